Background: an optimization exercise with open tools, aiming at small area and a short achievable clock period. Do not read the settings as production practice.
At most, simulation tests tie the RTL to the original design; equivalence was not proved.
The runs stand in the order in which they began. Some may have run side by side, so a run need not build on the results above it, and the first need not be the original design.
Not every run is shown, and edits may drop behaviour that the tests do not exercise.
For runs 1 to 5 and 8, only the layout was checked, not whether the RTL still works.

[flow/design.v]
`timescale 1ns / 1ps
module wallace_16bit(A,B,Z);
input [15:0] A,B;
output [31:0] Z;
reg p [15:0][15:0];
integer i,j;
wire [278:0]s,c;
always@(*)
begin
for(i=0;i<=15;i=i+1)
for(j=0;j<=15;j=j+1)
p[i][j] <= A[i]&B[j];
end
assign s[0] = p[0][0];
HA h1(s[1],c[1],p[0][1],p[1][0]);
FA f1(s[2],c[2],p[0][2],p[1][1],p[2][0]);
FA f2(s[3],c[3],p[0][3],p[1][2],p[2][1]);
FA f3(s[4],c[4],p[0][4],p[1][3],p[2][2]);
FA f4(s[5],c[5],p[0][5],p[1][4],p[2][3]);
FA f5(s[6],c[6],p[0][6],p[1][5],p[2][4]);
FA f6(s[7],c[7],p[0][7],p[1][6],p[2][5]);
FA f7(s[8],c[8],p[0][8],p[1][7],p[2][6]);
FA f8(s[9],c[9],p[0][9],p[1][8],p[2][7]);
FA f9(s[10],c[10],p[0][10],p[1][9],p[2][8]);
FA f10(s[11],c[11],p[0][11],p[1][10],p[2][9]);
FA f11(s[12],c[12],p[0][12],p[1][11],p[2][10]);
FA f12(s[13],c[13],p[0][13],p[1][12],p[2][11]);
FA f13(s[14],c[14],p[0][14],p[1][13],p[2][12]);
FA f14(s[15],c[15],p[0][15],p[1][14],p[2][13]);
HA h2(s[16],c[16],p[1][15],p[2][14]);
HA h3(s[17],c[17],p[3][1],p[4][0]);
FA f15(s[18],c[18],p[3][2],p[4][1],p[5][0]);
FA f16(s[19],c[19],p[3][3],p[4][2],p[5][1]);
FA f17(s[20],c[20],p[3][4],p[4][3],p[5][2]);
FA f18(s[21],c[21],p[3][5],p[4][4],p[5][3]);
FA f19(s[22],c[22],p[3][6],p[4][5],p[5][4]);
FA f20(s[23],c[23],p[3][7],p[4][6],p[5][5]);
FA f21(s[24],c[24],p[3][8],p[4][7],p[5][6]);
FA f22(s[25],c[25],p[3][9],p[4][8],p[5][7]);
FA f23(s[26],c[26],p[3][10],p[4][9],p[5][8]);
FA f24(s[27],c[27],p[3][11],p[4][10],p[5][9]);
FA f25(s[28],c[28],p[3][12],p[4][11],p[5][10]);
FA f26(s[29],c[29],p[3][13],p[4][12],p[5][11]);
FA f27(s[30],c[30],p[3][14],p[4][13],p[5][12]);
FA f28(s[31],c[31],p[3][15],p[4][14],p[5][13]);
HA h4(s[32],c[32],p[4][15],p[5][14]);
HA h5(s[33],c[33],p[6][1],p[7][0]);
FA f29(s[34],c[34],p[6][2],p[7][1],p[8][0]);
FA f30(s[35],c[35],p[6][3],p[7][2],p[8][1]);
FA f31(s[36],c[36],p[6][4],p[7][3],p[8][2]);
FA f32(s[37],c[37],p[6][5],p[7][4],p[8][3]);
FA f33(s[38],c[38],p[6][6],p[7][5],p[8][4]);
FA f34(s[39],c[39],p[6][7],p[7][6],p[8][5]);
FA f35(s[40],c[40],p[6][8],p[7][7],p[8][6]);
FA f36(s[41],c[41],p[6][9],p[7][8],p[8][7]);
FA f37(s[42],c[42],p[6][10],p[7][9],p[8][8]);
FA f38(s[43],c[43],p[6][11],p[7][10],p[8][9]);
FA f39(s[44],c[44],p[6][12],p[7][11],p[8][10]);
FA f40(s[45],c[45],p[6][13],p[7][12],p[8][11]);
FA f41(s[46],c[46],p[6][14],p[7][13],p[8][12]);
FA f42(s[47],c[47],p[6][15],p[7][14],p[8][13]);
HA h6(s[48],c[48],p[7][15],p[8][14]);
HA h7(s[49],c[49],p[9][1],p[10][0]);
FA f43(s[50],c[50],p[9][2],p[10][1],p[11][0]);
FA f44(s[51],c[51],p[9][3],p[10][2],p[11][1]);
FA f45(s[52],c[52],p[9][4],p[10][3],p[11][2]);
FA f46(s[53],c[53],p[9][5],p[10][4],p[11][3]);
FA f47(s[54],c[54],p[9][6],p[10][5],p[11][4]);
FA f48(s[55],c[55],p[9][7],p[10][6],p[11][5]);
FA f49(s[56],c[56],p[9][8],p[10][7],p[11][6]);
FA f50(s[57],c[57],p[9][9],p[10][8],p[11][7]);
FA f51(s[58],c[58],p[9][10],p[10][9],p[11][8]);
FA f52(s[59],c[59],p[9][11],p[10][10],p[11][9]);
FA f53(s[60],c[60],p[9][12],p[10][11],p[11][10]);
FA f54(s[61],c[61],p[9][13],p[10][12],p[11][11]);
FA f55(s[62],c[62],p[9][14],p[10][13],p[11][12]);
FA f56(s[63],c[63],p[9][15],p[10][14],p[11][13]);
HA h53(s[64],c[64],p[10][15],p[11][14]);
HA h8(s[65],c[65],p[12][1],p[13][0]);
FA f57(s[66],c[66],p[12][2],p[13][1],p[14][0]);
FA f58(s[67],c[67],p[12][3],p[13][2],p[14][1]);
FA f59(s[68],c[68],p[12][4],p[13][3],p[14][2]);
FA f60(s[69],c[69],p[12][5],p[13][4],p[14][3]);
FA f61(s[70],c[70],p[12][6],p[13][5],p[14][4]);
FA f62(s[71],c[71],p[12][7],p[13][6],p[14][5]);
FA f63(s[72],c[72],p[12][8],p[13][7],p[14][6]);
FA f64(s[73],c[73],p[12][9],p[13][8],p[14][7]);
FA f65(s[74],c[74],p[12][10],p[13][9],p[14][8]);
FA f66(s[75],c[75],p[12][11],p[13][10],p[14][9]);
FA f67(s[76],c[76],p[12][12],p[13][11],p[14][10]);
FA f68(s[77],c[77],p[12][13],p[13][12],p[14][11]);
FA f69(s[78],c[78],p[12][14],p[13][13],p[14][12]);
FA f70(s[79],c[79],p[12][15],p[13][14],p[14][13]);
HA h54(s[80],c[80],p[13][15],p[14][14]);
HA h9(s[81],c[81],s[2],c[1]);
FA f71(s[82],c[82],s[3],c[2],p[3][0]);
FA f72(s[83],c[83],s[4],c[3],s[17]);
FA f73(s[84],c[84],s[5],c[4],s[18]);
FA f74(s[85],c[85],s[6],c[5],s[19]);
FA f75(s[86],c[86],s[7],c[6],s[20]);
FA f76(s[87],c[87],s[8],c[7],s[21]);
FA f77(s[88],c[88],s[9],c[8],s[22]);
FA f78(s[89],c[89],s[10],c[9],s[23]);
FA f79(s[90],c[90],s[11],c[10],s[24]);
FA f80(s[91],c[91],s[12],c[11],s[25]);
FA f81(s[92],c[92],s[13],c[12],s[26]);
FA f82(s[93],c[93],s[14],c[13],s[27]);
FA f83(s[94],c[94],s[15],c[14],s[28]);
FA f84(s[95],c[95],s[16],c[15],s[29]);
FA f85(s[96],c[96],p[2][15],c[16],s[30]);
HA h10(s[97],c[97],p[6][0],c[18]);
HA h11(s[98],c[98],c[19],s[33]);
FA f86(s[99],c[99],c[20],s[34],c[33]);
FA f87(s[100],c[100],c[21],s[35],c[34]);
FA f88(s[101],c[101],c[22],s[36],c[35]);
FA f89(s[102],c[102],c[23],s[37],c[36]);
FA f90(s[103],c[103],c[24],s[38],c[37]);
FA f91(s[104],c[104],c[25],s[39],c[38]);
FA f92(s[105],c[105],c[26],s[40],c[39]);
FA f93(s[106],c[106],c[27],s[41],c[40]);
FA f94(s[107],c[107],c[28],s[42],c[41]);
FA f95(s[108],c[108],c[29],s[43],c[42]);
FA f96(s[109],c[109],c[30],s[44],c[43]);
FA f97(s[110],c[110],c[31],s[45],c[44]);
FA f98(s[111],c[111],c[32],s[46],c[45]);
HA h12(s[112],c[112],s[47],c[46]);
HA h13(s[113],c[113],s[48],c[47]);
HA h14(s[114],c[114],p[8][15],c[48]);
HA h15(s[115],c[115],s[50],c[49]);
FA f99(s[116],c[116],s[51],c[50],p[12][0]);
FA f100(s[117],c[117],s[52],c[51],s[65]);
FA f101(s[118],c[118],s[53],c[52],s[66]);
FA f102(s[119],c[119],s[54],c[53],s[67]);
FA f103(s[120],c[120],s[55],c[54],s[68]);
FA f104(s[121],c[121],s[56],c[55],s[69]);
FA f105(s[122],c[122],s[57],c[56],s[70]);
FA f106(s[123],c[123],s[58],c[57],s[71]);
FA f107(s[124],c[124],s[59],c[58],s[72]);
FA f108(s[125],c[125],s[60],c[59],s[73]);
FA f109(s[126],c[126],s[61],c[60],s[74]);
FA f110(s[127],c[127],s[62],c[61],s[75]);
FA f111(s[128],c[128],s[63],c[62],s[76]);
FA f112(s[129],c[129],s[64],c[63],s[77]);
FA f113(s[130],c[130],p[11][15],c[64],s[78]);
HA h16(s[131],c[131],s[82],c[81]);
HA h17(s[132],c[132],s[83],c[82]);
FA f114(s[133],c[133],s[84],c[83],c[17]);
FA f115(s[134],c[134],s[85],c[84],s[97]);
FA f116(s[135],c[135],s[86],c[85],s[98]);
FA f117(s[136],c[136],s[87],c[86],s[99]);
FA f118(s[137],c[137],s[88],c[87],s[100]);
FA f119(s[138],c[138],s[89],c[88],s[101]);
FA f120(s[139],c[139],s[90],c[89],s[102]);
FA f121(s[140],c[140],s[91],c[90],s[103]);
FA f122(s[141],c[141],s[92],c[91],s[104]);
FA f123(s[142],c[142],s[93],c[92],s[105]);
FA f124(s[143],c[143],s[94],c[93],s[106]);
FA f125(s[144],c[144],s[95],c[94],s[107]);
FA f126(s[145],c[145],s[96],c[95],s[108]);
FA f127(s[146],c[146],s[31],c[96],s[109]);
HA h18(s[147],c[147],s[32],s[110]);
HA h19(s[148],c[148],p[5][15],s[111]);
HA h20(s[149],c[149],c[99],p[9][0]);
HA h21(s[150],c[150],c[100],s[49]);
HA h22(s[151],c[151],c[101],s[115]);
FA f128(s[152],c[152],c[102],s[116],c[115]);
FA f129(s[153],c[153],c[103],s[117],c[116]);
FA f130(s[154],c[154],c[104],s[118],c[117]);
FA f131(s[155],c[155],c[105],s[119],c[118]);
FA f132(s[156],c[156],c[106],s[120],c[119]);
FA f133(s[157],c[157],c[107],s[121],c[120]);
FA f134(s[158],c[158],c[108],s[122],c[121]);
FA f135(s[159],c[159],c[109],s[123],c[122]);
FA f136(s[160],c[160],c[110],s[124],c[123]);
FA f137(s[161],c[161],c[111],s[125],c[124]);
FA f138(s[162],c[162],c[112],s[126],c[125]);
FA f139(s[163],c[163],c[113],s[127],c[126]);
FA f140(s[164],c[164],c[114],s[128],c[127]);
HA h23(s[165],c[165],s[129],c[128]);
HA h24(s[166],c[166],s[130],c[129]);
HA h25(s[167],c[167],s[79],c[130]);
HA h26(s[168],c[168],s[132],c[131]);
HA h27(s[169],c[169],s[133],c[132]);
HA h28(s[170],c[170],s[134],c[133]);
FA f141(s[171],c[171],s[135],c[134],c[97]);
FA f142(s[172],c[172],s[136],c[135],c[98]);
FA f143(s[173],c[173],s[137],c[136],s[149]);
FA f144(s[174],c[174],s[138],c[137],s[150]);
FA f145(s[175],c[175],s[139],c[138],s[151]);
FA f146(s[176],c[176],s[140],c[139],s[152]);
FA f147(s[177],c[177],s[141],c[140],s[153]);
FA f148(s[178],c[178],s[142],c[141],s[154]);
FA f149(s[179],c[179],s[143],c[142],s[155]);
FA f150(s[180],c[180],s[144],c[143],s[156]);
FA f151(s[181],c[181],s[145],c[144],s[157]);
FA f152(s[182],c[182],s[146],c[145],s[158]);
FA f153(s[183],c[183],s[147],c[146],s[159]);
FA f154(s[184],c[184],s[148],c[147],s[160]);
FA f155(s[185],c[185],s[112],c[148],s[161]);
HA h55(s[186],c[186],s[113],s[162]);
HA h29(s[187],c[187],s[114],c[163]);
HA h30(s[188],c[188],c[153],c[65]);
FA f156(s[189],c[189],c[154],c[66],p[15][0]);
FA f157(s[190],c[190],c[155],c[67],p[15][1]);
FA f158(s[191],c[191],c[156],c[68],p[15][2]);
FA f159(s[192],c[192],c[157],c[69],p[15][3]);
FA f160(s[193],c[193],c[158],c[70],p[15][4]);
FA f161(s[194],c[194],c[159],c[71],p[15][5]);
FA f162(s[195],c[195],c[160],c[72],p[15][6]);
FA f163(s[196],c[196],c[161],c[73],p[15][7]);
FA f164(s[197],c[197],c[162],c[74],p[15][8]);
FA f165(s[198],c[198],c[163],c[75],p[15][9]);
FA f166(s[199],c[199],c[164],c[76],p[15][10]);
FA f167(s[200],c[200],c[165],c[77],p[15][11]);
FA f168(s[201],c[201],c[166],c[78],p[15][12]);
FA f169(s[202],c[202],c[167],c[79],p[15][13]);
HA h31(s[203],c[203],c[80],p[15][14]);
HA h32(s[204],c[204],s[169],c[168]);
HA h33(s[205],c[205],s[170],c[169]);
HA h34(s[206],c[206],s[171],c[170]);
HA h35(s[207],c[207],s[172],c[171]);
HA h36(s[208],c[208],s[173],c[172]);
FA f170(s[209],c[209],s[174],c[173],c[149]);
FA f171(s[210],c[210],s[175],c[174],c[150]);
FA f172(s[211],c[211],s[176],c[175],c[151]);
FA f173(s[212],c[212],s[177],c[176],c[152]);
FA f174(s[213],c[213],s[178],c[177],s[188]);
FA f175(s[214],c[214],s[179],c[178],s[189]);
FA f176(s[215],c[215],s[180],c[179],s[190]);
FA f177(s[216],c[216],s[181],c[180],s[191]);
FA f178(s[217],c[217],s[182],c[181],s[192]);
FA f179(s[218],c[218],s[183],c[182],s[193]);
FA f180(s[219],c[219],s[184],c[183],s[194]);
FA f181(s[220],c[220],s[185],c[184],s[195]);
FA f182(s[221],c[221],s[186],c[185],s[196]);
FA f183(s[222],c[222],s[187],c[186],s[197]);
FA f184(s[223],c[223],s[164],c[187],s[198]);
HA h37(s[224],c[224],s[165],s[199]);
HA h38(s[225],c[225],s[166],s[200]);
HA h39(s[226],c[226],s[167],s[201]);
HA h40(s[227],c[227],s[80],s[202]);
HA h41(s[228],c[228],p[14][15],s[203]);
HA h42(s[229],c[229],s[205],c[204]);
HA h43(s[230],c[230],s[206],c[205]);
HA h44(s[231],c[231],s[207],c[206]);
HA h45(s[232],c[232],s[208],c[207]);
HA h46(s[233],c[233],s[209],c[208]);
HA h47(s[234],c[234],s[210],c[209]);
HA h48(s[235],c[235],s[211],c[210]);
HA h49(s[236],c[236],s[212],c[211]);
HA h50(s[237],c[237],s[213],c[212]);
FA f185(s[238],c[238],s[214],c[213],c[188]);
FA f186(s[239],c[239],s[215],c[214],c[189]);
FA f187(s[240],c[240],s[216],c[215],c[190]);
FA f188(s[241],c[241],s[217],c[216],c[191]);
FA f189(s[242],c[242],s[218],c[217],c[192]);
FA f190(s[243],c[243],s[219],c[218],c[193]);
FA f191(s[244],c[244],s[220],c[219],c[194]);
FA f192(s[245],c[245],s[221],c[220],c[195]);
FA f193(s[246],c[246],s[222],c[221],c[196]);
FA f194(s[247],c[247],s[223],c[222],c[197]);
FA f195(s[248],c[248],s[224],c[223],c[198]);
FA f196(s[249],c[249],s[225],c[224],c[199]);
FA f197(s[250],c[250],s[226],c[225],c[200]);
FA f198(s[251],c[251],s[227],c[226],c[201]);
FA f199(s[252],c[252],s[228],c[227],c[202]);
FA f200(s[253],c[253],p[15][15],c[228],c[203]);
HA h51(s[254],c[254],s[230],c[229]);
FA f201(s[255],c[255],s[231],c[230],c[254]);
FA f202(s[256],c[256],s[232],c[231],c[255]);
FA f203(s[257],c[257],s[233],c[232],c[256]);
FA f204(s[258],c[258],s[234],c[233],c[257]);
FA f205(s[259],c[259],s[235],c[234],c[258]);
FA f206(s[260],c[260],s[236],c[235],c[259]);
FA f207(s[261],c[261],s[237],c[236],c[260]);
FA f208(s[262],c[262],s[238],c[237],c[261]);
FA f209(s[263],c[263],s[239],c[238],c[262]);
FA f210(s[264],c[264],s[240],c[239],c[263]);
FA f211(s[265],c[265],s[241],c[240],c[264]);
FA f212(s[266],c[266],s[242],c[241],c[265]);
FA f213(s[267],c[267],s[243],c[242],c[266]);
FA f214(s[268],c[268],s[244],c[243],c[267]);
FA f215(s[269],c[269],s[245],c[244],c[268]);
FA f216(s[270],c[270],s[246],c[245],c[269]);
FA f217(s[271],c[271],s[247],c[246],c[270]);
FA f218(s[272],c[272],s[248],c[247],c[271]);
FA f219(s[273],c[273],s[249],c[248],c[272]);
FA f220(s[274],c[274],s[250],c[249],c[273]);
FA f221(s[275],c[275],s[251],c[250],c[274]);
FA f222(s[276],c[276],s[252],c[251],c[275]);
FA f223(s[277],c[277],s[253],c[252],c[276]);
HA h52(s[278],c[278],c[277],c[253]);
assign Z ={s[278],s[277],s[276],s[275],s[274],s[273],s[272],s[271],s[270],s[269],s[268],s[267],s[266],s[265],s[264],s[263],s[262],s[261],s[260],s[259],s[258],s[257],s[256],s[255],s[254],s[229],s[204],s[168],s[131],s[81],s[1],s[0]};
endmodule
module HA(sum,carry,a,b);
input a,b;
output sum,carry;
assign sum=a^b;
assign carry=a&b;
endmodule
module FA( S, Cout, X1, X2, Cin);  
  input X1, X2, Cin; 
  output S, Cout;
    reg[1:0] temp;
   always @(*)
   begin 
   temp = {1'b0,X1} + {1'b0,X2}+{1'b0,Cin};
   end 
   assign S = temp[0];
   assign Cout = temp[1];
endmodule  
`timescale 1ns / 1ps
module ALU_16bit(A, B, op_dec, data_in,clk,reset,
ans_ex, DM_data, data_out, flag_ex);
input [15:0] A,B,data_in;
input [5:0] op_dec;
input	clk,reset;
output reg [15:0] ans_ex, DM_data, data_out;
reg [1:0] flag_prv;
output wire [1:0] flag_ex;
wire [15:0] ans_tmp,data_out_buff;
wire[15:0] out;
wire [15:0] z;
wire[31:0] w;
wire c1,c2,b;
wire [15:0]sum,A1,B1,B3;
assign B3 = (op_dec[0]==1'b0) ? B :
					(op_dec[0]==1'b1) ? ~B + 16'b0000000000000001 : B;  
wallace_16bit w1(A,B,w);
assign b = (w[31:16] == 16'b0)?1'b0:1'b1;					
   assign {c1,sum[14:0]}=A[14:0]+B3[14:0];      
	assign {c2,sum[15]}=A[15]+B3[15]+c1;         
   assign flag_ex[0]=((op_dec==6'b000000) | (op_dec==6'b000001) | (op_dec==6'b001000) | (op_dec==6'b001001))?c1^c2:(op_dec== 6'b111111)?b:1'b0;  
right_shift r1(A,B,out);     
 assign ans_tmp = (op_dec==6'b000000)?sum:					 
                  (op_dec==6'b000001)?sum:					 
						(op_dec==6'b000010)?B:						 
					   (op_dec==6'b000100)?A&B:					 
						(op_dec==6'b000101)?A|B:					 
						(op_dec==6'b000110)?A^B:					 
					   (op_dec==6'b000111)?~B:						 
						(op_dec==6'b001000)?sum:					 
						(op_dec==6'b001001)?sum:					 
					   (op_dec==6'b001010)?B:						 
						(op_dec==6'b001100)?A&B:					 
						(op_dec==6'b001101)?A|B:					 
						(op_dec==6'b001110)?A^B:					 
						(op_dec==6'b001111)?~B:						 
					   (op_dec==6'b010000)?ans_ex:				 
						(op_dec==6'b010001)?ans_ex:				 
						(op_dec==6'b010100)?A:						 
					   (op_dec==6'b010101)?A:						 
						(op_dec==6'b010110)?data_in:				 
						(op_dec==6'b010111)?ans_ex:				 
						(op_dec==6'b011000)?ans_ex:				 
						(op_dec==6'b011001)?A<<B:					 
						(op_dec==6'b011010)?A>>B:					 
						(op_dec==6'b011011)?out:
						(op_dec==6'b111111)?w[15:0]:ans_ex;			 
	assign flag_ex[1]=(ans_tmp==0)?1'b1:1'b0;              
	assign data_out_buff = (op_dec==6'b010111)?A:data_out;  
	always@(posedge clk)
	begin	
	if(reset==0)
	begin
	ans_ex<=0;
	data_out<=0;							 
	flag_prv<=0;
	DM_data<=0;
	end
	else
	begin
	ans_ex<=ans_tmp;
   data_out <= data_out_buff;     
   flag_prv <= flag_ex;
	DM_data<=B;
	end
end	
endmodule
module right_shift(A1,B1,out);
input signed[15:0]A1;
input [3:0] B1;					 
output [15:0]out;
assign out=A1>>>B1;
endmodule
`timescale 1ns / 1ps
module Data_memory(ans_ex,DM_out,mem_mux_sel_dm,reset,clk,ans_dm);
input [15:0] ans_ex,DM_out;
input mem_mux_sel_dm,reset,clk;
output [15:0] ans_dm;
reg [15:0] Ex_out;
always@(posedge clk)
begin
if(reset==1'b0)
	begin					
		Ex_out<= 16'b0;				 
	end
else
	begin
		Ex_out<=ans_ex;        
	end
end
assign ans_dm = (mem_mux_sel_dm==0)?Ex_out:DM_out;		 
endmodule
`timescale 1ns / 1ps
module Dependency_check_block(ins,clk,reset,imm,op_dec,RW_dm,mux_sel_A,mux_sel_B,imm_sel,
mem_en_ex,mem_rw_ex,mem_mux_sel_dm);
input [31:0]ins;
input clk,reset;
output reg [15:0] imm;
output reg [5:0] op_dec;
output reg[4:0] RW_dm;
output [1:0] mux_sel_A,mux_sel_B;
output reg imm_sel,mem_en_ex,mem_rw_ex,mem_mux_sel_dm;
reg q1,q2,q3,q4,q5;
reg [4:0]reg1,reg2,reg3,reg4,reg5,reg6;
wire [14:0] in_ex,ins_and;
assign JMP = ((~ins[31])&ins[30]&ins[29]&(~ins[28])&(~ins[27])&(~ins[26]));  
assign Cond_J = ((~ins[31])&ins[30]&(ins[29])&(ins[28])); 
assign LD_fb = ((~ins[31])&ins[30]&(~ins[29])&(ins[28])&(~ins[27])&(~ins[26])&(~q1)); 
assign Imm = ((~ins[31])&(~ins[30])&ins[29]); 
assign LD1 = ((~ins[31])&ins[30]&(~ins[29])&(ins[28])&(~ins[27])&(~ins[26])); 
assign ST = ((~ins[31])&ins[30]&(~ins[29])&(ins[28])&(~ins[27])&(ins[26])); 
always@(posedge clk)
begin
	if(reset==0)
		begin
			q1<=0;
			op_dec<=0;
			imm<=0;
			imm_sel<=0;
			q2<=0;
			mem_rw_ex<=0;
			q3<=0;
			q4<=0;
			mem_en_ex<=0;								 
			q5<=0;
			mem_mux_sel_dm<=0;
			reg1<=0;
			reg2<=0;
			reg3<=0;
			reg4<=0;
			reg5<=0;
			reg6<=0;
		end
	else
		begin
			q1 <= LD_fb;
			op_dec <=ins[31:26];
			imm <=ins[15:0];
			imm_sel<=Imm;
			q2<=ins[26];
			mem_rw_ex<=q2;
			q3<=LD1&(~q3);
			q4<=ST;
			mem_en_ex<=(q3|q4);
			q5<=((~q2)&(q3|q4));
			mem_mux_sel_dm<=q5;		 
			reg1<=ins_and[14:10];
			reg2<=reg1;
			RW_dm<=reg2;
			reg4<=RW_dm;
			reg5<=ins_and[4:0];
			reg6<=ins_and[9:5];
		end
end 
assign in_ex = {15{~(JMP|Cond_J|q1)}};  
assign ins_and = ins[25:11]&in_ex;	
assign comp1 = (reg2==reg6)?1'b1:1'b0;
assign comp2 = (RW_dm==reg6)?1'b1:1'b0;
assign comp3 = (reg4==reg6)?1'b1:1'b0;		 
assign comp4 = (reg2==reg5)?1'b1:1'b0;
assign comp5 = (RW_dm==reg5)?1'b1:1'b0;
assign comp6 = (reg4==reg5)?1'b1:1'b0;
assign and1 = (~comp1)&comp2;
assign and2 = (~comp1)&(~comp2)&comp3;
assign and3 = (~comp4)&comp5;						 
assign and4 = (~comp4)&(~comp5)&comp6;
assign mux_sel_A=(and2==1)?2'b11:(and1==1)?2'b10:(comp1==1)?2'b01:2'b00; 
assign mux_sel_B=(and4==1)?2'b11:(and3==1)?2'b10:(comp4==1)?2'b01:2'b00; 
endmodule
`timescale 1ns / 1ps
module jump_control_block(jmp_address_pm,current_address, op, flag_ex,interrupt,clk, reset,jmp_loc,pc_mux_sel
    );
input [15:0] jmp_address_pm,current_address;
input [5:0] op;
input [1:0] flag_ex;
input interrupt,clk, reset;
output wire [15:0] jmp_loc;
output pc_mux_sel;
wire jnv, jv, jz, jnz, jmp, ret;
wire [1:0] flag_tmp,  flag_mux;
wire [15:0] jmp_address_pm_out, next_address;
wire [15:0] pc_counter_mux;
reg [15:0] current_address_tmp;
reg [1:0] flag_ex_tmp;
reg jmp_address_pm_sel, flag_ex_sel;
assign jv =(~op[5] & op[4] & op[3] & op[2] & ~op[1] & ~op[0]);
assign jnv = (~op[5] & op[4] & op[3] & op[2] & ~op[1] & op[0]);
assign jz = (~op[5] & op[4] & op[3] & op[2] & op[1] & ~op[0]);
assign jnz = (~op[5] & op[4] & op[3] & op[2] & op[1] & op[0]);
assign jmp = (~op[5] & op[4] & op[3] & ~op[2] & ~op[1] & ~op[0]);
assign ret = (~op[5] & op[4] & ~op[3] & ~op[2] & ~op[1] & ~op[0]);
always@(posedge clk)
begin
	if(reset == 1'b0)
	begin
	jmp_address_pm_sel <=0;
	flag_ex_sel	<= 0;
	end
	else
	begin
	jmp_address_pm_sel <= interrupt;
	flag_ex_sel	<= jmp_address_pm_sel;
	end
end
assign w1 = jv & flag_tmp[0];
assign w2 = jnv & ~flag_tmp[0];
assign w3 = jz & flag_tmp[1];
assign w4 = jnz & ~flag_tmp[1];
assign next_address = current_address + 16'b0000000000000001;
assign pc_mux_sel = (w1|w2|w3|w4|ret|jmp|jmp_address_pm_sel);
assign pc_counter_mux = ( interrupt == 0) ? current_address_tmp : next_address;
assign jmp_address_pm_out = (jmp_address_pm_sel == 0) ? jmp_address_pm : 16'b1111000000000000; 
assign jmp_loc = (ret == 1'b0) ? jmp_address_pm_out : current_address_tmp; 
assign flag_mux = (flag_ex_sel == 1'b0) ? flag_ex_tmp : flag_ex;
assign flag_tmp = (ret == 1'b0) ? flag_ex : flag_ex_tmp;
always@(posedge clk)
begin
if(reset == 1'b0)
begin
current_address_tmp <= 0;
flag_ex_tmp <= 0;
end
else
begin
current_address_tmp <= pc_counter_mux;
flag_ex_tmp <= flag_mux;
end
end
endmodule
`timescale 1ns / 1ps
module prog_memory(jmp_loc,pc_mux_sel,stall,stall_pm,reset,clk,PM_out,ins,current_address
    );
input [15:0] jmp_loc;
input pc_mux_sel,stall,stall_pm,reset,clk;
input [31:0] PM_out;
output [31:0] ins;
output [15:0] current_address;
wire [31:0] ins_pm;
wire [15:0] CAJ,CAR;
reg [31:0] ins_prv;
reg [15:0] hold_address,next_address;
assign CAJ = (stall==0)?next_address:hold_address;			 
assign CAR = (pc_mux_sel==0)?CAJ:jmp_loc;						 
assign current_address = (reset==0)?16'b0:CAR;				 
assign ins_pm = (stall_pm==0)?PM_out:ins_prv;				 
assign ins = (reset==0)?32'b0:ins_pm;							 
always@(posedge clk)
begin
if(reset==0)
begin
  ins_prv<=0;
  hold_address<=0;						 
  next_address<=0;
end
else
begin
 hold_address<=current_address;
 next_address<=current_address+16'b0000000000000001;		 
 ins_prv<=ins;
end
end
endmodule
`timescale 1ns / 1ps
module Register_bank(ans_ex,ans_wb,imm,mux_sel_A,mux_sel_B,imm_sel,RA,RB,RW_dm,clk,reset,ans_dm,A,B,AR,BR);
input [4:0] RA,RB,RW_dm;
input clk,reset,imm_sel;
input[1:0]mux_sel_A,mux_sel_B;
input [15:0] ans_dm,ans_ex,ans_wb,imm;
output wire [15:0]A,B;
output reg[15:0] AR,BR;
wire [15:0]BI;
integer k;
reg [15:0] register [31:1];   
assign A = (mux_sel_A==2'b00)?AR:(mux_sel_A==2'b01)?ans_ex:(mux_sel_A==2'b10)?ans_dm:(mux_sel_A==2'b11)?ans_wb:16'd0; 
assign BI = (mux_sel_B==2'b00)?BR:(mux_sel_B==2'b01)?ans_ex:(mux_sel_B==2'b10)?ans_dm:(mux_sel_B==2'b11)?ans_wb:16'd0;    
assign B = (imm_sel==1'b0)?BI:imm;  
always@(posedge clk)
begin
if(reset==1'b0)
begin
for(k=1;k<32;k=k+1)
  register[k] <= 16'd0;
AR <= 16'd0;
BR <= 16'd0;
end
else
begin
if(RW_dm!=5'd0)
  register[RW_dm] <= ans_dm;    
AR <= (RA==RW_dm)?ans_dm:(RA==5'd0)?16'b0000000000001000:register[RA];   
BR <= (RB==RW_dm)?ans_dm:(RB==5'd0)?16'b0000000000001000:register[RB];   
end
end
endmodule
`timescale 1ns / 1ps
module stall_control(op,clk,reset,stall,stall_pm);
input [5:0] op;
input clk,reset;
output reg stall_pm;
output stall;
wire jump,ld,hlt;
reg q,q1,q2;
wire p,p1,p2,stall_pm_tmp;
assign jump = (~op[5])&op[4]&op[3]&op[2]&(~q1);							 
assign ld = op[4]&op[2]&(~op[1])&(~op[5])&(~op[3])&(~op[0])&(~q2); 
assign hlt = (op==6'b010001)?1'b1:1'b0;											 
assign stall= (jump|ld|hlt);													 
assign p=(reset==0)?1'b0:jump;													 
assign p1=(reset==0)?1'b0:q;														 
assign p2=(reset==0)?1'b0:ld;
assign stall_pm_tmp=(reset==0)?1'b0:stall;
always@(posedge clk)
begin
	q<=p;																				 
	q1<=p1;
	q2<=p2;
	stall_pm<=stall_pm_tmp;
end
endmodule
`timescale 1ns / 1ps
module write_back(ans_dm,clk,reset,ans_wb);
input [15:0] ans_dm;
input clk,reset;
output reg [15:0] ans_wb;
always@(posedge clk)
begin
	if(reset==1'b0)
		ans_wb<=16'b0;
	else
		ans_wb<=ans_dm;								 
end
endmodule
`timescale 1ns / 1ps
module top(data_in,clk,interrupt,reset,data_out,
           pm_addr,pm_rdata,dm_en,dm_we,dm_addr,dm_wdata,dm_rdata);
input[15:0] data_in;
input clk,reset,interrupt;
output[15:0] data_out;
output [15:0] pm_addr;		 
input  [31:0] pm_rdata;		 
output dm_en,dm_we;		 
output [15:0] dm_addr,dm_wdata;	 
input  [15:0] dm_rdata;		 
wire [31:0] ins;
wire [15:0] A;
wire [15:0] B;
wire [15:0] Current_Address;
wire [15:0] ans_ex;
wire [15:0] ans_dm;
wire[15:0] ans_wb;
wire [1:0] mux_sel_A;
wire [1:0] mux_sel_B;
wire imm_sel;
wire [15:0] AR,BR;
wire [5:0] op_dec;
wire [4:0] RA ;
wire [4:0] RB ;
wire [4:0] RW_dm;
wire [15:0] DM_data, imm, jmp_address_pm, jmp_loc;
wire  [1:0] flag_ex;
wire pc_mux_sel, stall, stall_pm;
wire mem_rw_ex, mem_en_ex, mem_mux_sel_dm;
assign RB = ins[15:11];
assign RA = ins [20:16];
assign jmp_address_pm = ins[15:0]; 
assign pm_addr = Current_Address;
assign dm_en = mem_en_ex;
assign dm_we = mem_rw_ex;
assign dm_addr = ans_ex;
assign dm_wdata = DM_data;
ALU_16bit a1(A, B, op_dec, data_in,clk,reset,ans_ex, DM_data, data_out, flag_ex);		 
Data_memory a2(ans_ex,dm_rdata,mem_mux_sel_dm,reset,clk,ans_dm);		 
Dependency_check_block a7(ins,clk,reset,imm,op_dec,RW_dm,mux_sel_A,mux_sel_B,imm_sel,mem_en_ex,mem_rw_ex,mem_mux_sel_dm);  
jump_control_block a4(jmp_address_pm,Current_Address, ins[31:26], flag_ex,interrupt,clk, reset,jmp_loc,pc_mux_sel);  
prog_memory a8(jmp_loc,pc_mux_sel,stall,stall_pm,reset,clk,pm_rdata,ins,Current_Address);  
Register_bank a3(ans_ex,ans_wb,imm,mux_sel_A,mux_sel_B,imm_sel,RA,RB,RW_dm,clk,reset,ans_dm,A,B,AR,BR);  
stall_control a5(ins[31:26],clk,reset,stall,stall_pm);  
write_back a6(ans_dm,clk,reset,ans_wb);  
endmodule
[flow/run.sh]
#!/bin/bash
# synth_recipe.tcl (not shown) runs the flow's synth.tcl, then flattens the netlist and writes it again
# the make line also repeats each setting of config.mk as NAME=value (left out here)
make -C /OpenROAD-flow-scripts/flow DESIGN_CONFIG=/design/flow/config.mk WORK_HOME=/design/flow/orfs CLKGATE_MAP_FILE= SYNTH_SCRIPT=/design/flow/synth_recipe.tcl finish
[flow/config.mk]
export PLATFORM = sky130hd
export DESIGN_NAME = top
export DESIGN_NICKNAME = top
export VERILOG_FILES = /design/flow/design.v
export SDC_FILE = /design/flow/constraint.sdc
export NUM_CORES = 4
export LEC_CHECK = 0
export CAP_MARGIN = 20
export CORE_MARGIN = 2
export CORE_UTILIZATION = 40
export SLEW_MARGIN = 20
[flow/constraint.sdc]
create_clock -name core_clock -period 25.0 [get_ports {clk}]
set_input_delay 5.0000 -clock core_clock [delete_from_list [all_inputs] [get_ports {clk}]]
set_output_delay 5.0000 -clock core_clock [all_outputs]
set_load 0.01 [all_outputs]
==> results.ini, run 1 <==
[drt]
ant_nets = 0
drtIter0Drc = 6179
dr_total_vias = 48200
drc = 0
dr.pass1.iters = 6
wl_um = 234000
drt-vias-per-instance = 6.22
wl_per_cell_um = 30.1

[floorplan]
fp.dieW_um = 361
coreArea_mm2 = 0.126
ios = 133
die_h_um = 361
rows = 130
die_area_mm2 = 0.130
initial_utilization_pct = 40.4

[final_layout]
drive_above_1_share_pct = 9.62
nets = 6419
syn2layout_area_growth_pct = 14.3
stdcell_count = 7754
largest_register_ffs = 512
regMostFlops = a3.register

[placed_design]
io_buffers = 132
dp_hpwl_um = 161000
place.gp.congestion = 1.08
placed_cells = 7577

[clock_tree]
clkSinkCount = 747
clock-root-buffer = clkbuf_16
cts_buffer_depth = 3
numCtsBuffers = 87
htree_levels = 3
clk_pin_slew_worst_paths_ns = 0.06
cts-hold-fix-buffers = 0
cts_tree = done
clk_latency_ns = 0.74

[synthesis]
synth-edff-count = 517
synth.distinct_cells = 94
yosysSeqAreaShare_pct = 39.5
yosysMostFrequentCell = nand2_1
yosys-top-cells-count = nand2_1, nor2_1, edfxtp_1
yosys_warnings = 33
synth_cells = 5994
synthFlopType = edfxtp_1
async_flop_share_pct = 0
synth_top_area_cell = edfxtp_1
netlist_area_mm2 = 0.0509
syn_area_per_cell_um2 = 8.50
ys_top_cells_by_area = edfxtp_1, dfxtp_1, nand2_1, fa_1, nor2_1
synth.top_cell.area_share_pct = 30.5
ys_ff_latch = 747

[grt]
antenna_found_initial = 7
track_usage_pct = 35.0
grt_pass1_vias = 46400
grt_pass1_wl_um = 334000
grt_overflow = 0
grt_max_degree = 145

[setup_path]
worstReg2RegStart = a7.RW_dm[2]
r2r-end = a4.current_address_tmp[8]
crit_end = pm_addr[2]
cp_common_cell = fa_2
cp.required_ns = 20.00
path_class = in2out
crit_path_start = dm_rdata[3]
crit_path_top_delay_cell = fa_2
r2r_slack_ns = 7.16
path_max_fanout = 6
arrival_ns = 19.42
cp-end-kind = primary output
r2r_cells = 68
slowest_delay_ns = 0.52
startpoint_type = input port

[timing]
slew_viol_final = 0
rsz0062_at_grt = no
maxSlewHeadroom_pct = 16.8
hold_viol = 0
fmax_mhz = 40.9
period_minus_slack_ns = 24.42
worstMarginPinSlew_ns = 1.23
fin_crit_sh_pct = 97.7
clock-skew-final_ns = 0.0619
setup_viol = 0

[run]
cap_violations = 0

[worst_hold_path]
hp-start = a7.q1
hold_class = reg2reg

[outcome]
status = finished clean

layout by cell type, fill, tap and decap left out, types with 15 or more instances in the layout:
cell,Yosys,final
a22oi_1,25,22
clkinv_1,6,23
nor3_1,116,112
inv_1,334,329
o2111ai_1,17,17
a21o_1,16,16
clkbuf_16,0,90
xnor2_1,62,61
ha_1,103,101
mux2_2,23,23
mux4_2,15,15
a21oi_1,197,194
nand3_1,195,195
o21ai_0,142,142
nand2_1,1224,1215
o221ai_1,27,25
buf_4,2,267
conb_1,1,16
a211oi_1,66,64
edfxtp_1,517,517
and3_1,189,189
o22ai_1,49,49
clkdlybuf4s50_1,0,112
a221oi_1,29,26
mux2i_4,1,17
xor2_1,30,30
a311oi_1,195,193
o211ai_1,15,15
fa_2,0,22
nor2_1,950,947
dfxtp_1,230,228
clkinv_2,0,18
or3_1,16,16
mux2i_1,157,141
fa_1,224,202
a31oi_1,61,61
and2_1,39,39
worst min-delay path by stage:
stage | endpoint | slack, ns | cells after the start
after global placement | a7.q1 | 0.39 | 1
after floorplan | a7.q1 | 0.38 | 1
after detailed placement | a7.q1 | 0.40 | 1
final | a7.q1 | 0.40 | 1
after global routing | a7.q1 | 0.43 | 1
after CTS | a7.q1 | 0.41 | 1
cells by family after synthesis:
| family | count (synthesis) | share of synthesized area [%] |
|---|---|---|
| XOR/XNOR | 92 | 1.58 |
| other | 1 | 0.00736 |
| AO/OA/AOI/OAI | 978 | 13.6 |
| AND/OR/NAND/NOR | 2813 | 23.2 |
| buffers and inverters | 836 | 6.35 |
| flip-flops | 747 | 39.5 |
| multiplexers | 200 | 4.41 |
| adder cells (fa/ha/maj) | 327 | 11.3 |
cell type report:
type	instances	area (um^2)
flip-flops and latches	747	20100
diodes	4	10.0
repair buffers	416	3580
inverters	347	1330
clock inverters	56	592
fillers	12300	67800
well taps	1650	2060
clock buffers	108	2360
multi-input cells	4426	28200
what timing repair did:
item | in CTS | in global routing
setup endpoints to repair | 16 | 16
buffers inserted | 7 | 2
pin swaps | 8 | 37
resized for setup | 53 | 21
stage by stage:
stage	cell area, um^2	hold WS (ns)	util (%)	setup WS (ns)	setup TNS (ns)
after floorplan	51000	0.384	-	0.0392	0
after global routing	58200	0.430	46.2	0.0285	0
after global placement	55000	0.390	43.7	-1.19	-17.72
final	58200	0.405	46.2	0.576	0
after detailed placement	55000	0.397	43.7	-1.32	-19.94
after CTS	58100	0.405	46.1	0.0166	0
critical path: cells and delay by family:
family                   cells  cell delay (ns)
adder cells (fa/ha/maj)     31             9.89
buffers and inverters       15             2.15
AO/OA/AOI/OAI                7             1.31
AND/OR/NAND/NOR              3             0.46
multiplexers                 3             0.45
XOR/XNOR                     1             0.16
per-layer routing:
| layer | wire [um] | up-vias | global-route usage, % |
|---|---|---|---|
| met3 | 24200 | 664 | 6.74 |
| met4 | 18000 | 12 | 22.5 |
| met5 | 81 | - | 0 |
| met1 | 88400 | 23600 | 45.1 |
| li1 | - | 20800 | - |
| met2 | 103000 | 3160 | 54.0 |
Power of run 1 is not shown: the default activity estimate is doubtful for this run.
==> run 2: changes to the inputs <==
==> flow/design.v (replaced) <==
module wallace_16bit(A, B, LO, HNZ);
input [15:0] A, B;
output [15:0] LO;    
output HNZ;          
wire pp_0_0 = A[0] & B[0];
wire pp_0_1 = A[0] & B[1];
wire pp_0_2 = A[0] & B[2];
wire pp_0_3 = A[0] & B[3];
wire pp_0_4 = A[0] & B[4];
wire pp_0_5 = A[0] & B[5];
wire pp_0_6 = A[0] & B[6];
wire pp_0_7 = A[0] & B[7];
wire pp_0_8 = A[0] & B[8];
wire pp_0_9 = A[0] & B[9];
wire pp_0_10 = A[0] & B[10];
wire pp_0_11 = A[0] & B[11];
wire pp_0_12 = A[0] & B[12];
wire pp_0_13 = A[0] & B[13];
wire pp_0_14 = A[0] & B[14];
wire pp_0_15 = A[0] & B[15];
wire pp_1_0 = A[1] & B[0];
wire pp_1_1 = A[1] & B[1];
wire pp_1_2 = A[1] & B[2];
wire pp_1_3 = A[1] & B[3];
wire pp_1_4 = A[1] & B[4];
wire pp_1_5 = A[1] & B[5];
wire pp_1_6 = A[1] & B[6];
wire pp_1_7 = A[1] & B[7];
wire pp_1_8 = A[1] & B[8];
wire pp_1_9 = A[1] & B[9];
wire pp_1_10 = A[1] & B[10];
wire pp_1_11 = A[1] & B[11];
wire pp_1_12 = A[1] & B[12];
wire pp_1_13 = A[1] & B[13];
wire pp_1_14 = A[1] & B[14];
wire pp_1_15 = A[1] & B[15];
wire pp_2_0 = A[2] & B[0];
wire pp_2_1 = A[2] & B[1];
wire pp_2_2 = A[2] & B[2];
wire pp_2_3 = A[2] & B[3];
wire pp_2_4 = A[2] & B[4];
wire pp_2_5 = A[2] & B[5];
wire pp_2_6 = A[2] & B[6];
wire pp_2_7 = A[2] & B[7];
wire pp_2_8 = A[2] & B[8];
wire pp_2_9 = A[2] & B[9];
wire pp_2_10 = A[2] & B[10];
wire pp_2_11 = A[2] & B[11];
wire pp_2_12 = A[2] & B[12];
wire pp_2_13 = A[2] & B[13];
wire pp_2_14 = A[2] & B[14];
wire pp_2_15 = A[2] & B[15];
wire pp_3_0 = A[3] & B[0];
wire pp_3_1 = A[3] & B[1];
wire pp_3_2 = A[3] & B[2];
wire pp_3_3 = A[3] & B[3];
wire pp_3_4 = A[3] & B[4];
wire pp_3_5 = A[3] & B[5];
wire pp_3_6 = A[3] & B[6];
wire pp_3_7 = A[3] & B[7];
wire pp_3_8 = A[3] & B[8];
wire pp_3_9 = A[3] & B[9];
wire pp_3_10 = A[3] & B[10];
wire pp_3_11 = A[3] & B[11];
wire pp_3_12 = A[3] & B[12];
wire pp_3_13 = A[3] & B[13];
wire pp_3_14 = A[3] & B[14];
wire pp_3_15 = A[3] & B[15];
wire pp_4_0 = A[4] & B[0];
wire pp_4_1 = A[4] & B[1];
wire pp_4_2 = A[4] & B[2];
wire pp_4_3 = A[4] & B[3];
wire pp_4_4 = A[4] & B[4];
wire pp_4_5 = A[4] & B[5];
wire pp_4_6 = A[4] & B[6];
wire pp_4_7 = A[4] & B[7];
wire pp_4_8 = A[4] & B[8];
wire pp_4_9 = A[4] & B[9];
wire pp_4_10 = A[4] & B[10];
wire pp_4_11 = A[4] & B[11];
wire pp_4_12 = A[4] & B[12];
wire pp_4_13 = A[4] & B[13];
wire pp_4_14 = A[4] & B[14];
wire pp_4_15 = A[4] & B[15];
wire pp_5_0 = A[5] & B[0];
wire pp_5_1 = A[5] & B[1];
wire pp_5_2 = A[5] & B[2];
wire pp_5_3 = A[5] & B[3];
wire pp_5_4 = A[5] & B[4];
wire pp_5_5 = A[5] & B[5];
wire pp_5_6 = A[5] & B[6];
wire pp_5_7 = A[5] & B[7];
wire pp_5_8 = A[5] & B[8];
wire pp_5_9 = A[5] & B[9];
wire pp_5_10 = A[5] & B[10];
wire pp_5_11 = A[5] & B[11];
wire pp_5_12 = A[5] & B[12];
wire pp_5_13 = A[5] & B[13];
wire pp_5_14 = A[5] & B[14];
wire pp_5_15 = A[5] & B[15];
wire pp_6_0 = A[6] & B[0];
wire pp_6_1 = A[6] & B[1];
wire pp_6_2 = A[6] & B[2];
wire pp_6_3 = A[6] & B[3];
wire pp_6_4 = A[6] & B[4];
wire pp_6_5 = A[6] & B[5];
wire pp_6_6 = A[6] & B[6];
wire pp_6_7 = A[6] & B[7];
wire pp_6_8 = A[6] & B[8];
wire pp_6_9 = A[6] & B[9];
wire pp_6_10 = A[6] & B[10];
wire pp_6_11 = A[6] & B[11];
wire pp_6_12 = A[6] & B[12];
wire pp_6_13 = A[6] & B[13];
wire pp_6_14 = A[6] & B[14];
wire pp_6_15 = A[6] & B[15];
wire pp_7_0 = A[7] & B[0];
wire pp_7_1 = A[7] & B[1];
wire pp_7_2 = A[7] & B[2];
wire pp_7_3 = A[7] & B[3];
wire pp_7_4 = A[7] & B[4];
wire pp_7_5 = A[7] & B[5];
wire pp_7_6 = A[7] & B[6];
wire pp_7_7 = A[7] & B[7];
wire pp_7_8 = A[7] & B[8];
wire pp_7_9 = A[7] & B[9];
wire pp_7_10 = A[7] & B[10];
wire pp_7_11 = A[7] & B[11];
wire pp_7_12 = A[7] & B[12];
wire pp_7_13 = A[7] & B[13];
wire pp_7_14 = A[7] & B[14];
wire pp_7_15 = A[7] & B[15];
wire pp_8_0 = A[8] & B[0];
wire pp_8_1 = A[8] & B[1];
wire pp_8_2 = A[8] & B[2];
wire pp_8_3 = A[8] & B[3];
wire pp_8_4 = A[8] & B[4];
wire pp_8_5 = A[8] & B[5];
wire pp_8_6 = A[8] & B[6];
wire pp_8_7 = A[8] & B[7];
wire pp_8_8 = A[8] & B[8];
wire pp_8_9 = A[8] & B[9];
wire pp_8_10 = A[8] & B[10];
wire pp_8_11 = A[8] & B[11];
wire pp_8_12 = A[8] & B[12];
wire pp_8_13 = A[8] & B[13];
wire pp_8_14 = A[8] & B[14];
wire pp_8_15 = A[8] & B[15];
wire pp_9_0 = A[9] & B[0];
wire pp_9_1 = A[9] & B[1];
wire pp_9_2 = A[9] & B[2];
wire pp_9_3 = A[9] & B[3];
wire pp_9_4 = A[9] & B[4];
wire pp_9_5 = A[9] & B[5];
wire pp_9_6 = A[9] & B[6];
wire pp_9_7 = A[9] & B[7];
wire pp_9_8 = A[9] & B[8];
wire pp_9_9 = A[9] & B[9];
wire pp_9_10 = A[9] & B[10];
wire pp_9_11 = A[9] & B[11];
wire pp_9_12 = A[9] & B[12];
wire pp_9_13 = A[9] & B[13];
wire pp_9_14 = A[9] & B[14];
wire pp_9_15 = A[9] & B[15];
wire pp_10_0 = A[10] & B[0];
wire pp_10_1 = A[10] & B[1];
wire pp_10_2 = A[10] & B[2];
wire pp_10_3 = A[10] & B[3];
wire pp_10_4 = A[10] & B[4];
wire pp_10_5 = A[10] & B[5];
wire pp_10_6 = A[10] & B[6];
wire pp_10_7 = A[10] & B[7];
wire pp_10_8 = A[10] & B[8];
wire pp_10_9 = A[10] & B[9];
wire pp_10_10 = A[10] & B[10];
wire pp_10_11 = A[10] & B[11];
wire pp_10_12 = A[10] & B[12];
wire pp_10_13 = A[10] & B[13];
wire pp_10_14 = A[10] & B[14];
wire pp_10_15 = A[10] & B[15];
wire pp_11_0 = A[11] & B[0];
wire pp_11_1 = A[11] & B[1];
wire pp_11_2 = A[11] & B[2];
wire pp_11_3 = A[11] & B[3];
wire pp_11_4 = A[11] & B[4];
wire pp_11_5 = A[11] & B[5];
wire pp_11_6 = A[11] & B[6];
wire pp_11_7 = A[11] & B[7];
wire pp_11_8 = A[11] & B[8];
wire pp_11_9 = A[11] & B[9];
wire pp_11_10 = A[11] & B[10];
wire pp_11_11 = A[11] & B[11];
wire pp_11_12 = A[11] & B[12];
wire pp_11_13 = A[11] & B[13];
wire pp_11_14 = A[11] & B[14];
wire pp_11_15 = A[11] & B[15];
wire pp_12_0 = A[12] & B[0];
wire pp_12_1 = A[12] & B[1];
wire pp_12_2 = A[12] & B[2];
wire pp_12_3 = A[12] & B[3];
wire pp_12_4 = A[12] & B[4];
wire pp_12_5 = A[12] & B[5];
wire pp_12_6 = A[12] & B[6];
wire pp_12_7 = A[12] & B[7];
wire pp_12_8 = A[12] & B[8];
wire pp_12_9 = A[12] & B[9];
wire pp_12_10 = A[12] & B[10];
wire pp_12_11 = A[12] & B[11];
wire pp_12_12 = A[12] & B[12];
wire pp_12_13 = A[12] & B[13];
wire pp_12_14 = A[12] & B[14];
wire pp_12_15 = A[12] & B[15];
wire pp_13_0 = A[13] & B[0];
wire pp_13_1 = A[13] & B[1];
wire pp_13_2 = A[13] & B[2];
wire pp_13_3 = A[13] & B[3];
wire pp_13_4 = A[13] & B[4];
wire pp_13_5 = A[13] & B[5];
wire pp_13_6 = A[13] & B[6];
wire pp_13_7 = A[13] & B[7];
wire pp_13_8 = A[13] & B[8];
wire pp_13_9 = A[13] & B[9];
wire pp_13_10 = A[13] & B[10];
wire pp_13_11 = A[13] & B[11];
wire pp_13_12 = A[13] & B[12];
wire pp_13_13 = A[13] & B[13];
wire pp_13_14 = A[13] & B[14];
wire pp_13_15 = A[13] & B[15];
wire pp_14_0 = A[14] & B[0];
wire pp_14_1 = A[14] & B[1];
wire pp_14_2 = A[14] & B[2];
wire pp_14_3 = A[14] & B[3];
wire pp_14_4 = A[14] & B[4];
wire pp_14_5 = A[14] & B[5];
wire pp_14_6 = A[14] & B[6];
wire pp_14_7 = A[14] & B[7];
wire pp_14_8 = A[14] & B[8];
wire pp_14_9 = A[14] & B[9];
wire pp_14_10 = A[14] & B[10];
wire pp_14_11 = A[14] & B[11];
wire pp_14_12 = A[14] & B[12];
wire pp_14_13 = A[14] & B[13];
wire pp_14_14 = A[14] & B[14];
wire pp_14_15 = A[14] & B[15];
wire pp_15_0 = A[15] & B[0];
wire pp_15_1 = A[15] & B[1];
wire pp_15_2 = A[15] & B[2];
wire pp_15_3 = A[15] & B[3];
wire pp_15_4 = A[15] & B[4];
wire pp_15_5 = A[15] & B[5];
wire pp_15_6 = A[15] & B[6];
wire pp_15_7 = A[15] & B[7];
wire pp_15_8 = A[15] & B[8];
wire pp_15_9 = A[15] & B[9];
wire pp_15_10 = A[15] & B[10];
wire pp_15_11 = A[15] & B[11];
wire pp_15_12 = A[15] & B[12];
wire pp_15_13 = A[15] & B[13];
wire pp_15_14 = A[15] & B[14];
wire pp_15_15 = A[15] & B[15];
wire wc113;
wire wc126;
wire wc127;
wire wc47;
wire wc48;
wire wc60;
wire wc61;
wire wc62;
wire wc74;
wire wc75;
wire ws113;
wire ws126;
wire ws127;
wire ws47;
wire ws48;
wire ws60;
wire ws61;
wire ws62;
wire ws74;
wire ws75;
assign {wc48,ws48} = pp_7_15 + pp_8_14;
assign {wc47,ws47} = pp_6_15 + pp_7_14 + pp_8_13;
assign {wc113,ws113} = ws48 + wc47;
assign {wc62,ws62} = pp_9_14 + pp_10_13 + pp_11_12;
assign {wc61,ws61} = pp_9_13 + pp_10_12 + pp_11_11;
assign {wc75,ws75} = pp_12_11 + pp_13_10 + pp_14_9;
assign {wc127,ws127} = ws62 + wc61 + ws75;
assign {wc60,ws60} = pp_9_12 + pp_10_11 + pp_11_10;
assign {wc74,ws74} = pp_12_10 + pp_13_9 + pp_14_8;
assign {wc126,ws126} = ws61 + wc60 + ws74;
wire e_s, e_c;
assign {e_c, e_s} = wc113 + ws127 + wc126;
wire hs0, hc0;
assign hs0 = pp_0_13 ^ pp_1_12;
assign hc0 = pp_0_13 & pp_1_12;
wire fs1, fc1;
assign fs1 = pp_0_14 ^ pp_1_13 ^ pp_2_12;
assign fc1 = (pp_0_14 & pp_1_13) | (pp_0_14 & pp_2_12) | (pp_1_13 & pp_2_12);
wire hs2, hc2;
assign hs2 = pp_3_11 ^ pp_4_10;
assign hc2 = pp_3_11 & pp_4_10;
wire fs3, fc3;
assign fs3 = pp_0_15 ^ pp_1_14 ^ pp_2_13;
assign fc3 = (pp_0_15 & pp_1_14) | (pp_0_15 & pp_2_13) | (pp_1_14 & pp_2_13);
wire fs4, fc4;
assign fs4 = pp_3_12 ^ pp_4_11 ^ pp_5_10;
assign fc4 = (pp_3_12 & pp_4_11) | (pp_3_12 & pp_5_10) | (pp_4_11 & pp_5_10);
wire hs5, hc5;
assign hs5 = pp_6_9 ^ pp_7_8;
assign hc5 = pp_6_9 & pp_7_8;
wire fs6, fc6;
assign fs6 = pp_1_15 ^ pp_2_14 ^ pp_3_13;
assign fc6 = (pp_1_15 & pp_2_14) | (pp_1_15 & pp_3_13) | (pp_2_14 & pp_3_13);
wire fs7, fc7;
assign fs7 = pp_4_12 ^ pp_5_11 ^ pp_6_10;
assign fc7 = (pp_4_12 & pp_5_11) | (pp_4_12 & pp_6_10) | (pp_5_11 & pp_6_10);
wire hs8, hc8;
assign hs8 = pp_7_9 ^ pp_8_8;
assign hc8 = pp_7_9 & pp_8_8;
wire fs9, fc9;
assign fs9 = pp_2_15 ^ pp_3_14 ^ pp_4_13;
assign fc9 = (pp_2_15 & pp_3_14) | (pp_2_15 & pp_4_13) | (pp_3_14 & pp_4_13);
wire fs10, fc10;
assign fs10 = pp_5_12 ^ pp_6_11 ^ pp_7_10;
assign fc10 = (pp_5_12 & pp_6_11) | (pp_5_12 & pp_7_10) | (pp_6_11 & pp_7_10);
wire fs11, fc11;
assign fs11 = pp_3_15 ^ pp_4_14 ^ pp_5_13;
assign fc11 = (pp_3_15 & pp_4_14) | (pp_3_15 & pp_5_13) | (pp_4_14 & pp_5_13);
wire hs12, hc12;
assign hs12 = pp_0_9 ^ pp_1_8;
assign hc12 = pp_0_9 & pp_1_8;
wire fs13, fc13;
assign fs13 = pp_0_10 ^ pp_1_9 ^ pp_2_8;
assign fc13 = (pp_0_10 & pp_1_9) | (pp_0_10 & pp_2_8) | (pp_1_9 & pp_2_8);
wire hs14, hc14;
assign hs14 = pp_3_7 ^ pp_4_6;
assign hc14 = pp_3_7 & pp_4_6;
wire fs15, fc15;
assign fs15 = pp_0_11 ^ pp_1_10 ^ pp_2_9;
assign fc15 = (pp_0_11 & pp_1_10) | (pp_0_11 & pp_2_9) | (pp_1_10 & pp_2_9);
wire fs16, fc16;
assign fs16 = pp_3_8 ^ pp_4_7 ^ pp_5_6;
assign fc16 = (pp_3_8 & pp_4_7) | (pp_3_8 & pp_5_6) | (pp_4_7 & pp_5_6);
wire hs17, hc17;
assign hs17 = pp_6_5 ^ pp_7_4;
assign hc17 = pp_6_5 & pp_7_4;
wire fs18, fc18;
assign fs18 = pp_0_12 ^ pp_1_11 ^ pp_2_10;
assign fc18 = (pp_0_12 & pp_1_11) | (pp_0_12 & pp_2_10) | (pp_1_11 & pp_2_10);
wire fs19, fc19;
assign fs19 = pp_3_9 ^ pp_4_8 ^ pp_5_7;
assign fc19 = (pp_3_9 & pp_4_8) | (pp_3_9 & pp_5_7) | (pp_4_8 & pp_5_7);
wire fs20, fc20;
assign fs20 = pp_6_6 ^ pp_7_5 ^ pp_8_4;
assign fc20 = (pp_6_6 & pp_7_5) | (pp_6_6 & pp_8_4) | (pp_7_5 & pp_8_4);
wire hs21, hc21;
assign hs21 = pp_9_3 ^ pp_10_2;
assign hc21 = pp_9_3 & pp_10_2;
wire fs22, fc22;
assign fs22 = pp_2_11 ^ pp_3_10 ^ pp_4_9;
assign fc22 = (pp_2_11 & pp_3_10) | (pp_2_11 & pp_4_9) | (pp_3_10 & pp_4_9);
wire fs23, fc23;
assign fs23 = pp_5_8 ^ pp_6_7 ^ pp_7_6;
assign fc23 = (pp_5_8 & pp_6_7) | (pp_5_8 & pp_7_6) | (pp_6_7 & pp_7_6);
wire fs24, fc24;
assign fs24 = pp_8_5 ^ pp_9_4 ^ pp_10_3;
assign fc24 = (pp_8_5 & pp_9_4) | (pp_8_5 & pp_10_3) | (pp_9_4 & pp_10_3);
wire fs25, fc25;
assign fs25 = pp_11_2 ^ pp_12_1 ^ pp_13_0;
assign fc25 = (pp_11_2 & pp_12_1) | (pp_11_2 & pp_13_0) | (pp_12_1 & pp_13_0);
wire fs26, fc26;
assign fs26 = pp_5_9 ^ pp_6_8 ^ pp_7_7;
assign fc26 = (pp_5_9 & pp_6_8) | (pp_5_9 & pp_7_7) | (pp_6_8 & pp_7_7);
wire fs27, fc27;
assign fs27 = pp_8_6 ^ pp_9_5 ^ pp_10_4;
assign fc27 = (pp_8_6 & pp_9_5) | (pp_8_6 & pp_10_4) | (pp_9_5 & pp_10_4);
wire fs28, fc28;
assign fs28 = pp_11_3 ^ pp_12_2 ^ pp_13_1;
assign fc28 = (pp_11_3 & pp_12_2) | (pp_11_3 & pp_13_1) | (pp_12_2 & pp_13_1);
wire fs29, fc29;
assign fs29 = pp_14_0 ^ hc0 ^ hs2;
assign fc29 = (pp_14_0 & hc0) | (pp_14_0 & hs2) | (hc0 & hs2);
wire fs30, fc30;
assign fs30 = pp_8_7 ^ pp_9_6 ^ pp_10_5;
assign fc30 = (pp_8_7 & pp_9_6) | (pp_8_7 & pp_10_5) | (pp_9_6 & pp_10_5);
wire fs31, fc31;
assign fs31 = pp_11_4 ^ pp_12_3 ^ pp_13_2;
assign fc31 = (pp_11_4 & pp_12_3) | (pp_11_4 & pp_13_2) | (pp_12_3 & pp_13_2);
wire fs32, fc32;
assign fs32 = pp_14_1 ^ pp_15_0 ^ hc2;
assign fc32 = (pp_14_1 & pp_15_0) | (pp_14_1 & hc2) | (pp_15_0 & hc2);
wire fs33, fc33;
assign fs33 = hs5 ^ fc1 ^ fs3;
assign fc33 = (hs5 & fc1) | (hs5 & fs3) | (fc1 & fs3);
wire fs34, fc34;
assign fs34 = pp_9_7 ^ pp_10_6 ^ pp_11_5;
assign fc34 = (pp_9_7 & pp_10_6) | (pp_9_7 & pp_11_5) | (pp_10_6 & pp_11_5);
wire fs35, fc35;
assign fs35 = pp_12_4 ^ pp_13_3 ^ pp_14_2;
assign fc35 = (pp_12_4 & pp_13_3) | (pp_12_4 & pp_14_2) | (pp_13_3 & pp_14_2);
wire fs36, fc36;
assign fs36 = pp_15_1 ^ hc5 ^ hs8;
assign fc36 = (pp_15_1 & hc5) | (pp_15_1 & hs8) | (hc5 & hs8);
wire fs37, fc37;
assign fs37 = fc3 ^ fc4 ^ fs6;
assign fc37 = (fc3 & fc4) | (fc3 & fs6) | (fc4 & fs6);
wire fs38, fc38;
assign fs38 = pp_8_9 ^ pp_9_8 ^ pp_10_7;
assign fc38 = (pp_8_9 & pp_9_8) | (pp_8_9 & pp_10_7) | (pp_9_8 & pp_10_7);
wire fs39, fc39;
assign fs39 = pp_11_6 ^ pp_12_5 ^ pp_13_4;
assign fc39 = (pp_11_6 & pp_12_5) | (pp_11_6 & pp_13_4) | (pp_12_5 & pp_13_4);
wire fs40, fc40;
assign fs40 = pp_14_3 ^ pp_15_2 ^ hc8;
assign fc40 = (pp_14_3 & pp_15_2) | (pp_14_3 & hc8) | (pp_15_2 & hc8);
wire fs41, fc41;
assign fs41 = fc6 ^ fc7 ^ fs9;
assign fc41 = (fc6 & fc7) | (fc6 & fs9) | (fc7 & fs9);
wire fs42, fc42;
assign fs42 = pp_6_12 ^ pp_7_11 ^ pp_8_10;
assign fc42 = (pp_6_12 & pp_7_11) | (pp_6_12 & pp_8_10) | (pp_7_11 & pp_8_10);
wire fs43, fc43;
assign fs43 = pp_9_9 ^ pp_10_8 ^ pp_11_7;
assign fc43 = (pp_9_9 & pp_10_8) | (pp_9_9 & pp_11_7) | (pp_10_8 & pp_11_7);
wire fs44, fc44;
assign fs44 = pp_12_6 ^ pp_13_5 ^ pp_14_4;
assign fc44 = (pp_12_6 & pp_13_5) | (pp_12_6 & pp_14_4) | (pp_13_5 & pp_14_4);
wire fs45, fc45;
assign fs45 = pp_15_3 ^ fc9 ^ fc10;
assign fc45 = (pp_15_3 & fc9) | (pp_15_3 & fc10) | (fc9 & fc10);
wire fs46, fc46;
assign fs46 = pp_4_15 ^ pp_5_14 ^ pp_6_13;
assign fc46 = (pp_4_15 & pp_5_14) | (pp_4_15 & pp_6_13) | (pp_5_14 & pp_6_13);
wire fs47, fc47;
assign fs47 = pp_7_12 ^ pp_8_11 ^ pp_9_10;
assign fc47 = (pp_7_12 & pp_8_11) | (pp_7_12 & pp_9_10) | (pp_8_11 & pp_9_10);
wire fs48, fc48;
assign fs48 = pp_10_9 ^ pp_11_8 ^ pp_12_7;
assign fc48 = (pp_10_9 & pp_11_8) | (pp_10_9 & pp_12_7) | (pp_11_8 & pp_12_7);
wire fs49, fc49;
assign fs49 = pp_13_6 ^ pp_14_5 ^ pp_15_4;
assign fc49 = (pp_13_6 & pp_14_5) | (pp_13_6 & pp_15_4) | (pp_14_5 & pp_15_4);
wire fs50, fc50;
assign fs50 = pp_5_15 ^ pp_6_14 ^ pp_7_13;
assign fc50 = (pp_5_15 & pp_6_14) | (pp_5_15 & pp_7_13) | (pp_6_14 & pp_7_13);
wire fs51, fc51;
assign fs51 = pp_8_12 ^ pp_9_11 ^ pp_10_10;
assign fc51 = (pp_8_12 & pp_9_11) | (pp_8_12 & pp_10_10) | (pp_9_11 & pp_10_10);
wire fs52, fc52;
assign fs52 = pp_11_9 ^ pp_12_8 ^ pp_13_7;
assign fc52 = (pp_11_9 & pp_12_8) | (pp_11_9 & pp_13_7) | (pp_12_8 & pp_13_7);
wire fs53, fc53;
assign fs53 = pp_6_15 ^ pp_7_14 ^ pp_8_13;
assign fc53 = (pp_6_15 & pp_7_14) | (pp_6_15 & pp_8_13) | (pp_7_14 & pp_8_13);
wire fs54, fc54;
assign fs54 = pp_9_12 ^ pp_10_11 ^ pp_11_10;
assign fc54 = (pp_9_12 & pp_10_11) | (pp_9_12 & pp_11_10) | (pp_10_11 & pp_11_10);
wire fs55, fc55;
assign fs55 = pp_7_15 ^ pp_8_14 ^ pp_9_13;
assign fc55 = (pp_7_15 & pp_8_14) | (pp_7_15 & pp_9_13) | (pp_8_14 & pp_9_13);
wire fs56, fc56;
assign fs56 = pp_8_15 ^ pp_9_14 ^ pp_10_13;
assign fc56 = (pp_8_15 & pp_9_14) | (pp_8_15 & pp_10_13) | (pp_9_14 & pp_10_13);
wire hs57, hc57;
assign hs57 = pp_0_6 ^ pp_1_5;
assign hc57 = pp_0_6 & pp_1_5;
wire fs58, fc58;
assign fs58 = pp_0_7 ^ pp_1_6 ^ pp_2_5;
assign fc58 = (pp_0_7 & pp_1_6) | (pp_0_7 & pp_2_5) | (pp_1_6 & pp_2_5);
wire hs59, hc59;
assign hs59 = pp_3_4 ^ pp_4_3;
assign hc59 = pp_3_4 & pp_4_3;
wire fs60, fc60;
assign fs60 = pp_0_8 ^ pp_1_7 ^ pp_2_6;
assign fc60 = (pp_0_8 & pp_1_7) | (pp_0_8 & pp_2_6) | (pp_1_7 & pp_2_6);
wire fs61, fc61;
assign fs61 = pp_3_5 ^ pp_4_4 ^ pp_5_3;
assign fc61 = (pp_3_5 & pp_4_4) | (pp_3_5 & pp_5_3) | (pp_4_4 & pp_5_3);
wire hs62, hc62;
assign hs62 = pp_6_2 ^ pp_7_1;
assign hc62 = pp_6_2 & pp_7_1;
wire fs63, fc63;
assign fs63 = pp_2_7 ^ pp_3_6 ^ pp_4_5;
assign fc63 = (pp_2_7 & pp_3_6) | (pp_2_7 & pp_4_5) | (pp_3_6 & pp_4_5);
wire fs64, fc64;
assign fs64 = pp_5_4 ^ pp_6_3 ^ pp_7_2;
assign fc64 = (pp_5_4 & pp_6_3) | (pp_5_4 & pp_7_2) | (pp_6_3 & pp_7_2);
wire fs65, fc65;
assign fs65 = pp_8_1 ^ pp_9_0 ^ hs12;
assign fc65 = (pp_8_1 & pp_9_0) | (pp_8_1 & hs12) | (pp_9_0 & hs12);
wire fs66, fc66;
assign fs66 = pp_5_5 ^ pp_6_4 ^ pp_7_3;
assign fc66 = (pp_5_5 & pp_6_4) | (pp_5_5 & pp_7_3) | (pp_6_4 & pp_7_3);
wire fs67, fc67;
assign fs67 = pp_8_2 ^ pp_9_1 ^ pp_10_0;
assign fc67 = (pp_8_2 & pp_9_1) | (pp_8_2 & pp_10_0) | (pp_9_1 & pp_10_0);
wire fs68, fc68;
assign fs68 = hc12 ^ hs14 ^ fs13;
assign fc68 = (hc12 & hs14) | (hc12 & fs13) | (hs14 & fs13);
wire fs69, fc69;
assign fs69 = pp_8_3 ^ pp_9_2 ^ pp_10_1;
assign fc69 = (pp_8_3 & pp_9_2) | (pp_8_3 & pp_10_1) | (pp_9_2 & pp_10_1);
wire fs70, fc70;
assign fs70 = pp_11_0 ^ hc14 ^ hs17;
assign fc70 = (pp_11_0 & hc14) | (pp_11_0 & hs17) | (hc14 & hs17);
wire fs71, fc71;
assign fs71 = fc13 ^ fs15 ^ fs16;
assign fc71 = (fc13 & fs15) | (fc13 & fs16) | (fs15 & fs16);
wire fs72, fc72;
assign fs72 = pp_11_1 ^ pp_12_0 ^ hc17;
assign fc72 = (pp_11_1 & pp_12_0) | (pp_11_1 & hc17) | (pp_12_0 & hc17);
wire fs73, fc73;
assign fs73 = hs21 ^ fc15 ^ fc16;
assign fc73 = (hs21 & fc15) | (hs21 & fc16) | (fc15 & fc16);
wire fs74, fc74;
assign fs74 = fs18 ^ fs19 ^ fs20;
assign fc74 = (fs18 & fs19) | (fs18 & fs20) | (fs19 & fs20);
wire fs75, fc75;
assign fs75 = hc21 ^ hs0 ^ fc18;
assign fc75 = (hc21 & hs0) | (hc21 & fc18) | (hs0 & fc18);
wire fs76, fc76;
assign fs76 = fc19 ^ fc20 ^ fs22;
assign fc76 = (fc19 & fc20) | (fc19 & fs22) | (fc20 & fs22);
wire fs77, fc77;
assign fs77 = fs23 ^ fs24 ^ fs25;
assign fc77 = (fs23 & fs24) | (fs23 & fs25) | (fs24 & fs25);
wire fs78, fc78;
assign fs78 = fc22 ^ fc23 ^ fc24;
assign fc78 = (fc22 & fc23) | (fc22 & fc24) | (fc23 & fc24);
wire fs79, fc79;
assign fs79 = fc25 ^ fs26 ^ fs27;
assign fc79 = (fc25 & fs26) | (fc25 & fs27) | (fs26 & fs27);
wire fs80, fc80;
assign fs80 = fs28 ^ fs1 ^ fs29;
assign fc80 = (fs28 & fs1) | (fs28 & fs29) | (fs1 & fs29);
wire fs81, fc81;
assign fs81 = fc26 ^ fc27 ^ fc28;
assign fc81 = (fc26 & fc27) | (fc26 & fc28) | (fc27 & fc28);
wire fs82, fc82;
assign fs82 = fs30 ^ fs31 ^ fs4;
assign fc82 = (fs30 & fs31) | (fs30 & fs4) | (fs31 & fs4);
wire fs83, fc83;
assign fs83 = fc29 ^ fs32 ^ fs33;
assign fc83 = (fc29 & fs32) | (fc29 & fs33) | (fs32 & fs33);
wire fs84, fc84;
assign fs84 = fc30 ^ fc31 ^ fs34;
assign fc84 = (fc30 & fc31) | (fc30 & fs34) | (fc31 & fs34);
wire fs85, fc85;
assign fs85 = fs35 ^ fs7 ^ fc32;
assign fc85 = (fs35 & fs7) | (fs35 & fc32) | (fs7 & fc32);
wire fs86, fc86;
assign fs86 = fs36 ^ fc33 ^ fs37;
assign fc86 = (fs36 & fc33) | (fs36 & fs37) | (fc33 & fs37);
wire fs87, fc87;
assign fs87 = fc34 ^ fc35 ^ fs38;
assign fc87 = (fc34 & fc35) | (fc34 & fs38) | (fc35 & fs38);
wire fs88, fc88;
assign fs88 = fs39 ^ fs10 ^ fc36;
assign fc88 = (fs39 & fs10) | (fs39 & fc36) | (fs10 & fc36);
wire fs89, fc89;
assign fs89 = fs40 ^ fc37 ^ fs41;
assign fc89 = (fs40 & fc37) | (fs40 & fs41) | (fc37 & fs41);
wire fs90, fc90;
assign fs90 = fc38 ^ fc39 ^ fs42;
assign fc90 = (fc38 & fc39) | (fc38 & fs42) | (fc39 & fs42);
wire fs91, fc91;
assign fs91 = fs43 ^ fs44 ^ fs11;
assign fc91 = (fs43 & fs44) | (fs43 & fs11) | (fs44 & fs11);
wire fs92, fc92;
assign fs92 = fc40 ^ fc41 ^ fs45;
assign fc92 = (fc40 & fc41) | (fc40 & fs45) | (fc41 & fs45);
wire fs93, fc93;
assign fs93 = fc42 ^ fc43 ^ fc44;
assign fc93 = (fc42 & fc43) | (fc42 & fc44) | (fc43 & fc44);
wire fs94, fc94;
assign fs94 = fs46 ^ fs47 ^ fs48;
assign fc94 = (fs46 & fs47) | (fs46 & fs48) | (fs47 & fs48);
wire fs95, fc95;
assign fs95 = fs49 ^ fc11 ^ fc45;
assign fc95 = (fs49 & fc11) | (fs49 & fc45) | (fc11 & fc45);
wire fs96, fc96;
assign fs96 = pp_14_6 ^ pp_15_5 ^ fc46;
assign fc96 = (pp_14_6 & pp_15_5) | (pp_14_6 & fc46) | (pp_15_5 & fc46);
wire fs97, fc97;
assign fs97 = fc47 ^ fc48 ^ fc49;
assign fc97 = (fc47 & fc48) | (fc47 & fc49) | (fc48 & fc49);
wire fs98, fc98;
assign fs98 = fs50 ^ fs51 ^ fs52;
assign fc98 = (fs50 & fs51) | (fs50 & fs52) | (fs51 & fs52);
wire fs99, fc99;
assign fs99 = pp_12_9 ^ pp_13_8 ^ pp_14_7;
assign fc99 = (pp_12_9 & pp_13_8) | (pp_12_9 & pp_14_7) | (pp_13_8 & pp_14_7);
wire fs100, fc100;
assign fs100 = pp_15_6 ^ fc50 ^ fc51;
assign fc100 = (pp_15_6 & fc50) | (pp_15_6 & fc51) | (fc50 & fc51);
wire fs101, fc101;
assign fs101 = fc52 ^ fs53 ^ fs54;
assign fc101 = (fc52 & fs53) | (fc52 & fs54) | (fs53 & fs54);
wire fs102, fc102;
assign fs102 = pp_10_12 ^ pp_11_11 ^ pp_12_10;
assign fc102 = (pp_10_12 & pp_11_11) | (pp_10_12 & pp_12_10) | (pp_11_11 & pp_12_10);
wire fs103, fc103;
assign fs103 = pp_13_9 ^ pp_14_8 ^ pp_15_7;
assign fc103 = (pp_13_9 & pp_14_8) | (pp_13_9 & pp_15_7) | (pp_14_8 & pp_15_7);
wire fs104, fc104;
assign fs104 = fc53 ^ fc54 ^ fs55;
assign fc104 = (fc53 & fc54) | (fc53 & fs55) | (fc54 & fs55);
wire fs105, fc105;
assign fs105 = pp_11_12 ^ pp_12_11 ^ pp_13_10;
assign fc105 = (pp_11_12 & pp_12_11) | (pp_11_12 & pp_13_10) | (pp_12_11 & pp_13_10);
wire fs106, fc106;
assign fs106 = pp_14_9 ^ pp_15_8 ^ fc55;
assign fc106 = (pp_14_9 & pp_15_8) | (pp_14_9 & fc55) | (pp_15_8 & fc55);
wire fs107, fc107;
assign fs107 = fs56 ^ e_c ^ ~e_s;
assign fc107 = (fs56 & e_c) | (fs56 & ~e_s) | (e_c & ~e_s);
wire fs108, fc108;
assign fs108 = pp_9_15 ^ pp_10_14 ^ pp_11_13;
assign fc108 = (pp_9_15 & pp_10_14) | (pp_9_15 & pp_11_13) | (pp_10_14 & pp_11_13);
wire fs109, fc109;
assign fs109 = pp_12_12 ^ pp_13_11 ^ pp_14_10;
assign fc109 = (pp_12_12 & pp_13_11) | (pp_12_12 & pp_14_10) | (pp_13_11 & pp_14_10);
wire hs110, hc110;
assign hs110 = pp_15_9 ^ fc56;
assign hc110 = pp_15_9 & fc56;
wire fs111, fc111;
assign fs111 = pp_10_15 ^ pp_11_14 ^ pp_12_13;
assign fc111 = (pp_10_15 & pp_11_14) | (pp_10_15 & pp_12_13) | (pp_11_14 & pp_12_13);
wire hs112, hc112;
assign hs112 = pp_13_12 ^ pp_14_11;
assign hc112 = pp_13_12 & pp_14_11;
wire hs113, hc113;
assign hs113 = pp_11_15 ^ pp_12_14;
assign hc113 = pp_11_15 & pp_12_14;
wire hs114, hc114;
assign hs114 = pp_0_4 ^ pp_1_3;
assign hc114 = pp_0_4 & pp_1_3;
wire fs115, fc115;
assign fs115 = pp_0_5 ^ pp_1_4 ^ pp_2_3;
assign fc115 = (pp_0_5 & pp_1_4) | (pp_0_5 & pp_2_3) | (pp_1_4 & pp_2_3);
wire hs116, hc116;
assign hs116 = pp_3_2 ^ pp_4_1;
assign hc116 = pp_3_2 & pp_4_1;
wire fs117, fc117;
assign fs117 = pp_2_4 ^ pp_3_3 ^ pp_4_2;
assign fc117 = (pp_2_4 & pp_3_3) | (pp_2_4 & pp_4_2) | (pp_3_3 & pp_4_2);
wire fs118, fc118;
assign fs118 = pp_5_1 ^ pp_6_0 ^ hs57;
assign fc118 = (pp_5_1 & pp_6_0) | (pp_5_1 & hs57) | (pp_6_0 & hs57);
wire fs119, fc119;
assign fs119 = pp_5_2 ^ pp_6_1 ^ pp_7_0;
assign fc119 = (pp_5_2 & pp_6_1) | (pp_5_2 & pp_7_0) | (pp_6_1 & pp_7_0);
wire fs120, fc120;
assign fs120 = hc57 ^ hs59 ^ fs58;
assign fc120 = (hc57 & hs59) | (hc57 & fs58) | (hs59 & fs58);
wire fs121, fc121;
assign fs121 = pp_8_0 ^ hc59 ^ hs62;
assign fc121 = (pp_8_0 & hc59) | (pp_8_0 & hs62) | (hc59 & hs62);
wire fs122, fc122;
assign fs122 = fc58 ^ fs60 ^ fs61;
assign fc122 = (fc58 & fs60) | (fc58 & fs61) | (fs60 & fs61);
wire fs123, fc123;
assign fs123 = hc62 ^ fc60 ^ fc61;
assign fc123 = (hc62 & fc60) | (hc62 & fc61) | (fc60 & fc61);
wire fs124, fc124;
assign fs124 = fs63 ^ fs64 ^ fs65;
assign fc124 = (fs63 & fs64) | (fs63 & fs65) | (fs64 & fs65);
wire fs125, fc125;
assign fs125 = fc63 ^ fc64 ^ fs66;
assign fc125 = (fc63 & fc64) | (fc63 & fs66) | (fc64 & fs66);
wire fs126, fc126;
assign fs126 = fs67 ^ fc65 ^ fs68;
assign fc126 = (fs67 & fc65) | (fs67 & fs68) | (fc65 & fs68);
wire fs127, fc127;
assign fs127 = fc66 ^ fc67 ^ fs69;
assign fc127 = (fc66 & fc67) | (fc66 & fs69) | (fc67 & fs69);
wire fs128, fc128;
assign fs128 = fs70 ^ fc68 ^ fs71;
assign fc128 = (fs70 & fc68) | (fs70 & fs71) | (fc68 & fs71);
wire fs129, fc129;
assign fs129 = fc69 ^ fc70 ^ fs72;
assign fc129 = (fc69 & fc70) | (fc69 & fs72) | (fc70 & fs72);
wire fs130, fc130;
assign fs130 = fc71 ^ fs73 ^ fs74;
assign fc130 = (fc71 & fs73) | (fc71 & fs74) | (fs73 & fs74);
wire fs131, fc131;
assign fs131 = fc72 ^ fc73 ^ fc74;
assign fc131 = (fc72 & fc73) | (fc72 & fc74) | (fc73 & fc74);
wire fs132, fc132;
assign fs132 = fs75 ^ fs76 ^ fs77;
assign fc132 = (fs75 & fs76) | (fs75 & fs77) | (fs76 & fs77);
wire fs133, fc133;
assign fs133 = fc75 ^ fc76 ^ fc77;
assign fc133 = (fc75 & fc76) | (fc75 & fc77) | (fc76 & fc77);
wire fs134, fc134;
assign fs134 = fs78 ^ fs79 ^ fs80;
assign fc134 = (fs78 & fs79) | (fs78 & fs80) | (fs79 & fs80);
wire fs135, fc135;
assign fs135 = fc78 ^ fc79 ^ fs81;
assign fc135 = (fc78 & fc79) | (fc78 & fs81) | (fc79 & fs81);
wire fs136, fc136;
assign fs136 = fs82 ^ fc80 ^ fs83;
assign fc136 = (fs82 & fc80) | (fs82 & fs83) | (fc80 & fs83);
wire fs137, fc137;
assign fs137 = fc81 ^ fc82 ^ fs84;
assign fc137 = (fc81 & fc82) | (fc81 & fs84) | (fc82 & fs84);
wire fs138, fc138;
assign fs138 = fs85 ^ fc83 ^ fs86;
assign fc138 = (fs85 & fc83) | (fs85 & fs86) | (fc83 & fs86);
wire fs139, fc139;
assign fs139 = fc84 ^ fs87 ^ fc85;
assign fc139 = (fc84 & fs87) | (fc84 & fc85) | (fs87 & fc85);
wire fs140, fc140;
assign fs140 = fs88 ^ fc86 ^ fs89;
assign fc140 = (fs88 & fc86) | (fs88 & fs89) | (fc86 & fs89);
wire fs141, fc141;
assign fs141 = fc87 ^ fs90 ^ fs91;
assign fc141 = (fc87 & fs90) | (fc87 & fs91) | (fs90 & fs91);
wire fs142, fc142;
assign fs142 = fc88 ^ fc89 ^ fs92;
assign fc142 = (fc88 & fc89) | (fc88 & fs92) | (fc89 & fs92);
wire fs143, fc143;
assign fs143 = fc90 ^ fc91 ^ fs93;
assign fc143 = (fc90 & fc91) | (fc90 & fs93) | (fc91 & fs93);
wire fs144, fc144;
assign fs144 = fs94 ^ fc92 ^ fs95;
assign fc144 = (fs94 & fc92) | (fs94 & fs95) | (fc92 & fs95);
wire fs145, fc145;
assign fs145 = fc93 ^ fc94 ^ fs96;
assign fc145 = (fc93 & fc94) | (fc93 & fs96) | (fc94 & fs96);
wire fs146, fc146;
assign fs146 = fs97 ^ fs98 ^ fc95;
assign fc146 = (fs97 & fs98) | (fs97 & fc95) | (fs98 & fc95);
wire fs147, fc147;
assign fs147 = fs99 ^ fc96 ^ fc97;
assign fc147 = (fs99 & fc96) | (fs99 & fc97) | (fc96 & fc97);
wire fs148, fc148;
assign fs148 = fc98 ^ fs100 ^ fs101;
assign fc148 = (fc98 & fs100) | (fc98 & fs101) | (fs100 & fs101);
wire fs149, fc149;
assign fs149 = fc99 ^ fs102 ^ fs103;
assign fc149 = (fc99 & fs102) | (fc99 & fs103) | (fs102 & fs103);
wire fs150, fc150;
assign fs150 = fc100 ^ fc101 ^ fs104;
assign fc150 = (fc100 & fc101) | (fc100 & fs104) | (fc101 & fs104);
wire fs151, fc151;
assign fs151 = fc102 ^ fc103 ^ fs105;
assign fc151 = (fc102 & fc103) | (fc102 & fs105) | (fc103 & fs105);
wire fs152, fc152;
assign fs152 = fc104 ^ fs106 ^ fs107;
assign fc152 = (fc104 & fs106) | (fc104 & fs107) | (fs106 & fs107);
wire fs153, fc153;
assign fs153 = fc105 ^ fs108 ^ fs109;
assign fc153 = (fc105 & fs108) | (fc105 & fs109) | (fs108 & fs109);
wire fs154, fc154;
assign fs154 = hs110 ^ fc106 ^ fc107;
assign fc154 = (hs110 & fc106) | (hs110 & fc107) | (fc106 & fc107);
wire fs155, fc155;
assign fs155 = pp_15_10 ^ hs112 ^ fc108;
assign fc155 = (pp_15_10 & hs112) | (pp_15_10 & fc108) | (hs112 & fc108);
wire fs156, fc156;
assign fs156 = fc109 ^ fs111 ^ hc110;
assign fc156 = (fc109 & fs111) | (fc109 & hc110) | (fs111 & hc110);
wire fs157, fc157;
assign fs157 = pp_13_13 ^ pp_14_12 ^ pp_15_11;
assign fc157 = (pp_13_13 & pp_14_12) | (pp_13_13 & pp_15_11) | (pp_14_12 & pp_15_11);
wire fs158, fc158;
assign fs158 = hc112 ^ hs113 ^ fc111;
assign fc158 = (hc112 & hs113) | (hc112 & fc111) | (hs113 & fc111);
wire fs159, fc159;
assign fs159 = pp_12_15 ^ pp_13_14 ^ pp_14_13;
assign fc159 = (pp_12_15 & pp_13_14) | (pp_12_15 & pp_14_13) | (pp_13_14 & pp_14_13);
wire hs160, hc160;
assign hs160 = pp_15_12 ^ hc113;
assign hc160 = pp_15_12 & hc113;
wire hs161, hc161;
assign hs161 = pp_13_15 ^ pp_14_14;
assign hc161 = pp_13_15 & pp_14_14;
wire hs162, hc162;
assign hs162 = pp_0_3 ^ pp_1_2;
assign hc162 = pp_0_3 & pp_1_2;
wire fs163, fc163;
assign fs163 = pp_2_2 ^ pp_3_1 ^ pp_4_0;
assign fc163 = (pp_2_2 & pp_3_1) | (pp_2_2 & pp_4_0) | (pp_3_1 & pp_4_0);
wire fs164, fc164;
assign fs164 = pp_5_0 ^ hc114 ^ hs116;
assign fc164 = (pp_5_0 & hc114) | (pp_5_0 & hs116) | (hc114 & hs116);
wire fs165, fc165;
assign fs165 = hc116 ^ fc115 ^ fs117;
assign fc165 = (hc116 & fc115) | (hc116 & fs117) | (fc115 & fs117);
wire fs166, fc166;
assign fs166 = fc117 ^ fs119 ^ fc118;
assign fc166 = (fc117 & fs119) | (fc117 & fc118) | (fs119 & fc118);
wire fs167, fc167;
assign fs167 = fc119 ^ fs121 ^ fc120;
assign fc167 = (fc119 & fs121) | (fc119 & fc120) | (fs121 & fc120);
wire fs168, fc168;
assign fs168 = fc121 ^ fc122 ^ fs123;
assign fc168 = (fc121 & fc122) | (fc121 & fs123) | (fc122 & fs123);
wire fs169, fc169;
assign fs169 = fc123 ^ fs125 ^ fc124;
assign fc169 = (fc123 & fs125) | (fc123 & fc124) | (fs125 & fc124);
wire fs170, fc170;
assign fs170 = fc125 ^ fs127 ^ fc126;
assign fc170 = (fc125 & fs127) | (fc125 & fc126) | (fs127 & fc126);
wire fs171, fc171;
assign fs171 = fc127 ^ fs129 ^ fc128;
assign fc171 = (fc127 & fs129) | (fc127 & fc128) | (fs129 & fc128);
wire fs172, fc172;
assign fs172 = fc129 ^ fc130 ^ fs131;
assign fc172 = (fc129 & fc130) | (fc129 & fs131) | (fc130 & fs131);
wire fs173, fc173;
assign fs173 = fc131 ^ fc132 ^ fs133;
assign fc173 = (fc131 & fc132) | (fc131 & fs133) | (fc132 & fs133);
wire fs174, fc174;
assign fs174 = fc133 ^ fs135 ^ fc134;
assign fc174 = (fc133 & fs135) | (fc133 & fc134) | (fs135 & fc134);
wire fs175, fc175;
assign fs175 = fc135 ^ fs137 ^ fc136;
assign fc175 = (fc135 & fs137) | (fc135 & fc136) | (fs137 & fc136);
wire fs176, fc176;
assign fs176 = fc137 ^ fs139 ^ fc138;
assign fc176 = (fc137 & fs139) | (fc137 & fc138) | (fs139 & fc138);
wire fs177, fc177;
assign fs177 = fs141 ^ fc139 ^ fc140;
assign fc177 = (fs141 & fc139) | (fs141 & fc140) | (fc139 & fc140);
wire fs178, fc178;
assign fs178 = fc141 ^ fs143 ^ fc142;
assign fc178 = (fc141 & fs143) | (fc141 & fc142) | (fs143 & fc142);
wire fs179, fc179;
assign fs179 = fc143 ^ fs145 ^ fc144;
assign fc179 = (fc143 & fs145) | (fc143 & fc144) | (fs145 & fc144);
wire fs180, fc180;
assign fs180 = fc145 ^ fs147 ^ fs148;
assign fc180 = (fc145 & fs147) | (fc145 & fs148) | (fs147 & fs148);
wire fs181, fc181;
assign fs181 = fs149 ^ fc147 ^ fc148;
assign fc181 = (fs149 & fc147) | (fs149 & fc148) | (fc147 & fc148);
wire fs182, fc182;
assign fs182 = fc149 ^ fs151 ^ fc150;
assign fc182 = (fc149 & fs151) | (fc149 & fc150) | (fs151 & fc150);
wire fs183, fc183;
assign fs183 = fc151 ^ fs153 ^ fc152;
assign fc183 = (fc151 & fs153) | (fc151 & fc152) | (fs153 & fc152);
wire fs184, fc184;
assign fs184 = fc153 ^ fs155 ^ fs156;
assign fc184 = (fc153 & fs155) | (fc153 & fs156) | (fs155 & fs156);
wire fs185, fc185;
assign fs185 = fs157 ^ fc155 ^ fs158;
assign fc185 = (fs157 & fc155) | (fs157 & fs158) | (fc155 & fs158);
wire fs186, fc186;
assign fs186 = fc157 ^ fs159 ^ hs160;
assign fc186 = (fc157 & fs159) | (fc157 & hs160) | (fs159 & hs160);
wire fs187, fc187;
assign fs187 = pp_15_13 ^ hs161 ^ fc159;
assign fc187 = (pp_15_13 & hs161) | (pp_15_13 & fc159) | (hs161 & fc159);
wire hs188, hc188;
assign hs188 = pp_14_15 ^ pp_15_14;
assign hc188 = pp_14_15 & pp_15_14;
wire hs189, hc189;
assign hs189 = pp_0_2 ^ pp_1_1;
assign hc189 = pp_0_2 & pp_1_1;
wire fs190, fc190;
assign fs190 = pp_2_1 ^ pp_3_0 ^ hs162;
assign fc190 = (pp_2_1 & pp_3_0) | (pp_2_1 & hs162) | (pp_3_0 & hs162);
wire fs191, fc191;
assign fs191 = hc162 ^ hs114 ^ fs163;
assign fc191 = (hc162 & hs114) | (hc162 & fs163) | (hs114 & fs163);
wire fs192, fc192;
assign fs192 = fc163 ^ fs115 ^ fs164;
assign fc192 = (fc163 & fs115) | (fc163 & fs164) | (fs115 & fs164);
wire fs193, fc193;
assign fs193 = fc164 ^ fs118 ^ fs165;
assign fc193 = (fc164 & fs118) | (fc164 & fs165) | (fs118 & fs165);
wire fs194, fc194;
assign fs194 = fc165 ^ fs120 ^ fs166;
assign fc194 = (fc165 & fs120) | (fc165 & fs166) | (fs120 & fs166);
wire fs195, fc195;
assign fs195 = fs122 ^ fc166 ^ fs167;
assign fc195 = (fs122 & fc166) | (fs122 & fs167) | (fc166 & fs167);
wire fs196, fc196;
assign fs196 = fs124 ^ fc167 ^ fs168;
assign fc196 = (fs124 & fc167) | (fs124 & fs168) | (fc167 & fs168);
wire fs197, fc197;
assign fs197 = fc168 ^ fs126 ^ fs169;
assign fc197 = (fc168 & fs126) | (fc168 & fs169) | (fs126 & fs169);
wire fs198, fc198;
assign fs198 = fs128 ^ fc169 ^ fs170;
assign fc198 = (fs128 & fc169) | (fs128 & fs170) | (fc169 & fs170);
wire fs199, fc199;
assign fs199 = fs130 ^ fc170 ^ fs171;
assign fc199 = (fs130 & fc170) | (fs130 & fs171) | (fc170 & fs171);
wire fs200, fc200;
assign fs200 = fs132 ^ fc171 ^ fs172;
assign fc200 = (fs132 & fc171) | (fs132 & fs172) | (fc171 & fs172);
wire fs201, fc201;
assign fs201 = fs134 ^ fc172 ^ fs173;
assign fc201 = (fs134 & fc172) | (fs134 & fs173) | (fc172 & fs173);
wire fs202, fc202;
assign fs202 = fc173 ^ fs136 ^ fs174;
assign fc202 = (fc173 & fs136) | (fc173 & fs174) | (fs136 & fs174);
wire fs203, fc203;
assign fs203 = fs138 ^ fc174 ^ fs175;
assign fc203 = (fs138 & fc174) | (fs138 & fs175) | (fc174 & fs175);
wire fs204, fc204;
assign fs204 = fs140 ^ fc175 ^ fs176;
assign fc204 = (fs140 & fc175) | (fs140 & fs176) | (fc175 & fs176);
wire fs205, fc205;
assign fs205 = fs142 ^ fc176 ^ fs177;
assign fc205 = (fs142 & fc176) | (fs142 & fs177) | (fc176 & fs177);
wire fs206, fc206;
assign fs206 = fs144 ^ fc177 ^ fs178;
assign fc206 = (fs144 & fc177) | (fs144 & fs178) | (fc177 & fs178);
wire fs207, fc207;
assign fs207 = fs146 ^ fc178 ^ fs179;
assign fc207 = (fs146 & fc178) | (fs146 & fs179) | (fc178 & fs179);
wire fs208, fc208;
assign fs208 = fs180 ^ fc146 ^ fc179;
assign fc208 = (fs180 & fc146) | (fs180 & fc179) | (fc146 & fc179);
wire fs209, fc209;
assign fs209 = fs150 ^ fc180 ^ fs181;
assign fc209 = (fs150 & fc180) | (fs150 & fs181) | (fc180 & fs181);
wire fs210, fc210;
assign fs210 = fc181 ^ fs182 ^ fs152;
assign fc210 = (fc181 & fs182) | (fc181 & fs152) | (fs182 & fs152);
wire fs211, fc211;
assign fs211 = fc182 ^ fs154 ^ fs183;
assign fc211 = (fc182 & fs154) | (fc182 & fs183) | (fs154 & fs183);
wire fs212, fc212;
assign fs212 = fs184 ^ fc154 ^ fc183;
assign fc212 = (fs184 & fc154) | (fs184 & fc183) | (fc154 & fc183);
wire fs213, fc213;
assign fs213 = fc156 ^ fs185 ^ fc184;
assign fc213 = (fc156 & fs185) | (fc156 & fc184) | (fs185 & fc184);
wire fs214, fc214;
assign fs214 = fc158 ^ fs186 ^ fc185;
assign fc214 = (fc158 & fs186) | (fc158 & fc185) | (fs186 & fc185);
wire fs215, fc215;
assign fs215 = hc160 ^ fs187 ^ fc186;
assign fc215 = (hc160 & fs187) | (hc160 & fc186) | (fs187 & fc186);
wire fs216, fc216;
assign fs216 = hs188 ^ hc161 ^ fc187;
assign fc216 = (hs188 & hc161) | (hs188 & fc187) | (hc161 & fc187);
wire hs217, hc217;
assign hs217 = pp_15_15 ^ hc188;
assign hc217 = pp_15_15 & hc188;
wire [31:0] X = {hc217, fc216, fc215, fc214, fc213, fc212, fc211, fc210, fc209, fc208, fc207, fc206, fc205, fc204, fc203, fc202, fc201, fc200, fc199, fc198, fc197, fc196, fc195, fc194, fc193, fc192, fc191, fc190, hc189, hs189, pp_0_1, pp_0_0};
wire [31:0] Y = {1'b0, hs217, fs216, fs215, fs214, fs213, fs212, fs211, fs210, fs209, fs208, fs207, fs206, fs205, fs204, fs203, fs202, fs201, fs200, fs199, fs198, fs197, fs196, fs195, fs194, fs193, fs192, fs191, fs190, pp_2_0, pp_1_0, 1'b0};
wire cout;
assign {cout, LO} = X[15:0] + Y[15:0];
localparam [15:0] K = 16'h0080;
wire [15:0] xh = X[31:16], yh = Y[31:16];
wire [15:0] t = xh ^ yh ^ K;    
wire [15:0] g = (K & xh & yh) | (~K & (xh | yh));   
wire loc = &(~(g[14:0] ^ t[15:1]));
assign HNZ = ~(loc & (cout == t[0]));
endmodule
`timescale 1ns / 1ps
module top(data_in,clk,interrupt,reset,data_out,
           pm_addr,pm_rdata,dm_en,dm_we,dm_addr,dm_wdata,dm_rdata);
input[15:0] data_in;
input clk,reset,interrupt;
output[15:0] data_out;
output [15:0] pm_addr;		 
input  [31:0] pm_rdata;		 
output dm_en,dm_we;		 
output [15:0] dm_addr,dm_wdata;	 
input  [15:0] dm_rdata;		 
reg         stall_pm;
reg  [31:0] ins_prv;
wire [31:0] ins = reset ? (stall_pm ? ins_prv : pm_rdata) : 32'd0;
wire [5:0]  op  = ins[31:26];
wire [4:0]  RA  = ins[20:16];
wire [4:0]  RB  = ins[15:11];
reg sq, sq1, sq2;
wire st_jump = ~op[5] & op[4] & op[3] & op[2] & ~sq1;
wire st_ld   = (op == 6'b010100) & ~sq2;
wire st_hlt  = (op == 6'b010001);
wire stall   = st_jump | st_ld | st_hlt;
always @(posedge clk) begin
  sq       <= st_jump;
  sq1      <= reset & sq;
  sq2      <= st_ld;
  stall_pm <= stall;
end
reg  [5:0]  op_dec;
reg  [15:0] imm;
reg         imm_sel;
reg         q1, q2, q3, q4, q5;
reg         mem_rw_ex, mem_en_ex, mem_mux_sel_dm;
reg  [4:0]  reg1, reg2, RW_dm;
reg  [4:0]  RA_q;
wire [4:0]  RB_q = imm[15:11];
wire d_jmp   = (op == 6'b011000);
wire d_condj = (op[5:2] == 4'b0111);
wire d_ld    = (op == 6'b010100);
wire d_st    = (op == 6'b010101);
wire d_imm   = (op[5:3] == 3'b001);
wire keep    = ~(d_jmp | d_condj | q1);
wire [4:0] RWm = ins[25:21] & {5{keep}};
wire [4:0] RAm = RA & {5{keep}};
wire [4:0] RBm = RB & {5{keep}};
wire [4:0] reg2_n = reset ? reg1 : 5'd0;
wire [4:0] RW_n   = reset ? reg2 : RW_dm;
wire [4:0] reg4_n = reset ? RW_dm : 5'd0;
wire a_ex = (reg2_n == RAm);
wire a_dm = ~a_ex & (RW_n == RAm);
wire a_wb = ~a_ex & ~a_dm & (reg4_n == RAm);
wire b_ex = (reg2_n == RBm);
wire b_dm = ~b_ex & (RW_n == RBm);
wire b_wb = ~b_ex & ~b_dm & (reg4_n == RBm);
wire q5_n = reset & q5;	 
reg sA_ex, sA_exo, sA_rd, sA_wb, sA_bk;
reg sB_ex, sB_exo, sB_rd, sB_wb, sB_bk;
reg byA, byB;		 
always @(posedge clk) begin
  q1      <= d_ld & ~q1;
  op_dec  <= op;
  imm     <= ins[15:0];
  imm_sel <= d_imm;
  q2      <= ins[26];
  q3      <= d_ld & ~q3;
  q4      <= d_st;
  reg1    <= RWm;
  RA_q    <= RA;
  mem_rw_ex      <= reset & q2;
  mem_en_ex      <= reset & (q3 | q4);
  q5             <= reset & ~q2 & (q3 | q4);
  mem_mux_sel_dm <= reset & q5;
  reg2    <= reg2_n;
  RW_dm   <= RW_n;
  sA_ex  <= a_ex;
  sA_exo <= a_dm & ~q5_n;
  sA_rd  <= a_dm & q5_n;
  sA_wb  <= a_wb;
  sA_bk  <= ~a_ex & ~a_dm & ~a_wb;
  sB_ex  <= ~d_imm & b_ex;
  sB_exo <= ~d_imm & b_dm & ~q5_n;
  sB_rd  <= ~d_imm & b_dm & q5_n;
  sB_wb  <= ~d_imm & b_wb;
  sB_bk  <= ~d_imm & ~b_ex & ~b_dm & ~b_wb;
  byA    <= ~reset | (RA == RW_dm);
  byB    <= ~reset | (RB == RW_dm);
end
reg  [15:0] ans_ex, Ex_out, ans_wb;
wire [15:0] ans_dm = mem_mux_sel_dm ? dm_rdata : Ex_out;
reg  [15:0] rf [1:31];
integer k;
always @(posedge clk) begin
  if (!reset) begin
    for (k = 1; k < 32; k = k + 1) rf[k] <= 16'd0;
  end else if (RW_dm != 5'd0) begin
    rf[RW_dm] <= ans_dm;
  end
end
wire [15:0] AR = byA ? ans_wb : (RA_q == 5'd0) ? 16'd8 : rf[RA_q];
wire [15:0] BR = byB ? ans_wb : (RB_q == 5'd0) ? 16'd8 : rf[RB_q];
wire [15:0] A_e = ({16{sA_ex}} & ans_ex) | ({16{sA_exo}} & Ex_out) |
                  ({16{sA_wb}} & ans_wb) | ({16{sA_bk}} & AR);
wire [15:0] B_e = ({16{sB_ex}} & ans_ex) | ({16{sB_exo}} & Ex_out) |
                  ({16{sB_wb}} & ans_wb) | ({16{sB_bk}} & BR) | ({16{imm_sel}} & imm);
wire [15:0] A = sA_rd ? dm_rdata : A_e;
wire [15:0] B = sB_rd ? dm_rdata : B_e;
wire        sub = op_dec[0];
wire [15:0] Bx  = B ^ {16{sub}};
wire [15:0] sum = A + Bx + {15'd0, sub};
wire        b3_15 = sub ? (~B[15] ^ (B[14:0] == 15'd0)) : B[15];
wire        ovf_add = (A[15] == b3_15) & (sum[15] != A[15]);
wire        sh_l   = (op_dec == 6'b011001);
wire        sh_a   = (op_dec == 6'b011011);
wire        sh_big = (B[15:4] != 12'd0);
wire [3:0]  shn    = B[3:0];
function [15:0] rev16(input [15:0] x);
  integer i;
  for (i = 0; i < 16; i = i + 1) rev16[i] = x[15-i];
endfunction
wire [15:0] sh_in  = sh_l ? rev16(A) : A;
wire        sh_f   = sh_a & A[15];
wire [31:0] sh_ext = {{16{sh_f}}, sh_in} >> shn;
wire [15:0] sh_r   = sh_ext[15:0];
wire [15:0] sh_out = (sh_big & ~sh_a) ? 16'd0 : (sh_l ? rev16(sh_r) : sh_r);
wire [15:0] mul_lo;
wire        mul_hnz;
wallace_16bit w1(A, B, mul_lo, mul_hnz);
reg [15:0] ans_tmp;
always @(*) begin
  case (op_dec)
    6'b000000, 6'b000001, 6'b001000, 6'b001001: ans_tmp = sum;
    6'b000010, 6'b001010: ans_tmp = B;
    6'b000100, 6'b001100: ans_tmp = A & B;
    6'b000101, 6'b001101: ans_tmp = A | B;
    6'b000110, 6'b001110: ans_tmp = A ^ B;
    6'b000111, 6'b001111: ans_tmp = ~B;
    6'b010100, 6'b010101: ans_tmp = A;
    6'b010110: ans_tmp = data_in;
    6'b011001, 6'b011010, 6'b011011: ans_tmp = sh_out;
    6'b111111: ans_tmp = mul_lo;
    default:   ans_tmp = ans_ex;
  endcase
end
wire [15:0] zx = A, zy = Bx;
wire        z_add = (~((zx[0] ^ zy[0]) ^ sub)) &
                    (&(~((zx[14:0] | zy[14:0]) ^ (zx[15:1] ^ zy[15:1]))));
wire [16:0] za, zb;	 
genvar gi;
generate for (gi = 0; gi <= 16; gi = gi + 1) begin : g_tz
  if (gi == 0) begin
    assign za[gi] = 1'b1;
    assign zb[gi] = 1'b1;
  end else begin
    assign za[gi] = (A[gi-1:0] == 0);
    assign zb[gi] = (B[gi-1:0] == 0);
  end
end endgenerate
wire [16:0] zab;
generate for (gi = 0; gi <= 16; gi = gi + 1) begin : g_tzab
  assign zab[gi] = za[gi] & zb[16-gi];
end endgenerate
wire        z_mul = |zab;
wire [15:0] mask_r = 16'hffff << shn;	 
wire [15:0] mask_l = 16'hffff >> shn;	 
wire        z_shr = ((A & mask_r) == 16'd0);
wire        z_shl = ((A & mask_l) == 16'd0);
reg zero;
always @(*) begin
  case (op_dec)
    6'b000000, 6'b000001, 6'b001000, 6'b001001: zero = z_add;
    6'b000010, 6'b001010: zero = (B == 16'd0);
    6'b000100, 6'b001100: zero = ((A & B) == 16'd0);
    6'b000101, 6'b001101: zero = ((A | B) == 16'd0);
    6'b000110, 6'b001110: zero = (A == B);
    6'b000111, 6'b001111: zero = (B == 16'hffff);
    6'b010100, 6'b010101: zero = (A == 16'd0);
    6'b010110: zero = (data_in == 16'd0);
    6'b011001: zero = sh_big | z_shl;
    6'b011010: zero = sh_big | z_shr;
    6'b011011: zero = z_shr;
    6'b111111: zero = z_mul;
    default:   zero = (ans_ex == 16'd0);
  endcase
end
wire addsub = (op_dec[5:4] == 2'b00) & (op_dec[2:1] == 2'b00);
wire ovf = addsub ? ovf_add : (op_dec == 6'b111111) ? mul_hnz : 1'b0;
wire [1:0] flag_ex = {zero, ovf};
reg [15:0] DM_data, data_out;
always @(posedge clk) begin
  ans_ex   <= reset ? ans_tmp : 16'd0;
  data_out <= reset ? ((op_dec == 6'b010111) ? A : data_out) : 16'd0;
  DM_data  <= B;	 
  Ex_out   <= reset ? ans_ex : 16'd0;
  ans_wb   <= reset ? ans_dm : 16'd0;
end
reg         jsel;
reg  [15:0] cat;		 
reg  [15:0] hold_address, next_address;
wire j_v   = (op == 6'b011100);
wire j_nv  = (op == 6'b011101);
wire j_z   = (op == 6'b011110);
wire j_nz  = (op == 6'b011111);
wire j_mp  = (op == 6'b011000);
wire j_ret = (op == 6'b010000);
wire j_unc = j_mp | j_ret | jsel;
wire taken = j_unc | (j_v & flag_ex[0]) | (j_nv & ~flag_ex[0]) |
             (j_z & flag_ex[1]) | (j_nz & ~flag_ex[1]);
wire [15:0] jmp_loc = j_ret ? cat : (jsel ? 16'hf000 : ins[15:0]);
wire [15:0] CAJ     = stall ? hold_address : next_address;
assign pm_addr = reset ? (taken ? jmp_loc : CAJ) : 16'd0;
wire [15:0] pc_inc = pm_addr + 16'd1;
always @(posedge clk) begin
  jsel         <= reset & interrupt;
  cat          <= reset ? (interrupt ? pc_inc : cat) : 16'd0;
  hold_address <= pm_addr;
  next_address <= reset ? pc_inc : 16'd0;
  ins_prv      <= ins;
end
assign dm_en    = mem_en_ex;
assign dm_we    = mem_rw_ex;
assign dm_addr  = ans_ex;
assign dm_wdata = DM_data;
endmodule
==> run 2 against run 1 <==
Effect of this change:
- still clean
- sequential share of layout area up 1.1 points
- flip-flop and latch count down 35
- cell count down 17%
- critical path depth down 29
- global-route usage down 4.8 points
- register-to-register slack better by 4.4 ns
- wire length down 17%
- die area down 4.9%
- first-iteration DRC count down 4.2%
- clock skew down 0.011 ns
- hold slack better by 0.011 ns
- non-clock buffer count down 147
==> results.ini, run 2 <==
[worst_hold_path]
hp-start = sq1
hold_class = reg2reg

[timing]
slew_viol_final = 0  ; unchanged
clock-skew-final_ns = 0.0511  ; -0.0109 ns
maxSlewHeadroom_pct = 20.9  ; +4.1 points
rsz0062_at_grt = no
fmax_mhz = 50.9  ; +24%
hold_viol = 0  ; unchanged
worst_hold_slack_ns = 0.416  ; +0.0109 ns
fin_crit_sh_pct = 78.6  ; -19 points
worstMarginPinSlew_ns = 1.18  ; -0.0570 ns
setup_viol = 0  ; unchanged
final.setup.tns_ns = 0  ; unchanged
period_minus_slack_ns = 19.66  ; -4.77 ns

[grt]
track_usage_pct = 30.2  ; -4.8 points
antenna_found_initial = 14  ; +7
grt_pass1_vias = 38900  ; -16%
grt_pass1_wl_um = 277000  ; -17%
grt_overflow = 0  ; unchanged
grt_max_degree = 88  ; -39%

[final_layout]
regMostFlops = rf
final_common_cell = nor2_1
post-route-util_pct = 45.4  ; -0.82 points
final_cell_mix = nor2_1, edfxtp_1, inv_1
drive_above_1_share_pct = 12.2  ; +2.6 points
seq_area_mm2 = 0.0194  ; -3.6%
largest_register_ffs = 512  ; unchanged
syn2layout_area_growth_pct = 12.4
multi_input_area_mm2 = 0.0263  ; -6.4%
final_area_mm2 = 0.0544  ; -6.5%
nets = 5136  ; -20%
n_fill_cell = 11200  ; -8.6%

[synthesis]
muxShareOfSynthArea_pct = 14.5  ; +10 points
synthFlopType = edfxtp_1
synth_fa_ha_area_share_pct = 11.3  ; -0.048 points
yosys-top-cells-count = nor2_1, edfxtp_1, inv_1
synth-edff-count = 512  ; -0.97%
synth_cells = 4752  ; -21%
synth_top_family_by_area = multiplexers
yosys_warnings = 1  ; -97%
yosysMostFrequentCell = nor2_1
synth.distinct_cells = 113  ; +20%
synth_top_area_cell = edfxtp_1
synth-xor-area-share_pct = 2.18  ; +0.60 points
netlist_area_mm2 = 0.0484  ; -4.9%
ys_ff_latch = 712  ; -4.7%
synth_compound_area_share_pct = 11.2  ; -2.4 points
synth.top_cell.area_share_pct = 31.7  ; +1.3 points
async_flop_share_pct = 0  ; unchanged
ys_top_cells_by_area = edfxtp_1, dfxtp_1, fa_1, mux4_2, nor2_1
synth-simple-area-share_pct = 14.3  ; -8.9 points
yosysSeqAreaShare_pct = 40.0  ; +0.50 points
syn_area_per_cell_um2 = 10.2  ; +20%

[drt]
wl_um = 193000  ; -17%
wl_per_cell_um = 29.9  ; -0.59%
dr_total_vias = 40400  ; -16%
drc = 0  ; unchanged
dr.pass1.iters = 8  ; +2
drtIter0Drc = 5920  ; -4.2%
drt-vias-per-instance = 6.28  ; +1.0%
ant_nets = 0  ; unchanged

[setup_path]
cp-end-kind = primary output
cp_common_cell = fa_1
crit_path_top_delay_cell = clkdlybuf4s50_1
arrival_ns = 14.66  ; -4.76 ns
path_class = in2out
crit_path_start = dm_rdata[11]
slowest_delay_ns = 0.60  ; +0.08 ns
cp.required_ns = 20.00  ; about the same
startpoint_type = input port
path_max_fanout = 39  ; +33
worstReg2RegStart = RA_q[0]

[outcome]
status = finished clean

[placed_design]
dpl_cell_area_mm2 = 0.0516  ; -6.3%
place.gp.congestion = 1.01  ; -6.7%
dp_hpwl_um = 132000  ; -18%
io_buffers = 132  ; unchanged

[clock_tree]
numCtsBuffers = 86  ; -1.1%
cts_buffer_depth = 3  ; unchanged
htree_levels = 3  ; unchanged
clkSinkCount = 712  ; -4.7%
clk_pin_slew_worst_paths_ns = 0.06  ; about the same
cts_tree = done
clock-root-buffer = clkbuf_16
cts_post_setup_buffers_inserted = 0  ; -7
cts-hold-fix-buffers = 0  ; unchanged
clk_latency_ns = 0.69  ; -0.05 ns
ctsResizeCount = 0  ; -100%

[floorplan]
die_area_mm2 = 0.124  ; -4.9%
fp.dieW_um = 352  ; -2.5%
die_h_um = 352  ; -2.5%
coreArea_mm2 = 0.120  ; -4.8%
initial_utilization_pct = 40.4  ; -0.041 points
ios = 133  ; unchanged
rows = 127  ; -2.3%

[run]
cap_violations = 0  ; unchanged

[run 2: cell count changes in the layout (fill, tap and decap cells not counted), sizes merged, moves of 126 or more]
cell    delta
nand2    -904
a311oi   -193
and3     -176
buf      -147
mux4     +146
nand3    -126
[run 2: cell families after synthesis]
kind of cell | Yosys count
simple gates | 1599
buf+inv | 757
compound gates | 756
flops | 712
mux | 491
fa+ha+maj | 317
xor+xnor | 119
other cells | 1
[run 2: path summary, 6_finish.rpt]
kind | endpoint | slack (ns) | cells after the start
worst max-delay path | pm_addr[14] | 5.34 | 31
worst min-delay path | sq | 0.42 | 1
worst max register to register | cat[14] | 11.51 | 39
worst min register to register | sq | 0.42 | 1
[run 2: cell type report]
cell class              count  share of cell area (%)
inverters                 386                    2.67
flip-flops and latches    712                    35.6
multi-input cells        3298                    48.4
repair buffers            269                    4.40
clock buffers              99                    4.12
well taps                1612                    3.71
clock inverters            58                    1.05
diodes                      4                  0.0184
[run 2: stage by stage]
stage | cells | worst slack [ns]
after floorplan | 4767 | 7.47
after global placement | 6276 | 5.67
after detailed placement | 6277 | 5.51
after CTS | 6434 | 5.47
after global routing | 6438 | 4.64
final | 6438 | 5.34
[run 2: worst max-delay path: cells and delay by family]
| family | cells | cell delay [ns] |
|---|---|---|
| adder cells (fa/ha/maj) | 8 | 3.68 |
| multiplexers | 2 | 0.48 |
| XOR/XNOR | 4 | 0.63 |
| AND/OR/NAND/NOR | 7 | 2.24 |
| buffers and inverters | 4 | 1.33 |
| AO/OA/AOI/OAI | 6 | 1.25 |
[run 2: layer usage]
layer | track usage, % | wire, um | up-vias | share of wire, %
met3 | 8.11 | 24200 | 618 | 13
li1 | - | - | 16900 | -
met1 | 39.6 | 72500 | 20000 | 38
met5 | 0 | 87 | - | 0.045
met4 | 16.2 | 12200 | 14 | 6.3
met2 | 45.6 | 83900 | 2927 | 44
Power of run 2 is not shown: the default activity estimate is doubtful for this run.
==> run 3: changes to the inputs <==
--- a/flow/config.mk
+++ b/flow/config.mk
@@ -7,2 +7,3 @@
 export LEC_CHECK = 0
+export ABC_CLOCK_PERIOD_IN_PS = 10000
 export CAP_MARGIN = 20
==> run 3 against run 2 <==
Effect of this change:
- design area did not move
- critical endpoint unchanged
- clock-buffer cell count did not move
- non-clock buffer count did not move
- still clean on timing, DRC and antenna
- clock skew did not move
- die area did not move
- first-iteration DRC count did not move
- maximum frequency did not move
- wire length did not move
- global-route usage did not move
- sequential share of layout area did not move
==> results.ini, run 3 <==
[setup_path]
path_depth = 31  ; unchanged
crit_end = pm_addr[14]
path_max_fanout = 39  ; unchanged
arrival_ns = 14.66  ; about the same
critical_path_buf_inv_count = 4  ; unchanged
startpoint_type = input port
r2r_slack_ns = 11.51  ; about the same
r2r-end = cat[14]
cp_common_cell = fa_1
cp.required_ns = 20.00  ; about the same
cp_top_family = adder cells
slowest_delay_ns = 0.60  ; about the same
cp-end-kind = primary output
r2r_cells = 39  ; unchanged
worstReg2RegStart = RA_q[0]
crit_path_start = dm_rdata[11]
crit_path_top_delay_cell = clkdlybuf4s50_1
path_class = in2out

[grt]
grt_overflow = 0  ; unchanged
antenna_found_initial = 14  ; unchanged
grt_max_degree = 88  ; unchanged
grt_pass1_vias = 38900  ; unchanged
grt_pass1_wl_um = 277000  ; unchanged
track_usage_pct = 30.2  ; unchanged

[synthesis]
yosysSeqAreaShare_pct = 40.0  ; unchanged
syn_area_per_cell_um2 = 10.2  ; unchanged
synth_cells = 4752  ; unchanged
synth-edff-count = 512  ; unchanged
ys_ff_latch = 712  ; unchanged
yosys-top-cells-count = nor2_1, edfxtp_1, inv_1
yosysMostFrequentCell = nor2_1
yosys_warnings = 1  ; unchanged
synthFlopType = edfxtp_1
ys_top_cells_by_area = edfxtp_1, dfxtp_1, fa_1, mux4_2, nor2_1
synth_top_area_cell = edfxtp_1
netlist_area_mm2 = 0.0484  ; unchanged
synth.top_cell.area_share_pct = 31.7  ; unchanged
async_flop_share_pct = 0  ; unchanged
synth.distinct_cells = 113  ; unchanged

[placed_design]
io_buffers = 132  ; unchanged
dpl_cell_area_mm2 = 0.0516  ; unchanged
place.gp.congestion = 1.01  ; unchanged
dp_hpwl_um = 132000  ; unchanged
placed_cells = 6277  ; unchanged

[clock_tree]
cts-hold-fix-buffers = 0  ; unchanged
cts_tree = done
htree_levels = 3  ; unchanged
numCtsBuffers = 86  ; unchanged
clk_latency_ns = 0.69  ; about the same
cts_buffer_depth = 3  ; unchanged
cts_post_setup_buffers_inserted = 0  ; unchanged
clk_pin_slew_worst_paths_ns = 0.06  ; about the same
ctsResizeCount = 0  ; unchanged
clkSinkCount = 712  ; unchanged
clock-root-buffer = clkbuf_16

[timing]
maxSlewHeadroom_pct = 20.9  ; unchanged
final.setup.tns_ns = 0  ; unchanged
fin_crit_sh_pct = 78.6  ; unchanged
fmax_mhz = 50.9  ; unchanged
rsz0062_at_grt = no
slew_viol_final = 0  ; unchanged
setup_viol = 0  ; unchanged
hold_viol = 0  ; unchanged
period_minus_slack_ns = 19.66  ; unchanged
clock-skew-final_ns = 0.0511  ; unchanged
worstMarginPinSlew_ns = 1.18  ; unchanged

[final_layout]
largest_register_ffs = 512  ; unchanged
seq_area_mm2 = 0.0194  ; unchanged
final_cell_mix = nor2_1, edfxtp_1, inv_1
multi_input_area_mm2 = 0.0263  ; unchanged
regMostFlops = rf
final_common_cell = nor2_1
nets = 5136  ; unchanged
final_area_mm2 = 0.0544  ; unchanged
stdcell_count = 6438  ; unchanged
syn2layout_area_growth_pct = 12.4  ; unchanged
n_fill_cell = 11200  ; unchanged
drive_above_1_share_pct = 12.2  ; unchanged

[floorplan]
rows = 127  ; unchanged
initial_utilization_pct = 40.4  ; unchanged
fp.dieW_um = 352  ; unchanged
coreArea_mm2 = 0.120  ; unchanged
die_area_mm2 = 0.124  ; unchanged
ios = 133  ; unchanged
die_h_um = 352  ; unchanged

[drt]
wl_um = 193000  ; unchanged
dr_total_vias = 40400  ; unchanged
dr.pass1.iters = 8  ; unchanged
drtIter0Drc = 5920  ; unchanged
drt-vias-per-instance = 6.28  ; unchanged
ant_nets = 0  ; unchanged
wl_per_cell_um = 29.9  ; unchanged
drc = 0  ; unchanged

[worst_hold_path]
hold_class = reg2reg

[run]
cap_violations = 0  ; unchanged

[outcome]
status = finished clean

[run 3: cell counts after synthesis]
Identical to the previous run, type by type.
[run 3: worst register-to-register path: cells and delay by family, from the launching register on]
family	cells	cell delay, ns
buf+inv	6	2.58
mux	3	1.12
xor+xnor	1	0.14
flops	1	0.83
simple gates	11	2.81
compound gates	9	2.23
fa+ha+maj	9	3.72
[run 3: per-stage QoR]
stage               setup WS (ns)  hold slack, ns  util [%]
finish                       5.34           0.416      45.4
detailed placement           5.51           0.403      43.0
global placement             5.67           0.402      43.0
CTS                          5.47           0.417      45.3
global route                 4.64           0.445      45.4
floorplan                    7.47           0.393         -
[run 3: layer usage]
metal	part of all wire (%)	vias up	global-route usage, %
met1	38	20000	39.6
met3	13	618	8.11
met5	0.045	-	0
met4	6.3	14	16.2
met2	44	2927	45.6
li1	-	16900	-
[run 3: cell families (layout without fill, tap and decap cells)]
kind of cell	count (synthesis)	after routing	synth area share, %
AND/OR/NAND/NOR	1599	1599	14.3
multiplexers	491	491	14.5
AO/OA/AOI/OAI	756	756	11.2
flip-flops	712	712	40.0
XOR/XNOR	119	119	2.18
buffers and inverters	757	812	6.46
adder cells (fa/ha/maj)	317	317	11.3
other	1	20	0.00774
[run 3: cell type report]
class	count	area share [%]
multi-input combinational	3298	48.4
sequential	712	35.6
timing repair buffer	269	4.40
clock buffer	99	4.12
tap	1612	3.71
inverter	386	2.67
clock inverter	58	1.05
antenna	4	0.0184
[run 3: worst min-delay path by stage]
stage,start,to,slack (ns),cells past startpoint
final,sq1,sq,0.42,1
after global routing,sq2,sq2,0.45,1
after CTS,sq2,sq2,0.42,1
after detailed placement,sq1,sq,0.40,1
after global placement,sq2,sq2,0.40,1
after floorplan,sq2,sq2,0.39,1
Power of run 3 is not shown: the default activity estimate is doubtful for this run.
==> run 4: changes to the inputs <==
--- a/flow/design.v
+++ b/flow/design.v
@@ -1047,12 +1047,25 @@
 reg  [15:0] rf [1:31];
+wire [15:0] rf_wd = ans_dm & {16{reset}};
 integer k;
 always @(posedge clk) begin
-  if (!reset) begin
-    for (k = 1; k < 32; k = k + 1) rf[k] <= 16'd0;
-  end else if (RW_dm != 5'd0) begin
-    rf[RW_dm] <= ans_dm;
-  end
+  for (k = 1; k < 32; k = k + 1)
+    if (!reset || RW_dm == k) rf[k] <= rf_wd;
 end
-wire [15:0] AR = byA ? ans_wb : (RA_q == 5'd0) ? 16'd8 : rf[RA_q];
-wire [15:0] BR = byB ? ans_wb : (RB_q == 5'd0) ? 16'd8 : rf[RB_q];
+function [15:0] rf_rd(input [4:0] a);
+  reg [15:0] m [0:7];
+  integer i;
+  begin
+    for (i = 0; i < 8; i = i + 1) begin
+      case (a[1:0])
+        2'd0:    m[i] = (i == 0) ? 16'd8 : rf[4*i];
+        2'd1:    m[i] = rf[4*i+1];
+        2'd2:    m[i] = rf[4*i+2];
+        default: m[i] = rf[4*i+3];
+      endcase
+    end
+    rf_rd = m[a[4:2]];
+  end
+endfunction
+wire [15:0] AR = byA ? ans_wb : rf_rd(RA_q);
+wire [15:0] BR = byB ? ans_wb : rf_rd(RB_q);
 wire [15:0] A_e = ({16{sA_ex}} & ans_ex) | ({16{sA_exo}} & Ex_out) |
@@ -1100,46 +1113,5 @@
 end
-wire [15:0] zx = A, zy = Bx;
-wire        z_add = (~((zx[0] ^ zy[0]) ^ sub)) &
-                    (&(~((zx[14:0] | zy[14:0]) ^ (zx[15:1] ^ zy[15:1]))));
-wire [16:0] za, zb;	 
-genvar gi;
-generate for (gi = 0; gi <= 16; gi = gi + 1) begin : g_tz
-  if (gi == 0) begin
-    assign za[gi] = 1'b1;
-    assign zb[gi] = 1'b1;
-  end else begin
-    assign za[gi] = (A[gi-1:0] == 0);
-    assign zb[gi] = (B[gi-1:0] == 0);
-  end
-end endgenerate
-wire [16:0] zab;
-generate for (gi = 0; gi <= 16; gi = gi + 1) begin : g_tzab
-  assign zab[gi] = za[gi] & zb[16-gi];
-end endgenerate
-wire        z_mul = |zab;
-wire [15:0] mask_r = 16'hffff << shn;	 
-wire [15:0] mask_l = 16'hffff >> shn;	 
-wire        z_shr = ((A & mask_r) == 16'd0);
-wire        z_shl = ((A & mask_l) == 16'd0);
-reg zero;
-always @(*) begin
-  case (op_dec)
-    6'b000000, 6'b000001, 6'b001000, 6'b001001: zero = z_add;
-    6'b000010, 6'b001010: zero = (B == 16'd0);
-    6'b000100, 6'b001100: zero = ((A & B) == 16'd0);
-    6'b000101, 6'b001101: zero = ((A | B) == 16'd0);
-    6'b000110, 6'b001110: zero = (A == B);
-    6'b000111, 6'b001111: zero = (B == 16'hffff);
-    6'b010100, 6'b010101: zero = (A == 16'd0);
-    6'b010110: zero = (data_in == 16'd0);
-    6'b011001: zero = sh_big | z_shl;
-    6'b011010: zero = sh_big | z_shr;
-    6'b011011: zero = z_shr;
-    6'b111111: zero = z_mul;
-    default:   zero = (ans_ex == 16'd0);
-  endcase
-end
 wire addsub = (op_dec[5:4] == 2'b00) & (op_dec[2:1] == 2'b00);
 wire ovf = addsub ? ovf_add : (op_dec == 6'b111111) ? mul_hnz : 1'b0;
-wire [1:0] flag_ex = {zero, ovf};
+wire [1:0] flag_ex = {ans_tmp == 16'd0, ovf};
 reg [15:0] DM_data, data_out;
==> flow/flow/run.sh (new file) <==
#!/bin/bash
# Own layout flow: the standard ORFS flow (standard synthesis unchanged),
# with port buffers of a faster cell, smaller clock-tree buffers and a
# setup-repair margin, so that repair_timing works below the clock period.
set -euo pipefail
cd "$(dirname "$0")/.."
bash standard.sh \
  "BUFFER_PORTS_ARGS=-buffer_cell sky130_fd_sc_hd__buf_2" \
  "CTS_BUF_LIST=sky130_fd_sc_hd__clkbuf_8" \
  "SETUP_SLACK_MARGIN=5" \
  finish > make_standard.log 2>&1
==> flow/standard.sh (new file) <==
#!/bin/bash
# synth_recipe.tcl (not shown) runs the flow's synth.tcl, then flattens the netlist and writes it again
# the make line also repeats each setting of config.mk as NAME=value (left out here)
make -C /OpenROAD-flow-scripts/flow DESIGN_CONFIG=/design/flow/config.mk WORK_HOME=/design/flow/orfs CLKGATE_MAP_FILE= SYNTH_SCRIPT=/design/flow/synth_recipe.tcl "${@:-finish}"
--- a/flow/config.mk
+++ b/flow/config.mk
@@ -7,3 +7,2 @@
 export LEC_CHECK = 0
-export ABC_CLOCK_PERIOD_IN_PS = 10000
 export CAP_MARGIN = 20
removed: flow/run.sh
==> run 4 against run 3 <==
Effect of this change:
- critical path depth is the same
- worst setup slack gained 0.65 ns
- wire length shrank 9.6%
- global-route usage shrank 0.82 points
- hold slack lost 0.011 ns
- non-clock buffer count shrank 7
- clock skew grew 0.067 ns
- design area shrank 8.1%
- sequential share of layout area grew 2.2 points
- synthesized area shrank 6.4%
- cell count shrank 9.1%
- register-to-register slack gained 0.08 ns
- critical path type unchanged
- highest routed layer unchanged
==> results.ini, run 4 <==
[floorplan]
initial_utilization_pct = 40.3  ; -0.075 points
fp.dieW_um = 341  ; -3.2%
die_area_mm2 = 0.116  ; -6.3%
ios = 133  ; unchanged
coreArea_mm2 = 0.112  ; -6.2%
rows = 123  ; -3.1%
die_h_um = 341  ; -3.2%

[drt]
wl_per_cell_um = 29.8  ; -0.56%
drt-vias-per-instance = 6.32  ; +0.58%
drc = 0  ; unchanged
drtIter0Drc = 4858  ; -18%
ant_nets = 0  ; unchanged
wl_um = 174000  ; -9.6%
dr.pass1.iters = 6  ; -2
dr_total_vias = 37000  ; -8.6%

[clock_tree]
ctsResizeCount = 0  ; unchanged
numCtsBuffers = 120  ; +40%
cts_buffer_depth = 3  ; unchanged
cts_tree = done
clk_pin_slew_worst_paths_ns = 0.06  ; about the same
clkSinkCount = 696  ; -2.2%
cts-hold-fix-buffers = 0  ; unchanged
clk_latency_ns = 0.85  ; +0.16 ns
htree_levels = 3  ; unchanged
cts_post_setup_buffers_inserted = 0  ; unchanged
clock-root-buffer = clkbuf_8

[synthesis]
synth.distinct_cells = 123  ; +8.8%
synthFlopType = edfxtp_1
synth.top_cell.area_share_pct = 32.9  ; +1.1 points
synth_cells = 4147  ; -13%
syn_area_per_cell_um2 = 10.9  ; +7.3%
yosys-top-cells-count = edfxtp_1, nor2_1, inv_1
yosysMostFrequentCell = edfxtp_1
yosys_warnings = 4  ; +3
netlist_area_mm2 = 0.0453  ; -6.4%
yosysSeqAreaShare_pct = 41.7  ; +1.7 points
ys_ff_latch = 696  ; -2.2%
ys_top_cells_by_area = edfxtp_1, dfxtp_1, fa_1, mux4_2, mux2i_1
synth-edff-count = 496  ; -3.1%
async_flop_share_pct = 0  ; unchanged
synth_top_area_cell = edfxtp_1

[setup_path]
path_class = in2out
slowest_delay_ns = 0.82  ; +0.22 ns
startpoint_type = input port
cp_top_family = adder cells
arrival_ns = 14.01  ; -0.65 ns
r2r_cells = 36  ; -7.7%
cp-end-kind = primary output
path_max_fanout = 16  ; -59%
cp.required_ns = 20.00  ; about the same
critical_path_buf_inv_count = 6  ; +2
r2r_slack_ns = 11.59  ; +0.08 ns
crit_path_top_delay_cell = nor3_2
path_depth = 31  ; unchanged

[placed_design]
io_buffers = 132  ; unchanged
dp_hpwl_um = 119000  ; -9.8%
place.gp.congestion = 0.993  ; -1.2%

[grt]
grt_max_degree = 126  ; +43%
gr-max-usage-layer = met2
grtUsageMet1_pct = 38.3  ; -1.3 points
grt_pass1_wl_um = 251000  ; -9.3%
grt_pass1_vias = 36200  ; -6.9%
grt_util_met3_pct = 6.06  ; -2.1 points
grt_overflow = 0  ; unchanged
antenna_found_initial = 11  ; -3
use_met2_pct = 46.0  ; +0.39 points
track_usage_pct = 29.4  ; -0.82 points

[timing]
setup_viol = 0  ; unchanged
slew_viol_final = 0  ; unchanged
fmax_mhz = 52.6  ; +3.4%
rsz0062_at_grt = no
fin_crit_sh_pct = 76.0  ; -2.6 points
hold_viol = 0  ; unchanged
final.setup.tns_ns = 0  ; unchanged
period_minus_slack_ns = 19.01  ; -0.647 ns
maxSlewHeadroom_pct = 17.6  ; -3.3 points
worstMarginPinSlew_ns = 1.23  ; +0.0540 ns
clock-skew-final_ns = 0.118  ; +0.0669 ns

[worst_hold_path]
hold_class = reg2reg
holdPathStages = 1  ; unchanged

[final_layout]
regMostFlops = rf
final_cell_mix = edfxtp_1, nor2_1, inv_1
final_common_cell = edfxtp_1
largest_register_ffs = 496  ; -3.1%
n_fill_cell = 10600  ; -5.5%
nets = 4611  ; -10%
syn2layout_area_growth_pct = 10.3
drive_above_1_share_pct = 16.7  ; +4.4 points

[run]
cap_violations = 0  ; unchanged

[outcome]
status = finished clean

-- run 4: logic make-up after synthesis --
family,share of synthesized area [%]
mux,11.8
fa+ha+maj,11.6
simple gates,12.6
xor+xnor,1.87
flops,41.7
compound gates,14.3
buf+inv,6.14
-- run 4: worst paths after layout --
path          startpoint         end
max          dm_rdata[5]  pm_addr[0]
min                  sq1          sq
max reg2reg      imm[12]      cat[6]
min reg2reg          sq1          sq
-- run 4: routing by layer --
layer	part of all wire, %	wire [um]	vias to the layer above
met5	0.0080	14	-
met4	6.1	10700	2
met3	11	18600	520
met2	45	78400	2381
met1	38	66600	18500
li1	-	-	15600
-- run 4: final cells by class --
type | count | area, um^2 | share of cell area [%]
diodes | 7 | 17.5 | 0.0350
inverters | 331 | 1240 | 2.49
well taps | 1500 | 1880 | 3.75
flip-flops and latches | 696 | 18900 | 37.8
clock inverters | 95 | 571 | 1.14
repair buffers | 262 | 1660 | 3.32
clock buffers | 130 | 1790 | 3.58
multi-input cells | 2832 | 23900 | 47.9
-- run 4: through the flow --
step / utilization [%] / area (um^2) / hold slack (ns) / std cells / worst slack (ns)
floorplan: - / 45300 / 0.380 / 4147 / 7.96
global placement: 42.3 / 47600 / 0.398 / 5619 / 6.31
detailed placement: 42.3 / 47600 / 0.406 / 5620 / 6.24
CTS: 44.4 / 50000 / 0.398 / 5845 / 6.21
global route: 44.4 / 50000 / 0.430 / 5848 / 5.66
finish: 44.5 / 50000 / 0.405 / 5853 / 5.99
Power of run 4 is not shown: the default activity estimate is doubtful for this run.
==> run 5: changes to the inputs <==
--- a/flow/flow/run.sh
+++ b/flow/flow/run.sh
@@ -9,3 +9,3 @@
   "CTS_BUF_LIST=sky130_fd_sc_hd__clkbuf_8" \
-  "SETUP_SLACK_MARGIN=5" \
+  "SETUP_SLACK_MARGIN=9" \
   finish > make_standard.log 2>&1
==> run 5 against run 4 <==
Effect of this change:
- maximum frequency increased by 12%
- die area stayed put
- clock skew decreased by 0.033 ns
- register-to-register slack improved by 1.6 ns
==> results.ini, run 5 <==
[synthesis]
synth_fa_ha_area_share_pct = 11.6  ; unchanged
yosys_warnings = 4  ; unchanged
netlist_area_mm2 = 0.0453  ; unchanged
synth-simple-area-share_pct = 12.6  ; unchanged
yosysSeqAreaShare_pct = 41.7  ; unchanged
yosys-top-cells-count = edfxtp_1, nor2_1, inv_1
synth-xor-area-share_pct = 1.87  ; unchanged
synth.top_cell.area_share_pct = 32.9  ; unchanged
synth_compound_area_share_pct = 14.3  ; unchanged
synth_cells = 4147  ; unchanged
synth_top_area_cell = edfxtp_1
synthFlopType = edfxtp_1
syn_area_per_cell_um2 = 10.9  ; unchanged
ys_top_cells_by_area = edfxtp_1, dfxtp_1, fa_1, mux4_2, mux2i_1
synth-edff-count = 496  ; unchanged
yosysMostFrequentCell = edfxtp_1
muxShareOfSynthArea_pct = 11.8  ; unchanged
synth.distinct_cells = 123  ; unchanged
async_flop_share_pct = 0  ; unchanged
ys_ff_latch = 696  ; unchanged
synth_top_family_by_area = compound AO/OA/AOI/OAI gates

[setup_path]
cp.required_ns = 20.00  ; about the same
worstReg2RegStart = RA_q[1]
r2r-end = cat[6]
cp-end-kind = primary output
crit_path_top_delay_cell = fa_1
startpoint_type = input port
r2r_cells = 42  ; +17%
r2r_slack_ns = 13.19  ; +1.60 ns
crit_end = pm_addr[13]
crit_path_start = dm_rdata[5]
path_max_fanout = 7  ; -9
arrival_ns = 11.92  ; -2.09 ns
slowest_delay_ns = 0.58  ; -0.24 ns
path_class = in2out
cp_common_cell = fa_1

[clock_tree]
cts-hold-fix-buffers = 0  ; unchanged
clk_pin_slew_worst_paths_ns = 0.06  ; about the same
htree_levels = 3  ; unchanged
clk_latency_ns = 0.83  ; -0.02 ns
cts_tree = done
clock-root-buffer = clkbuf_8
cts_buffer_depth = 3  ; unchanged
numCtsBuffers = 121  ; +0.83%
clkSinkCount = 696  ; unchanged

[final_layout]
final_cell_mix = edfxtp_1, nor2_1, inv_1
largest_register_ffs = 496  ; unchanged
regMostFlops = rf
post-route-util_pct = 46.8  ; +2.4 points
final_common_cell = edfxtp_1
stdcell_count = 5960  ; +1.8%
drive_above_1_share_pct = 23.1  ; +6.4 points
nets = 4728  ; +2.5%
syn2layout_area_growth_pct = 16.2

[timing]
worstMarginPinSlew_ns = 1.20  ; -0.0317 ns
fin_crit_sh_pct = 67.7  ; -8.4 points
hold_viol = 0  ; unchanged
clock-skew-final_ns = 0.0851  ; -0.0329 ns
fmax_mhz = 59.1  ; +12%
setup_viol = 0  ; unchanged
period_minus_slack_ns = 16.92  ; -2.09 ns
rsz0062_at_grt = yes
final.setup.tns_ns = 0  ; unchanged
post-route-worst-setup-slack_ns = 8.08  ; +2.09 ns
maxSlewHeadroom_pct = 19.2  ; +1.6 points
slew_viol_final = 0  ; unchanged

[drt]
wl_um = 177000  ; +1.8%
dr.pass1.iters = 9  ; +3
dr_total_vias = 37500  ; +1.3%
drt-vias-per-instance = 6.29  ; -0.50%
ant_nets = 0  ; unchanged
drtIter0Drc = 4725  ; -2.7%
drc = 0  ; unchanged
wl_per_cell_um = 29.8  ; about the same

[grt]
grt_pass1_wl_um = 255000  ; +1.6%
grt_overflow = 0  ; unchanged
track_usage_pct = 29.9  ; +0.44 points
grt_max_degree = 100  ; -21%
antenna_found_initial = 10  ; -1
grt_pass1_vias = 36200  ; +0.099%

[floorplan]
coreArea_mm2 = 0.112  ; unchanged
initial_utilization_pct = 40.3  ; unchanged
die_area_mm2 = 0.116  ; unchanged
rows = 123  ; unchanged
die_h_um = 341  ; unchanged
ios = 133  ; unchanged
fp.dieW_um = 341  ; unchanged

[placed_design]
io_buffers = 132  ; unchanged
place.gp.congestion = 0.977  ; -1.7%
dp_slack_ns = 6.59  ; +0.352 ns
placed_cells = 5607  ; -0.23%
dp_hpwl_um = 120000  ; +0.65%

[outcome]
status = finished clean

[worst_hold_path]
holdPathStages = 1  ; unchanged
hold_class = reg2reg

[run]
cap_violations = 0  ; unchanged

-- run 5: changes by cell type in the layout (fill, tap and decap cells not counted), moves of 13 or more --
cell    before  now
buf_6        0   36
fa_2         0   13
inv_1      363  321
buf_4      127  205
nor2_1     424  404
buf_12       2   16
buf_2      132  111
ha_1       101   86
fa_1       200  187
-- run 5: repair_timing --
item	4_1_cts	5_1_grt
setup endpoints to repair	16	16
hold endpoints to repair	0	0
gates cloned	6	0
pin swaps	71	49
resized for setup	196	63
buffers inserted	97	25
-- run 5: cell type report --
type | instances | area [um^2]
diodes | 10 | 25.0
clock buffers | 126 | 1730
clock inverters | 87 | 646
well taps | 1500 | 1880
multi-input cells | 2833 | 25100
repair inverters | 1 | 8.76
fillers | 10300 | 59800
inverters | 331 | 1350
repair buffers | 376 | 3040
flip-flops and latches | 696 | 18900
-- run 5: worst max-delay path: cells and delay by family --
kind | cells | cell delay [ns]
simple gates | 7 | 1.03
mux | 1 | 0.18
compound gates | 6 | 1.83
buf+inv | 10 | 1.23
xor+xnor | 1 | 0.20
fa+ha+maj | 6 | 2.41
-- run 5: worst min path at each step --
stage	from	endpoint	slack [ns]
floorplan	sq1	sq	0.38
global placement	sq1	sq	0.40
detailed placement	sq1	sq	0.41
CTS	sq1	sq	0.42
global route	q3	q3	0.43
finish	sq1	sq	0.41
-- run 5: kinds of logic (layout without fill, tap and decap cells) --
kind of cell / after synthesis / after routing
AOI/OAI and AO/OA: 892 / 892
xor gates and xnor gates: 95 / 95
and+or+nand+nor: 1148 / 1149
other: 0 / 10
muxes: 395 / 395
adders and majority gates: 302 / 302
DFF: 696 / 696
buffers and inverters: 619 / 921
-- run 5: per-stage QoR --
| step | hold slack, ns | area [um^2] |
|---|---|---|
| 6_report | 0.411 | 52700 |
| 5_1_grt | 0.433 | 52600 |
| 4_1_cts | 0.417 | 52100 |
| 3_5_place_dp | 0.408 | 47900 |
| 3_3_place_gp | 0.398 | 47900 |
| 2_1_floorplan | 0.380 | 45800 |
-- run 5: routing by layer --
metal  GRT usage, %  wire length [um]  vias up
li1               -                 -    15800
met1           39.1             68400    18700
met2           46.8             80200     2463
met3           5.88             18100      528
met4           16.0             10600        6
met5              0                93        -
Power of run 5 is not shown: the default activity estimate is doubtful for this run.
==> run 6: changes to the inputs <==
--- a/flow/design.v
+++ b/flow/design.v
@@ -1091,5 +1091,8 @@
 wire        sh_f   = sh_a & A[15];
-wire [31:0] sh_ext = {{16{sh_f}}, sh_in} >> shn;
-wire [15:0] sh_r   = sh_ext[15:0];
-wire [15:0] sh_out = (sh_big & ~sh_a) ? 16'd0 : (sh_l ? rev16(sh_r) : sh_r);
+wire [15:0] st1    = shn[0] ? {sh_f, sh_in[15:1]} : sh_in;
+wire [15:0] st2    = shn[1] ? {{2{sh_f}}, st1[15:2]} : st1;
+wire [15:0] st3    = shn[2] ? {{4{sh_f}}, st2[15:4]} : st2;
+wire [15:0] st4    = shn[3] ? {{8{sh_f}}, st3[15:8]} : st3;
+wire [15:0] sh_r   = st4 & {16{~(sh_big & ~sh_a)}};	 
+wire [15:0] sh_out = sh_l ? rev16(sh_r) : sh_r;
 wire [15:0] mul_lo;
@@ -1126,3 +1129,4 @@
 reg  [15:0] cat;		 
-reg  [15:0] hold_address, next_address;
+reg  [15:0] hold_address;
+reg         run;		 
 wire j_v   = (op == 6'b011100);
@@ -1137,2 +1141,3 @@
 wire [15:0] jmp_loc = j_ret ? cat : (jsel ? 16'hf000 : ins[15:0]);
+wire [15:0] next_address = run ? hold_address + 16'd1 : 16'd0;
 wire [15:0] CAJ     = stall ? hold_address : next_address;
@@ -1144,3 +1149,3 @@
   hold_address <= pm_addr;
-  next_address <= reset ? pc_inc : 16'd0;
+  run          <= reset;
   ins_prv      <= ins;
==> flow/flow/run.sh (replaced) <==
#!/bin/bash
# Own layout flow: the standard ORFS flow (standard synthesis unchanged),
# with port buffers of a faster cell, a clock tree of mid-size buffers
# without dummy loads, and a setup-repair margin so that repair_timing
# works below the clock period. Each step's log is in orfs/logs/.
set -euo pipefail
cd "$(dirname "$0")/.."
bash standard.sh \
  "BUFFER_PORTS_ARGS=-buffer_cell sky130_fd_sc_hd__buf_2" \
  "CTS_ARGS=-sink_clustering_enable -repair_clock_nets -buf_list sky130_fd_sc_hd__clkbuf_8 -sink_clustering_size 24 -dont_use_dummy_load" \
  "SETUP_SLACK_MARGIN=9" \
  finish > make_standard.log 2>&1
==> run 6 against run 5 <==
Effect of this change:
- still clean on timing, DRC and antenna
- hold slack gained 0.0090 ns
- cell count down 3.2%
- sequential share of layout area up 1.3 points
- die area is 2.4% lower
- synthesized cell count fell by 0.19%
- clock-buffer cell count is 16 lower
- maximum frequency down 1.4%
- clock skew rose by 0.010 ns
- utilization shrank 1.0 points
- worst setup slack got worse by 0.24 ns
- largest cell class unchanged
- highest routed layer unchanged
==> results.ini, run 6 <==
[outcome]
status = finished clean

[synthesis]
synth_fa_ha_area_share_pct = 11.9  ; +0.30 points
synth_top_area_cell = edfxtp_1
yosys_warnings = 4  ; unchanged
synth_compound_area_share_pct = 12.8  ; -1.5 points
synth_cells = 4139  ; -0.19%
yosys-top-cells-count = edfxtp_1, nor2_1, mux2i_1
syn_area_per_cell_um2 = 10.7  ; -2.3%
synth.top_cell.area_share_pct = 33.7  ; +0.83 points
muxShareOfSynthArea_pct = 13.1  ; +1.3 points
netlist_area_mm2 = 0.0442  ; -2.5%
synth-simple-area-share_pct = 12.2  ; -0.46 points
ys_top_cells_by_area = edfxtp_1, fa_1, dfxtp_1, mux2i_1, nor2_1
synth-edff-count = 496  ; unchanged
synth.distinct_cells = 107  ; -13%
yosysMostFrequentCell = edfxtp_1
synth-xor-area-share_pct = 2.08  ; +0.21 points
ys_ff_latch = 681  ; -2.2%
async_flop_share_pct = 0  ; unchanged
synth_top_family_by_area = multiplexers
synthFlopType = edfxtp_1
yosysSeqAreaShare_pct = 42.1  ; +0.37 points

[setup_path]
slowest_delay_ns = 0.54  ; -0.04 ns
cp-end-kind = primary output
cp_common_cell = fa_1
startpoint_type = input port
path_class = in2out
cp.required_ns = 20.00  ; about the same
arrival_ns = 12.16  ; +0.24 ns
crit_path_top_delay_cell = fa_1
path_max_fanout = 8  ; +1

[floorplan]
rows = 121  ; -1.6%
fp.dieW_um = 336  ; -1.2%
die_area_mm2 = 0.113  ; -2.4%
initial_utilization_pct = 40.5  ; +0.16 points
ios = 133  ; unchanged
coreArea_mm2 = 0.109  ; -2.8%
die_h_um = 336  ; -1.2%

[timing]
post-route-worst-setup-slack_ns = 7.84  ; -0.237 ns
worstMarginPinSlew_ns = 1.22  ; +0.0245 ns
fin_crit_sh_pct = 68.6  ; +0.95 points
period_minus_slack_ns = 17.16  ; +0.237 ns
setup_viol = 0  ; unchanged
slew_viol_final = 0  ; unchanged
fmax_mhz = 58.3  ; -1.4%
final.setup.tns_ns = 0  ; unchanged
maxSlewHeadroom_pct = 18.0  ; -1.2 points
clock-skew-final_ns = 0.0953  ; +0.0103 ns
rsz0062_at_grt = yes
hold_viol = 0  ; unchanged

[final_layout]
n_fill_cell = 10300  ; -0.068%
nets = 4662  ; -1.4%
final_common_cell = edfxtp_1
largest_register_ffs = 496  ; unchanged
drive_above_1_share_pct = 18.1  ; -5.0 points
final_cell_mix = edfxtp_1, nor2_1, mux2i_1
multi_input_area_mm2 = 0.0242  ; -3.4%
seq_area_mm2 = 0.0186  ; -1.6%
regMostFlops = rf
syn2layout_area_growth_pct = 13.2

[clock_tree]
cts_buffer_depth = 3  ; unchanged
cts_tree = done
htree_levels = 3  ; unchanged
clkSinkCount = 681  ; -2.2%
clk_pin_slew_worst_paths_ns = 0.06  ; about the same
clock-root-buffer = clkbuf_8
clk_latency_ns = 0.78  ; -0.05 ns
numCtsBuffers = 110  ; -9.1%

[drt]
drt-vias-per-instance = 6.35  ; +0.95%
wl_per_cell_um = 30.1  ; +1.1%
dr.pass1.iters = 7  ; -2
dr_total_vias = 36600  ; -2.3%
wl_um = 174000  ; -2.2%
ant_nets = 0  ; unchanged
drtIter0Drc = 5071  ; +7.3%
drc = 0  ; unchanged

[grt]
grt_overflow = 0  ; unchanged
antenna_found_initial = 12  ; +2
track_usage_pct = 30.0  ; +0.15 points
grt_max_degree = 127  ; +27%
grt_pass1_vias = 35400  ; -2.3%
grt_pass1_wl_um = 247000  ; -3.0%

[run]
cap_violations = 0  ; unchanged

[placed_design]
dp_slack_ns = 6.78  ; +0.182 ns
place.gp.congestion = 0.971  ; -0.55%
io_buffers = 132  ; unchanged
dp_hpwl_um = 116000  ; -2.9%

[worst_hold_path]
hold_class = reg2reg

run 6: changes by cell type after synthesis, sizes merged, moves of 30 or more:
| cell | change |
|---|---|
| mux2 | -30 |
| o22ai | +67 |
| mux4 | -32 |
| mux2i | +153 |
| o221ai | -36 |
| a211oi | -31 |
run 6: area by class of cell:
| type | instances | share of cell area (%) |
|---|---|---|
| Multi-Input combinational cell | 2841 | 48.4 |
| Inverter | 337 | 2.70 |
| Sequential cell | 681 | 37.2 |
| Timing Repair Buffer | 322 | 4.98 |
| Antenna cell | 2 | 0.0100 |
| Tap cell | 1476 | 3.69 |
| Clock buffer | 110 | 3.03 |
run 6: final timing paths:
kind                                  start          to  slack (ns)  cells past startpoint
worst min register to register           q3          q3        0.42                      1
worst max register to register      imm[12]     cat[10]       12.26                     41
worst max-delay path            dm_rdata[4]  pm_addr[7]        7.84                     31
worst min-delay path                     q3          q3        0.42                      1
run 6: timing repair:
item                       in CTS  in global routing
setup endpoints to repair      16                 16
hold buffers                    0                  0
cloned                          3                  1
gates resized for setup       123                 78
setup buffers                  45                 21
pin swaps                      57                 56
run 6: per-stage QoR:
stage,hold slack [ns],cell area (um^2),utilization (%),std cells
finish,0.420,50000,45.8,5769
global route,0.430,50000,45.8,5768
CTS,0.419,49500,45.3,5743
detailed placement,0.409,46900,42.9,5585
global placement,0.401,46900,42.9,5584
floorplan,0.392,44500,-,4139
run 6: cells by family (layout without fill, tap and decap cells):
kind of cell               after synthesis  after routing
buffers and inverters                  617            769
and+or+nand+nor                       1125           1125
other                                    0              2
AOI/OAI and AO/OA                      823            823
muxes                                  486            486
DFF                                    681            681
adders and majority gates              302            302
xor gates and xnor gates               105            105
run 6: critical path, delay by kind of cell:
family	cells	cell delay, ns
xor gates and xnor gates	2	0.40
buffers and inverters	9	1.22
AOI/OAI and AO/OA	10	2.05
and+or+nand+nor	5	1.20
adders and majority gates	5	2.23
run 6: metal layers:
layer	vias to the layer above	track usage, %	share of wire [%]
met2	2318	45.4	44
li1	15400	-	-
met3	460	6.83	11
met4	14	14.5	5.3
met5	-	0	0.048
met1	18400	40.7	40
Power of run 6 is not shown: the default activity estimate is doubtful for this run.
==> run 7: changes to the inputs <==
--- a/flow/flow/run.sh
+++ b/flow/flow/run.sh
@@ -10,3 +10,3 @@
   "CTS_ARGS=-sink_clustering_enable -repair_clock_nets -buf_list sky130_fd_sc_hd__clkbuf_8 -sink_clustering_size 24 -dont_use_dummy_load" \
-  "SETUP_SLACK_MARGIN=9" \
+  "SETUP_SLACK_MARGIN=12" \
   finish > make_standard.log 2>&1
==> run 7 against run 6 <==
Effect of this change:
- wire length fell by 0.30%
- largest cell class unchanged
- first-iteration DRC count decreased by 3.6%
- critical path type unchanged
- utilization about the same
- clock-buffer cell count shrank 1
- still clean on timing, DRC and antenna
- clock skew rose by 0.036 ns
- via count is essentially flat
- global-route usage grew 0.073 points
==> results.ini, run 7 <==
[drt]
wl_um = 173000  ; -0.30%
drc = 0  ; unchanged
ant_nets = 0  ; unchanged
dr_total_vias = 36600  ; +0.085%
drtIter0Drc = 4890  ; -3.6%
drt-vias-per-instance = 6.34  ; -0.16%
dr.pass1.iters = 6  ; -1
wl_per_cell_um = 29.9  ; -0.55%

[synthesis]
yosys-top-cells-count = edfxtp_1, nor2_1, mux2i_1
synth_top_family_by_area = multiplexers
synth-simple-area-share_pct = 12.2  ; unchanged
synth-edff-count = 496  ; unchanged
ys_top_cells_by_area = edfxtp_1, fa_1, dfxtp_1, mux2i_1, nor2_1
synth_fa_ha_area_share_pct = 11.9  ; unchanged
ys_ff_latch = 681  ; unchanged
netlist_area_mm2 = 0.0442  ; unchanged
yosys_warnings = 4  ; unchanged
synth_top_area_cell = edfxtp_1
synthFlopType = edfxtp_1
synth.top_cell.area_share_pct = 33.7  ; unchanged
synth-xor-area-share_pct = 2.08  ; unchanged
synth_cells = 4139  ; unchanged
synth_compound_area_share_pct = 12.8  ; unchanged
synth.distinct_cells = 107  ; unchanged
syn_area_per_cell_um2 = 10.7  ; unchanged
async_flop_share_pct = 0  ; unchanged
muxShareOfSynthArea_pct = 13.1  ; unchanged
yosysSeqAreaShare_pct = 42.1  ; unchanged
yosysMostFrequentCell = edfxtp_1

[setup_path]
cp.required_ns = 20.00  ; about the same
startpoint_type = input port
cp-end-kind = primary output
slowest_delay_ns = 0.55  ; about the same
cp_common_cell = fa_2
path_class = in2out
crit_path_top_delay_cell = fa_2
cp_top_family = adder cells
arrival_ns = 12.08  ; -0.08 ns
critical_path_buf_inv_count = 7  ; -2
path_max_fanout = 16  ; +8

[placed_design]
place.gp.congestion = 0.959  ; -1.3%
io_buffers = 132  ; unchanged
dpl_cell_area_mm2 = 0.0470  ; about the same
dp_slack_ns = 6.93  ; +0.155 ns
dp_hpwl_um = 118000  ; +1.8%

[floorplan]
ios = 133  ; unchanged
rows = 121  ; unchanged
initial_utilization_pct = 40.5  ; unchanged
coreArea_mm2 = 0.109  ; unchanged
die_h_um = 336  ; unchanged
fp.dieW_um = 336  ; unchanged
die_area_mm2 = 0.113  ; unchanged

[timing]
hold_viol = 0  ; unchanged
worstMarginPinSlew_ns = 1.22  ; -0.00554 ns
clock-skew-final_ns = 0.131  ; +0.0355 ns
setup_viol = 0  ; unchanged
final.setup.tns_ns = 0  ; unchanged
fmax_mhz = 58.5  ; +0.42%
worst_hold_slack_ns = 0.416  ; -0.00451 ns
rsz0062_at_grt = yes
slew_viol_final = 0  ; unchanged
maxSlewHeadroom_pct = 18.0  ; +0.052 points
post-route-worst-setup-slack_ns = 7.92  ; +0.0719 ns
period_minus_slack_ns = 17.08  ; -0.0719 ns
fin_crit_sh_pct = 68.3  ; -0.29 points

[clock_tree]
clk_pin_slew_worst_paths_ns = 0.05  ; about the same
cts_buffer_depth = 3  ; unchanged
htree_levels = 3  ; unchanged
clkSinkCount = 681  ; unchanged
numCtsBuffers = 109  ; -0.91%
clk_latency_ns = 0.80  ; +0.02 ns
cts_tree = done
clock-root-buffer = clkbuf_8

[final_layout]
syn2layout_area_growth_pct = 13.3  ; about the same
final_cell_mix = edfxtp_1, nor2_1, mux2i_1
nets = 4673  ; +0.24%
regMostFlops = rf
final_area_mm2 = 0.0501  ; about the same
drive_above_1_share_pct = 18.6  ; +0.44 points
largest_register_ffs = 496  ; unchanged
final_common_cell = edfxtp_1

[grt]
grt_max_degree = 54  ; -57%
grtUsageMet1_pct = 40.8  ; +0.075 points
track_usage_pct = 30.1  ; +0.073 points
gr-max-usage-layer = met2
grt_pass1_wl_um = 249000  ; +0.54%
grt_pass1_vias = 35900  ; +1.6%
grt_util_met3_pct = 7.39  ; +0.56 points
use_met2_pct = 45.1  ; -0.37 points
antenna_found_initial = 12  ; unchanged
grt_overflow = 0  ; unchanged

[outcome]
status = finished clean

[worst_hold_path]
hold_class = reg2reg

[run]
cap_violations = 0  ; unchanged

-- run 7: changes by cell type in the layout (fill, tap and decap cells not counted), sizes merged --
| cell | previous run | this run |
|---|---|---|
| inv | 323 | 320 |
| buf | 319 | 333 |
| clkbuf | 112 | 109 |
| clkinvlp | 6 | 8 |
| diode | 2 | 5 |
| clkinv | 8 | 9 |
-- run 7: per-layer routing --
metal	routed length [um]	share of wire, %
met1	67500	39
met2	74800	43
met3	21000	12
met4	9690	5.6
met5	93	0.054
-- run 7: logic make-up (layout without fill, tap and decap cells) --
logic type	Yosys count	count (layout)
AND/OR/NAND/NOR	1125	1125
AO/OA/AOI/OAI	823	823
flip-flops	681	681
buffers and inverters	617	780
multiplexers	486	486
adder cells (fa/ha/maj)	302	302
XOR/XNOR	105	105
other	0	5
-- run 7: worst paths after layout --
kind | start | end | slack [ns] | cells past startpoint
setup / recovery | dm_rdata[9] | pm_addr[14] | 7.92 | 27
hold reg to reg | sq2 | sq2 | 0.42 | 1
setup reg to reg | RA_q[0] | cat[10] | 12.58 | 40
hold / removal | sq2 | sq2 | 0.42 | 1
-- run 7: final cells by class --
cell class / count / area [um^2]
Tap cell: 1476 / 1850
Sequential cell: 681 / 18600
Multi-Input combinational cell: 2841 / 24300
Clock buffer: 109 / 1500
Timing Repair Buffer: 334 / 2480
Inverter: 337 / 1370
Antenna cell: 5 / 12.5
Fill cell: 10300 / 59200
-- run 7: repair_timing --
item | 4_1_cts | 5_1_grt
resized for setup | 157 | 51
pin swaps | 60 | 17
setup endpoints to repair | 22 | 21
hold buffers | 0 | 0
buffers inserted | 54 | 19
gates cloned | 3 | 0
-- run 7: through the flow --
| step | std cells | utilization, % |
|---|---|---|
| 2_1_floorplan | 4139 | - |
| 3_3_place_gp | 5593 | 43.0 |
| 3_5_place_dp | 5593 | 43.0 |
| 4_1_cts | 5759 | 45.4 |
| 5_1_grt | 5779 | 45.8 |
| 6_report | 5783 | 45.8 |
Power of run 7 is not shown: the default activity estimate is doubtful for this run.
==> run 8: changes to the inputs <==
==> flow/design.v (replaced) <==
module wallace_16bit(A, B, LO, HNZ);
input [15:0] A, B;
output [15:0] LO;    
output HNZ;          
wire pp_10_11 = A[10] & B[11];
wire pp_10_12 = A[10] & B[12];
wire pp_10_13 = A[10] & B[13];
wire pp_11_10 = A[11] & B[10];
wire pp_11_11 = A[11] & B[11];
wire pp_11_12 = A[11] & B[12];
wire pp_12_10 = A[12] & B[10];
wire pp_12_11 = A[12] & B[11];
wire pp_13_10 = A[13] & B[10];
wire pp_13_9 = A[13] & B[9];
wire pp_14_8 = A[14] & B[8];
wire pp_14_9 = A[14] & B[9];
wire pp_6_15 = A[6] & B[15];
wire pp_7_14 = A[7] & B[14];
wire pp_7_15 = A[7] & B[15];
wire pp_8_13 = A[8] & B[13];
wire pp_8_14 = A[8] & B[14];
wire pp_9_12 = A[9] & B[12];
wire pp_9_13 = A[9] & B[13];
wire pp_9_14 = A[9] & B[14];
wire wc113;
wire wc126;
wire wc127;
wire wc47;
wire wc48;
wire wc60;
wire wc61;
wire wc62;
wire wc74;
wire wc75;
wire ws113;
wire ws126;
wire ws127;
wire ws47;
wire ws48;
wire ws60;
wire ws61;
wire ws62;
wire ws74;
wire ws75;
assign {wc48,ws48} = pp_7_15 + pp_8_14;
assign {wc47,ws47} = pp_6_15 + pp_7_14 + pp_8_13;
assign {wc113,ws113} = ws48 + wc47;
assign {wc62,ws62} = pp_9_14 + pp_10_13 + pp_11_12;
assign {wc61,ws61} = pp_9_13 + pp_10_12 + pp_11_11;
assign {wc75,ws75} = pp_12_11 + pp_13_10 + pp_14_9;
assign {wc127,ws127} = ws62 + wc61 + ws75;
assign {wc60,ws60} = pp_9_12 + pp_10_11 + pp_11_10;
assign {wc74,ws74} = pp_12_10 + pp_13_9 + pp_14_8;
assign {wc126,ws126} = ws61 + wc60 + ws74;
wire e_s, e_c;
assign {e_c, e_s} = wc113 + ws127 + wc126;
wire [17:0] bx = {2'b00, B};
wire [8:0] b_neg, b_one, b_two;
genvar gj;
generate for (gj = 0; gj < 9; gj = gj + 1) begin : g_dig
  wire x0 = (gj == 0) ? 1'b0 : bx[2*gj-1];
  wire x1 = bx[2*gj], x2 = bx[2*gj+1];
  assign b_neg[gj] = x2;
  assign b_one[gj] = x1 ^ x0;
  assign b_two[gj] = (x2 & ~x1 & ~x0) | (~x2 & x1 & x0);
end endgenerate
wire [16:0] ax = {A, 1'b0};    
wire [16:0] az = {1'b0, A};    
wire [16:0] r0 = ((az & {17{b_one[0]}}) | (ax & {17{b_two[0]}})) ^ {17{b_neg[0]}};
wire [16:0] r1 = ((az & {17{b_one[1]}}) | (ax & {17{b_two[1]}})) ^ {17{b_neg[1]}};
wire [16:0] r2 = ((az & {17{b_one[2]}}) | (ax & {17{b_two[2]}})) ^ {17{b_neg[2]}};
wire [16:0] r3 = ((az & {17{b_one[3]}}) | (ax & {17{b_two[3]}})) ^ {17{b_neg[3]}};
wire [16:0] r4 = ((az & {17{b_one[4]}}) | (ax & {17{b_two[4]}})) ^ {17{b_neg[4]}};
wire [16:0] r5 = ((az & {17{b_one[5]}}) | (ax & {17{b_two[5]}})) ^ {17{b_neg[5]}};
wire [16:0] r6 = ((az & {17{b_one[6]}}) | (ax & {17{b_two[6]}})) ^ {17{b_neg[6]}};
wire [16:0] r7 = ((az & {17{b_one[7]}}) | (ax & {17{b_two[7]}})) ^ {17{b_neg[7]}};
wire [16:0] r8 = ((az & {17{b_one[8]}}) | (ax & {17{b_two[8]}})) ^ {17{b_neg[8]}};
wire hs0, hc0;
assign hs0 = b_neg[5] ^ r0[10];
assign hc0 = b_neg[5] & r0[10];
wire hs1, hc1;
assign hs1 = r0[11] ^ r1[9];
assign hc1 = r0[11] & r1[9];
wire fs2, fc2;
assign fs2 = b_neg[6] ^ r0[12] ^ r1[10];
assign fc2 = (b_neg[6] & r0[12]) | (b_neg[6] & r1[10]) | (r0[12] & r1[10]);
wire hs3, hc3;
assign hs3 = r2[8] ^ r3[6];
assign hc3 = r2[8] & r3[6];
wire fs4, fc4;
assign fs4 = r0[13] ^ r1[11] ^ r2[9];
assign fc4 = (r0[13] & r1[11]) | (r0[13] & r2[9]) | (r1[11] & r2[9]);
wire hs5, hc5;
assign hs5 = r3[7] ^ r4[5];
assign hc5 = r3[7] & r4[5];
wire fs6, fc6;
assign fs6 = b_neg[7] ^ r0[14] ^ r1[12];
assign fc6 = (b_neg[7] & r0[14]) | (b_neg[7] & r1[12]) | (r0[14] & r1[12]);
wire fs7, fc7;
assign fs7 = r2[10] ^ r3[8] ^ r4[6];
assign fc7 = (r2[10] & r3[8]) | (r2[10] & r4[6]) | (r3[8] & r4[6]);
wire hs8, hc8;
assign hs8 = r5[4] ^ r6[2];
assign hc8 = r5[4] & r6[2];
wire fs9, fc9;
assign fs9 = r0[15] ^ r1[13] ^ r2[11];
assign fc9 = (r0[15] & r1[13]) | (r0[15] & r2[11]) | (r1[13] & r2[11]);
wire fs10, fc10;
assign fs10 = r3[9] ^ r4[7] ^ r5[5];
assign fc10 = (r3[9] & r4[7]) | (r3[9] & r5[5]) | (r4[7] & r5[5]);
wire hs11, hc11;
assign hs11 = r6[3] ^ r7[1];
assign hc11 = r6[3] & r7[1];
wire fs12, fc12;
assign fs12 = r0[16] ^ r1[14] ^ r2[12];
assign fc12 = (r0[16] & r1[14]) | (r0[16] & r2[12]) | (r1[14] & r2[12]);
wire fs13, fc13;
assign fs13 = r3[10] ^ r4[8] ^ r5[6];
assign fc13 = (r3[10] & r4[8]) | (r3[10] & r5[6]) | (r4[8] & r5[6]);
wire fs14, fc14;
assign fs14 = r6[4] ^ r7[2] ^ r8[0];
assign fc14 = (r6[4] & r7[2]) | (r6[4] & r8[0]) | (r7[2] & r8[0]);
wire fs15, fc15;
assign fs15 = ~b_neg[0] ^ r1[15] ^ r2[13];
assign fc15 = (~b_neg[0] & r1[15]) | (~b_neg[0] & r2[13]) | (r1[15] & r2[13]);
wire fs16, fc16;
assign fs16 = r3[11] ^ r4[9] ^ r5[7];
assign fc16 = (r3[11] & r4[9]) | (r3[11] & r5[7]) | (r4[9] & r5[7]);
wire fs17, fc17;
assign fs17 = r6[5] ^ r7[3] ^ r8[1];
assign fc17 = (r6[5] & r7[3]) | (r6[5] & r8[1]) | (r7[3] & r8[1]);
wire fs18, fc18;
assign fs18 = r1[16] ^ r2[14] ^ r3[12];
assign fc18 = (r1[16] & r2[14]) | (r1[16] & r3[12]) | (r2[14] & r3[12]);
wire fs19, fc19;
assign fs19 = r4[10] ^ r5[8] ^ r6[6];
assign fc19 = (r4[10] & r5[8]) | (r4[10] & r6[6]) | (r5[8] & r6[6]);
wire hs20, hc20;
assign hs20 = r7[4] ^ r8[2];
assign hc20 = r7[4] & r8[2];
wire fs21, fc21;
assign fs21 = ~b_neg[1] ^ r2[15] ^ r3[13];
assign fc21 = (~b_neg[1] & r2[15]) | (~b_neg[1] & r3[13]) | (r2[15] & r3[13]);
wire fs22, fc22;
assign fs22 = r4[11] ^ r5[9] ^ r6[7];
assign fc22 = (r4[11] & r5[9]) | (r4[11] & r6[7]) | (r5[9] & r6[7]);
wire hs23, hc23;
assign hs23 = r7[5] ^ r8[3];
assign hc23 = r7[5] & r8[3];
wire fs24, fc24;
assign fs24 = r2[16] ^ r3[14] ^ r4[12];
assign fc24 = (r2[16] & r3[14]) | (r2[16] & r4[12]) | (r3[14] & r4[12]);
wire fs25, fc25;
assign fs25 = r5[10] ^ r6[8] ^ r7[6];
assign fc25 = (r5[10] & r6[8]) | (r5[10] & r7[6]) | (r6[8] & r7[6]);
wire fs26, fc26;
assign fs26 = ~b_neg[2] ^ r3[15] ^ r4[13];
assign fc26 = (~b_neg[2] & r3[15]) | (~b_neg[2] & r4[13]) | (r3[15] & r4[13]);
wire hs27, hc27;
assign hs27 = r5[11] ^ r6[9];
assign hc27 = r5[11] & r6[9];
wire fs28, fc28;
assign fs28 = r3[16] ^ r4[14] ^ r5[12];
assign fc28 = (r3[16] & r4[14]) | (r3[16] & r5[12]) | (r4[14] & r5[12]);
wire fs29, fc29;
assign fs29 = ~b_neg[3] ^ r4[15] ^ r5[13];
assign fc29 = (~b_neg[3] & r4[15]) | (~b_neg[3] & r5[13]) | (r4[15] & r5[13]);
wire hs30, hc30;
assign hs30 = r6[11] ^ r7[9];
assign hc30 = r6[11] & r7[9];
wire hs31, hc31;
assign hs31 = r4[16] ^ r5[14];
assign hc31 = r4[16] & r5[14];
wire hs32, hc32;
assign hs32 = b_neg[3] ^ r0[6];
assign hc32 = b_neg[3] & r0[6];
wire hs33, hc33;
assign hs33 = r0[7] ^ r1[5];
assign hc33 = r0[7] & r1[5];
wire fs34, fc34;
assign fs34 = b_neg[4] ^ r0[8] ^ r1[6];
assign fc34 = (b_neg[4] & r0[8]) | (b_neg[4] & r1[6]) | (r0[8] & r1[6]);
wire hs35, hc35;
assign hs35 = r2[4] ^ r3[2];
assign hc35 = r2[4] & r3[2];
wire fs36, fc36;
assign fs36 = r0[9] ^ r1[7] ^ r2[5];
assign fc36 = (r0[9] & r1[7]) | (r0[9] & r2[5]) | (r1[7] & r2[5]);
wire hs37, hc37;
assign hs37 = r3[3] ^ r4[1];
assign hc37 = r3[3] & r4[1];
wire fs38, fc38;
assign fs38 = r1[8] ^ r2[6] ^ r3[4];
assign fc38 = (r1[8] & r2[6]) | (r1[8] & r3[4]) | (r2[6] & r3[4]);
wire fs39, fc39;
assign fs39 = r4[2] ^ r5[0] ^ hs0;
assign fc39 = (r4[2] & r5[0]) | (r4[2] & hs0) | (r5[0] & hs0);
wire fs40, fc40;
assign fs40 = r2[7] ^ r3[5] ^ r4[3];
assign fc40 = (r2[7] & r3[5]) | (r2[7] & r4[3]) | (r3[5] & r4[3]);
wire fs41, fc41;
assign fs41 = r5[1] ^ hc0 ^ hs1;
assign fc41 = (r5[1] & hc0) | (r5[1] & hs1) | (hc0 & hs1);
wire fs42, fc42;
assign fs42 = r4[4] ^ r5[2] ^ r6[0];
assign fc42 = (r4[4] & r5[2]) | (r4[4] & r6[0]) | (r5[2] & r6[0]);
wire fs43, fc43;
assign fs43 = hc1 ^ hs3 ^ fs2;
assign fc43 = (hc1 & hs3) | (hc1 & fs2) | (hs3 & fs2);
wire fs44, fc44;
assign fs44 = r5[3] ^ r6[1] ^ hc3;
assign fc44 = (r5[3] & r6[1]) | (r5[3] & hc3) | (r6[1] & hc3);
wire fs45, fc45;
assign fs45 = hs5 ^ fc2 ^ fs4;
assign fc45 = (hs5 & fc2) | (hs5 & fs4) | (fc2 & fs4);
wire fs46, fc46;
assign fs46 = r7[0] ^ hc5 ^ hs8;
assign fc46 = (r7[0] & hc5) | (r7[0] & hs8) | (hc5 & hs8);
wire fs47, fc47;
assign fs47 = fc4 ^ fs6 ^ fs7;
assign fc47 = (fc4 & fs6) | (fc4 & fs7) | (fs6 & fs7);
wire fs48, fc48;
assign fs48 = hc8 ^ hs11 ^ fc6;
assign fc48 = (hc8 & hs11) | (hc8 & fc6) | (hs11 & fc6);
wire fs49, fc49;
assign fs49 = fc7 ^ fs9 ^ fs10;
assign fc49 = (fc7 & fs9) | (fc7 & fs10) | (fs9 & fs10);
wire fs50, fc50;
assign fs50 = hc11 ^ fc9 ^ fc10;
assign fc50 = (hc11 & fc9) | (hc11 & fc10) | (fc9 & fc10);
wire fs51, fc51;
assign fs51 = fs12 ^ fs13 ^ fs14;
assign fc51 = (fs12 & fs13) | (fs12 & fs14) | (fs13 & fs14);
wire fs52, fc52;
assign fs52 = fc12 ^ fc13 ^ fc14;
assign fc52 = (fc12 & fc13) | (fc12 & fc14) | (fc13 & fc14);
wire fs53, fc53;
assign fs53 = fs15 ^ fs16 ^ fs17;
assign fc53 = (fs15 & fs16) | (fs15 & fs17) | (fs16 & fs17);
wire fs54, fc54;
assign fs54 = hs20 ^ fc15 ^ fc16;
assign fc54 = (hs20 & fc15) | (hs20 & fc16) | (fc15 & fc16);
wire fs55, fc55;
assign fs55 = fc17 ^ fs18 ^ fs19;
assign fc55 = (fc17 & fs18) | (fc17 & fs19) | (fs18 & fs19);
wire fs56, fc56;
assign fs56 = hc20 ^ hs23 ^ fc18;
assign fc56 = (hc20 & hs23) | (hc20 & fc18) | (hs23 & fc18);
wire fs57, fc57;
assign fs57 = fc19 ^ fs21 ^ fs22;
assign fc57 = (fc19 & fs21) | (fc19 & fs22) | (fs21 & fs22);
wire fs58, fc58;
assign fs58 = r8[4] ^ hc23 ^ fc21;
assign fc58 = (r8[4] & hc23) | (r8[4] & fc21) | (hc23 & fc21);
wire fs59, fc59;
assign fs59 = fc22 ^ fs24 ^ fs25;
assign fc59 = (fc22 & fs24) | (fc22 & fs25) | (fs24 & fs25);
wire fs60, fc60;
assign fs60 = r7[7] ^ r8[5] ^ hs27;
assign fc60 = (r7[7] & r8[5]) | (r7[7] & hs27) | (r8[5] & hs27);
wire fs61, fc61;
assign fs61 = fc24 ^ fc25 ^ fs26;
assign fc61 = (fc24 & fc25) | (fc24 & fs26) | (fc25 & fs26);
wire fs62, fc62;
assign fs62 = r6[10] ^ r7[8] ^ r8[6];
assign fc62 = (r6[10] & r7[8]) | (r6[10] & r8[6]) | (r7[8] & r8[6]);
wire fs63, fc63;
assign fs63 = hc27 ^ fc26 ^ fs28;
assign fc63 = (hc27 & fc26) | (hc27 & fs28) | (fc26 & fs28);
wire fs64, fc64;
assign fs64 = r8[7] ^ hs30 ^ fc28;
assign fc64 = (r8[7] & hs30) | (r8[7] & fc28) | (hs30 & fc28);
wire fs65, fc65;
assign fs65 = fs29 ^ e_c ^ ~e_s;
assign fc65 = (fs29 & e_c) | (fs29 & ~e_s) | (e_c & ~e_s);
wire fs66, fc66;
assign fs66 = r6[12] ^ r7[10] ^ r8[8];
assign fc66 = (r6[12] & r7[10]) | (r6[12] & r8[8]) | (r7[10] & r8[8]);
wire fs67, fc67;
assign fs67 = hc30 ^ hs31 ^ fc29;
assign fc67 = (hc30 & hs31) | (hc30 & fc29) | (hs31 & fc29);
wire fs68, fc68;
assign fs68 = ~b_neg[4] ^ r5[15] ^ r6[13];
assign fc68 = (~b_neg[4] & r5[15]) | (~b_neg[4] & r6[13]) | (r5[15] & r6[13]);
wire fs69, fc69;
assign fs69 = r7[11] ^ r8[9] ^ hc31;
assign fc69 = (r7[11] & r8[9]) | (r7[11] & hc31) | (r8[9] & hc31);
wire fs70, fc70;
assign fs70 = r5[16] ^ r6[14] ^ r7[12];
assign fc70 = (r5[16] & r6[14]) | (r5[16] & r7[12]) | (r6[14] & r7[12]);
wire hs71, hc71;
assign hs71 = ~b_neg[5] ^ r6[15];
assign hc71 = ~b_neg[5] & r6[15];
wire hs72, hc72;
assign hs72 = b_neg[2] ^ r0[4];
assign hc72 = b_neg[2] & r0[4];
wire hs73, hc73;
assign hs73 = r0[5] ^ r1[3];
assign hc73 = r0[5] & r1[3];
wire fs74, fc74;
assign fs74 = r1[4] ^ r2[2] ^ r3[0];
assign fc74 = (r1[4] & r2[2]) | (r1[4] & r3[0]) | (r2[2] & r3[0]);
wire fs75, fc75;
assign fs75 = r2[3] ^ r3[1] ^ hc32;
assign fc75 = (r2[3] & r3[1]) | (r2[3] & hc32) | (r3[1] & hc32);
wire fs76, fc76;
assign fs76 = r4[0] ^ hc33 ^ hs35;
assign fc76 = (r4[0] & hc33) | (r4[0] & hs35) | (hc33 & hs35);
wire fs77, fc77;
assign fs77 = hc35 ^ hs37 ^ fc34;
assign fc77 = (hc35 & hs37) | (hc35 & fc34) | (hs37 & fc34);
wire fs78, fc78;
assign fs78 = hc37 ^ fc36 ^ fs38;
assign fc78 = (hc37 & fc36) | (hc37 & fs38) | (fc36 & fs38);
wire fs79, fc79;
assign fs79 = fc38 ^ fs40 ^ fc39;
assign fc79 = (fc38 & fs40) | (fc38 & fc39) | (fs40 & fc39);
wire fs80, fc80;
assign fs80 = fc40 ^ fs42 ^ fc41;
assign fc80 = (fc40 & fs42) | (fc40 & fc41) | (fs42 & fc41);
wire fs81, fc81;
assign fs81 = fc42 ^ fs44 ^ fc43;
assign fc81 = (fc42 & fs44) | (fc42 & fc43) | (fs44 & fc43);
wire fs82, fc82;
assign fs82 = fc44 ^ fs46 ^ fc45;
assign fc82 = (fc44 & fs46) | (fc44 & fc45) | (fs46 & fc45);
wire fs83, fc83;
assign fs83 = fc46 ^ fc47 ^ fs48;
assign fc83 = (fc46 & fc47) | (fc46 & fs48) | (fc47 & fs48);
wire fs84, fc84;
assign fs84 = fc48 ^ fc49 ^ fs50;
assign fc84 = (fc48 & fc49) | (fc48 & fs50) | (fc49 & fs50);
wire fs85, fc85;
assign fs85 = fc50 ^ fc51 ^ fs52;
assign fc85 = (fc50 & fc51) | (fc50 & fs52) | (fc51 & fs52);
wire fs86, fc86;
assign fs86 = fc52 ^ fc53 ^ fs54;
assign fc86 = (fc52 & fc53) | (fc52 & fs54) | (fc53 & fs54);
wire fs87, fc87;
assign fs87 = fc54 ^ fc55 ^ fs56;
assign fc87 = (fc54 & fc55) | (fc54 & fs56) | (fc55 & fs56);
wire fs88, fc88;
assign fs88 = fc56 ^ fc57 ^ fs58;
assign fc88 = (fc56 & fc57) | (fc56 & fs58) | (fc57 & fs58);
wire fs89, fc89;
assign fs89 = fs60 ^ fc58 ^ fc59;
assign fc89 = (fs60 & fc58) | (fs60 & fc59) | (fc58 & fc59);
wire fs90, fc90;
assign fs90 = fs62 ^ fc60 ^ fc61;
assign fc90 = (fs62 & fc60) | (fs62 & fc61) | (fc60 & fc61);
wire fs91, fc91;
assign fs91 = fc62 ^ fc63 ^ fs64;
assign fc91 = (fc62 & fc63) | (fc62 & fs64) | (fc63 & fs64);
wire fs92, fc92;
assign fs92 = fs66 ^ fc64 ^ fs67;
assign fc92 = (fs66 & fc64) | (fs66 & fs67) | (fc64 & fs67);
wire fs93, fc93;
assign fs93 = fc66 ^ fs68 ^ fs69;
assign fc93 = (fc66 & fs68) | (fc66 & fs69) | (fs68 & fs69);
wire fs94, fc94;
assign fs94 = r8[10] ^ fc68 ^ fs70;
assign fc94 = (r8[10] & fc68) | (r8[10] & fs70) | (fc68 & fs70);
wire fs95, fc95;
assign fs95 = r7[13] ^ r8[11] ^ hs71;
assign fc95 = (r7[13] & r8[11]) | (r7[13] & hs71) | (r8[11] & hs71);
wire fs96, fc96;
assign fs96 = r6[16] ^ r7[14] ^ r8[12];
assign fc96 = (r6[16] & r7[14]) | (r6[16] & r8[12]) | (r7[14] & r8[12]);
wire hs97, hc97;
assign hs97 = ~b_neg[6] ^ r7[15];
assign hc97 = ~b_neg[6] & r7[15];
wire hs98, hc98;
assign hs98 = b_neg[1] ^ r0[2];
assign hc98 = b_neg[1] & r0[2];
wire hs99, hc99;
assign hs99 = r0[3] ^ r1[1];
assign hc99 = r0[3] & r1[1];
wire fs100, fc100;
assign fs100 = r1[2] ^ r2[0] ^ hs72;
assign fc100 = (r1[2] & r2[0]) | (r1[2] & hs72) | (r2[0] & hs72);
wire fs101, fc101;
assign fs101 = r2[1] ^ hc72 ^ hs73;
assign fc101 = (r2[1] & hc72) | (r2[1] & hs73) | (hc72 & hs73);
wire fs102, fc102;
assign fs102 = hc73 ^ hs32 ^ fs74;
assign fc102 = (hc73 & hs32) | (hc73 & fs74) | (hs32 & fs74);
wire fs103, fc103;
assign fs103 = hs33 ^ fc74 ^ fs75;
assign fc103 = (hs33 & fc74) | (hs33 & fs75) | (fc74 & fs75);
wire fs104, fc104;
assign fs104 = fs34 ^ fc75 ^ fs76;
assign fc104 = (fs34 & fc75) | (fs34 & fs76) | (fc75 & fs76);
wire fs105, fc105;
assign fs105 = fs36 ^ fc76 ^ fs77;
assign fc105 = (fs36 & fc76) | (fs36 & fs77) | (fc76 & fs77);
wire fs106, fc106;
assign fs106 = fs39 ^ fc77 ^ fs78;
assign fc106 = (fs39 & fc77) | (fs39 & fs78) | (fc77 & fs78);
wire fs107, fc107;
assign fs107 = fs41 ^ fc78 ^ fs79;
assign fc107 = (fs41 & fc78) | (fs41 & fs79) | (fc78 & fs79);
wire fs108, fc108;
assign fs108 = fs43 ^ fc79 ^ fs80;
assign fc108 = (fs43 & fc79) | (fs43 & fs80) | (fc79 & fs80);
wire fs109, fc109;
assign fs109 = fs45 ^ fc80 ^ fs81;
assign fc109 = (fs45 & fc80) | (fs45 & fs81) | (fc80 & fs81);
wire fs110, fc110;
assign fs110 = fs47 ^ fc81 ^ fs82;
assign fc110 = (fs47 & fc81) | (fs47 & fs82) | (fc81 & fs82);
wire fs111, fc111;
assign fs111 = fs49 ^ fc82 ^ fs83;
assign fc111 = (fs49 & fc82) | (fs49 & fs83) | (fc82 & fs83);
wire fs112, fc112;
assign fs112 = fs51 ^ fc83 ^ fs84;
assign fc112 = (fs51 & fc83) | (fs51 & fs84) | (fc83 & fs84);
wire fs113, fc113;
assign fs113 = fs53 ^ fc84 ^ fs85;
assign fc113 = (fs53 & fc84) | (fs53 & fs85) | (fc84 & fs85);
wire fs114, fc114;
assign fs114 = fs55 ^ fc85 ^ fs86;
assign fc114 = (fs55 & fc85) | (fs55 & fs86) | (fc85 & fs86);
wire fs115, fc115;
assign fs115 = fs57 ^ fc86 ^ fs87;
assign fc115 = (fs57 & fc86) | (fs57 & fs87) | (fc86 & fs87);
wire fs116, fc116;
assign fs116 = fs59 ^ fc87 ^ fs88;
assign fc116 = (fs59 & fc87) | (fs59 & fs88) | (fc87 & fs88);
wire fs117, fc117;
assign fs117 = fs61 ^ fc88 ^ fs89;
assign fc117 = (fs61 & fc88) | (fs61 & fs89) | (fc88 & fs89);
wire fs118, fc118;
assign fs118 = fs63 ^ fc89 ^ fs90;
assign fc118 = (fs63 & fc89) | (fs63 & fs90) | (fc89 & fs90);
wire fs119, fc119;
assign fs119 = fc90 ^ fs91 ^ fs65;
assign fc119 = (fc90 & fs91) | (fc90 & fs65) | (fs91 & fs65);
wire fs120, fc120;
assign fs120 = fc91 ^ fs92 ^ fc65;
assign fc120 = (fc91 & fs92) | (fc91 & fc65) | (fs92 & fc65);
wire fs121, fc121;
assign fs121 = fc67 ^ fs93 ^ fc92;
assign fc121 = (fc67 & fs93) | (fc67 & fc92) | (fs93 & fc92);
wire fs122, fc122;
assign fs122 = fc69 ^ fs94 ^ fc93;
assign fc122 = (fc69 & fs94) | (fc69 & fc93) | (fs94 & fc93);
wire fs123, fc123;
assign fs123 = fc70 ^ fs95 ^ fc94;
assign fc123 = (fc70 & fs95) | (fc70 & fc94) | (fs95 & fc94);
wire fs124, fc124;
assign fs124 = hc71 ^ fs96 ^ fc95;
assign fc124 = (hc71 & fs96) | (hc71 & fc95) | (fs96 & fc95);
wire fs125, fc125;
assign fs125 = r8[13] ^ hs97 ^ fc96;
assign fc125 = (r8[13] & hs97) | (r8[13] & fc96) | (hs97 & fc96);
wire fs126, fc126;
assign fs126 = r7[16] ^ r8[14] ^ hc97;
assign fc126 = (r7[16] & r8[14]) | (r7[16] & hc97) | (r8[14] & hc97);
wire hs127, hc127;
assign hs127 = ~b_neg[7] ^ r8[15];
assign hc127 = ~b_neg[7] & r8[15];
wire [31:0] X = {fc126, fc125, fc124, fc123, fc122, fc121, fc120, fc119, fc118, fc117, fc116, fc115, fc114, fc113, fc112, fc111, fc110, fc109, fc108, fc107, fc106, fc105, fc104, fc103, fc102, fc101, fc100, hc99, hc98, hs98, r0[1], b_neg[0]};
wire [31:0] Y = {hs127, fs126, fs125, fs124, fs123, fs122, fs121, fs120, fs119, fs118, fs117, fs116, fs115, fs114, fs113, fs112, fs111, fs110, fs109, fs108, fs107, fs106, fs105, fs104, fs103, fs102, fs101, fs100, hs99, r1[0], 1'b0, r0[0]};
wire cout;
assign {cout, LO} = X[15:0] + Y[15:0];
localparam [15:0] K = 16'hab2a;
wire [15:0] xh = X[31:16], yh = Y[31:16];
wire [15:0] t = xh ^ yh ^ K;    
wire [15:0] g = (K & xh & yh) | (~K & (xh | yh));   
wire loc = &(~(g[14:0] ^ t[15:1]));
assign HNZ = ~(loc & (cout == t[0]));
endmodule
`timescale 1ns / 1ps
module top(data_in,clk,interrupt,reset,data_out,
           pm_addr,pm_rdata,dm_en,dm_we,dm_addr,dm_wdata,dm_rdata);
input[15:0] data_in;
input clk,reset,interrupt;
output[15:0] data_out;
output [15:0] pm_addr;		 
input  [31:0] pm_rdata;		 
output dm_en,dm_we;		 
output [15:0] dm_addr,dm_wdata;	 
input  [15:0] dm_rdata;		 
reg         stall_pm;
reg  [31:0] ins_prv;
wire [31:0] ins = reset ? (stall_pm ? ins_prv : pm_rdata) : 32'd0;
wire [5:0]  op  = ins[31:26];
wire [4:0]  RA  = ins[20:16];
wire [4:0]  RB  = ins[15:11];
reg sq, sq1, sq2;
wire st_jump = ~op[5] & op[4] & op[3] & op[2] & ~sq1;
wire st_ld   = (op == 6'b010100) & ~sq2;
wire st_hlt  = (op == 6'b010001);
wire stall   = st_jump | st_ld | st_hlt;
always @(posedge clk) begin
  sq       <= st_jump;
  sq1      <= reset & sq;
  sq2      <= st_ld;
  stall_pm <= stall;
end
reg  [5:0]  op_dec;
reg  [15:0] imm;
reg         imm_sel;
reg         q1, q2, q3, q4, q5;
reg         mem_rw_ex, mem_en_ex, mem_mux_sel_dm;
reg  [4:0]  reg1, reg2, RW_dm;
reg  [4:0]  RA_q;
wire [4:0]  RB_q = imm[15:11];
wire d_jmp   = (op == 6'b011000);
wire d_condj = (op[5:2] == 4'b0111);
wire d_ld    = (op == 6'b010100);
wire d_st    = (op == 6'b010101);
wire d_imm   = (op[5:3] == 3'b001);
wire keep    = ~(d_jmp | d_condj | q1);
wire [4:0] RWm = ins[25:21] & {5{keep}};
wire [4:0] RAm = RA & {5{keep}};
wire [4:0] RBm = RB & {5{keep}};
wire [4:0] reg2_n = reset ? reg1 : 5'd0;
wire [4:0] RW_n   = reset ? reg2 : RW_dm;
wire [4:0] reg4_n = reset ? RW_dm : 5'd0;
wire a_ex = (reg2_n == RAm);
wire a_dm = ~a_ex & (RW_n == RAm);
wire a_wb = ~a_ex & ~a_dm & (reg4_n == RAm);
wire b_ex = (reg2_n == RBm);
wire b_dm = ~b_ex & (RW_n == RBm);
wire b_wb = ~b_ex & ~b_dm & (reg4_n == RBm);
wire q5_n = reset & q5;	 
reg sA_ex, sA_exo, sA_rd, sA_wb, sA_bk;
reg sB_ex, sB_exo, sB_rd, sB_wb, sB_bk;
reg byA, byB;		 
always @(posedge clk) begin
  q1      <= d_ld & ~q1;
  op_dec  <= op;
  imm     <= ins[15:0];
  imm_sel <= d_imm;
  q2      <= ins[26];
  q3      <= d_ld & ~q3;
  q4      <= d_st;
  reg1    <= RWm;
  RA_q    <= RA;
  mem_rw_ex      <= reset & q2;
  mem_en_ex      <= reset & (q3 | q4);
  q5             <= reset & ~q2 & (q3 | q4);
  mem_mux_sel_dm <= reset & q5;
  reg2    <= reg2_n;
  RW_dm   <= RW_n;
  sA_ex  <= a_ex;
  sA_exo <= a_dm & ~q5_n;
  sA_rd  <= a_dm & q5_n;
  sA_wb  <= a_wb;
  sA_bk  <= ~a_ex & ~a_dm & ~a_wb;
  sB_ex  <= ~d_imm & b_ex;
  sB_exo <= ~d_imm & b_dm & ~q5_n;
  sB_rd  <= ~d_imm & b_dm & q5_n;
  sB_wb  <= ~d_imm & b_wb;
  sB_bk  <= ~d_imm & ~b_ex & ~b_dm & ~b_wb;
  byA    <= ~reset | (RA == RW_dm);
  byB    <= ~reset | (RB == RW_dm);
end
reg  [15:0] ans_ex, Ex_out, ans_wb;
wire [15:0] ans_dm = mem_mux_sel_dm ? dm_rdata : Ex_out;
reg  [15:0] rf [1:31];
wire [15:0] rf_wd = ans_dm & {16{reset}};
integer k;
always @(posedge clk) begin
  for (k = 1; k < 32; k = k + 1)
    if (!reset || RW_dm == k) rf[k] <= rf_wd;
end
function [15:0] rf_rd(input [4:0] a);
  integer i;
  begin
    rf_rd = (a == 5'd0) ? 16'd8 : 16'd0;
    for (i = 1; i < 32; i = i + 1)
      rf_rd = rf_rd | (rf[i] & {16{a == i}});
  end
endfunction
wire [15:0] AR = byA ? ans_wb : rf_rd(RA_q);
wire [15:0] BR = byB ? ans_wb : rf_rd(RB_q);
wire [15:0] A_e = ({16{sA_ex}} & ans_ex) | ({16{sA_exo}} & Ex_out) |
                  ({16{sA_wb}} & ans_wb) | ({16{sA_bk}} & AR);
wire [15:0] B_e = ({16{sB_ex}} & ans_ex) | ({16{sB_exo}} & Ex_out) |
                  ({16{sB_wb}} & ans_wb) | ({16{sB_bk}} & BR) | ({16{imm_sel}} & imm);
wire [15:0] A = sA_rd ? dm_rdata : A_e;
wire [15:0] B = sB_rd ? dm_rdata : B_e;
wire        sub = op_dec[0];
wire [15:0] Bx  = B ^ {16{sub}};
wire [15:0] sum = A + Bx + {15'd0, sub};
wire        b3_15 = sub ? (~B[15] ^ (B[14:0] == 15'd0)) : B[15];
wire        ovf_add = (A[15] == b3_15) & (sum[15] != A[15]);
wire        sh_l   = (op_dec == 6'b011001);
wire        sh_a   = (op_dec == 6'b011011);
wire        sh_big = (B[15:4] != 12'd0);
wire [3:0]  shn    = B[3:0];
function [15:0] rev16(input [15:0] x);
  integer i;
  for (i = 0; i < 16; i = i + 1) rev16[i] = x[15-i];
endfunction
wire [15:0] sh_in  = sh_l ? rev16(A) : A;
wire        sh_f   = sh_a & A[15];
wire [15:0] st1    = shn[0] ? {sh_f, sh_in[15:1]} : sh_in;
wire [15:0] st2    = shn[1] ? {{2{sh_f}}, st1[15:2]} : st1;
wire [15:0] st3    = shn[2] ? {{4{sh_f}}, st2[15:4]} : st2;
wire [15:0] st4    = shn[3] ? {{8{sh_f}}, st3[15:8]} : st3;
wire [15:0] sh_r   = st4 & {16{~(sh_big & ~sh_a)}};	 
wire [15:0] sh_out = sh_l ? rev16(sh_r) : sh_r;
wire [15:0] mul_lo;
wire        mul_hnz;
wallace_16bit w1(A, B, mul_lo, mul_hnz);
reg [15:0] ans_tmp;
always @(*) begin
  case (op_dec)
    6'b000000, 6'b000001, 6'b001000, 6'b001001: ans_tmp = sum;
    6'b000010, 6'b001010: ans_tmp = B;
    6'b000100, 6'b001100: ans_tmp = A & B;
    6'b000101, 6'b001101: ans_tmp = A | B;
    6'b000110, 6'b001110: ans_tmp = A ^ B;
    6'b000111, 6'b001111: ans_tmp = ~B;
    6'b010100, 6'b010101: ans_tmp = A;
    6'b010110: ans_tmp = data_in;
    6'b011001, 6'b011010, 6'b011011: ans_tmp = sh_out;
    6'b111111: ans_tmp = mul_lo;
    default:   ans_tmp = ans_ex;
  endcase
end
wire addsub = (op_dec[5:4] == 2'b00) & (op_dec[2:1] == 2'b00);
wire ovf = addsub ? ovf_add : (op_dec == 6'b111111) ? mul_hnz : 1'b0;
wire [1:0] flag_ex = {ans_tmp == 16'd0, ovf};
reg [15:0] DM_data, data_out;
always @(posedge clk) begin
  ans_ex   <= reset ? ans_tmp : 16'd0;
  data_out <= reset ? ((op_dec == 6'b010111) ? A : data_out) : 16'd0;
  DM_data  <= B;	 
  Ex_out   <= reset ? ans_ex : 16'd0;
  ans_wb   <= reset ? ans_dm : 16'd0;
end
reg         jsel;
reg  [15:0] cat;		 
reg  [15:0] hold_address;
reg         run;		 
wire j_v   = (op == 6'b011100);
wire j_nv  = (op == 6'b011101);
wire j_z   = (op == 6'b011110);
wire j_nz  = (op == 6'b011111);
wire j_mp  = (op == 6'b011000);
wire j_ret = (op == 6'b010000);
wire j_unc = j_mp | j_ret | jsel;
wire taken = j_unc | (j_v & flag_ex[0]) | (j_nv & ~flag_ex[0]) |
             (j_z & flag_ex[1]) | (j_nz & ~flag_ex[1]);
wire [15:0] jmp_loc = j_ret ? cat : (jsel ? 16'hf000 : ins[15:0]);
wire [15:0] next_address = run ? hold_address + 16'd1 : 16'd0;
wire [15:0] CAJ     = stall ? hold_address : next_address;
assign pm_addr = reset ? (taken ? jmp_loc : CAJ) : 16'd0;
wire [15:0] pc_inc = pm_addr + 16'd1;
always @(posedge clk) begin
  jsel         <= reset & interrupt;
  cat          <= reset ? (interrupt ? pc_inc : cat) : 16'd0;
  hold_address <= pm_addr;
  run          <= reset;
  ins_prv      <= ins;
end
assign dm_en    = mem_en_ex;
assign dm_we    = mem_rw_ex;
assign dm_addr  = ans_ex;
assign dm_wdata = DM_data;
endmodule
==> flow/flow/run.sh (replaced) <==
#!/bin/bash
# Own layout flow: the standard ORFS flow, with
#  * the standard synthesis, except that the final ABC mapping uses
#    flow/abc_map.script (area-recovering mapping) instead of ORFS's speed
#    script; registers are mapped before ABC, so they are the standard ones;
#  * port buffers of a faster cell;
#  * a clock tree of mid-size buffers without dummy loads;
#  * a setup-repair margin, so that repair_timing works below the clock period.
# make's output is in make_standard.log, each step's log in orfs/logs/.
set -euo pipefail
cd "$(dirname "$0")/.."
W=$(pwd)
{
  cat <<'EOT'
# Use the flow's own ABC script for the technology mapping.
proc abc {args} {
  set i [lsearch -exact $args -script]
  if {$i >= 0} { lset args [expr {$i + 1}] $::env(OWN_ABC_SCRIPT) }
  yosys abc {*}$args
}
EOT
  cat synth_recipe.tcl
} > own_synth.tcl
export OWN_ABC_SCRIPT=$W/flow/abc_map.script
bash standard.sh \
  "SYNTH_SCRIPT=$W/own_synth.tcl" \
  "BUFFER_PORTS_ARGS=-buffer_cell sky130_fd_sc_hd__buf_2" \
  "CTS_ARGS=-sink_clustering_enable -repair_clock_nets -buf_list sky130_fd_sc_hd__clkbuf_8 -sink_clustering_size 12 -sink_clustering_max_diameter 60 -dont_use_dummy_load" \
  "SETUP_SLACK_MARGIN=12" \
  finish > make_standard.log 2>&1
==> flow/flow/abc_map.script (new file) <==
&get -n
&st
&dch -f
&nf -R 1000
&st
&dch -f
&nf -R 1000
&put
buffer -c
topo
stime -c
upsize -c
dnsize -c
==> run 8 against run 7 <==
Effect of this change:
- utilization rose by 1.9 points
- non-clock buffer count rose by 129
- worst setup slack improved by 0.81 ns
- still clean on timing, DRC and antenna
- clock skew increased by 0.013 ns
- critical path type unchanged
==> results.ini, run 8 <==
[floorplan]
rows = 114  ; -5.8%
initial_utilization_pct = 40.5  ; about the same
fp.dieW_um = 317  ; -5.8%
ios = 133  ; unchanged
die_h_um = 317  ; -5.8%
coreArea_mm2 = 0.0969  ; -11%
die_area_mm2 = 0.100  ; -11%

[synthesis]
ys_top_cells_by_area = edfxtp_1, dfxtp_1, fa_1, xnor2_1, a22oi_1
netlist_area_mm2 = 0.0392  ; -11%
ys_ff_latch = 681  ; unchanged
synth_cells = 3673  ; -11%
yosys_warnings = 2  ; -2
synth.top_cell.area_share_pct = 38.0  ; +4.3 points
async_flop_share_pct = 0  ; unchanged
syn_area_per_cell_um2 = 10.7  ; -0.15%
yosysSeqAreaShare_pct = 47.5  ; +5.4 points
synth.distinct_cells = 87  ; -19%
yosys-top-cells-count = edfxtp_1, nor2_1, clkbuf_1
synth_top_area_cell = edfxtp_1
synth-edff-count = 496  ; unchanged
synthFlopType = edfxtp_1
yosysMostFrequentCell = edfxtp_1

[final_layout]
largest_register_ffs = 496  ; unchanged
stdcell_count = 5199  ; -10%
n_fill_cell = 8712  ; -15%
syn2layout_area_growth_pct = 18.0
nets = 4201  ; -10%
regMostFlops = rf
final_cell_mix = edfxtp_1, buf_4, nor2_1
final_common_cell = edfxtp_1
drive_above_1_share_pct = 21.0  ; +2.4 points

[clock_tree]
clk_latency_ns = 0.76  ; -0.04 ns
clock-root-buffer = clkbuf_8
cts_buffer_depth = 3  ; unchanged
clkSinkCount = 681  ; unchanged
htree_levels = 3  ; unchanged
cts-hold-fix-buffers = 0  ; unchanged
clk_pin_slew_worst_paths_ns = 0.07  ; +0.02 ns
cts_tree = done
numCtsBuffers = 75  ; -31%

[setup_path]
crit_path_top_delay_cell = fa_1
worstReg2RegStart = imm[12]
startpoint_type = input port
path_max_fanout = 9  ; -7
arrival_ns = 11.27  ; -0.81 ns
r2r_cells = 43  ; +7.5%
r2r_slack_ns = 14.02  ; +1.44 ns
cp-end-kind = primary output
cp.required_ns = 20.00  ; about the same
r2r-end = cat[15]
slowest_delay_ns = 0.56  ; about the same
path_class = in2out

[placed_design]
dp_slack_ns = 7.28  ; +0.350 ns
place.gp.congestion = 0.937  ; -2.3%
io_buffers = 132  ; unchanged
placed_cells = 4956  ; -11%
dp_hpwl_um = 106000  ; -10%

[drt]
drtIter0Drc = 7459  ; +53%
wl_um = 181000  ; +4.7%
wl_per_cell_um = 34.9  ; +16%
ant_nets = 0  ; unchanged
drt-vias-per-instance = 6.98  ; +10%
drc = 0  ; unchanged
dr.pass1.iters = 8  ; +2
dr_total_vias = 36300  ; -0.96%

[timing]
worstMarginPinSlew_ns = 1.30  ; +0.0788 ns
period_minus_slack_ns = 16.27  ; -0.813 ns
maxSlewHeadroom_pct = 12.8  ; -5.2 points
rsz0062_at_grt = yes
hold_viol = 0  ; unchanged
fin_crit_sh_pct = 65.1  ; -3.3 points
final.setup.tns_ns = 0  ; unchanged
setup_viol = 0  ; unchanged
clock-skew-final_ns = 0.143  ; +0.0126 ns
fmax_mhz = 61.5  ; +5.0%
slew_viol_final = 0  ; unchanged
worst_hold_slack_ns = 0.409  ; -0.00665 ns
post-route-worst-setup-slack_ns = 8.73  ; +0.813 ns

[grt]
grt_pass1_wl_um = 252000  ; +1.2%
track_usage_pct = 35.2  ; +5.2 points
antenna_found_initial = 13  ; +1
grt_pass1_vias = 34000  ; -5.4%
grt_max_degree = 61  ; +13%
grt_overflow = 0  ; unchanged

[run]
cap_violations = 0  ; unchanged

[worst_hold_path]
hold_class = reg2reg
hold_path_end = sq2
holdPathStages = 1  ; unchanged
hp-start = sq2

[outcome]
status = finished clean

## run 8: worst max path at each step
stage	start	endpoint	slack [ns]	cells past startpoint
floorplan	dm_rdata[3]	pm_addr[13]	9.43	30
global placement	dm_rdata[15]	pm_addr[9]	7.44	31
detailed placement	dm_rdata[15]	pm_addr[9]	7.28	31
CTS	dm_rdata[3]	pm_addr[8]	8.81	31
global route	dm_rdata[1]	pm_addr[8]	8.56	34
finish	dm_rdata[1]	pm_addr[8]	8.73	34
## run 8: routing by layer
metal	up-vias	global-route usage, %	part of all wire, %
li1	14500	-	-
met1	17500	47.0	36
met2	3448	49.2	40
met3	791	13.5	17
met4	12	18.8	6.7
met5	-	0	0.057
## run 8: area by class of cell
cell class,instances,area (um^2),area share (%)
Sequential cell,681,18600,40.2
Antenna cell,4,10.0,0.0216
Inverter,191,817,1.77
Clock buffer,75,1030,2.23
Tap cell,1276,1600,3.45
Multi-Input combinational cell,2508,20300,44.0
Timing Repair Buffer,463,3840,8.31
Timing Repair inverter,1,16.3,0.0352
## run 8: per-stage QoR
| stage | util (%) | cell area [um^2] |
|---|---|---|
| CTS | 47.2 | 45700 |
| global route | 47.7 | 46200 |
| detailed placement | 43.8 | 42400 |
| floorplan | - | 39600 |
| finish | 47.8 | 46200 |
| global placement | 43.8 | 42400 |
## run 8: kinds of logic after synthesis
logic type | share of synthesized area (%)
multiplexers | 1.37
flip-flops | 47.5
adder cells (fa/ha/maj) | 8.89
buffers and inverters | 4.91
AND/OR/NAND/NOR | 10.6
XOR/XNOR | 4.92
AO/OA/AOI/OAI | 21.8
## run 8: what timing repair did
| item | 4_1_cts | 5_1_grt |
|---|---|---|
| pin swaps | 53 | 43 |
| buffers inserted | 126 | 23 |
| endpoints found under the setup margin | 16 | 16 |
| cloned | 13 | 0 |
| resized for setup | 199 | 61 |
## run 8: critical path: cells and delay by family
kind,cells,cell delay [ns]
adder cells (fa/ha/maj),3,1.33
XOR/XNOR,2,0.39
buffers and inverters,9,1.00
AO/OA/AOI/OAI,9,1.77
AND/OR/NAND/NOR,11,1.75
Power of run 8 is not shown: the default activity estimate is doubtful for this run.
==> run 9: changes to the inputs <==
==> flow/design.v: back to that of run 6 <==
--- a/flow/flow/run.sh
+++ b/flow/flow/run.sh
@@ -27,4 +27,4 @@
   "BUFFER_PORTS_ARGS=-buffer_cell sky130_fd_sc_hd__buf_2" \
-  "CTS_ARGS=-sink_clustering_enable -repair_clock_nets -buf_list sky130_fd_sc_hd__clkbuf_8 -sink_clustering_size 12 -sink_clustering_max_diameter 60 -dont_use_dummy_load" \
-  "SETUP_SLACK_MARGIN=12" \
+  "CTS_ARGS=-sink_clustering_enable -repair_clock_nets -buf_list sky130_fd_sc_hd__clkbuf_8 -sink_clustering_size 24 -dont_use_dummy_load" \
+  "SETUP_SLACK_MARGIN=9" \
   finish > make_standard.log 2>&1
==> run 9 against run 8 <==
Effect of this change:
- still clean
- via count rose by 0.41%
- non-clock buffer count decreased by 19
- cell count up 9.3%
- clock skew fell by 0.010 ns
- flip-flop and latch count unchanged
- design area up 3.6%
- maximum frequency is 1.4% lower
- sequential share of layout area down 1.4 points
- clock-buffer cell count is 37 higher
- hold slack lost 0.0066 ns
- critical path type unchanged
- critical endpoint is now pm_addr[13]
- largest cell class unchanged
==> results.ini, run 9 <==
[clock_tree]
clkSinkCount = 681  ; unchanged
cts_tree = done
clk_pin_slew_worst_paths_ns = 0.06  ; about the same
cts_buffer_depth = 3  ; unchanged
htree_levels = 3  ; unchanged
clk_latency_ns = 0.80  ; +0.04 ns
clock-root-buffer = clkbuf_8
cts-hold-fix-buffers = 0  ; unchanged
numCtsBuffers = 112  ; +49%

[synthesis]
async_flop_share_pct = 0  ; unchanged
synth-edff-count = 496  ; unchanged
synth.top_cell.area_share_pct = 36.5  ; -1.6 points
yosysSeqAreaShare_pct = 45.5  ; -1.9 points
ys_top_cells_by_area = edfxtp_1, fa_1, dfxtp_1, o21ai_0, a21oi_1
synth_cells = 4064  ; +11%
synth.distinct_cells = 86  ; -1.1%
yosys-top-cells-count = edfxtp_1, nor2_1, o21ai_0
yosys_warnings = 4  ; +2
syn_area_per_cell_um2 = 10.1  ; -5.8%
synthFlopType = edfxtp_1
synth_top_area_cell = edfxtp_1
netlist_area_mm2 = 0.0409  ; +4.3%
yosysMostFrequentCell = edfxtp_1
ys_ff_latch = 681  ; unchanged

[final_layout]
syn2layout_area_growth_pct = 17.3
drive_above_1_share_pct = 19.0  ; -2.0 points
final_common_cell = edfxtp_1
n_fill_cell = 9452  ; +8.5%
regMostFlops = rf
nets = 4685  ; +12%
seq_area_mm2 = 0.0186  ; about the same
largest_register_ffs = 496  ; unchanged
final_cell_mix = edfxtp_1, nor2_1, o21ai_0
multi_input_area_mm2 = 0.0211  ; +3.6%

[floorplan]
die_h_um = 324  ; +2.1%
ios = 133  ; unchanged
coreArea_mm2 = 0.102  ; +4.9%
rows = 117  ; +2.6%
initial_utilization_pct = 40.2  ; -0.24 points
die_area_mm2 = 0.105  ; +4.2%
fp.dieW_um = 324  ; +2.1%

[grt]
antenna_found_initial = 9  ; -4
grt_pass1_wl_um = 237000  ; -5.8%
grt_overflow = 0  ; unchanged
grt_max_degree = 119  ; +95%
track_usage_pct = 30.9  ; -4.3 points
grt_pass1_vias = 34700  ; +2.2%

[worst_hold_path]
hold_class = reg2reg
holdPathStages = 1  ; unchanged

[timing]
worst_hold_slack_ns = 0.402  ; -0.00658 ns
hold_viol = 0  ; unchanged
rsz0062_at_grt = yes
fmax_mhz = 60.6  ; -1.4%
final.setup.tns_ns = 0  ; unchanged
period_minus_slack_ns = 16.50  ; +0.228 ns
setup_viol = 0  ; unchanged
slew_viol_final = 0  ; unchanged
fin_crit_sh_pct = 66.0  ; +0.91 points
maxSlewHeadroom_pct = 13.1  ; +0.22 points
worstMarginPinSlew_ns = 1.30  ; +0.00189 ns
clock-skew-final_ns = 0.133  ; -0.0103 ns

[placed_design]
place.gp.congestion = 0.951  ; +1.5%
io_buffers = 132  ; unchanged
dp_hpwl_um = 102000  ; -3.6%

[setup_path]
slowest_delay_ns = 0.63  ; +0.07 ns
crit_path_top_delay_cell = fa_1
r2r_cells = 40  ; -7.0%
arrival_ns = 11.50  ; +0.23 ns
startpoint_type = input port
cp.required_ns = 20.00  ; about the same
path_max_fanout = 8  ; -1
path_class = in2out
cp-end-kind = primary output
cp_common_cell = fa_1

[drt]
wl_per_cell_um = 29.3  ; -16%
ant_nets = 0  ; unchanged
drc = 0  ; unchanged
drt-vias-per-instance = 6.41  ; -8.2%
wl_um = 166000  ; -8.2%
dr_total_vias = 36400  ; +0.41%
drtIter0Drc = 5671  ; -24%
dr.pass1.iters = 8  ; unchanged

[outcome]
status = finished clean

[run]
cap_violations = 0  ; unchanged

run 9: cell count changes in the layout (fill, tap and decap cells not counted), sizes merged, moves of 91 or more:
cell	change
o21ai	+219
a21oi	+187
a22oi	-160
nor2	+156
inv	+119
a221o	+117
xnor2	-117
a22o	-93
fa	+91
run 9: path summary, 6_finish.rpt:
path | from | end | slack, ns
worst max register to register | RA_q[1] | cat[12] | 13.14
worst min-delay path | sq2 | sq2 | 0.40
worst min register to register | sq2 | sq2 | 0.40
worst max-delay path | dm_rdata[8] | pm_addr[13] | 8.50
run 9: layout make-up:
cell class / count / share of cell area [%]
Antenna cell: 2 / 0.0104
Clock buffer: 112 / 3.22
Inverter: 320 / 2.79
Multi-Input combinational cell: 2757 / 44.0
Sequential cell: 681 / 38.8
Tap cell: 1368 / 3.57
Timing Repair Buffer: 444 / 7.63
run 9: cell families (layout without fill, tap and decap cells):
family / Yosys count / after routing / share of synthesized area, %
flip-flops: 681 / 681 / 45.5
AND/OR/NAND/NOR: 941 / 943 / 10.3
multiplexers: 34 / 34 / 0.833
adder cells (fa/ha/maj): 302 / 302 / 12.9
XOR/XNOR: 95 / 95 / 2.04
other: 0 / 2 / 0
AO/OA/AOI/OAI: 1383 / 1383 / 22.4
buffers and inverters: 628 / 876 / 6.02
run 9: through the flow:
step | worst slack, ns | instance area [um^2] | utilization, % | std cells
after floorplan | 9.00 | 41000 | - | 4064
after global placement | 7.09 | 43700 | 43.0 | 5395
after detailed placement | 6.97 | 43700 | 43.0 | 5395
after CTS | 8.63 | 47400 | 46.7 | 5646
after global routing | 8.35 | 47900 | 47.2 | 5683
final | 8.50 | 47900 | 47.2 | 5684
run 9: layer usage:
layer  track usage, %  wire [um]
met1             42.3      64500
met2             46.4      72900
met3             6.48      20000
met4             15.6       8910
met5                0         64
run 9: what timing repair did:
action                                  in CTS  in global routing
pin swaps                                   70                 46
endpoints found under the setup margin      16                 16
hold endpoints to repair                     0                  0
gates cloned                                 5                  0
resized for setup                          240                 50
setup buffers                              134                 36
run 9: critical path, delay by kind of cell:
| family | cells | cell delay (ns) |
|---|---|---|
| AO/OA/AOI/OAI | 6 | 0.98 |
| XOR/XNOR | 1 | 0.09 |
| adder cells (fa/ha/maj) | 6 | 2.55 |
| buffers and inverters | 7 | 1.07 |
| AND/OR/NAND/NOR | 11 | 1.77 |
Power of run 9 is not shown: the default activity estimate is doubtful for this run.
==> run 10: changes to the inputs <==
==> flow/design.v (replaced) <==
module wallace_16bit(A, B, LO, HNZ);
input [15:0] A, B;
output [15:0] LO;    
output HNZ;          
wire pp_10_11 = A[10] & B[11];
wire pp_10_12 = A[10] & B[12];
wire pp_10_13 = A[10] & B[13];
wire pp_11_10 = A[11] & B[10];
wire pp_11_11 = A[11] & B[11];
wire pp_11_12 = A[11] & B[12];
wire pp_12_10 = A[12] & B[10];
wire pp_12_11 = A[12] & B[11];
wire pp_13_10 = A[13] & B[10];
wire pp_13_9 = A[13] & B[9];
wire pp_14_8 = A[14] & B[8];
wire pp_14_9 = A[14] & B[9];
wire pp_6_15 = A[6] & B[15];
wire pp_7_14 = A[7] & B[14];
wire pp_7_15 = A[7] & B[15];
wire pp_8_13 = A[8] & B[13];
wire pp_8_14 = A[8] & B[14];
wire pp_9_12 = A[9] & B[12];
wire pp_9_13 = A[9] & B[13];
wire pp_9_14 = A[9] & B[14];
wire wc113;
wire wc126;
wire wc127;
wire wc47;
wire wc48;
wire wc60;
wire wc61;
wire wc62;
wire wc74;
wire wc75;
wire ws113;
wire ws126;
wire ws127;
wire ws47;
wire ws48;
wire ws60;
wire ws61;
wire ws62;
wire ws74;
wire ws75;
assign {wc48,ws48} = pp_7_15 + pp_8_14;
assign {wc47,ws47} = pp_6_15 + pp_7_14 + pp_8_13;
assign {wc113,ws113} = ws48 + wc47;
assign {wc62,ws62} = pp_9_14 + pp_10_13 + pp_11_12;
assign {wc61,ws61} = pp_9_13 + pp_10_12 + pp_11_11;
assign {wc75,ws75} = pp_12_11 + pp_13_10 + pp_14_9;
assign {wc127,ws127} = ws62 + wc61 + ws75;
assign {wc60,ws60} = pp_9_12 + pp_10_11 + pp_11_10;
assign {wc74,ws74} = pp_12_10 + pp_13_9 + pp_14_8;
assign {wc126,ws126} = ws61 + wc60 + ws74;
wire e_s, e_c;
assign {e_c, e_s} = wc113 + ws127 + wc126;
wire [17:0] bx = {2'b00, B};
wire [8:0] b_neg, b_one, b_two;
genvar gj;
generate for (gj = 0; gj < 9; gj = gj + 1) begin : g_dig
  wire x0 = (gj == 0) ? 1'b0 : bx[2*gj-1];
  wire x1 = bx[2*gj], x2 = bx[2*gj+1];
  assign b_neg[gj] = x2;
  assign b_one[gj] = x1 ^ x0;
  assign b_two[gj] = (x2 & ~x1 & ~x0) | (~x2 & x1 & x0);
end endgenerate
wire [16:0] ax = {A, 1'b0};    
wire [16:0] az = {1'b0, A};    
wire [16:0] r0 = ((az & {17{b_one[0]}}) | (ax & {17{b_two[0]}})) ^ {17{b_neg[0]}};
wire [16:0] r1 = ((az & {17{b_one[1]}}) | (ax & {17{b_two[1]}})) ^ {17{b_neg[1]}};
wire [16:0] r2 = ((az & {17{b_one[2]}}) | (ax & {17{b_two[2]}})) ^ {17{b_neg[2]}};
wire [16:0] r3 = ((az & {17{b_one[3]}}) | (ax & {17{b_two[3]}})) ^ {17{b_neg[3]}};
wire [16:0] r4 = ((az & {17{b_one[4]}}) | (ax & {17{b_two[4]}})) ^ {17{b_neg[4]}};
wire [16:0] r5 = ((az & {17{b_one[5]}}) | (ax & {17{b_two[5]}})) ^ {17{b_neg[5]}};
wire [16:0] r6 = ((az & {17{b_one[6]}}) | (ax & {17{b_two[6]}})) ^ {17{b_neg[6]}};
wire [16:0] r7 = ((az & {17{b_one[7]}}) | (ax & {17{b_two[7]}})) ^ {17{b_neg[7]}};
wire [16:0] r8 = ((az & {17{b_one[8]}}) | (ax & {17{b_two[8]}})) ^ {17{b_neg[8]}};
wire hs0, hc0;
assign hs0 = b_neg[5] ^ r0[10];
assign hc0 = b_neg[5] & r0[10];
wire hs1, hc1;
assign hs1 = r0[11] ^ r1[9];
assign hc1 = r0[11] & r1[9];
wire fs2, fc2;
assign fs2 = b_neg[6] ^ r0[12] ^ r1[10];
assign fc2 = (b_neg[6] & r0[12]) | (b_neg[6] & r1[10]) | (r0[12] & r1[10]);
wire hs3, hc3;
assign hs3 = r2[8] ^ r3[6];
assign hc3 = r2[8] & r3[6];
wire fs4, fc4;
assign fs4 = r0[13] ^ r1[11] ^ r2[9];
assign fc4 = (r0[13] & r1[11]) | (r0[13] & r2[9]) | (r1[11] & r2[9]);
wire hs5, hc5;
assign hs5 = r3[7] ^ r4[5];
assign hc5 = r3[7] & r4[5];
wire fs6, fc6;
assign fs6 = b_neg[7] ^ r0[14] ^ r1[12];
assign fc6 = (b_neg[7] & r0[14]) | (b_neg[7] & r1[12]) | (r0[14] & r1[12]);
wire fs7, fc7;
assign fs7 = r2[10] ^ r3[8] ^ r4[6];
assign fc7 = (r2[10] & r3[8]) | (r2[10] & r4[6]) | (r3[8] & r4[6]);
wire hs8, hc8;
assign hs8 = r5[4] ^ r6[2];
assign hc8 = r5[4] & r6[2];
wire fs9, fc9;
assign fs9 = r0[15] ^ r1[13] ^ r2[11];
assign fc9 = (r0[15] & r1[13]) | (r0[15] & r2[11]) | (r1[13] & r2[11]);
wire fs10, fc10;
assign fs10 = r3[9] ^ r4[7] ^ r5[5];
assign fc10 = (r3[9] & r4[7]) | (r3[9] & r5[5]) | (r4[7] & r5[5]);
wire hs11, hc11;
assign hs11 = r6[3] ^ r7[1];
assign hc11 = r6[3] & r7[1];
wire fs12, fc12;
assign fs12 = r0[16] ^ r1[14] ^ r2[12];
assign fc12 = (r0[16] & r1[14]) | (r0[16] & r2[12]) | (r1[14] & r2[12]);
wire fs13, fc13;
assign fs13 = r3[10] ^ r4[8] ^ r5[6];
assign fc13 = (r3[10] & r4[8]) | (r3[10] & r5[6]) | (r4[8] & r5[6]);
wire fs14, fc14;
assign fs14 = r6[4] ^ r7[2] ^ r8[0];
assign fc14 = (r6[4] & r7[2]) | (r6[4] & r8[0]) | (r7[2] & r8[0]);
wire fs15, fc15;
assign fs15 = ~b_neg[0] ^ r1[15] ^ r2[13];
assign fc15 = (~b_neg[0] & r1[15]) | (~b_neg[0] & r2[13]) | (r1[15] & r2[13]);
wire fs16, fc16;
assign fs16 = r3[11] ^ r4[9] ^ r5[7];
assign fc16 = (r3[11] & r4[9]) | (r3[11] & r5[7]) | (r4[9] & r5[7]);
wire fs17, fc17;
assign fs17 = r6[5] ^ r7[3] ^ r8[1];
assign fc17 = (r6[5] & r7[3]) | (r6[5] & r8[1]) | (r7[3] & r8[1]);
wire fs18, fc18;
assign fs18 = r1[16] ^ r2[14] ^ r3[12];
assign fc18 = (r1[16] & r2[14]) | (r1[16] & r3[12]) | (r2[14] & r3[12]);
wire fs19, fc19;
assign fs19 = r4[10] ^ r5[8] ^ r6[6];
assign fc19 = (r4[10] & r5[8]) | (r4[10] & r6[6]) | (r5[8] & r6[6]);
wire hs20, hc20;
assign hs20 = r7[4] ^ r8[2];
assign hc20 = r7[4] & r8[2];
wire fs21, fc21;
assign fs21 = ~b_neg[1] ^ r2[15] ^ r3[13];
assign fc21 = (~b_neg[1] & r2[15]) | (~b_neg[1] & r3[13]) | (r2[15] & r3[13]);
wire fs22, fc22;
assign fs22 = r4[11] ^ r5[9] ^ r6[7];
assign fc22 = (r4[11] & r5[9]) | (r4[11] & r6[7]) | (r5[9] & r6[7]);
wire hs23, hc23;
assign hs23 = r7[5] ^ r8[3];
assign hc23 = r7[5] & r8[3];
wire fs24, fc24;
assign fs24 = r2[16] ^ r3[14] ^ r4[12];
assign fc24 = (r2[16] & r3[14]) | (r2[16] & r4[12]) | (r3[14] & r4[12]);
wire fs25, fc25;
assign fs25 = r5[10] ^ r6[8] ^ r7[6];
assign fc25 = (r5[10] & r6[8]) | (r5[10] & r7[6]) | (r6[8] & r7[6]);
wire fs26, fc26;
assign fs26 = ~b_neg[2] ^ r3[15] ^ r4[13];
assign fc26 = (~b_neg[2] & r3[15]) | (~b_neg[2] & r4[13]) | (r3[15] & r4[13]);
wire hs27, hc27;
assign hs27 = r5[11] ^ r6[9];
assign hc27 = r5[11] & r6[9];
wire fs28, fc28;
assign fs28 = r3[16] ^ r4[14] ^ r5[12];
assign fc28 = (r3[16] & r4[14]) | (r3[16] & r5[12]) | (r4[14] & r5[12]);
wire fs29, fc29;
assign fs29 = ~b_neg[3] ^ r4[15] ^ r5[13];
assign fc29 = (~b_neg[3] & r4[15]) | (~b_neg[3] & r5[13]) | (r4[15] & r5[13]);
wire hs30, hc30;
assign hs30 = r6[11] ^ r7[9];
assign hc30 = r6[11] & r7[9];
wire hs31, hc31;
assign hs31 = r4[16] ^ r5[14];
assign hc31 = r4[16] & r5[14];
wire hs32, hc32;
assign hs32 = b_neg[3] ^ r0[6];
assign hc32 = b_neg[3] & r0[6];
wire hs33, hc33;
assign hs33 = r0[7] ^ r1[5];
assign hc33 = r0[7] & r1[5];
wire fs34, fc34;
assign fs34 = b_neg[4] ^ r0[8] ^ r1[6];
assign fc34 = (b_neg[4] & r0[8]) | (b_neg[4] & r1[6]) | (r0[8] & r1[6]);
wire hs35, hc35;
assign hs35 = r2[4] ^ r3[2];
assign hc35 = r2[4] & r3[2];
wire fs36, fc36;
assign fs36 = r0[9] ^ r1[7] ^ r2[5];
assign fc36 = (r0[9] & r1[7]) | (r0[9] & r2[5]) | (r1[7] & r2[5]);
wire hs37, hc37;
assign hs37 = r3[3] ^ r4[1];
assign hc37 = r3[3] & r4[1];
wire fs38, fc38;
assign fs38 = r1[8] ^ r2[6] ^ r3[4];
assign fc38 = (r1[8] & r2[6]) | (r1[8] & r3[4]) | (r2[6] & r3[4]);
wire fs39, fc39;
assign fs39 = r4[2] ^ r5[0] ^ hs0;
assign fc39 = (r4[2] & r5[0]) | (r4[2] & hs0) | (r5[0] & hs0);
wire fs40, fc40;
assign fs40 = r2[7] ^ r3[5] ^ r4[3];
assign fc40 = (r2[7] & r3[5]) | (r2[7] & r4[3]) | (r3[5] & r4[3]);
wire fs41, fc41;
assign fs41 = r5[1] ^ hc0 ^ hs1;
assign fc41 = (r5[1] & hc0) | (r5[1] & hs1) | (hc0 & hs1);
wire fs42, fc42;
assign fs42 = r4[4] ^ r5[2] ^ r6[0];
assign fc42 = (r4[4] & r5[2]) | (r4[4] & r6[0]) | (r5[2] & r6[0]);
wire fs43, fc43;
assign fs43 = hc1 ^ hs3 ^ fs2;
assign fc43 = (hc1 & hs3) | (hc1 & fs2) | (hs3 & fs2);
wire fs44, fc44;
assign fs44 = r5[3] ^ r6[1] ^ hc3;
assign fc44 = (r5[3] & r6[1]) | (r5[3] & hc3) | (r6[1] & hc3);
wire fs45, fc45;
assign fs45 = hs5 ^ fc2 ^ fs4;
assign fc45 = (hs5 & fc2) | (hs5 & fs4) | (fc2 & fs4);
wire fs46, fc46;
assign fs46 = r7[0] ^ hc5 ^ hs8;
assign fc46 = (r7[0] & hc5) | (r7[0] & hs8) | (hc5 & hs8);
wire fs47, fc47;
assign fs47 = fc4 ^ fs6 ^ fs7;
assign fc47 = (fc4 & fs6) | (fc4 & fs7) | (fs6 & fs7);
wire fs48, fc48;
assign fs48 = hc8 ^ hs11 ^ fc6;
assign fc48 = (hc8 & hs11) | (hc8 & fc6) | (hs11 & fc6);
wire fs49, fc49;
assign fs49 = fc7 ^ fs9 ^ fs10;
assign fc49 = (fc7 & fs9) | (fc7 & fs10) | (fs9 & fs10);
wire fs50, fc50;
assign fs50 = hc11 ^ fc9 ^ fc10;
assign fc50 = (hc11 & fc9) | (hc11 & fc10) | (fc9 & fc10);
wire fs51, fc51;
assign fs51 = fs12 ^ fs13 ^ fs14;
assign fc51 = (fs12 & fs13) | (fs12 & fs14) | (fs13 & fs14);
wire fs52, fc52;
assign fs52 = fc12 ^ fc13 ^ fc14;
assign fc52 = (fc12 & fc13) | (fc12 & fc14) | (fc13 & fc14);
wire fs53, fc53;
assign fs53 = fs15 ^ fs16 ^ fs17;
assign fc53 = (fs15 & fs16) | (fs15 & fs17) | (fs16 & fs17);
wire fs54, fc54;
assign fs54 = hs20 ^ fc15 ^ fc16;
assign fc54 = (hs20 & fc15) | (hs20 & fc16) | (fc15 & fc16);
wire fs55, fc55;
assign fs55 = fc17 ^ fs18 ^ fs19;
assign fc55 = (fc17 & fs18) | (fc17 & fs19) | (fs18 & fs19);
wire fs56, fc56;
assign fs56 = hc20 ^ hs23 ^ fc18;
assign fc56 = (hc20 & hs23) | (hc20 & fc18) | (hs23 & fc18);
wire fs57, fc57;
assign fs57 = fc19 ^ fs21 ^ fs22;
assign fc57 = (fc19 & fs21) | (fc19 & fs22) | (fs21 & fs22);
wire fs58, fc58;
assign fs58 = r8[4] ^ hc23 ^ fc21;
assign fc58 = (r8[4] & hc23) | (r8[4] & fc21) | (hc23 & fc21);
wire fs59, fc59;
assign fs59 = fc22 ^ fs24 ^ fs25;
assign fc59 = (fc22 & fs24) | (fc22 & fs25) | (fs24 & fs25);
wire fs60, fc60;
assign fs60 = r7[7] ^ r8[5] ^ hs27;
assign fc60 = (r7[7] & r8[5]) | (r7[7] & hs27) | (r8[5] & hs27);
wire fs61, fc61;
assign fs61 = fc24 ^ fc25 ^ fs26;
assign fc61 = (fc24 & fc25) | (fc24 & fs26) | (fc25 & fs26);
wire fs62, fc62;
assign fs62 = r6[10] ^ r7[8] ^ r8[6];
assign fc62 = (r6[10] & r7[8]) | (r6[10] & r8[6]) | (r7[8] & r8[6]);
wire fs63, fc63;
assign fs63 = hc27 ^ fc26 ^ fs28;
assign fc63 = (hc27 & fc26) | (hc27 & fs28) | (fc26 & fs28);
wire fs64, fc64;
assign fs64 = r8[7] ^ hs30 ^ fc28;
assign fc64 = (r8[7] & hs30) | (r8[7] & fc28) | (hs30 & fc28);
wire fs65, fc65;
assign fs65 = fs29 ^ e_c ^ ~e_s;
assign fc65 = (fs29 & e_c) | (fs29 & ~e_s) | (e_c & ~e_s);
wire fs66, fc66;
assign fs66 = r6[12] ^ r7[10] ^ r8[8];
assign fc66 = (r6[12] & r7[10]) | (r6[12] & r8[8]) | (r7[10] & r8[8]);
wire fs67, fc67;
assign fs67 = hc30 ^ hs31 ^ fc29;
assign fc67 = (hc30 & hs31) | (hc30 & fc29) | (hs31 & fc29);
wire fs68, fc68;
assign fs68 = ~b_neg[4] ^ r5[15] ^ r6[13];
assign fc68 = (~b_neg[4] & r5[15]) | (~b_neg[4] & r6[13]) | (r5[15] & r6[13]);
wire fs69, fc69;
assign fs69 = r7[11] ^ r8[9] ^ hc31;
assign fc69 = (r7[11] & r8[9]) | (r7[11] & hc31) | (r8[9] & hc31);
wire fs70, fc70;
assign fs70 = r5[16] ^ r6[14] ^ r7[12];
assign fc70 = (r5[16] & r6[14]) | (r5[16] & r7[12]) | (r6[14] & r7[12]);
wire hs71, hc71;
assign hs71 = ~b_neg[5] ^ r6[15];
assign hc71 = ~b_neg[5] & r6[15];
wire hs72, hc72;
assign hs72 = b_neg[2] ^ r0[4];
assign hc72 = b_neg[2] & r0[4];
wire hs73, hc73;
assign hs73 = r0[5] ^ r1[3];
assign hc73 = r0[5] & r1[3];
wire fs74, fc74;
assign fs74 = r1[4] ^ r2[2] ^ r3[0];
assign fc74 = (r1[4] & r2[2]) | (r1[4] & r3[0]) | (r2[2] & r3[0]);
wire fs75, fc75;
assign fs75 = r2[3] ^ r3[1] ^ hc32;
assign fc75 = (r2[3] & r3[1]) | (r2[3] & hc32) | (r3[1] & hc32);
wire fs76, fc76;
assign fs76 = r4[0] ^ hc33 ^ hs35;
assign fc76 = (r4[0] & hc33) | (r4[0] & hs35) | (hc33 & hs35);
wire fs77, fc77;
assign fs77 = hc35 ^ hs37 ^ fc34;
assign fc77 = (hc35 & hs37) | (hc35 & fc34) | (hs37 & fc34);
wire fs78, fc78;
assign fs78 = hc37 ^ fc36 ^ fs38;
assign fc78 = (hc37 & fc36) | (hc37 & fs38) | (fc36 & fs38);
wire fs79, fc79;
assign fs79 = fc38 ^ fs40 ^ fc39;
assign fc79 = (fc38 & fs40) | (fc38 & fc39) | (fs40 & fc39);
wire fs80, fc80;
assign fs80 = fc40 ^ fs42 ^ fc41;
assign fc80 = (fc40 & fs42) | (fc40 & fc41) | (fs42 & fc41);
wire fs81, fc81;
assign fs81 = fc42 ^ fs44 ^ fc43;
assign fc81 = (fc42 & fs44) | (fc42 & fc43) | (fs44 & fc43);
wire fs82, fc82;
assign fs82 = fc44 ^ fs46 ^ fc45;
assign fc82 = (fc44 & fs46) | (fc44 & fc45) | (fs46 & fc45);
wire fs83, fc83;
assign fs83 = fc46 ^ fc47 ^ fs48;
assign fc83 = (fc46 & fc47) | (fc46 & fs48) | (fc47 & fs48);
wire fs84, fc84;
assign fs84 = fc48 ^ fc49 ^ fs50;
assign fc84 = (fc48 & fc49) | (fc48 & fs50) | (fc49 & fs50);
wire fs85, fc85;
assign fs85 = fc50 ^ fc51 ^ fs52;
assign fc85 = (fc50 & fc51) | (fc50 & fs52) | (fc51 & fs52);
wire fs86, fc86;
assign fs86 = fc52 ^ fc53 ^ fs54;
assign fc86 = (fc52 & fc53) | (fc52 & fs54) | (fc53 & fs54);
wire fs87, fc87;
assign fs87 = fc54 ^ fc55 ^ fs56;
assign fc87 = (fc54 & fc55) | (fc54 & fs56) | (fc55 & fs56);
wire fs88, fc88;
assign fs88 = fc56 ^ fc57 ^ fs58;
assign fc88 = (fc56 & fc57) | (fc56 & fs58) | (fc57 & fs58);
wire fs89, fc89;
assign fs89 = fs60 ^ fc58 ^ fc59;
assign fc89 = (fs60 & fc58) | (fs60 & fc59) | (fc58 & fc59);
wire fs90, fc90;
assign fs90 = fs62 ^ fc60 ^ fc61;
assign fc90 = (fs62 & fc60) | (fs62 & fc61) | (fc60 & fc61);
wire fs91, fc91;
assign fs91 = fc62 ^ fc63 ^ fs64;
assign fc91 = (fc62 & fc63) | (fc62 & fs64) | (fc63 & fs64);
wire fs92, fc92;
assign fs92 = fs66 ^ fc64 ^ fs67;
assign fc92 = (fs66 & fc64) | (fs66 & fs67) | (fc64 & fs67);
wire fs93, fc93;
assign fs93 = fc66 ^ fs68 ^ fs69;
assign fc93 = (fc66 & fs68) | (fc66 & fs69) | (fs68 & fs69);
wire fs94, fc94;
assign fs94 = r8[10] ^ fc68 ^ fs70;
assign fc94 = (r8[10] & fc68) | (r8[10] & fs70) | (fc68 & fs70);
wire fs95, fc95;
assign fs95 = r7[13] ^ r8[11] ^ hs71;
assign fc95 = (r7[13] & r8[11]) | (r7[13] & hs71) | (r8[11] & hs71);
wire fs96, fc96;
assign fs96 = r6[16] ^ r7[14] ^ r8[12];
assign fc96 = (r6[16] & r7[14]) | (r6[16] & r8[12]) | (r7[14] & r8[12]);
wire hs97, hc97;
assign hs97 = ~b_neg[6] ^ r7[15];
assign hc97 = ~b_neg[6] & r7[15];
wire hs98, hc98;
assign hs98 = b_neg[1] ^ r0[2];
assign hc98 = b_neg[1] & r0[2];
wire hs99, hc99;
assign hs99 = r0[3] ^ r1[1];
assign hc99 = r0[3] & r1[1];
wire fs100, fc100;
assign fs100 = r1[2] ^ r2[0] ^ hs72;
assign fc100 = (r1[2] & r2[0]) | (r1[2] & hs72) | (r2[0] & hs72);
wire fs101, fc101;
assign fs101 = r2[1] ^ hc72 ^ hs73;
assign fc101 = (r2[1] & hc72) | (r2[1] & hs73) | (hc72 & hs73);
wire fs102, fc102;
assign fs102 = hc73 ^ hs32 ^ fs74;
assign fc102 = (hc73 & hs32) | (hc73 & fs74) | (hs32 & fs74);
wire fs103, fc103;
assign fs103 = hs33 ^ fc74 ^ fs75;
assign fc103 = (hs33 & fc74) | (hs33 & fs75) | (fc74 & fs75);
wire fs104, fc104;
assign fs104 = fs34 ^ fc75 ^ fs76;
assign fc104 = (fs34 & fc75) | (fs34 & fs76) | (fc75 & fs76);
wire fs105, fc105;
assign fs105 = fs36 ^ fc76 ^ fs77;
assign fc105 = (fs36 & fc76) | (fs36 & fs77) | (fc76 & fs77);
wire fs106, fc106;
assign fs106 = fs39 ^ fc77 ^ fs78;
assign fc106 = (fs39 & fc77) | (fs39 & fs78) | (fc77 & fs78);
wire fs107, fc107;
assign fs107 = fs41 ^ fc78 ^ fs79;
assign fc107 = (fs41 & fc78) | (fs41 & fs79) | (fc78 & fs79);
wire fs108, fc108;
assign fs108 = fs43 ^ fc79 ^ fs80;
assign fc108 = (fs43 & fc79) | (fs43 & fs80) | (fc79 & fs80);
wire fs109, fc109;
assign fs109 = fs45 ^ fc80 ^ fs81;
assign fc109 = (fs45 & fc80) | (fs45 & fs81) | (fc80 & fs81);
wire fs110, fc110;
assign fs110 = fs47 ^ fc81 ^ fs82;
assign fc110 = (fs47 & fc81) | (fs47 & fs82) | (fc81 & fs82);
wire fs111, fc111;
assign fs111 = fs49 ^ fc82 ^ fs83;
assign fc111 = (fs49 & fc82) | (fs49 & fs83) | (fc82 & fs83);
wire fs112, fc112;
assign fs112 = fs51 ^ fc83 ^ fs84;
assign fc112 = (fs51 & fc83) | (fs51 & fs84) | (fc83 & fs84);
wire fs113, fc113;
assign fs113 = fs53 ^ fc84 ^ fs85;
assign fc113 = (fs53 & fc84) | (fs53 & fs85) | (fc84 & fs85);
wire fs114, fc114;
assign fs114 = fs55 ^ fc85 ^ fs86;
assign fc114 = (fs55 & fc85) | (fs55 & fs86) | (fc85 & fs86);
wire fs115, fc115;
assign fs115 = fs57 ^ fc86 ^ fs87;
assign fc115 = (fs57 & fc86) | (fs57 & fs87) | (fc86 & fs87);
wire fs116, fc116;
assign fs116 = fs59 ^ fc87 ^ fs88;
assign fc116 = (fs59 & fc87) | (fs59 & fs88) | (fc87 & fs88);
wire fs117, fc117;
assign fs117 = fs61 ^ fc88 ^ fs89;
assign fc117 = (fs61 & fc88) | (fs61 & fs89) | (fc88 & fs89);
wire fs118, fc118;
assign fs118 = fs63 ^ fc89 ^ fs90;
assign fc118 = (fs63 & fc89) | (fs63 & fs90) | (fc89 & fs90);
wire fs119, fc119;
assign fs119 = fc90 ^ fs91 ^ fs65;
assign fc119 = (fc90 & fs91) | (fc90 & fs65) | (fs91 & fs65);
wire fs120, fc120;
assign fs120 = fc91 ^ fs92 ^ fc65;
assign fc120 = (fc91 & fs92) | (fc91 & fc65) | (fs92 & fc65);
wire fs121, fc121;
assign fs121 = fc67 ^ fs93 ^ fc92;
assign fc121 = (fc67 & fs93) | (fc67 & fc92) | (fs93 & fc92);
wire fs122, fc122;
assign fs122 = fc69 ^ fs94 ^ fc93;
assign fc122 = (fc69 & fs94) | (fc69 & fc93) | (fs94 & fc93);
wire fs123, fc123;
assign fs123 = fc70 ^ fs95 ^ fc94;
assign fc123 = (fc70 & fs95) | (fc70 & fc94) | (fs95 & fc94);
wire fs124, fc124;
assign fs124 = hc71 ^ fs96 ^ fc95;
assign fc124 = (hc71 & fs96) | (hc71 & fc95) | (fs96 & fc95);
wire fs125, fc125;
assign fs125 = r8[13] ^ hs97 ^ fc96;
assign fc125 = (r8[13] & hs97) | (r8[13] & fc96) | (hs97 & fc96);
wire fs126, fc126;
assign fs126 = r7[16] ^ r8[14] ^ hc97;
assign fc126 = (r7[16] & r8[14]) | (r7[16] & hc97) | (r8[14] & hc97);
wire hs127, hc127;
assign hs127 = ~b_neg[7] ^ r8[15];
assign hc127 = ~b_neg[7] & r8[15];
wire [31:0] X = {fc126, fc125, fc124, fc123, fc122, fc121, fc120, fc119, fc118, fc117, fc116, fc115, fc114, fc113, fc112, fc111, fc110, fc109, fc108, fc107, fc106, fc105, fc104, fc103, fc102, fc101, fc100, hc99, hc98, hs98, r0[1], b_neg[0]};
wire [31:0] Y = {hs127, fs126, fs125, fs124, fs123, fs122, fs121, fs120, fs119, fs118, fs117, fs116, fs115, fs114, fs113, fs112, fs111, fs110, fs109, fs108, fs107, fs106, fs105, fs104, fs103, fs102, fs101, fs100, hs99, r1[0], 1'b0, r0[0]};
wire cout;
assign {cout, LO} = X[15:0] + Y[15:0];
localparam [15:0] K = 16'hab2a;
wire [15:0] xh = X[31:16], yh = Y[31:16];
wire [15:0] t = xh ^ yh ^ K;    
wire [15:0] g = (K & xh & yh) | (~K & (xh | yh));   
wire loc = &(~(g[14:0] ^ t[15:1]));
assign HNZ = ~(loc & (cout == t[0]));
endmodule
`timescale 1ns / 1ps
module top(data_in,clk,interrupt,reset,data_out,
           pm_addr,pm_rdata,dm_en,dm_we,dm_addr,dm_wdata,dm_rdata);
input[15:0] data_in;
input clk,reset,interrupt;
output[15:0] data_out;
output [15:0] pm_addr;		 
input  [31:0] pm_rdata;		 
output dm_en,dm_we;		 
output [15:0] dm_addr,dm_wdata;	 
input  [15:0] dm_rdata;		 
reg         stall_pm;
reg  [31:0] ins_prv;
wire [31:0] ins = reset ? (stall_pm ? ins_prv : pm_rdata) : 32'd0;
wire [5:0]  op  = ins[31:26];
wire [4:0]  RA  = ins[20:16];
wire [4:0]  RB  = ins[15:11];
reg sq, sq1, sq2;
wire st_jump = ~op[5] & op[4] & op[3] & op[2] & ~sq1;
wire st_ld   = (op == 6'b010100) & ~sq2;
wire st_hlt  = (op == 6'b010001);
wire stall   = st_jump | st_ld | st_hlt;
always @(posedge clk) begin
  sq       <= st_jump;
  sq1      <= reset & sq;
  sq2      <= st_ld;
  stall_pm <= stall;
end
reg  [5:0]  op_dec;
reg  [15:0] imm;
reg         imm_sel;
reg         q1, q2, q3, q4, q5;
reg         mem_rw_ex, mem_en_ex, mem_mux_sel_dm;
reg  [4:0]  reg1, reg2, RW_dm;
reg  [4:0]  RA_q;
wire [4:0]  RB_q = imm[15:11];
wire d_jmp   = (op == 6'b011000);
wire d_condj = (op[5:2] == 4'b0111);
wire d_ld    = (op == 6'b010100);
wire d_st    = (op == 6'b010101);
wire d_imm   = (op[5:3] == 3'b001);
wire keep    = ~(d_jmp | d_condj | q1);
wire [4:0] RWm = ins[25:21] & {5{keep}};
wire [4:0] RAm = RA & {5{keep}};
wire [4:0] RBm = RB & {5{keep}};
wire [4:0] reg2_n = reset ? reg1 : 5'd0;
wire [4:0] RW_n   = reset ? reg2 : RW_dm;
wire [4:0] reg4_n = reset ? RW_dm : 5'd0;
wire a_ex = (reg2_n == RAm);
wire a_dm = ~a_ex & (RW_n == RAm);
wire a_wb = ~a_ex & ~a_dm & (reg4_n == RAm);
wire b_ex = (reg2_n == RBm);
wire b_dm = ~b_ex & (RW_n == RBm);
wire b_wb = ~b_ex & ~b_dm & (reg4_n == RBm);
wire q5_n = reset & q5;	 
wire a_bk = ~a_ex & ~a_dm & ~a_wb;
wire b_bk = ~b_ex & ~b_dm & ~b_wb;
wire a_by = (RA == RW_dm);
wire b_by = (RB == RW_dm);
reg sA_ex, sA_exo, sA_rd, sA_wb, sA_bk;
reg sB_ex, sB_exo, sB_rd, sB_wb, sB_bk;
always @(posedge clk) begin
  q1      <= d_ld & ~q1;
  op_dec  <= op;
  imm     <= ins[15:0];
  imm_sel <= d_imm;
  q2      <= ins[26];
  q3      <= d_ld & ~q3;
  q4      <= d_st;
  reg1    <= RWm;
  RA_q    <= RA;
  mem_rw_ex      <= reset & q2;
  mem_en_ex      <= reset & (q3 | q4);
  q5             <= reset & ~q2 & (q3 | q4);
  mem_mux_sel_dm <= reset & q5;
  reg2    <= reg2_n;
  RW_dm   <= RW_n;
  sA_ex  <= a_ex;
  sA_exo <= a_dm & ~q5_n;
  sA_rd  <= a_dm & q5_n;
  sA_wb  <= a_wb | (a_bk & a_by);
  sA_bk  <= a_bk & ~a_by;
  sB_ex  <= ~d_imm & b_ex;
  sB_exo <= ~d_imm & b_dm & ~q5_n;
  sB_rd  <= ~d_imm & b_dm & q5_n;
  sB_wb  <= ~d_imm & (b_wb | (b_bk & b_by));
  sB_bk  <= ~d_imm & b_bk & ~b_by;
end
reg  [15:0] ans_ex, Ex_out, ans_wb;
wire [15:0] ans_dm = mem_mux_sel_dm ? dm_rdata : Ex_out;
reg  [15:0] rf [1:31];
wire [15:0] rf_wd = ans_dm & {16{reset}};
integer k;
always @(posedge clk) begin
  for (k = 1; k < 32; k = k + 1)
    if (!reset || RW_dm == k) rf[k] <= rf_wd;
end
function [15:0] rf_rd(input [4:0] a);
  integer i;
  begin
    rf_rd = (a == 5'd0) ? 16'd8 : 16'd0;
    for (i = 1; i < 32; i = i + 1)
      rf_rd = rf_rd | (rf[i] & {16{a == i}});
  end
endfunction
wire [15:0] AR = rf_rd(RA_q);
wire [15:0] BR = rf_rd(RB_q);
wire [15:0] A_e = ({16{sA_ex}} & ans_ex) | ({16{sA_exo}} & Ex_out) |
                  ({16{sA_wb}} & ans_wb) | ({16{sA_bk}} & AR);
wire [15:0] B_e = ({16{sB_ex}} & ans_ex) | ({16{sB_exo}} & Ex_out) |
                  ({16{sB_wb}} & ans_wb) | ({16{sB_bk}} & BR) | ({16{imm_sel}} & imm);
wire [15:0] A = sA_rd ? dm_rdata : A_e;
wire [15:0] B = sB_rd ? dm_rdata : B_e;
wire        sub = op_dec[0];
wire [15:0] Bx  = B ^ {16{sub}};
wire [15:0] sum = A + Bx + {15'd0, sub};
wire        b3_15 = sub ? (~B[15] ^ (B[14:0] == 15'd0)) : B[15];
wire        ovf_add = (A[15] == b3_15) & (sum[15] != A[15]);
wire        sh_l   = (op_dec == 6'b011001);
wire        sh_a   = (op_dec == 6'b011011);
wire        sh_big = (B[15:4] != 12'd0);
wire [3:0]  shn    = B[3:0];
function [15:0] rev16(input [15:0] x);
  integer i;
  for (i = 0; i < 16; i = i + 1) rev16[i] = x[15-i];
endfunction
wire [15:0] sh_in  = sh_l ? rev16(A) : A;
wire        sh_f   = sh_a & A[15];
wire [15:0] st1    = shn[0] ? {sh_f, sh_in[15:1]} : sh_in;
wire [15:0] st2    = shn[1] ? {{2{sh_f}}, st1[15:2]} : st1;
wire [15:0] st3    = shn[2] ? {{4{sh_f}}, st2[15:4]} : st2;
wire [15:0] st4    = shn[3] ? {{8{sh_f}}, st3[15:8]} : st3;
wire [15:0] sh_r   = st4 & {16{~(sh_big & ~sh_a)}};	 
wire [15:0] sh_out = sh_l ? rev16(sh_r) : sh_r;
wire [15:0] mul_lo;
wire        mul_hnz;
wallace_16bit w1(A, B, mul_lo, mul_hnz);
reg [15:0] ans_nm;	 
always @(*) begin
  case (op_dec)
    6'b000000, 6'b000001, 6'b001000, 6'b001001: ans_nm = sum;
    6'b000010, 6'b001010: ans_nm = B;
    6'b000100, 6'b001100: ans_nm = A & B;
    6'b000101, 6'b001101: ans_nm = A | B;
    6'b000110, 6'b001110: ans_nm = A ^ B;
    6'b000111, 6'b001111: ans_nm = ~B;
    6'b010100, 6'b010101: ans_nm = A;
    6'b010110: ans_nm = data_in;
    6'b011001, 6'b011010, 6'b011011: ans_nm = sh_out;
    default:   ans_nm = ans_ex;
  endcase
end
wire        mulop   = (op_dec == 6'b111111);
wire [15:0] ans_tmp = mulop ? mul_lo : ans_nm;
wire [16:0] tza, tzb;	 
assign tza[0] = 1'b1;
assign tzb[0] = 1'b1;
genvar gi;
generate for (gi = 1; gi <= 16; gi = gi + 1) begin : g_tz
  assign tza[gi] = tza[gi-1] & ~A[gi-1];
  assign tzb[gi] = tzb[gi-1] & ~B[gi-1];
end endgenerate
wire [16:0] tzab;
generate for (gi = 0; gi <= 16; gi = gi + 1) begin : g_tzab
  assign tzab[gi] = tza[gi] & tzb[16-gi];
end endgenerate
wire zero = mulop ? (|tzab) : (ans_nm == 16'd0);
wire addsub = (op_dec[5:4] == 2'b00) & (op_dec[2:1] == 2'b00);
wire ovf = addsub ? ovf_add : mulop ? mul_hnz : 1'b0;
wire [1:0] flag_ex = {zero, ovf};
reg [15:0] DM_data, data_out;
always @(posedge clk) begin
  ans_ex   <= reset ? ans_tmp : 16'd0;
  data_out <= reset ? ((op_dec == 6'b010111) ? A : data_out) : 16'd0;
  DM_data  <= B;	 
  Ex_out   <= reset ? ans_ex : 16'd0;
  ans_wb   <= reset ? ans_dm : 16'd0;
end
reg         jsel;
reg  [15:0] cat;		 
reg  [15:0] hold_address;
reg         run;		 
wire j_v   = (op == 6'b011100);
wire j_nv  = (op == 6'b011101);
wire j_z   = (op == 6'b011110);
wire j_nz  = (op == 6'b011111);
wire j_mp  = (op == 6'b011000);
wire j_ret = (op == 6'b010000);
wire j_unc = j_mp | j_ret | jsel;
wire taken = j_unc | (j_v & flag_ex[0]) | (j_nv & ~flag_ex[0]) |
             (j_z & flag_ex[1]) | (j_nz & ~flag_ex[1]);
wire [15:0] jmp_loc = j_ret ? cat_eff : (jsel ? 16'hf000 : ins[15:0]);
wire [15:0] next_address = run ? hold_address + 16'd1 : 16'd0;
wire [15:0] CAJ     = stall ? hold_address : next_address;
wire [15:0] cat_eff = jsel ? next_address : cat;
assign pm_addr = taken ? (jmp_loc & {16{reset}}) : (CAJ & {16{reset}});
always @(posedge clk) begin
  jsel         <= reset & interrupt;
  cat          <= reset ? cat_eff : 16'd0;
  hold_address <= pm_addr;
  run          <= reset;
  ins_prv      <= ins;
end
assign dm_en    = mem_en_ex;
assign dm_we    = mem_rw_ex;
assign dm_addr  = ans_ex;
assign dm_wdata = DM_data;
endmodule
--- a/flow/flow/run.sh
+++ b/flow/flow/run.sh
@@ -5,3 +5,4 @@
 #    script; registers are mapped before ABC, so they are the standard ones;
-#  * port buffers of a faster cell;
+#  * port buffers of the smallest buffer cell (repair sizes the critical ones);
+#  * a higher core utilization;
 #  * a clock tree of mid-size buffers without dummy loads;
@@ -26,5 +27,6 @@
   "SYNTH_SCRIPT=$W/own_synth.tcl" \
-  "BUFFER_PORTS_ARGS=-buffer_cell sky130_fd_sc_hd__buf_2" \
-  "CTS_ARGS=-sink_clustering_enable -repair_clock_nets -buf_list sky130_fd_sc_hd__clkbuf_8 -sink_clustering_size 24 -dont_use_dummy_load" \
-  "SETUP_SLACK_MARGIN=9" \
+  "BUFFER_PORTS_ARGS=-buffer_cell sky130_fd_sc_hd__buf_1" \
+  "CTS_ARGS=-sink_clustering_enable -repair_clock_nets -buf_list sky130_fd_sc_hd__clkbuf_8 -sink_clustering_size 12 -sink_clustering_max_diameter 60 -dont_use_dummy_load" \
+  "SETUP_SLACK_MARGIN=12" \
+  "CORE_UTILIZATION=55" \
   finish > make_standard.log 2>&1
==> flow/flow/abc_map.script (replaced) <==
&get -n
&st
&dch -f
&nf -R 1000
&st
&dch -f
&nf -R 1000
&put
==> run 10 against run 9 <==
Effect of this change:
- still clean on timing, DRC and antenna
- wire length rose by 4.9%
- via count rose by 0.24%
- sequential share of layout area rose by 2.3 points
- global-route usage rose by 18 points
- clock skew fell by 0.011 ns
- design area fell by 5.9%
- first-iteration DRC count rose by 45%
- synthesized cell count fell by 18%
- hold slack improved by 0.0024 ns
- synthesized area fell by 8.6%
- largest cell class unchanged
==> results.ini, run 10 <==
[outcome]
status = finished clean

[synthesis]
synthFlopType = edfxtp_1
synth.distinct_cells = 56  ; -35%
synth_top_area_cell = edfxtp_1
synth_cells = 3347  ; -18%
ys_ff_latch = 679  ; -0.29%
synth-edff-count = 496  ; unchanged
synth.top_cell.area_share_pct = 39.9  ; +3.5 points
yosysMostFrequentCell = edfxtp_1
yosys_warnings = 2  ; -2
yosys-top-cells-count = edfxtp_1, nor2_1, a22oi_1
ys_top_cells_by_area = edfxtp_1, dfxtp_1, fa_1, a22oi_1, xnor2_1
yosysSeqAreaShare_pct = 49.7  ; +4.2 points
netlist_area_mm2 = 0.0373  ; -8.6%
syn_area_per_cell_um2 = 11.2  ; +11%
async_flop_share_pct = 0  ; unchanged

[timing]
rsz0062_at_grt = yes
fmax_mhz = 62.6  ; +3.4%
final.setup.tns_ns = 0  ; unchanged
worstMarginPinSlew_ns = 1.08  ; -0.220 ns
period_minus_slack_ns = 15.96  ; -0.536 ns
maxSlewHeadroom_pct = 27.4  ; +14 points
hold_viol = 0  ; unchanged
fin_crit_sh_pct = 63.9  ; -2.1 points
setup_viol = 0  ; unchanged
clock-skew-final_ns = 0.123  ; -0.0106 ns
slew_viol_final = 0  ; unchanged

[floorplan]
fp.dieW_um = 265  ; -18%
ios = 133  ; unchanged
initial_utilization_pct = 55.6  ; +15 points
die_h_um = 265  ; -18%
die_area_mm2 = 0.0700  ; -33%
coreArea_mm2 = 0.0672  ; -34%
rows = 95  ; -19%

[clock_tree]
htree_levels = 3  ; unchanged
clk_latency_ns = 0.72  ; -0.08 ns
clock-root-buffer = clkbuf_8
cts_tree = done
clk_pin_slew_worst_paths_ns = 0.08  ; +0.02 ns
clkSinkCount = 679  ; -0.29%
cts_buffer_depth = 3  ; unchanged
numCtsBuffers = 71  ; -37%

[drt]
drtIter0Drc = 8208  ; +45%
dr_total_vias = 36500  ; +0.24%
wl_per_cell_um = 36.8  ; +26%
drt-vias-per-instance = 7.70  ; +20%
ant_nets = 0  ; unchanged
wl_um = 175000  ; +4.9%
dr.pass1.iters = 15  ; +7
drc = 0  ; unchanged

[placed_design]
io_buffers = 132  ; unchanged
dp_hpwl_um = 102000  ; about the same
place.gp.congestion = 1.00  ; +5.4%

[setup_path]
path_class = in2out
cp_top_family = adder cells
cp.required_ns = 20.00  ; about the same
startpoint_type = input port
cp-end-kind = primary output
slowest_delay_ns = 0.57  ; -0.06 ns
cp_common_cell = fa_1
crit_path_top_delay_cell = fa_1
path_max_fanout = 7  ; -1
arrival_ns = 10.96  ; -0.54 ns
critical_path_buf_inv_count = 5  ; -2

[final_layout]
n_fill_cell = 5131  ; -46%
drive_above_1_share_pct = 18.7  ; -0.27 points
largest_register_ffs = 496  ; unchanged
syn2layout_area_growth_pct = 20.9
final_common_cell = edfxtp_1
final_cell_mix = edfxtp_1, nor2_1, buf_4
nets = 4149  ; -11%
regMostFlops = rf

[grt]
antenna_found_initial = 9  ; unchanged
grt_max_degree = 79  ; -34%
grt_pass1_vias = 35000  ; +0.72%
grt_pass1_wl_um = 243000  ; +2.6%
track_usage_pct = 48.4  ; +18 points
grt_overflow = 0  ; unchanged

[worst_hold_path]
hold_class = reg2reg

[run]
cap_violations = 0  ; unchanged

run 10: changes by cell type after synthesis, moves of 165 or more:
cell      delta
a21oi_1    -168
a22oi_1    +186
clkbuf_1   -207
clkinv_1   +165
inv_1      -303
o21ai_0    -182
run 10: final timing paths:
kind         cells after the start          from              end  slack, ns
max                             26  dm_rdata[11]       pm_addr[8]       9.04
min                              1           sq2              sq2       0.40
max reg2reg                     35       imm[13]  hold_address[3]      15.81
min reg2reg                      1           sq2              sq2       0.40
run 10: layer usage:
layer  up-vias  part of all wire, %  GRT usage, %
met5         -                0.058         0.624
met4        14                  7.6          28.5
met3      1031                   19          23.2
met2      3787                   40          66.1
met1     17300                   34          62.2
li1      14400                    -             -
run 10: what timing repair did:
action / CTS / global route
endpoints found under the hold margin: 0 / 0
endpoints found under the setup margin: 16 / 16
setup buffers: 106 / 37
pin swaps: 129 / 68
hold buffers: 0 / 0
resized for setup: 284 / 84
cloned: 14 / 2
run 10: kinds of logic (layout without fill, tap and decap cells):
logic type                 after synthesis  after routing  synth area share (%)
AOI/OAI and AO/OA                     1176           1177                  22.3
xor gates and xnor gates               203            203                  4.76
adders and majority gates              212            212                  9.30
buffers and inverters                  169            686                  1.70
DFF                                    679            679                  49.7
muxes                                   58             58                  1.56
other                                    0              5                     0
and+or+nand+nor                        850            853                  10.7
run 10: worst reg2reg max path, delay by kind of cell (launching register included):
family | cells | cell delay [ns]
and+or+nand+nor | 10 | 2.46
AOI/OAI and AO/OA | 9 | 2.00
xor gates and xnor gates | 1 | 0.17
buffers and inverters | 10 | 1.68
adders and majority gates | 5 | 2.16
DFF | 1 | 0.64
run 10: layout make-up:
cell class,count,area [um^2],share of cell area [%]
clock buffers,71,977,2.17
repair buffers,444,3510,7.78
flip-flops and latches,679,18600,41.1
well taps,873,1090,2.42
repair inverters,2,25.0,0.0555
inverters,169,815,1.81
diodes,5,12.5,0.0277
multi-input cells,2503,20100,44.6
run 10: through the flow:
stage                     cell area (um^2)  utilization (%)  cells  setup WS (ns)  hold slack [ns]
after floorplan                      37700                -   3347           8.96            0.379
after global placement               41100             61.1   4510           7.46            0.388
after detailed placement             41100             61.1   4510           7.19            0.392
after CTS                            44300             66.0   4701           9.16            0.403
after global routing                 45100             67.2   4745           8.80            0.421
final                                45100             67.2   4746           9.04            0.405
Power of run 10 is not shown: the default activity estimate is doubtful for this run.
==> run 11: changes to the inputs <==
--- a/flow/flow/run.sh
+++ b/flow/flow/run.sh
@@ -30,3 +30,3 @@
   "SETUP_SLACK_MARGIN=12" \
-  "CORE_UTILIZATION=55" \
+  "CORE_UTILIZATION=50" \
   finish > make_standard.log 2>&1
==> flow/flow/abc_map.script (replaced) <==
&get -n
&st
&dc2
&dch -f
&nf -R 1000
&st
&dch -f
&nf -R 1000
&put
==> run 11 against run 10 <==
Effect of this change:
- maximum frequency decreased by 0.48%
- highest routed layer unchanged
- synthesized area shrank 0.20%
- worst setup slack got worse by 0.078 ns
- critical path depth did not move
- largest cell class unchanged
- global-route usage is 3.5 points lower
==> results.ini, run 11 <==
[outcome]
status = finished clean

[synthesis]
ys_ff_latch = 679  ; unchanged
yosys_warnings = 2  ; unchanged
ys_top_cells_by_area = edfxtp_1, dfxtp_1, fa_1, a22oi_1, xnor2_1
netlist_area_mm2 = 0.0372  ; -0.20%
yosysSeqAreaShare_pct = 49.8  ; +0.10 points
yosysMostFrequentCell = edfxtp_1
syn_area_per_cell_um2 = 11.2  ; +0.24%
synth_top_area_cell = edfxtp_1
synth.distinct_cells = 60  ; +7.1%
synth.top_cell.area_share_pct = 40.0  ; +0.082 points
synth_cells = 3332  ; -0.45%
async_flop_share_pct = 0  ; unchanged
synthFlopType = edfxtp_1
yosys-top-cells-count = edfxtp_1, nor2_1, a22oi_1
synth-edff-count = 496  ; unchanged

[drt]
dr.pass1.iters = 11  ; -4
drtIter0Drc = 8050  ; -1.9%
wl_um = 179000  ; +2.7%
drc = 0  ; unchanged
wl_per_cell_um = 37.1  ; +0.71%
drt-vias-per-instance = 7.57  ; -1.6%
ant_nets = 0  ; unchanged
dr_total_vias = 36700  ; +0.36%

[setup_path]
r2r_cells = 34  ; -2.9%
startpoint_type = input port
cp.required_ns = 20.00  ; about the same
path_depth = 26  ; unchanged
path_class = in2out
cp_top_family = adder cells
cp-end-kind = primary output
slowest_delay_ns = 0.60  ; +0.03 ns
path_max_fanout = 11  ; +4
arrival_ns = 11.04  ; +0.08 ns
critical_path_buf_inv_count = 5  ; unchanged
crit_path_top_delay_cell = fa_1

[timing]
rsz0062_at_grt = yes
fmax_mhz = 62.3  ; -0.48%
period_minus_slack_ns = 16.04  ; +0.0777 ns
final.setup.tns_ns = 0  ; unchanged
slew_viol_final = 0  ; unchanged
hold_viol = 0  ; unchanged
maxSlewHeadroom_pct = 27.6  ; +0.22 points
setup_viol = 0  ; unchanged
clock-skew-final_ns = 0.138  ; +0.0151 ns
fin_crit_sh_pct = 64.2  ; +0.31 points
worstMarginPinSlew_ns = 1.09  ; +0.00574 ns

[floorplan]
rows = 100  ; +5.3%
coreArea_mm2 = 0.0741  ; +10%
fp.dieW_um = 277  ; +4.7%
initial_utilization_pct = 50.3  ; -5.3 points
ios = 133  ; unchanged
die_area_mm2 = 0.0767  ; +9.6%
die_h_um = 277  ; +4.7%

[grt]
grt_max_degree = 76  ; -3.8%
antenna_found_initial = 14  ; +5
grt_pass1_vias = 34900  ; -0.21%
grt_overflow = 0  ; unchanged
grt_pass1_wl_um = 248000  ; +1.8%
track_usage_pct = 45.0  ; -3.5 points

[clock_tree]
cts-hold-fix-buffers = 0  ; unchanged
htree_levels = 3  ; unchanged
clk_latency_ns = 0.73  ; about the same
clock-root-buffer = clkbuf_8
clkSinkCount = 679  ; unchanged
cts_buffer_depth = 3  ; unchanged
cts_tree = done
clk_pin_slew_worst_paths_ns = 0.07  ; about the same
numCtsBuffers = 72  ; +1.4%

[final_layout]
regMostFlops = rf
drive_above_1_share_pct = 18.8  ; +0.058 points
final_cell_mix = edfxtp_1, nor2_1, buf_4
largest_register_ffs = 496  ; unchanged
final_common_cell = edfxtp_1
nets = 4137  ; -0.29%
syn2layout_area_growth_pct = 21.5

[placed_design]
io_buffers = 132  ; unchanged
place.gp.congestion = 0.993  ; -0.91%
dp_hpwl_um = 104000  ; +1.5%

[worst_hold_path]
holdPathStages = 1  ; unchanged
hold_class = reg2reg

[run]
cap_violations = 0  ; unchanged

==> run 11: changes by cell type after synthesis, moves of 19 or more <==
cell and delta:
nor2_1 +23, a211oi_1 +27, o21ai_0 -21, nand2_1 -24, mux2i_1 -19, nor3_1 +22
==> run 11: cell type report <==
cell class | instances | area, um^2
Timing Repair inverter | 2 | 32.5
Multi-Input combinational cell | 2483 | 20100
Fill cell | 6062 | 28800
Antenna cell | 15 | 37.5
Tap cell | 969 | 1210
Inverter | 175 | 826
Clock buffer | 72 | 991
Sequential cell | 679 | 18600
Timing Repair Buffer | 445 | 3530
==> run 11: cell families after synthesis <==
kind of cell	share of synthesized area [%]
AOI/OAI and AO/OA	22.7
xor gates and xnor gates	4.59
adders and majority gates	9.32
buffers and inverters	1.76
DFF	49.8
muxes	1.11
and+or+nand+nor	10.7
==> run 11: final timing paths <==
| check | from | endpoint | slack [ns] |
|---|---|---|---|
| worst min-delay path | sq1 | sq | 0.40 |
| worst max register to register | imm[11] | hold_address[13] | 15.86 |
| worst max-delay path | dm_rdata[9] | pm_addr[3] | 8.96 |
| worst min register to register | sq1 | sq | 0.40 |
==> run 11: layer usage <==
metal / up-vias / routed length, um / global-route usage, %
met4: 12 / 13600 / 26.4
met3: 971 / 31800 / 21.1
met2: 3621 / 71300 / 61.7
met5: - / 69 / 0.938
li1: 14400 / - / -
met1: 17600 / 62600 / 57.6
==> run 11: timing repair <==
action,4_1_cts,5_1_grt
gates cloned,11,6
resized for setup,232,105
pin swaps,103,72
buffers inserted,102,28
endpoints found under the setup margin,16,16
==> run 11: through the flow <==
stage / util [%] / area (um^2) / setup WS [ns] / std cells / hold slack (ns)
finish: 61.1 / 45300 / 8.96 / 4840 / 0.402
global route: 61.1 / 45200 / 8.85 / 4832 / 0.425
CTS: 59.8 / 44300 / 8.96 / 4789 / 0.407
detailed placement: 55.7 / 41300 / 7.45 / 4604 / 0.393
global placement: 55.7 / 41200 / 7.60 / 4603 / 0.386
floorplan: - / 37600 / 9.15 / 3332 / 0.380
Power of run 11 is not shown: the default activity estimate is doubtful for this run.
==> run 12: changes to the inputs <==
--- a/flow/flow/run.sh
+++ b/flow/flow/run.sh
@@ -8,3 +8,4 @@
 #  * a clock tree of mid-size buffers without dummy loads;
-#  * a setup-repair margin, so that repair_timing works below the clock period.
+#  * a setup-repair margin, so that repair_timing works below the clock period,
+#    on the worst 5% of the endpoints.
 # make's output is in make_standard.log, each step's log in orfs/logs/.
@@ -30,2 +31,3 @@
   "SETUP_SLACK_MARGIN=12" \
+  "TNS_END_PERCENT=5" \
   "CORE_UTILIZATION=50" \
==> run 12 against run 11 <==
Effect of this change:
- utilization fell by 0.16 points
- first-iteration DRC count fell by 0.80%
- hold slack improved by 0.0032 ns
- cell count did not move
- still clean
- clock skew fell by 0.023 ns
- maximum frequency fell by 0.20%
- critical endpoint is now pm_addr[14]
- register-to-register slack got worse by 0.12 ns
==> results.ini, run 12 <==
[outcome]
status = finished clean

[setup_path]
cp_common_cell = a21oi_2
cp-end-kind = primary output
arrival_ns = 11.07  ; +0.03 ns
slowest_delay_ns = 0.62  ; +0.02 ns
critical_path_buf_inv_count = 7  ; +2
startpoint_type = input port
cp.required_ns = 20.00  ; about the same
path_max_fanout = 8  ; -3
crit_path_top_delay_cell = fa_1
path_class = in2out
cp_top_family = compound AO/OA/AOI/OAI gates

[synthesis]
synth-simple-area-share_pct = 10.7  ; unchanged
muxShareOfSynthArea_pct = 1.11  ; unchanged
synth_top_family_by_area = compound AO/OA/AOI/OAI gates
synth-edff-count = 496  ; unchanged
yosys_warnings = 2  ; unchanged
synth_fa_ha_area_share_pct = 9.32  ; unchanged
netlist_area_mm2 = 0.0372  ; unchanged
yosysMostFrequentCell = edfxtp_1
synth.top_cell.area_share_pct = 40.0  ; unchanged
synth-xor-area-share_pct = 4.59  ; unchanged
yosys-top-cells-count = edfxtp_1, nor2_1, a22oi_1
yosysSeqAreaShare_pct = 49.8  ; unchanged
ys_ff_latch = 679  ; unchanged
syn_area_per_cell_um2 = 11.2  ; unchanged
ys_top_cells_by_area = edfxtp_1, dfxtp_1, fa_1, a22oi_1, xnor2_1
synth_compound_area_share_pct = 22.7  ; unchanged
synth.distinct_cells = 60  ; unchanged
synth_cells = 3332  ; unchanged
synth_top_area_cell = edfxtp_1
async_flop_share_pct = 0  ; unchanged
synthFlopType = edfxtp_1

[final_layout]
drive_above_1_share_pct = 18.4  ; -0.39 points
syn2layout_area_growth_pct = 21.2
final_cell_mix = edfxtp_1, nor2_1, buf_4
nets = 4143  ; +0.15%
n_fill_cell = 6007  ; -0.91%
post-route-util_pct = 60.9  ; -0.16 points
regMostFlops = rf
largest_register_ffs = 496  ; unchanged
final_common_cell = edfxtp_1

[timing]
post-route-worst-setup-slack_ns = 8.93  ; -0.0319 ns
worst_hold_slack_ns = 0.405  ; +0.00316 ns
rsz0062_at_grt = yes
fmax_mhz = 62.2  ; -0.20%
fin_crit_sh_pct = 64.3  ; +0.13 points
worstMarginPinSlew_ns = 1.08  ; -0.00826 ns
setup_viol = 0  ; unchanged
hold_viol = 0  ; unchanged
maxSlewHeadroom_pct = 27.5  ; -0.11 points
period_minus_slack_ns = 16.07  ; +0.0319 ns
clock-skew-final_ns = 0.115  ; -0.0229 ns
slew_viol_final = 0  ; unchanged
final.setup.tns_ns = 0  ; unchanged

[grt]
antenna_found_initial = 16  ; +2
grt_pass1_wl_um = 249000  ; +0.40%
grt_overflow = 0  ; unchanged
grt_max_degree = 62  ; -18%
grt_pass1_vias = 34700  ; -0.54%
track_usage_pct = 45.4  ; +0.43 points

[drt]
wl_um = 181000  ; +1.1%
wl_per_cell_um = 37.5  ; +1.1%
drc = 0  ; unchanged
ant_nets = 0  ; unchanged
drtIter0Drc = 7986  ; -0.80%
dr_total_vias = 36800  ; +0.49%
dr.pass1.iters = 13  ; +2
drt-vias-per-instance = 7.61  ; +0.49%

[floorplan]
initial_utilization_pct = 50.3  ; unchanged
die_h_um = 277  ; unchanged
ios = 133  ; unchanged
coreArea_mm2 = 0.0741  ; unchanged
rows = 100  ; unchanged
fp.dieW_um = 277  ; unchanged
die_area_mm2 = 0.0767  ; unchanged

[placed_design]
dp_slack_ns = 7.32  ; -0.125 ns
place.gp.congestion = 1.01  ; +1.5%
io_buffers = 132  ; unchanged
dp_hpwl_um = 103000  ; -0.77%

[worst_hold_path]
hold_class = reg2reg

[clock_tree]
clkSinkCount = 679  ; unchanged
clock-root-buffer = clkbuf_8
cts_buffer_depth = 3  ; unchanged
cts_tree = done
clk_latency_ns = 0.72  ; about the same
numCtsBuffers = 75  ; +4.2%
clk_pin_slew_worst_paths_ns = 0.08  ; about the same
htree_levels = 3  ; unchanged

[run]
cap_violations = 0  ; unchanged

-- run 12: cell count changes in the layout (fill, tap and decap cells not counted), moves of 5 or more --
cell,change
xnor2_2,+6
o22ai_2,-10
diode_2,-6
o22ai_1,+7
buf_1,+11
nor2_2,-8
xnor2_1,-6
buf_2,-9
buf_12,-7
clkinv_2,+5
nor2_1,+10
buf_4,+14
-- run 12: layout make-up --
cell class | count | area (um^2) | share of cell area, %
well taps | 969 | 1210 | 2.69
repair inverters | 2 | 32.5 | 0.0721
inverters | 175 | 805 | 1.78
clock buffers | 75 | 1030 | 2.29
multi-input cells | 2483 | 20100 | 44.5
diodes | 9 | 22.5 | 0.0499
flip-flops and latches | 679 | 18600 | 41.1
repair buffers | 448 | 3410 | 7.56
-- run 12: final timing paths --
check	to	startpoint	slack, ns	cells past startpoint
min reg2reg	sq2	sq2	0.40	1
min	sq2	sq2	0.40	1
max reg2reg	hold_address[14]	imm[11]	15.74	39
max	pm_addr[14]	dm_rdata[4]	8.93	31
-- run 12: repair_timing --
item,CTS,global route
hold buffers,0,0
hold endpoints to repair,0,0
resized for setup,231,75
endpoints found under the setup margin,16,16
gates cloned,12,5
pin swaps,116,65
buffers inserted,97,39
-- run 12: per-layer routing --
metal	up-vias	global-route usage, %	share of wire (%)
met5	-	1.56	0.16
met4	26	24.8	7.3
li1	14400	-	-
met2	3767	62.4	40
met3	970	21.5	19
met1	17600	58.7	35
-- run 12: worst reg2reg max path: cells and delay by family (launching register included) --
family / cells / cell delay, ns
buf+inv: 6 / 1.07
flops: 1 / 0.75
compound gates: 14 / 3.19
fa+ha+maj: 4 / 1.60
simple gates: 13 / 2.11
xor+xnor: 2 / 0.44
-- run 12: cell families (layout without fill, tap and decap cells) --
| logic type | Yosys count | after routing |
|---|---|---|
| buffers and inverters | 175 | 700 |
| AO/OA/AOI/OAI | 1182 | 1183 |
| flip-flops | 679 | 679 |
| multiplexers | 41 | 41 |
| AND/OR/NAND/NOR | 848 | 852 |
| adder cells (fa/ha/maj) | 212 | 212 |
| other | 0 | 9 |
| XOR/XNOR | 195 | 195 |
-- run 12: per-stage QoR --
step	std cells	instance area [um^2]
after global placement	4601	41200
after CTS	4785	44300
after floorplan	3332	37600
after detailed placement	4601	41200
final	4840	45100
after global routing	4834	45100
Power of run 12 is not shown: the default activity estimate is doubtful for this run.
==> run 13: changes to the inputs <==
--- a/flow/flow/run.sh
+++ b/flow/flow/run.sh
@@ -32,3 +32,3 @@
   "TNS_END_PERCENT=5" \
-  "CORE_UTILIZATION=50" \
+  "CORE_UTILIZATION=55" \
   finish > make_standard.log 2>&1
==> flow/flow/abc_map.script (replaced) <==
&get -n
&st
&dch -f
&nf -R 1000
&st
&dch -f
&nf -R 1000
&put
==> run 13 against run 12 <==
Effect of this change:
- clock-buffer cell count decreased by 1
- hold slack got worse by 0.0046 ns
- cell count decreased by 2.7%
- wire length decreased by 5.9%
- design area decreased by 3.0%
- synthesized area increased by 0.20%
- clock skew increased by 0.021 ns
- global-route usage increased by 2.0 points
- flip-flop and latch count unchanged
- critical path depth decreased by 1
- critical path type unchanged
==> results.ini, run 13 <==
[final_layout]
regMostFlops = rf
drive_above_1_share_pct = 14.3  ; -4.1 points
nets = 4109  ; -0.82%
syn2layout_area_growth_pct = 17.3
final_common_cell = edfxtp_1
final_cell_mix = edfxtp_1, nor2_1, buf_4
largest_register_ffs = 496  ; unchanged
post-route-util_pct = 65.2  ; +4.2 points

[floorplan]
die_area_mm2 = 0.0700  ; -8.8%
initial_utilization_pct = 55.6  ; +5.3 points
coreArea_mm2 = 0.0672  ; -9.3%
fp.dieW_um = 265  ; -4.5%
rows = 95  ; -5.0%
ios = 133  ; unchanged
die_h_um = 265  ; -4.5%

[drt]
wl_um = 171000  ; -5.9%
ant_nets = 0  ; unchanged
wl_per_cell_um = 36.3  ; -3.2%
drtIter0Drc = 8161  ; +2.2%
dr_total_vias = 36400  ; -1.1%
drt-vias-per-instance = 7.74  ; +1.7%
drc = 0  ; unchanged
dr.pass1.iters = 13  ; unchanged

[timing]
period_minus_slack_ns = 16.20  ; +0.128 ns
final.setup.tns_ns = 0  ; unchanged
post-route-worst-setup-slack_ns = 8.80  ; -0.127 ns
fin_crit_sh_pct = 64.8  ; +0.51 points
worstMarginPinSlew_ns = 1.16  ; +0.0839 ns
clock-skew-final_ns = 0.136  ; +0.0211 ns
fmax_mhz = 61.7  ; -0.79%
hold_viol = 0  ; unchanged
rsz0062_at_grt = yes
maxSlewHeadroom_pct = 22.3  ; -5.2 points
slew_viol_final = 0  ; unchanged
setup_viol = 0  ; unchanged

[synthesis]
netlist_area_mm2 = 0.0373  ; +0.20%
yosys-top-cells-count = edfxtp_1, nor2_1, a22oi_1
async_flop_share_pct = 0  ; unchanged
ys_top_cells_by_area = edfxtp_1, dfxtp_1, fa_1, a22oi_1, xnor2_1
synth-edff-count = 496  ; unchanged
synth_cells = 3347  ; +0.45%
yosys_warnings = 2  ; unchanged
synth.distinct_cells = 56  ; -6.7%
ys_ff_latch = 679  ; unchanged
synth.top_cell.area_share_pct = 39.9  ; -0.082 points
syn_area_per_cell_um2 = 11.2  ; -0.24%
synth_top_area_cell = edfxtp_1
yosysMostFrequentCell = edfxtp_1
synthFlopType = edfxtp_1
yosysSeqAreaShare_pct = 49.7  ; -0.10 points

[grt]
grt_pass1_vias = 34500  ; -0.53%
track_usage_pct = 47.4  ; +2.0 points
grt_max_degree = 76  ; +23%
grt_pass1_wl_um = 238000  ; -4.2%
antenna_found_initial = 9  ; -7
grt_overflow = 0  ; unchanged

[clock_tree]
cts_buffer_depth = 3  ; unchanged
clkSinkCount = 679  ; unchanged
clock-root-buffer = clkbuf_8
clk_latency_ns = 0.74  ; +0.02 ns
numCtsBuffers = 74  ; -1.3%
clk_pin_slew_worst_paths_ns = 0.08  ; about the same
cts_tree = done
htree_levels = 3  ; unchanged

[placed_design]
io_buffers = 132  ; unchanged
dp_slack_ns = 7.03  ; -0.289 ns
dp_hpwl_um = 102000  ; -1.1%
place.gp.congestion = 1.02  ; +1.5%

[setup_path]
cp.required_ns = 20.00  ; about the same
path_max_fanout = 16  ; +8
path_class = in2out
r2r_slack_ns = 15.23  ; -0.51 ns
cp_common_cell = fa_1
arrival_ns = 11.20  ; +0.13 ns
startpoint_type = input port
crit_path_top_delay_cell = fa_1
cp-end-kind = primary output
slowest_delay_ns = 0.55  ; -0.07 ns

[outcome]
status = finished clean

[worst_hold_path]
hold_class = reg2reg

[run]
cap_violations = 0  ; unchanged

[run 13: cell families (layout without fill, tap and decap cells)]
logic type               Yosys count  after routing  share of synthesized area, %
other                              0              6                             0
multiplexers                      58             58                          1.56
AND/OR/NAND/NOR                  850            853                          10.7
adder cells (fa/ha/maj)          212            212                          9.30
flip-flops                       679            679                          49.7
buffers and inverters            169            646                          1.70
XOR/XNOR                         203            203                          4.76
AO/OA/AOI/OAI                   1176           1177                          22.3
[run 13: final cells by class]
cell class	count	area [um^2]
Antenna cell	6	15.0
Timing Repair Buffer	401	2900
Timing Repair inverter	2	20.0
Fill cell	5221	23400
Inverter	169	754
Multi-Input combinational cell	2503	19400
Sequential cell	679	18600
Tap cell	873	1090
Clock buffer	74	1020
[run 13: routing by layer]
metal  global-route usage, %  routed length, um  vias to the layer above
met5                   0.832                 84                        -
li1                        -                  -                    14300
met1                    61.6              57900                    17300
met4                    26.8              13200                       10
met3                    21.0              31800                     1020
met2                    65.5              67800                     3845
[run 13: final timing paths]
check | start | endpoint | cells past startpoint
worst max register to register | imm[12] | hold_address[12] | 38
worst min-delay path | sq2 | sq2 | 1
worst min register to register | sq2 | sq2 | 1
worst max-delay path | dm_rdata[11] | pm_addr[9] | 30
[run 13: worst max-delay path: cells and delay by family]
kind            cells  cell delay [ns]
xor+xnor            2             0.31
buf+inv             8             0.98
simple gates        8             1.42
fa+ha+maj           5             2.21
compound gates      7             1.27
[run 13: per-stage QoR]
stage	instances	instance area, um^2	hold WS (ns)
5_1_grt	4703	43800	0.417
2_1_floorplan	3347	37600	0.379
4_1_cts	4679	43300	0.402
3_5_place_dp	4510	40900	0.392
6_report	4707	43800	0.400
3_3_place_gp	4510	40900	0.387
[run 13: timing repair]
item | in CTS | in global routing
gates resized for setup | 118 | 68
endpoints found under the hold margin | 0 | 0
pin swaps | 39 | 51
setup endpoints to repair | 16 | 16
cloned | 9 | 2
hold buffers | 0 | 0
setup buffers | 86 | 20
Power of run 13 is not shown: the default activity estimate is doubtful for this run.

[afterwards: timing with drivers on the ports]
How much do the figures lean on ideal ports? The routed layouts below were timed once more, with nothing changed but the port constraints. Step 1 assumes that a clkbuf_16 drives the clock port and a buf_2 every other input. Step 2 adds t to the input delays and takes it off the output delays; t is the mean of the earliest and latest rising clock arrival at the registers after step 1. Input paths then give back, and output paths get back, about the clock's delay inside the block. Three values: ideal ports, drivers, drivers and shift; two values: the first two.
| run | t (ns) | setup slack, ns | latest minus earliest clock arrival (ns) | worst register clock-pin slew, ns | pins driven straight from the clock port |
|---|---|---|---|---|---|
| run 1 | 0.791 | 0.576 / 0.553 / 0.553 | 0.069 / 0.068 | 0.07 / 0.07 | 1 |
| run 2 | 0.735 | 5.344 / 5.261 / 5.261 | 0.059 / 0.058 | 0.07 / 0.07 | 1 |
| run 3 | 0.735 | 5.344 / 5.261 / 5.261 | 0.059 / 0.058 | 0.07 / 0.07 | 1 |
| run 4 | 0.853 | 5.992 / 5.842 / 5.842 | 0.118 / 0.119 | 0.07 / 0.07 | 1 |
| run 5 | 0.869 | 8.080 / 7.957 / 7.957 | 0.107 / 0.107 | 0.08 / 0.08 | 1 |
| run 6 | 0.804 | 7.844 / 7.727 / 7.727 | 0.099 / 0.098 | 0.07 / 0.07 | 1 |
| run 7 | 0.804 | 7.915 / 7.823 / 7.823 | 0.134 / 0.134 | 0.07 / 0.07 | 1 |
| run 8 | 0.752 | 8.728 / 8.674 / 8.674 | 0.143 / 0.143 | 0.09 / 0.09 | 1 |
| run 9 | 0.794 | 8.501 / 8.357 / 8.357 | 0.133 / 0.133 | 0.07 / 0.07 | 1 |
| run 10 | 0.718 | 9.037 / 8.926 / 8.926 | 0.123 / 0.122 | 0.09 / 0.09 | 1 |
| run 11 | 0.729 | 8.959 / 8.827 / 8.827 | 0.138 / 0.138 | 0.09 / 0.09 | 1 |
| run 12 | 0.731 | 8.927 / 8.842 / 8.842 | 0.118 / 0.118 | 0.09 / 0.09 | 1 |
| run 13 | 0.740 | 8.799 / 8.686 / 8.686 | 0.139 / 0.140 | 0.09 / 0.09 | 1 |
After both steps setup and hold are still met in every run listed. The setup slack of run 4, which loses most, moves by -0.150 ns with the drivers and by -0.150 ns with both steps.
